This is an optimization exercise on Yosys and OpenROAD, whose aim is small area, not a production implementation. Where RTL was checked, it was by simulation tests only, not by an equivalence proof against the original. The runs stand in the order in which they began. Some may have run side by side, so a run need not build on the results above it, and the first need not be the original design. Some runs may be left out. An edit can pass the tests and still lose a function that they never use. Function not checked in run 3: the RTL went through the layout flow alone. In runs 6, 7 and 9 to 13 the design's own scripts or RTL, not TritonCTS, make the clock network. The flow treats the clock pin as an ideal source. Dropping or thinning the clock tree relies on that and would not hold on a real chip. No activity file was given, so power comes from the tool's default toggle rates.

==> design/flow/design.v <==
module master_in_port #(parameter DATA_LEN=8, parameter BURST_LEN=12)(
	input clk, 
	input reset,
	input tx_done,
	input [1:0]instruction,
	input [BURST_LEN-1:0]burst_num,
	output reg[DATA_LEN-1:0]data,
	output reg rx_done,
	output reg new_rx,
	input rx_data,
	input slave_valid,
	output reg master_ready);
reg [2:0]state;
reg [DATA_LEN-1:0]temp_data;
parameter IDLE=0, WAIT_HANDSHAKE=1, RECEIVE_DATA=2;
integer count;
integer burst_count;
always @ (posedge clk or posedge reset) 
begin
	if (reset)
	begin
		count <= 0;
		state <= IDLE;
		data  <= 0;
		temp_data <= 0;
		rx_done <= 0;
		new_rx <= 0;
		master_ready <= 1;
		burst_count <= 0;
	end	
	else
		case (state)
		IDLE:
		begin
			if (instruction == 2'b11 && tx_done == 1)
			begin
				count <= 0;
				state <= WAIT_HANDSHAKE;
				data	<= data;
				temp_data <= temp_data;		
				rx_done <= 0;
				new_rx <= 0;
				master_ready <= 1;
				burst_count <= 0;
			end
			else
			begin
				count <= count;
				state <= IDLE;
				data	<= data;
				temp_data <= temp_data;	
				rx_done <= 0;
				new_rx <= 0;
				master_ready <= 1;
				burst_count <= burst_count;
			end
		end
		WAIT_HANDSHAKE:
		begin
			if (slave_valid == 1 && master_ready == 1)
			begin
				count <= count + 1;
				state <= RECEIVE_DATA;
				temp_data[count] <= rx_data;
				data <= data;	
				rx_done <= rx_done;
				new_rx <= 0;
				master_ready <= 0;
				burst_count <= burst_count;
			end
			else
			begin
				count <= count;
				state <= WAIT_HANDSHAKE;
				data	<= data;
				temp_data <= temp_data;	
				rx_done <= rx_done;
				new_rx <= 0;
				master_ready <= 1;
				burst_count <= burst_count;
			end
		end
		RECEIVE_DATA:
		begin
			if (count >= DATA_LEN-1)
			begin
				count <= 0;
				if (burst_count >= burst_num)
				begin
					state <= IDLE;
					rx_done <= 1;
					burst_count <= burst_count;
				end
				else
				begin
					state <= WAIT_HANDSHAKE;
					rx_done <= 0;
					burst_count <= burst_count+1;
				end
				new_rx <= 1;  
				temp_data[count] <= rx_data;
				data[count] <= rx_data;
				data[DATA_LEN-2:0] <= temp_data[DATA_LEN-2:0];
				master_ready <= 1;
			end
			else
			begin
				count <= count + 1;
				state <= RECEIVE_DATA;
				temp_data[count] <= rx_data;
				data <= data;	
				rx_done <= rx_done;
				new_rx <= new_rx;
				master_ready <= 0;
				burst_count <= burst_count;
			end
		end
		default:
		begin 
			count <= count;
			state <= IDLE;
			data	<= data;
			temp_data <= temp_data;	
			rx_done <= 0;
			new_rx <= 0;
			master_ready <= 1;
			burst_count <= burst_count;
		end
		endcase
end
endmodule
`timescale 1ns / 1ps
module master_out_port #(parameter SLAVE_LEN=2, parameter ADDR_LEN=12, parameter DATA_LEN=8, parameter BURST_LEN=12)(
	input clk, 
	input reset,
	input slave_select,
	input [1:0]instruction, 
	input [ADDR_LEN-1:0]address,
	input [DATA_LEN-1:0]data,
	input [BURST_LEN-1:0]burst_num,
	input rx_done,
	output reg tx_done,
	input slave_ready,
	input arbitor_busy,
	input bus_busy,
	input approval_grant,
	output reg master_ready,
	output reg approval_request,
	output reg tx_slave_select,
	output reg master_valid,
	output reg write_en,
	output reg read_en,	
	output reg tx_address,
	output reg tx_data,
	output reg tx_burst_num);  
reg [4:0]state;
reg [DATA_LEN-1:0]temp_data;
parameter IDLE=0, WAIT_ARBITOR=1, TRANSMIT_SELECT=2, WAIT_APPROVAL=3, WAIT_HANDSHAKE=4, 
				TRANSMIT_BURST_ADDR_DATA=5, TRANSMIT_ADDR_DATA=6, TRANSMIT_BURST_ADDR=7, TRANSMIT_BURST_DATA=8,
				TRANSMIT_BURST_FIRST_BIT=9, TRANSMIT_DATA=10, TRANSMIT_ADDR=11, WAIT_BUS=12, FIRST_BIT_BURST=13,
				WAIT_HANDSHAKE_BURST=14, TRANSMIT_DATA_BURST=15, FINISH=16, READ_WAIT=17;
parameter INACTIVE=2'b00, WRITE=2'b10, READ=2'b11;
integer count;
integer count2;
integer burst_count;
wire address_bit = (count >= 0 && count < ADDR_LEN) ? address[count] : 1'b0;
wire temp_data_bit = (count >= 0 && count < DATA_LEN) ? temp_data[count] : 1'b0;
wire burst_num_bit = (count2 >= 0 && count2 < BURST_LEN) ? burst_num[count2] : 1'b0;
always @ (posedge clk or posedge reset) 
begin
	if (reset)
	begin
		count <= 0;
		state <=IDLE;
		master_ready<= 1;
		approval_request<= 0;
		tx_slave_select<= 0;
		master_valid<= 0;
		write_en<= 0;
		read_en<= 0;	
		tx_address<= 0;
		tx_data<= 0;
		tx_done<= 0;
		burst_count <= 0;
		temp_data <= 0;
		tx_burst_num <= 0;
		count2 <= 0;
	end
	else
		case (state)
		IDLE:
		begin
			if (instruction[1]==1)
			begin
				if (bus_busy == 0 && arbitor_busy == 0)
				begin
					count <= count+1;
					state <= TRANSMIT_SELECT;
					master_ready<= 0;
					approval_request <= 1;
					tx_slave_select <= slave_select;
					master_valid <= 0;
					write_en <= 0;
					read_en <= 0;	
					tx_address <= tx_address;
					tx_data <= tx_data;
					tx_done <= 0;
					burst_count <= 0;
					temp_data <= data;
					tx_burst_num <= tx_burst_num;
					count2 <= count2;
				end
				else
				begin
					count <= count;
					state <= WAIT_ARBITOR;
					master_ready<= 0;
					approval_request <= 0;
					tx_slave_select <= tx_slave_select;
					master_valid <= 0;
					write_en <= 0;
					read_en <= 0;	
					tx_address <= tx_address;
					tx_data <= tx_data;
					tx_done <= 0;
					burst_count <= 0;
					temp_data <= data;
					tx_burst_num <= tx_burst_num;
					count2 <= count2;
				end
			end
			else
			begin
				count <= 0;
				state <=IDLE;
				master_ready <= 1;
				approval_request <= 0;
				tx_slave_select <= tx_slave_select;
				master_valid <= 0;
				write_en <= 0;
				read_en <= 0;	
				tx_address <= tx_address;
				tx_data <= tx_data;
				tx_done <= 0;
				burst_count <= burst_count;
				temp_data <= temp_data;
				tx_burst_num <= tx_burst_num;
				count2 <= count2;
			end
		end
		WAIT_ARBITOR:
		begin
			if (bus_busy == 0 && arbitor_busy == 0)
			begin
				count <= count+1;
				state <= TRANSMIT_SELECT;
				master_ready<= 0;
				approval_request <= 1;
				tx_slave_select <= slave_select;
				master_valid <= 0;
				write_en <= 0;
				read_en <= 0;	
				tx_address <= tx_address;
				tx_data <= tx_data;
				tx_done <= 0;
				burst_count <= burst_count;
				temp_data <= temp_data;
				tx_burst_num <= tx_burst_num;
				count2 <= count2;
			end
			else
			begin
				count <= count;
				state <= WAIT_ARBITOR;
				master_ready<= 0;
				approval_request <= 0;
				tx_slave_select <= tx_slave_select;
				master_valid <= 0;
				write_en <= 0;
				read_en <= 0;	
				tx_address <= tx_address;
				tx_data <= tx_data;
				tx_done <= 0;
				burst_count <= burst_count;
				temp_data <= temp_data;
				tx_burst_num <= tx_burst_num;
				count2 <= count2;
			end
		end
		TRANSMIT_SELECT:
		begin
			if (count >= SLAVE_LEN-1)
			begin
				count <= 0;
				if (bus_busy==0)
					state <=WAIT_APPROVAL;
				else	
					state <=WAIT_BUS;
				master_ready <= 0;
				approval_request <= 0;
				tx_slave_select <= slave_select;
				master_valid <= 0;
				write_en <= 0;
				read_en <= 0;	
				tx_address <= tx_address;
				tx_data <= tx_data;
				tx_done <= 0;
				burst_count <= burst_count;
				temp_data <= temp_data;
				tx_burst_num <= tx_burst_num;
				count2 <= count2;
			end
			else
			begin
				count <= count+1;
				state <=TRANSMIT_SELECT;
				master_ready <= 0;
				approval_request <= 1;
				tx_slave_select <= slave_select;
				master_valid <= 0;
				write_en <= 0;
				read_en <= 0;	
				tx_address <= tx_address;
				tx_data <= tx_data;
				tx_done <= 0;
				burst_count <= burst_count;
				temp_data <= temp_data;
				tx_burst_num <= tx_burst_num;
				count2 <= count2;
			end
		end
		WAIT_BUS:
		begin
			if (bus_busy==0)
			begin
				count <= count;
				state <= WAIT_APPROVAL;
				master_ready <= 0;
				approval_request <= 0;
				tx_slave_select <= tx_slave_select;
				master_valid <= 0;
				write_en <= 0;
				read_en <= 0;	
				tx_address <= tx_address;
				tx_data <= tx_data;
				tx_done <= 0;
				burst_count <= burst_count;
				temp_data <= temp_data;
				tx_burst_num <= tx_burst_num;
				count2 <= count2;
			end
			else
			begin
				count <= count;
				state <= WAIT_BUS;
				master_ready <= 0;
				approval_request <= 0;
				tx_slave_select <= tx_slave_select;
				master_valid <= 0;
				write_en <= 0;
				read_en <= 0;	
				tx_address <= tx_address;
				tx_data <= tx_data;
				tx_done <= 0;
				burst_count <= burst_count;
				temp_data <= temp_data;
				tx_burst_num <= tx_burst_num;
				count2 <= count2;
			end
		end
		WAIT_APPROVAL:
		begin
			if (approval_grant==1)
			begin
				count <= count+1;
				state <=WAIT_HANDSHAKE;
				master_ready <= 0;
				approval_request <= 0;
				tx_slave_select <= tx_slave_select;
				master_valid <= 1;
				if (instruction[0]==1)
				begin
					write_en <= 0;
					read_en <= 1;	
				end
				else
				begin
					write_en <= 1;
					read_en <= 0;	
				end
				tx_address <= address_bit;
				tx_data <= temp_data_bit;
				tx_done <= 0;
				burst_count <= burst_count;
				temp_data <= temp_data;
				if (burst_num==0)
					tx_burst_num <= 0;
				else
					tx_burst_num <= 1;
				count2 <= 0;
			end
			else
			begin
				if (bus_busy == 1) 
				begin
					count <= 0;
					state <= WAIT_ARBITOR;
					master_ready<= 0;
					approval_request <= 1;
					tx_slave_select <= slave_select;
					master_valid <= 0;
					write_en <= 0;
					read_en <= 0;	
					tx_address <= tx_address;
					tx_data <= tx_data;
					tx_done <= 0;
					burst_count <= burst_count;
					temp_data <= temp_data;
					tx_burst_num <= tx_burst_num;
					count2 <= count2;
				end
				else
				begin
					count <= count;
					state <= WAIT_APPROVAL;
					master_ready <= 0;
					approval_request <= 0;
					tx_slave_select <= tx_slave_select;
					master_valid <= 0;
					write_en <= 0;
					read_en <= 0;	
					tx_address <= tx_address;
					tx_data <= tx_data;
					tx_done <= 0;
					burst_count <= burst_count;
					temp_data <= temp_data;
					tx_burst_num <= tx_burst_num;
					count2 <= count2;
				end
			end
		end
		WAIT_HANDSHAKE:
		begin
			if (master_valid==1 && slave_ready==1)
			begin
				count <= count+1;
				state <=TRANSMIT_BURST_ADDR_DATA;
				master_ready <= 0;
				approval_request <= 0;
				tx_slave_select <= tx_slave_select;
				master_valid <= 1;
				write_en <= write_en;
				read_en <= read_en;
				tx_address <= address_bit;
				tx_data <= temp_data_bit;
				tx_done <= 0;
				burst_count <= burst_count;
				temp_data <= temp_data;
				tx_burst_num <= burst_num_bit;
				count2 <= count2+1;
			end
			else
			begin
				count <= count;
				state <= WAIT_HANDSHAKE;
				master_ready <= 0;
				approval_request <= 0;
				tx_slave_select <= tx_slave_select;
				master_valid <= 1;
				write_en <= write_en;
				read_en <= read_en;	
				tx_address <= tx_address;
				tx_data <= tx_data;
				tx_done <= 0;
				burst_count <= burst_count;
				temp_data <= temp_data;
				tx_burst_num <= tx_burst_num;
				count2 <= count2;
			end
		end
		TRANSMIT_BURST_ADDR_DATA:
		begin
			if (count >= DATA_LEN-1 && count >= ADDR_LEN-1 && count2 >= BURST_LEN-1)
			begin
				count <= 0;
				if (instruction[0]==0)
				begin
					if (burst_num==0)
					begin
						state <= FINISH;
						temp_data <= temp_data;
						tx_done <= 1;
					end
					else
					begin
						state <= FIRST_BIT_BURST;
						temp_data <= temp_data+1;
						tx_done <= 0;
					end
				end
				else
				begin
					state <= READ_WAIT;
					temp_data <= temp_data;
					tx_done <= 1;
				end
				master_ready <= 0;
				approval_request <= 0;
				tx_slave_select <= tx_slave_select;
				master_valid <= 1;
				write_en <= write_en;
				read_en <= read_en;
				tx_address <= address_bit;
				tx_data <= temp_data_bit;
				burst_count <= burst_count;
				tx_burst_num <= burst_num_bit;
				count2 <= count2;
			end
			else if (count < DATA_LEN-1 && count < ADDR_LEN-1 && count2 >= BURST_LEN-1)
			begin
				count <= count+1;
				state <= TRANSMIT_ADDR_DATA;
				master_ready <= 0;
				approval_request <= 0;
				tx_slave_select <= tx_slave_select;
				master_valid <= 1;
				write_en <= write_en;
				read_en <= read_en;
				tx_address <= address_bit;
				tx_data <= temp_data_bit;
				tx_done <= 0;
				burst_count <= burst_count;
				temp_data <= temp_data;
				tx_burst_num <= burst_num_bit;
				count2 <= count2;
			end
			else if (count >= DATA_LEN-1 && count < ADDR_LEN-1 && count2 < BURST_LEN-1)
			begin
				count <= count+1;
				state <= TRANSMIT_BURST_ADDR;
				master_ready <= 0;
				approval_request <= 0;
				tx_slave_select <= tx_slave_select;
				master_valid <= 1;
				write_en <= write_en;
				read_en <= read_en;
				tx_address <= address_bit;
				tx_data <= temp_data_bit;
				tx_done <= 0;
				burst_count <= burst_count;
				temp_data <= temp_data;
				tx_burst_num <= burst_num_bit;
				count2 <= count2+1;
			end
			else if (count < DATA_LEN-1 && count >= ADDR_LEN-1 && count2 < BURST_LEN-1)
			begin
				count <= count+1;
				state <= TRANSMIT_BURST_DATA;
				master_ready <= 0;
				approval_request <= 0;
				tx_slave_select <= tx_slave_select;
				master_valid <= 1;
				write_en <= write_en;
				read_en <= read_en;
				tx_address <= address_bit;
				tx_data <= temp_data_bit;
				tx_done <= 0;
				burst_count <= burst_count;
				temp_data <= temp_data;
				tx_burst_num <= burst_num_bit;
				count2 <= count2+1;
			end
			else if (count >= DATA_LEN-1 && count < ADDR_LEN-1 && count2 >= BURST_LEN-1)
			begin
				count <= count+1;
				state <= TRANSMIT_ADDR;
				master_ready <= 0;
				approval_request <= 0;
				tx_slave_select <= tx_slave_select;
				master_valid <= 1;
				write_en <= write_en;
				read_en <= read_en;
				tx_address <= address_bit;
				tx_data <= temp_data_bit;
				tx_done <= 0;
				burst_count <= burst_count;
				temp_data <= temp_data;
				tx_burst_num <= burst_num_bit;
				count2 <= count2;
			end
			else if (count < DATA_LEN-1 && count >= ADDR_LEN-1 && count2 >= BURST_LEN-1)
			begin
				count <= count+1;
				state <= TRANSMIT_DATA;
				master_ready <= 0;
				approval_request <= 0;
				tx_slave_select <= tx_slave_select;
				master_valid <= 1;
				write_en <= write_en;
				read_en <= read_en;
				tx_address <= address_bit;
				tx_data <= temp_data_bit;
				tx_done <= 0;
				burst_count <= burst_count;
				temp_data <= temp_data;
				tx_burst_num <= burst_num_bit;
				count2 <= count2;
			end
			else if (count >= DATA_LEN-1 && count >= ADDR_LEN-1 && count2 < BURST_LEN-1)
			begin
				count <= 0;
				if (instruction[0]==0)
				begin
					if (burst_num==0)
					begin
						state <= FINISH;
						tx_done <= 1;
						temp_data <= temp_data;
					end
					else
					begin
						state <= TRANSMIT_BURST_FIRST_BIT;
						tx_done <= 0;
						temp_data <= temp_data+1;
					end
				end
				else
				begin
					if (burst_num==0)
					begin
						state <= READ_WAIT;
						tx_done <= 1;
						temp_data <= temp_data;
					end
					else
					begin
						state <= TRANSMIT_BURST_FIRST_BIT;
						tx_done <= 0;
						temp_data <= temp_data+1;
					end
				end
				master_ready <= 0;
				approval_request <= 0;
				tx_slave_select <= tx_slave_select;
				master_valid <= 1;
				write_en <= write_en;
				read_en <= read_en;
				tx_address <= address_bit;
				tx_data <= temp_data_bit;
				burst_count <= burst_count;
				tx_burst_num <= burst_num_bit;
				count2 <= count2+1;
			end
			else
			begin
				count <= count+1;
				state <= TRANSMIT_BURST_ADDR_DATA;
				master_ready <= 0;
				approval_request <= 0;
				tx_slave_select <= tx_slave_select;
				master_valid <= 1;
				write_en <= 0;
				read_en <= 0;	
				tx_address <= address_bit;
				tx_data <= temp_data_bit;
				tx_done <= 0;
				burst_count <= burst_count;
				temp_data <= temp_data;
				tx_burst_num <= burst_num_bit;
				count2 <= count2+1;
			end
		end
		TRANSMIT_ADDR_DATA:
		begin
			if (count >= DATA_LEN-1 && count >= ADDR_LEN-1)
			begin
				count <= 0;
				if (instruction[0]==0)
				begin
					if (burst_num==0)
					begin
						state <= FINISH;
						temp_data <= temp_data;
						tx_done <= 1;
					end
					else
					begin
						state <= FIRST_BIT_BURST;
						temp_data <= temp_data+1;
						tx_done <= 0;
					end
				end
				else
				begin
					state <= READ_WAIT;
					temp_data <= temp_data;
					tx_done <= 1;
				end
				master_ready <= 0;
				approval_request <= 0;
				tx_slave_select <= tx_slave_select;
				master_valid <= 1;
				write_en <= write_en;
				read_en <= read_en;
				tx_address <= address_bit;
				tx_data <= temp_data_bit;
				burst_count <= burst_count;
				tx_burst_num <= tx_burst_num;
				count2 <= count2;
			end
			else if (count >= DATA_LEN-1 && count < ADDR_LEN-1)
			begin
				count <= count+1;
				state <= TRANSMIT_ADDR;
				master_ready <= 0;
				approval_request <= 0;
				tx_slave_select <= tx_slave_select;
				master_valid <= 1;
				write_en <= write_en;
				read_en <= read_en;
				tx_address <= address_bit;
				tx_data <= temp_data_bit;
				tx_done <= 0;
				burst_count <= burst_count;
				temp_data <= temp_data;
				tx_burst_num <= tx_burst_num;
				count2 <= count2;
			end
			else if (count < DATA_LEN-1 && count >= ADDR_LEN-1)
			begin
				count <= count+1;
				state <= TRANSMIT_DATA;
				master_ready <= 0;
				approval_request <= 0;
				tx_slave_select <= tx_slave_select;
				master_valid <= 1;
				write_en <= write_en;
				read_en <= read_en;
				tx_address <= address_bit;
				tx_data <= temp_data_bit;
				tx_done <= 0;
				burst_count <= burst_count;
				temp_data <= temp_data;
				tx_burst_num <= tx_burst_num;
				count2 <= count2;
			end
			else
			begin
				count <= count+1;
				state <= TRANSMIT_ADDR_DATA;
				master_ready <= 0;
				approval_request <= 0;
				tx_slave_select <= tx_slave_select;
				master_valid <= 1;
				write_en <= 0;
				read_en <= 0;	
				tx_address <= address_bit;
				tx_data <= temp_data_bit;
				tx_done <= 0;
				burst_count <= burst_count;
				temp_data <= temp_data;
				tx_burst_num <= tx_burst_num;
				count2 <= count2;
			end
		end
		TRANSMIT_BURST_ADDR:
		begin
			if (count2 >= BURST_LEN-1 && count >= ADDR_LEN-1)
			begin
				count <= 0;
				if (instruction[0]==0)
				begin
					if (burst_num==0)
					begin
						state <= FINISH;
						temp_data <= temp_data;
						tx_done <= 1;
					end
					else
					begin
						state <= FIRST_BIT_BURST;
						temp_data <= temp_data+1;
						tx_done <= 0;
					end
				end
				else
				begin
					state <= READ_WAIT;
					temp_data <= temp_data;
					tx_done <= 1;
				end
				master_ready <= 0;
				approval_request <= 0;
				tx_slave_select <= tx_slave_select;
				master_valid <= 1;
				write_en <= write_en;
				read_en <= read_en;
				tx_address <= address_bit;
				tx_data <= tx_data;
				burst_count <= burst_count;
				tx_burst_num <= burst_num_bit;
				count2 <= count2;
			end
			else if (count2 >= BURST_LEN-1 && count < ADDR_LEN-1)
			begin
				count <= count+1;
				state <= TRANSMIT_ADDR;
				master_ready <= 0;
				approval_request <= 0;
				tx_slave_select <= tx_slave_select;
				master_valid <= 1;
				write_en <= write_en;
				read_en <= read_en;
				tx_address <= address_bit;
				tx_data <= tx_data;
				tx_done <= 0;
				burst_count <= burst_count;
				temp_data <= temp_data;
				tx_burst_num <= burst_num_bit;
				count2 <= count2;
			end
			else if (count2 < BURST_LEN-1 && count >= ADDR_LEN-1)
			begin
				count <= 0;
				if (instruction[0]==0)
				begin
					if (burst_num==0)
					begin
						state <= FINISH;
						temp_data <= temp_data;
						tx_done <= 1;
					end
					else
					begin
						state <= TRANSMIT_BURST_FIRST_BIT;
						temp_data <= temp_data+1;
						tx_done <= 0;
					end
				end
				else
				begin
					if (burst_num==0)
					begin
						state <= READ_WAIT;
						temp_data <= temp_data;
						tx_done <= 1;
					end
					else
					begin
						state <= TRANSMIT_BURST_FIRST_BIT;
						temp_data <= temp_data+1;
						tx_done <= 0;
					end
				end
				master_ready <= 0;
				approval_request <= 0;
				tx_slave_select <= tx_slave_select;
				master_valid <= 1;
				write_en <= write_en;
				read_en <= read_en;
				tx_address <= address_bit;
				tx_data <= tx_data;
				burst_count <= burst_count;
				tx_burst_num <= burst_num_bit;
				count2 <= count2+1;
			end
			else
			begin
				count <= count+1;
				state <= TRANSMIT_BURST_ADDR;
				master_ready <= 0;
				approval_request <= 0;
				tx_slave_select <= tx_slave_select;
				master_valid <= 1;
				write_en <= 0;
				read_en <= 0;	
				tx_address <= address_bit;
				tx_data <= tx_data;
				tx_done <= 0;
				burst_count <= burst_count;
				temp_data <= temp_data;
				tx_burst_num <= burst_num_bit;
				count2 <= count2+1;
			end
		end
		TRANSMIT_BURST_DATA:
		begin
			if (count >= DATA_LEN-1 && count2 >= BURST_LEN-1)
			begin
				count <= 0;
				if (instruction[0]==0)
				begin
					if (burst_num==0)
					begin
						state <= FINISH;
						temp_data <= temp_data;
						tx_done <= 1;
					end
					else
					begin
						state <= FIRST_BIT_BURST;
						temp_data <= temp_data+1;
						tx_done <= 0;
					end
				end
				else
				begin
					state <= READ_WAIT;
					temp_data <= temp_data;
					tx_done <= 1;
				end
				master_ready <= 0;
				approval_request <= 0;
				tx_slave_select <= tx_slave_select;
				master_valid <= 1;
				write_en <= write_en;
				read_en <= read_en;
				tx_address <= tx_address;
				tx_data <= temp_data_bit;
				burst_count <= burst_count;
				tx_burst_num <= burst_num_bit;
				count2 <= count2;
			end
			else if (count >= DATA_LEN-1 && count2 < BURST_LEN-1)
			begin
				count <= 0;
				if (instruction[0]==0)
				begin
					if (burst_num==0)
					begin
						state <= FINISH;
						temp_data <= temp_data;
						tx_done <= 1;
					end
					else
					begin
						state <= TRANSMIT_BURST_FIRST_BIT;						
						temp_data <= temp_data+1;
						tx_done <= 0;
					end
				end
				else
				begin
					if (burst_num==0)
					begin
						state <= READ_WAIT;
						tx_done <= 1;
					end
					else
					begin
						state <= TRANSMIT_BURST_FIRST_BIT;
						tx_done <= 0;
					end
				end
				master_ready <= 0;
				approval_request <= 0;
				tx_slave_select <= tx_slave_select;
				master_valid <= 1;
				write_en <= write_en;
				read_en <= read_en;
				tx_address <= tx_address;
				tx_data <= temp_data_bit;
				burst_count <= burst_count;
				tx_burst_num <= burst_num_bit;
				count2 <= count2+1;
			end
			else if (count < DATA_LEN-1 && count2 >= BURST_LEN-1)
			begin
				count <= count+1;
				state <= TRANSMIT_DATA;
				master_ready <= 0;
				approval_request <= 0;
				tx_slave_select <= tx_slave_select;
				master_valid <= 1;
				write_en <= write_en;
				read_en <= read_en;
				tx_address <= tx_address;
				tx_data <= temp_data_bit;
				tx_done <= 0;
				burst_count <= burst_count;
				temp_data <= temp_data;
				tx_burst_num <= burst_num_bit;
				count2 <= count2;
			end
			else
			begin
				count <= count+1;
				state <= TRANSMIT_BURST_DATA;
				master_ready <= 0;
				approval_request <= 0;
				tx_slave_select <= tx_slave_select;
				master_valid <= 1;
				write_en <= 0;
				read_en <= 0;	
				tx_address <= tx_address;
				tx_data <= temp_data_bit;
				tx_done <= 0;
				burst_count <= burst_count;
				temp_data <= temp_data;
				tx_burst_num <= burst_num_bit;
				count2 <= count2+1;
			end
		end
		TRANSMIT_DATA:
		begin
			if (count >= DATA_LEN-1)
			begin
				count <= 0;
				if (instruction[0]==0)
				begin
					if (burst_num==0)
					begin
						state <= FINISH;
						temp_data <= temp_data;
						tx_done <= 1;
					end
					else
					begin
						state <= FIRST_BIT_BURST;
						temp_data <= temp_data+1;
						tx_done <= 0;
					end
				end
				else
				begin
					state <= READ_WAIT;
					temp_data <= temp_data;
					tx_done <= 1;
				end
				master_ready <= 0;
				approval_request <= 0;
				tx_slave_select <= tx_slave_select;
				master_valid <= 1;
				write_en <= write_en;
				read_en <= read_en;
				tx_address <= tx_address;
				tx_data <= temp_data_bit;
				burst_count <= burst_count;
				tx_burst_num <= tx_burst_num;
				count2 <= count2;
			end
			else
			begin
				count <= count+1;
				state <= TRANSMIT_DATA;
				master_ready <= 0;
				approval_request <= 0;
				tx_slave_select <= tx_slave_select;
				master_valid <= 1;
				write_en <= write_en;
				read_en <= read_en;	
				tx_address <= tx_address;
				tx_data <= temp_data_bit;
				tx_done <= 0;
				burst_count <= burst_count;
				temp_data <= temp_data;
				tx_burst_num <= tx_burst_num;
				count2 <= count2;
			end
		end
		TRANSMIT_ADDR:
		begin
			if (count >= ADDR_LEN-1)
			begin
				count <= 0;
				if (instruction[0]==0)
				begin
					if (burst_num==0)
					begin
						state <= FINISH;
						temp_data <= temp_data;
						tx_done <= 1;
					end
					else
					begin
						state <= FIRST_BIT_BURST;
						temp_data <= temp_data+1;
						tx_done <= 0;
					end
				end
				else
				begin
					state <= READ_WAIT;
					temp_data <= temp_data;
					tx_done <= 1;
				end
				master_ready <= 0;
				approval_request <= 0;
				tx_slave_select <= tx_slave_select;
				master_valid <= 1;
				write_en <= write_en;
				read_en <= read_en;
				tx_address <= address_bit;
				tx_data <= tx_data;
				burst_count <= burst_count;
				tx_burst_num <= tx_burst_num;
				count2 <= count2;
			end
			else
			begin
				count <= count+1;
				state <= TRANSMIT_ADDR;
				master_ready <= 0;
				approval_request <= 0;
				tx_slave_select <= tx_slave_select;
				master_valid <= 1;
				write_en <= write_en;
				read_en <= read_en;
				tx_address <= address_bit;
				tx_data <= tx_data;
				tx_done <= 0;
				burst_count <= burst_count;
				temp_data <= temp_data;
				tx_burst_num <= tx_burst_num;
				count2 <= count2;
			end
		end
		TRANSMIT_BURST_FIRST_BIT:
		begin
			if (count2 >= BURST_LEN-1)
			begin
				count <= count+1;
				if (instruction[0]==0)
				begin
					state <= WAIT_HANDSHAKE_BURST;
					tx_done <= 0;
				end
				else
				begin
					state <= READ_WAIT;
					tx_done <= 1;
				end
				master_ready <= 0;
				approval_request <= 0;
				tx_slave_select <= tx_slave_select;
				master_valid <= 1;
				write_en <= write_en;
				read_en <= read_en;
				tx_address <= tx_address;
				tx_data <= temp_data_bit;
				temp_data <= temp_data;
				burst_count <= burst_count+1;
				tx_burst_num <= burst_num_bit;
				count2 <= count2;
			end
			else
			begin
				count <= count;
				state <= TRANSMIT_BURST_FIRST_BIT;
				master_ready <= 0;
				approval_request <= 0;
				tx_slave_select <= tx_slave_select;
				master_valid <= 1;
				write_en <= write_en;
				read_en <= read_en;
				tx_address <= tx_address;
				tx_data <= tx_data;
				tx_done <= 0;
				burst_count <= burst_count;
				temp_data <= temp_data;
				tx_burst_num <= burst_num_bit;
				count2 <= count2+1;
			end
		end
		FIRST_BIT_BURST:
		begin
			count <= count+1;
			state <=WAIT_HANDSHAKE_BURST;
			master_ready <= 0;
			approval_request <= 0;
			tx_slave_select <= tx_slave_select;
			master_valid <= 1;
			write_en <= write_en;
			read_en <= read_en;	
			tx_address <= tx_address;
			tx_data <= temp_data_bit;
			tx_done <= 0;
			burst_count <= burst_count+1;
			temp_data <= temp_data;	
			tx_burst_num <= tx_burst_num;
			count2 <= count2;
		end
		WAIT_HANDSHAKE_BURST:
		begin
			if (master_valid==1 && slave_ready==1)
			begin
				count <= count+1;
				state <=TRANSMIT_DATA_BURST;
				master_ready <= 0;
				approval_request <= 0;
				tx_slave_select <= tx_slave_select;
				master_valid <= 1;
				write_en <= write_en;
				read_en <= read_en;
				tx_address <= tx_address;
				tx_data <= temp_data_bit;
				tx_done <= 0;
				burst_count <= burst_count;
				temp_data <= temp_data;
				tx_burst_num <= tx_burst_num;
				count2 <= count2;
			end
			else
			begin
				count <= count;
				state <= WAIT_HANDSHAKE_BURST;
				master_ready <= 0;
				approval_request <= 0;
				tx_slave_select <= tx_slave_select;
				master_valid <= 1;
				write_en <= write_en;
				read_en <= read_en;	
				tx_address <= tx_address;
				tx_data <= tx_data;
				tx_done <= 0;
				burst_count <= burst_count;
				temp_data <= temp_data;
				tx_burst_num <= tx_burst_num;
				count2 <= count2;
			end
		end
		TRANSMIT_DATA_BURST:
		begin
			if (count >= DATA_LEN-1)
			begin
				count <= 0;
				if (burst_count >= burst_num)
				begin
					state <= FINISH;
					temp_data <= temp_data;
					tx_done <= 1;
				end
				else
				begin
					state <= FIRST_BIT_BURST;
					temp_data <= temp_data+1;
					tx_done <= 0;
				end
				master_ready <= 0;
				approval_request <= 0;
				tx_slave_select <= tx_slave_select;
				master_valid <= 1;
				write_en <= write_en;
				read_en <= read_en;
				tx_address <= tx_address;
				tx_data <= temp_data_bit;
				burst_count <= burst_count;
				tx_burst_num <= tx_burst_num;
				count2 <= count2;
			end
			else
			begin
				count <= count+1;
				state <= TRANSMIT_DATA_BURST;
				master_ready <= 0;
				approval_request <= 0;
				tx_slave_select <= tx_slave_select;
				master_valid <= 1;
				write_en <= write_en;
				read_en <= read_en;	
				tx_address <= tx_address;
				tx_data <= temp_data_bit;
				tx_done <= 0;
				burst_count <= burst_count;
				temp_data <= temp_data;
				tx_burst_num <= tx_burst_num;
				count2 <= count2;
			end
		end
		READ_WAIT:
		begin
			count <= 0;
			if (rx_done == 1)
				state <= IDLE;
			else
				state <= READ_WAIT;
			master_ready <= 1;
			approval_request <= 0;
			tx_slave_select <= tx_slave_select;
			master_valid <= 0;
			write_en <= 0;
			read_en <= 0;	
			tx_address <= tx_address;
			tx_data <= tx_data;
			tx_done <= 0;
			burst_count <= burst_count;
			temp_data <= temp_data;
			tx_burst_num <= tx_burst_num;
			count2 <= count2;
		end
		FINISH:
		begin
			count <= 0;
			state <=IDLE;
			master_ready <= 1;
			approval_request <= 0;
			tx_slave_select <= tx_slave_select;
			master_valid <= 0;
			write_en <= 0;
			read_en <= 0;	
			tx_address <= tx_address;
			tx_data <= tx_data;
			tx_done <= 0;
			burst_count <= burst_count;
			temp_data <= temp_data;
			tx_burst_num <= tx_burst_num;
			count2 <= count2;
		end
		default:
		begin 
			count <= 0;
			state <= IDLE;
			master_ready <= 1;
			approval_request <= 0;
			tx_slave_select <= tx_slave_select;
			master_valid <= 0;
			write_en <= 0;
			read_en <= 0;
			tx_address <= tx_address;
			tx_data <= tx_data;
			tx_done <= 0;
			burst_count <= 0;
			temp_data <= 0;
			tx_burst_num <= tx_burst_num;
			count2 <= 0;
		end
		endcase
end
endmodule
module master_port #(parameter SLAVE_LEN=2, parameter ADDR_LEN=12, parameter DATA_LEN=8, parameter BURST_LEN=12)(
	input clk, 
	input reset,
	input [1:0]instruction,
	input slave_select,
	input [ADDR_LEN-1:0]address,
	input [DATA_LEN-1:0]data_out,
	input [BURST_LEN-1:0]burst_num,
	output [DATA_LEN-1:0]data_in,
	output rx_done,
	output tx_done,
	output new_rx,
	input arbitor_busy,
	input bus_busy,
	input approval_grant,
	output approval_request,
	output tx_slave_select,
	output trans_done,
	input rx_data,
	output tx_address,
	output tx_data,
	output tx_burst_num,
	input slave_valid,
	input slave_ready,
	output master_valid,
	output master_ready,
	output write_en,
	output read_en);
wire master_ready_IN;
wire master_ready_OUT;
assign master_ready = master_ready_IN && master_ready_OUT;
assign trans_done = (instruction==2'b10) ? tx_done : ((instruction==2'b11) ? rx_done : tx_done);
master_in_port #(.DATA_LEN(DATA_LEN), .BURST_LEN(BURST_LEN)) MASTER_IN_PORT(
	.clk(clk), 
	.reset(reset),
	.tx_done(tx_done),
	.instruction(instruction),
	.burst_num(burst_num),
	.data(data_in),
	.rx_done(rx_done),
	.new_rx(new_rx),
	.rx_data(rx_data),
	.slave_valid(slave_valid),
	.master_ready(master_ready_IN));
master_out_port #(.SLAVE_LEN(SLAVE_LEN), .ADDR_LEN(ADDR_LEN), .DATA_LEN(DATA_LEN), .BURST_LEN(BURST_LEN)) MASTER_OUT_PORT(
	.clk(clk), 
	.reset(reset),
	.slave_select(slave_select),
	.instruction(instruction), 
	.address(address),
	.data(data_out),
	.burst_num(burst_num),
	.rx_done(rx_done),
	.tx_done(tx_done),
	.slave_ready(slave_ready),
	.arbitor_busy(arbitor_busy),
	.bus_busy(bus_busy),	
	.approval_grant(approval_grant),
	.master_ready(master_ready_OUT),
	.approval_request(approval_request),
	.tx_slave_select(tx_slave_select),
	.master_valid(master_valid),
	.write_en(write_en),
	.read_en(read_en),	
	.tx_address(tx_address),
	.tx_data(tx_data),
	.tx_burst_num(tx_burst_num));
endmodule
==> design/flow/run.sh <==
#!/bin/bash
# synth_recipe.tcl (not shown) runs the flow's synth.tcl, then flattens the netlist and writes it again
# the make line also repeats each setting of config.mk as NAME=value (left out here)
make -C /OpenROAD-flow-scripts/flow DESIGN_CONFIG=/design/flow/config.mk WORK_HOME=/design/flow/orfs CLKGATE_MAP_FILE= SYNTH_SCRIPT=/design/flow/synth_recipe.tcl finish
==> design/flow/config.mk <==
export PLATFORM = sky130hd
export DESIGN_NAME = master_port
export DESIGN_NICKNAME = master_port
export VERILOG_FILES = /design/flow/design.v
export SDC_FILE = /design/flow/constraint.sdc
export NUM_CORES = 4
export LEC_CHECK = 0
export CAP_MARGIN = 20
export CORE_MARGIN = 2
export CORE_UTILIZATION = 40
export SLEW_MARGIN = 20
==> design/flow/constraint.sdc <==
create_clock -name core_clock -period 5.0 [get_ports {clk}]
set_input_delay 1.0000 -clock core_clock [delete_from_list [all_inputs] [get_ports {clk}]]
set_output_delay 1.0000 -clock core_clock [all_outputs]
set_load 0.01 [all_outputs]
==> impl_metrics.tcl, run 1 <==
set metrics [dict create \
    status "timing/DRC/antenna clean" \
    grt_pass1_wl_mm 65.0 \
    post-cts-setup-buffer-count 0 \
    yosysMostFrequentCell "dfrtp_1" \
    die_x_um 191 \
    avgRoutedWirePerCell_um 18.0 \
    diodes 0 \
    yosysTopAreaCell "dfrtp_1" \
    synth.area.top_cells "dfrtp_1 (36%), o21ai_0 (4.6%), nor2_1 (4.5%)" \
    yosysUniqueCellTypes 88 \
    vias 12900 \
    critPathMaxFanout 17 \
    grt_pass1_vias 12400 \
    hold_violations 0 \
    track_usage 0.216 \
    overflow 0 \
    grt_max_degree 106 \
    cts_resized 0 \
    drtAntennaViolNets 0 \
    syn_to_final_growth_pct 14.4 \
    p_sw_uw 2420 \
    p_int_uw 3850 \
    rsz0062_at_grt "false" \
    dieArea_sq_um 36300 \
    antenna_found_initial 0 \
    cts_root_buffer "clkbuf_16" \
    vias_per_cell 5.94 \
    io_pins 64 \
    clockBufferDepth 3 \
    drv_slew 0 \
    gp_congestion 0.897 \
    synthArstFlopShare 1.00 \
    arrival_ns 4.29 \
    totalWireLength_mm 39.1 \
    nets 1778 \
    cts_buffers 26 \
    start_util 0.404 \
    remaining_drc_errors 0 \
    synthCells 1672 \
    tightest_slew_ns 1.04 \
    syn_area_per_cell_sq_um 8.33 \
    synth_ff_type "dfrtp_1" \
    p_comb_frac 0.379 \
    setup_violations 0 \
    synth-edff-count 0 \
    seqPwrFrac 0.302 \
    ir_worst_vdd_v 0.000243 \
    htree_levels 1 \
    fmax_mhz 258 \
    timing.slew.headroom 0.301 \
    clock_latency_ns 0.54 \
    synth_area_sq_um 13900 \
    end_kind "flip-flop" \
    start_kind "flip-flop" \
    drt_iter0_drc 1033 \
    cellLeakagePower_uw 0.00673 \
    dp_hpwl_mm 27.9 \
    cts_hold_buf 0 \
    finalCritPeriodShare 0.776 \
    timing.hold.ws_ns 0.482 \
    setup_tns_ns 0 \
    hp-class "reg -> reg" \
    rows 68 \
    core_area_sq_um 34500 \
    die_y_um 191 \
    synth-warning-count 2 \
    cts_tree "built" \
    required_ns 5.41 \
    cts.sinks 203 \
    powerDensity_nw_per_um2 394 \
    cap_violations 0 \
    yosysSeqAreaShare 0.365 \
    p_clk_frac 0.319 \
    worstSetupPathType "reg -> reg" \
    final.min_clock_period_ns 3.88 \
    swShare 0.386 \
    skew_ns 0.0227 \
    first_pass_iters 6 \
    synth_nets 1753 \
    port_buffers 63 \
    netlist.area_leader.share 0.361 \
    synth_seq_cells 203 \
    drive_above_1_share 0.0745 \
    synth_commonest_cells "dfrtp_1 (201), nor2_1 (167), nand2_1 (154)" \
    clk_pin_slew_ns 0.06 \
]
sequential cells by signal, indices dropped and copies added, names as in the netlist:
name,count
MASTER_OUT_PORT.tx_burst_num,1
MASTER_OUT_PORT.tx_done,1
MASTER_OUT_PORT.state,5
MASTER_OUT_PORT.temp_data,8
MASTER_OUT_PORT.tx_data,1
MASTER_OUT_PORT.write_en,1
MASTER_OUT_PORT.count2,32
MASTER_IN_PORT.temp_data,7
MASTER_OUT_PORT.tx_address,1
MASTER_OUT_PORT.approval_request,1
MASTER_IN_PORT.burst_count,32
MASTER_IN_PORT.count,32
MASTER_OUT_PORT.count,32
MASTER_OUT_PORT.master_valid,1
MASTER_IN_PORT.rx_done,1
MASTER_IN_PORT.data,8
MASTER_OUT_PORT.tx_slave_select,1
MASTER_IN_PORT.master_ready,1
MASTER_IN_PORT.new_rx,1
MASTER_OUT_PORT.burst_count,32
MASTER_IN_PORT.state,2
MASTER_OUT_PORT.read_en,1
MASTER_OUT_PORT.master_ready,1
stage by stage:
stage                     cells  power [uW]  setup slack (ns)  utilization  instance area [sq um]
after global routing       2172        6670             0.769        0.462                  15900
after global placement     2124        4250              1.08        0.436                  15000
after CTS                  2172        6290             0.994        0.462                  15900
after detailed placement   2124        4260             0.990        0.436                  15000
final                      2172        6270              1.12        0.462                  15900
after floorplan            1672        3560              1.37            -                  13900
path summary, 6_finish.rpt:
kind	from	endpoint	slack, ns	cells past startpoint
max in group asynchronous	reset	MASTER_IN_PORT.burst_count[26]$_DFFE_PP0P_	2.99	3
hold reg to reg	MASTER_IN_PORT.burst_count[24]$_DFFE_PP0P_	MASTER_IN_PORT.burst_count[24]$_DFFE_PP0P_	0.48	1
setup reg to reg	MASTER_IN_PORT.count[0]$_DFFE_PP0P_	MASTER_IN_PORT.temp_data[1]$_DFFE_PP0P_	1.12	11
hold / removal	MASTER_IN_PORT.burst_count[24]$_DFFE_PP0P_	MASTER_IN_PORT.burst_count[24]$_DFFE_PP0P_	0.48	1
min in group asynchronous	reset	MASTER_OUT_PORT.temp_data[3]$_DFFE_PP0P_	0.98	2
setup / recovery	MASTER_IN_PORT.count[0]$_DFFE_PP0P_	MASTER_IN_PORT.temp_data[1]$_DFFE_PP0P_	1.12	11
kinds of logic (layout without fill, tap and decap cells):
logic type | after synthesis | in the layout | share of synthesized area
compound gates | 400 | 400 | 0.188
xor+xnor | 69 | 69 | 0.0434
fa+ha+maj | 38 | 38 | 0.0341
buf+inv | 150 | 195 | 0.0420
flops | 203 | 203 | 0.365
mux | 42 | 42 | 0.0390
simple gates | 770 | 770 | 0.289
critical path: stages, from the launching register on:
cell and delay (ns):
dfrtp_1 0.54, inv_1 0.22, ha_1 0.18, buf_4 0.22, nor4b_1 0.33, nand4_1 0.27
nor4b_1 0.37, o21ai_0 0.13, or4_4 0.48, a2111oi_4 0.49, nand4_1 0.19, mux2_1 0.35
layout by cell type (no fill, tap or decap), types with 43 or more instances in the layout:
cell / count
o21ai_0: 128
nor2_1: 167
nor4_1: 47
nand3_1: 96
inv_1: 50
a21oi_1: 78
nand2_1: 154
xnor2_1: 43
dfrtp_1: 201
clkdlybuf4s50_1: 63
nand4_1: 55
final cells by class:
class                      instances  area (sq um)
sequential                       203          5080
clock inverter                    12           185
timing repair buffer              94           888
fill                            3353         18500
multi-input combinational       1319          8280
inverter                          53           203
clock buffer                      36           729
tap                              455           569
power by group through the flow:
stage          clock network [uW]  registers, uW  logic [uW]
2_1_floorplan                   0           1840        1720
3_3_place_gp                    0           1920        2330
3_5_place_dp                    0           1920        2340
4_1_cts                      2050           1890        2350
5_1_grt                      2120           1920        2630
6_report                     2000           1890        2370
routing by layer:
layer,routed length (um),GRT usage,share of wire,vias up
met1,18100,0.303,0.46,6183
met3,1990,0.0259,0.051,79
li1,-,-,-,6238
met4,1010,0.0668,0.026,0
met2,18000,0.349,0.46,395
met5,0,0,0,-
==> run 2: changes to the inputs <==
==> design/flow/design.v (replaced) <==
module master_in_port(
	input clk,
	input reset,
	input tx_done,
	input [1:0]instruction,
	input [11:0]burst_num,
	output reg [7:0]data,
	output reg rx_done,
	output reg new_rx,
	input rx_data,
	input slave_valid,
	output master_ready);
reg [3:0] st;
reg [6:0] shift;         
reg [11:0] burst_count;  
wire last = (st == 4'd7);
wire beats_done = (burst_count >= burst_num);
assign master_ready = (st[2:0] == 3'd0);
always @(posedge clk)
begin
	shift <= {rx_data, shift[6:1]};
	if (st[3])
		burst_count <= 12'd0;
	else if (last && !beats_done)
		burst_count <= burst_count + 12'd1;
end
always @(posedge clk or posedge reset)
begin
	if (reset)
	begin
		st <= 4'd8;
		data <= 8'd0;
		rx_done <= 1'b0;
		new_rx <= 1'b0;
	end
	else
	begin
		new_rx <= last;
		rx_done <= last & beats_done;
		if (last)
			data <= {rx_data, shift};
		if (st[3])
		begin
			if (instruction == 2'b11 && tx_done)
				st <= 4'd0;
		end
		else if (st == 4'd0)
		begin
			if (slave_valid)
				st <= 4'd1;
		end
		else if (last)
			st <= beats_done ? 4'd8 : 4'd0;
		else
			st <= st + 4'd1;
	end
end
endmodule
module master_out_port(
	input clk,
	input reset,
	input slave_select,
	input [1:0]instruction,
	input [11:0]address,
	input [7:0]data,
	input [11:0]burst_num,
	input rx_done,
	output tx_done,
	input slave_ready,
	input arbitor_busy,
	input bus_busy,
	input approval_grant,
	output master_ready,
	output approval_request,
	output reg tx_slave_select,
	output master_valid,
	output write_en,
	output read_en,
	output reg tx_address,
	output reg tx_data,
	output reg tx_burst_num);
localparam C_IDLE = 3'b000, C_RW2 = 3'b001, C_TS = 3'b010, C_WAA = 3'b011,
           C_WA = 3'b100, C_WB = 3'b101, C_FIN = 3'b110, C_RW1 = 3'b111;
reg p;
reg [3:0] k;
reg rd;                  
reg [7:0] temp_data;     
reg [11:0] burst_count;
wire grp_a = !p;
wire grp_d = p & !k[3];
wire grp_c = p & k[3];
wire [2:0] c = k[2:0];
wire free = !bus_busy & !arbitor_busy;
wire burst = |burst_num;
wire beats_done = (burst_count >= burst_num);
assign master_ready     = grp_c & (c[2:1] == 2'b00);
assign approval_request = grp_c & (c[2:1] == 2'b01);
assign tx_done          = grp_c & (c[2:1] == 2'b11);
assign master_valid     = (grp_a & (k != 4'd0)) | grp_d | tx_done;
wire rw_phase = grp_a & (k == 4'd1 || k == 4'd2);
assign write_en = rw_phase & !rd;
assign read_en  = rw_phase & rd;
wire [15:0] addr_ext = {4'd0, address};
wire [15:0] bn_ext = {3'd0, burst_num, burst};
reg np;
reg [3:0] nk;
always @*
begin
	np = p;
	nk = k;
	if (grp_c)
		case (c)
		C_IDLE: if (instruction[1]) nk = free ? {1'b1, C_TS} : {1'b1, C_WA};
		C_WA, C_WAA: nk = free ? {1'b1, C_TS} : {1'b1, C_WA};
		C_TS: if (bus_busy) nk = {1'b1, C_WB}; else begin np = 1'b0; nk = 4'd0; end
		C_WB: if (!bus_busy) begin np = 1'b0; nk = 4'd0; end
		C_FIN: nk = {1'b1, C_IDLE};
		default: nk = rx_done ? {1'b1, C_IDLE} : {1'b1, C_RW2};
		endcase
	else if (grp_a)
	begin
		if (k == 4'd0)
		begin
			if (approval_grant) nk = 4'd1;
			else if (bus_busy) begin np = 1'b1; nk = {1'b1, C_WAA}; end
		end
		else if (k == 4'd1)
		begin
			if (slave_ready) nk = 4'd2;
		end
		else if (k == 4'd11)
		begin
			if (burst) nk = 4'd12;
			else begin np = 1'b1; nk = {1'b1, instruction[0] ? C_RW1 : C_FIN}; end
		end
		else if (k == 4'd12)
		begin
			np = 1'b1;
			nk = instruction[0] ? {1'b1, C_RW1} : 4'd1;
		end
		else
			nk = k + 4'd1;
	end
	else
	begin
		if (k[2:0] == 3'd1)
		begin
			if (slave_ready) nk = 4'd2;
		end
		else if (k[2:0] == 3'd7)
			nk = beats_done ? {1'b1, C_FIN} : 4'd0;
		else
			nk = k + 4'd1;
	end
end
wire a_go = grp_a & ((k == 4'd0) ? approval_grant : (k == 4'd1) ? slave_ready : 1'b1);
wire ta_en = a_go & (k <= 4'd11);
wire tb_en = a_go;
wire td_en = (a_go & (k <= 4'd7 || k == 4'd12)) | (grp_d & ((k[2:0] == 3'd1) ? slave_ready : 1'b1));
wire [2:0] td_idx = (grp_a & k[3]) ? 3'd0 : k[2:0];
wire ss_en = (grp_c & (c == C_IDLE) & instruction[1] & free) |
             (grp_c & (c == C_WA || c == C_WAA) & free) |
             (grp_c & (c == C_TS)) |
             (grp_a & (k == 4'd0) & !approval_grant & bus_busy);
wire inc = (grp_a & (k == 4'd11) & burst) | (grp_d & (k[2:0] == 3'd7) & !beats_done);
always @(posedge clk)
begin
	if (grp_c & (c == C_IDLE))
	begin
		temp_data <= data;
		burst_count <= 12'd0;
	end
	else
	begin
		if (inc)
			temp_data <= temp_data + 8'd1;
		if ((grp_a & (k == 4'd12)) | (grp_d & (k[2:0] == 3'd0)))
			burst_count <= burst_count + 12'd1;
	end
	if (grp_a & (k == 4'd0) & approval_grant)
		rd <= instruction[0];
end
always @(posedge clk or posedge reset)
begin
	if (reset)
	begin
		p <= 1'b1;
		k <= {1'b1, C_IDLE};
		tx_slave_select <= 1'b0;
		tx_address <= 1'b0;
		tx_data <= 1'b0;
		tx_burst_num <= 1'b0;
	end
	else
	begin
		p <= np;
		k <= nk;
		if (ss_en) tx_slave_select <= slave_select;
		if (ta_en) tx_address <= addr_ext[k];
		if (td_en) tx_data <= temp_data[td_idx];
		if (tb_en) tx_burst_num <= bn_ext[k];
	end
end
endmodule
module master_port #(parameter SLAVE_LEN=2, parameter ADDR_LEN=12, parameter DATA_LEN=8, parameter BURST_LEN=12)(
	input clk,
	input reset,
	input [1:0]instruction,
	input slave_select,
	input [ADDR_LEN-1:0]address,
	input [DATA_LEN-1:0]data_out,
	input [BURST_LEN-1:0]burst_num,
	output [DATA_LEN-1:0]data_in,
	output rx_done,
	output tx_done,
	output new_rx,
	input arbitor_busy,
	input bus_busy,
	input approval_grant,
	output approval_request,
	output tx_slave_select,
	output trans_done,
	input rx_data,
	output tx_address,
	output tx_data,
	output tx_burst_num,
	input slave_valid,
	input slave_ready,
	output master_valid,
	output master_ready,
	output write_en,
	output read_en);
wire master_ready_IN;
wire master_ready_OUT;
assign master_ready = master_ready_IN & master_ready_OUT;
assign trans_done = (instruction == 2'b11) ? rx_done : tx_done;
master_in_port MASTER_IN_PORT(
	.clk(clk),
	.reset(reset),
	.tx_done(tx_done),
	.instruction(instruction),
	.burst_num(burst_num),
	.data(data_in),
	.rx_done(rx_done),
	.new_rx(new_rx),
	.rx_data(rx_data),
	.slave_valid(slave_valid),
	.master_ready(master_ready_IN));
master_out_port MASTER_OUT_PORT(
	.clk(clk),
	.reset(reset),
	.slave_select(slave_select),
	.instruction(instruction),
	.address(address),
	.data(data_out),
	.burst_num(burst_num),
	.rx_done(rx_done),
	.tx_done(tx_done),
	.slave_ready(slave_ready),
	.arbitor_busy(arbitor_busy),
	.bus_busy(bus_busy),
	.approval_grant(approval_grant),
	.master_ready(master_ready_OUT),
	.approval_request(approval_request),
	.tx_slave_select(tx_slave_select),
	.master_valid(master_valid),
	.write_en(write_en),
	.read_en(read_en),
	.tx_address(tx_address),
	.tx_data(tx_data),
	.tx_burst_num(tx_burst_num));
endmodule
==> impl_metrics.tcl, run 2 <==
set metrics [dict create \
    status "timing/DRC/antenna clean" \
    synth_commonest_cells "nand2_1 (62), nor2_1 (43), a21oi_1 (36)" \
    reg_top3 "MASTER_IN_PORT.burst_count (12), MASTER_OUT_PORT.burst_count (12)" \
    remaining_drc_errors 0 \
    synth-warning-count 2 \
    fmax_mhz 246 \
    finalCritPeriodShare 0.814 \
    synth_area_sq_um 4280 \
    rsz0062_at_grt "false" \
    cts_resized 0 \
    synth.area.top_cells "dfxtp_1 (14%), dfrtp_1 (12%), ha_1 (9.9%)" \
    final_cells 701 \
    timing.slew.headroom 0.507 \
    die_y_um 107 \
    final.min_clock_period_ns 4.07 \
    cts_root_buffer "clkbuf_8" \
    grt_pass1_vias 3725 \
    antenna_found_initial 0 \
    drv_slew 0 \
    synth_seq_cells 63 \
    netlist.area_leader.share 0.145 \
    totalWireLength_mm 11.7 \
    core_area_sq_um 10400 \
    worstSetupPathType "reg -> out" \
    powerDensity_nw_per_um2 471 \
    final_cell_mix "clkdlybuf4s50_1 (63), nand2_1 (62), nor2_1 (43), a21oi_1 (36), ha_1 (34)" \
    vias 3959 \
    required_ns 4.00 \
    drt_iter0_drc 221 \
    drive_above_1_share 0.0779 \
    cellLeakagePower_uw 0.00219 \
    layout_commonest_cell "clkdlybuf4s50_1" \
    critPathMaxFanout 23 \
    synthCells 505 \
    cts.sinks 63 \
    hp-class "reg -> reg" \
    clock_latency_ns 0.36 \
    critPathMaxStageDelay_ns 0.83 \
    crit_path_cell_trace "inv_1 > ha_1 > buf_4 > nand2b_1 > o21ai_0 > a22oi_1 > clkdlybuf4s50_1" \
    synth_ff_type "dfxtp_1" \
    synthArstFlopShare 0.365 \
    clockBufferDepth 2 \
    clk_pin_slew_ns 0.09 \
    power.total_uw 2470 \
    die_x_um 107 \
    port_buffers 63 \
    ir_worst_vdd_v 0.000243 \
    tightest_slew_ns 0.739 \
    vias_per_cell 5.65 \
    avgRoutedWirePerCell_um 16.7 \
    dp.cells 684 \
    yosysMostFrequentCell "nand2_1" \
    io_pins 64 \
    gp_congestion 0.929 \
    syn_area_per_cell_sq_um 8.48 \
    setup_violations 0 \
    drtAntennaViolNets 0 \
    grt_max_degree 27 \
    cts_buffers 9 \
    start_util 0.413 \
    rows 37 \
    end_kind "primary output" \
    dieArea_sq_um 11500 \
    track_usage 0.208 \
    arrival_ns 3.07 \
    htree_levels 3 \
    nets 637 \
    start_kind "flip-flop" \
    cts_hold_buf 0 \
    syn_to_final_growth_pct 22.6 \
    yosysTopAreaCell "dfxtp_1" \
    post-cts-setup-buffer-count 0 \
    grt_pass1_wl_mm 18.8 \
    yosysUniqueCellTypes 68 \
    critPathSlowestCell "dfrtp_1" \
    cts_tree "built" \
    first_pass_iters 5 \
    cap_violations 0 \
    synth_nets 582 \
    setup_tns_ns 0 \
    diodes 0 \
    dp_hpwl_mm 8.56 \
    overflow 0 \
    skew_ns 0.0115 \
    synth-edff-count 9 \
    yosysSeqAreaShare 0.343 \
    hold_violations 0 \
]
-- run 2: report_power, final --
group          total [uW]  leakage, uW  switching [uW]  internal (uW)
logic                1150      0.00145             632            523
clock network         500     0.000113             234            267
registers             816     0.000622             170            646
-- run 2: cell families (layout without fill, tap and decap cells) --
family,after synthesis,in the layout,share of synthesized area
simple gates,196,196,0.226
compound gates,125,125,0.193
flops,63,63,0.343
buf+inv,55,115,0.0506
fa+ha+maj,34,34,0.0994
mux,19,19,0.0611
xor+xnor,13,13,0.0266
-- run 2: stage by stage --
stage	setup slack, ns	utilization	area [sq um]	hold WS (ns)
floorplan	2.24	-	4280	0.331
global placement	1.36	0.483	5010	0.336
detailed placement	1.32	0.483	5010	0.341
CTS	0.979	0.505	5240	0.357
global route	0.793	0.506	5250	0.363
finish	0.929	0.506	5250	0.355
-- run 2: final timing paths --
| check | from | end | slack, ns | cells past startpoint |
|---|---|---|---|---|
| worst max-delay path | MASTER_OUT_PORT.k[1]$_DFFE_PP0P_ | master_valid | 0.93 | 7 |
| worst min-delay path | MASTER_IN_PORT.shift[1]$_DFF_P_ | MASTER_IN_PORT.shift[0]$_DFF_P_ | 0.36 | 0 |
| worst max register to register | MASTER_OUT_PORT.k[1]$_DFFE_PP0P_ | MASTER_OUT_PORT.temp_data[2]$_DFFE_PP_ | 2.03 | 6 |
| worst min register to register | MASTER_IN_PORT.shift[1]$_DFF_P_ | MASTER_IN_PORT.shift[0]$_DFF_P_ | 0.36 | 0 |
| max in group asynchronous | reset | MASTER_OUT_PORT.k[3]$_DFFE_PP1P_ | 3.48 | 3 |
| min in group asynchronous | reset | MASTER_IN_PORT.data[1]$_DFFE_PP0P_ | 0.97 | 2 |
-- run 2: final cells by class --
type / instances / area (sq um)
clock buffers: 10 / 149
clock inverters: 6 / 73.8
fillers: 993 / 5120
inverters: 31 / 116
multi-input cells: 387 / 2590
flip-flops and latches: 63 / 1470
well taps: 136 / 170
repair buffers: 68 / 676
-- run 2: per-layer routing --
layer  wire (um)  vias to the layer above  track usage
li1            -                     1968            -
met1        5410                     1859        0.278
met2        5480                      118        0.344
met3         663                       14       0.0430
met4         126                        0       0.0504
met5           0                        -            0
-- run 2: worst max-delay path: cells and delay by family, from the launching register on --
kind | cells | cell delay [ns]
adder cells (fa/ha/maj) | 1 | 0.23
AND/OR/NAND/NOR | 1 | 0.25
AO/OA/AOI/OAI | 2 | 0.34
buffers and inverters | 3 | 1.04
flip-flops | 1 | 0.83
==> run 3: changes to the inputs <==
--- a/design/flow/design.v
+++ b/design/flow/design.v
@@ -14,14 +14,15 @@
 reg [6:0] shift;         
 reg [11:0] burst_count;  
 wire last = (st == 4'd7);
-wire beats_done = (burst_count >= burst_num);
+wire beats_done;
+burst_ge BURST_GE(.a(burst_count), .b(burst_num), .ge(beats_done));
 assign master_ready = (st[2:0] == 3'd0);
 always @(posedge clk)
 begin
 	shift <= {rx_data, shift[6:1]};
 	if (st[3])
 		burst_count <= 12'd0;
-	else if (last && !beats_done)
+	else if (last)    
 		burst_count <= burst_count + 12'd1;
 end
 always @(posedge clk or posedge reset)
@@ -55,6 +56,21 @@
 			st <= st + 4'd1;
 	end
 end
+endmodule
+module burst_ge(
+	input [11:0] a,
+	input [11:0] b,
+	output ge);
+wire [12:0] c;
+assign c[0] = 1'b1;
+genvar i;
+generate
+	for (i = 0; i < 12; i = i + 1)
+	begin: chain
+		assign c[i+1] = (a[i] & ~b[i]) | (a[i] & c[i]) | (~b[i] & c[i]);
+	end
+endgenerate
+assign ge = c[12];
 endmodule
 module master_out_port(
 	input clk,
@@ -92,7 +108,8 @@
 wire [2:0] c = k[2:0];
 wire free = !bus_busy & !arbitor_busy;
 wire burst = |burst_num;
-wire beats_done = (burst_count >= burst_num);
+wire beats_done;
+burst_ge BURST_GE(.a(burst_count), .b(burst_num), .ge(beats_done));
 assign master_ready     = grp_c & (c[2:1] == 2'b00);
 assign approval_request = grp_c & (c[2:1] == 2'b01);
 assign tx_done          = grp_c & (c[2:1] == 2'b11);
@@ -162,7 +179,7 @@
              (grp_c & (c == C_WA || c == C_WAA) & free) |
              (grp_c & (c == C_TS)) |
              (grp_a & (k == 4'd0) & !approval_grant & bus_busy);
-wire inc = (grp_a & (k == 4'd11) & burst) | (grp_d & (k[2:0] == 3'd7) & !beats_done);
+wire inc = (grp_a & (k == 4'd11)) | (grp_d & (k[2:0] == 3'd7));
 always @(posedge clk)
 begin
 	if (grp_c & (c == C_IDLE))
@@ -173,9 +190,10 @@
 	else
 	begin
 		if (inc)
+		begin
 			temp_data <= temp_data + 8'd1;
-		if ((grp_a & (k == 4'd12)) | (grp_d & (k[2:0] == 3'd0)))
 			burst_count <= burst_count + 12'd1;
+		end
 	end
 	if (grp_a & (k == 4'd0) & approval_grant)
 		rd <= instruction[0];
==> design/flow/flow/run.sh (new file) <==
#!/bin/bash
# Layout flow: the standard flow (standard synthesis unchanged), with the
# smallest buffer on the ports and a clock tree without dummy loads.
set -uo pipefail
bash standard.sh synth > synth.log 2>&1 || exit 1
bash standard.sh \
  "BUFFER_PORTS_ARGS=-buffer_cell sky130_fd_sc_hd__buf_1" \
  "CTS_ARGS=-sink_clustering_enable -repair_clock_nets -dont_use_dummy_load" \
  finish > finish.log 2>&1 || exit 1
==> design/flow/standard.sh (new file) <==
#!/bin/bash
# synth_recipe.tcl (not shown) runs the flow's synth.tcl, then flattens the netlist and writes it again
# the make line also repeats each setting of config.mk as NAME=value (left out here)
make -C /OpenROAD-flow-scripts/flow DESIGN_CONFIG=/design/flow/config.mk WORK_HOME=/design/flow/orfs CLKGATE_MAP_FILE= SYNTH_SCRIPT=/design/flow/synth_recipe.tcl "${@:-finish}"
removed: design/flow/run.sh
==> impl_metrics.tcl, run 3 <==
set metrics [dict create \
    die_y_um 105 \
    htree_levels 3 \
    diodes 0 \
    clockBufferDepth 2 \
    p_comb_frac 0.491 \
    fmax_mhz 292 \
    track_usage 0.189 \
    syn_area_per_cell_sq_um 8.82 \
    layout_commonest_cell "buf_1" \
    vias 3624 \
    arrival_ns 2.43 \
    synth.area.top_cells "dfxtp_1 (15%), dfrtp_1 (12%), edfxtp_1 (6.7%)" \
    drt_iter0_drc 234 \
    powerDensity_nw_per_um2 527 \
    rsz0062_at_grt "false" \
    grt_max_degree 40 \
    reg_top3 "MASTER_IN_PORT.burst_count (12), MASTER_OUT_PORT.burst_count (12)" \
    required_ns 4.00 \
    synthCells 460 \
    synth_commonest_cells "nor2_1 (40), o21ai_0 (39), nand2_1 (37)" \
    cts_buffers 9 \
    crit_path_cell_trace "inv_1 > ha_1 > nor2b_1 > a21oi_1 > a2bb2oi_1 > buf_1" \
    hold_violations 0 \
    synthArstFlopShare 0.365 \
    drive_above_1_share 0.0914 \
    cts_resized 0 \
    grt_pass1_wl_mm 17.0 \
    core_area_sq_um 9820 \
    skew_ns 0.0274 \
    ir_worst_vdd_v 0.000255 \
    cts_root_buffer "clkbuf_8" \
    end_kind "primary output" \
    cts_hold_buf 0 \
    antenna_found_initial 0 \
    netlist.area_leader.share 0.153 \
    synth_area_sq_um 4060 \
    clk_pin_slew_ns 0.07 \
    vias_per_cell 5.60 \
    die_x_um 105 \
    syn_to_final_growth_pct 10.8 \
    finalCritPeriodShare 0.686 \
    dieArea_sq_um 11000 \
    avgRoutedWirePerCell_um 15.7 \
    tightest_slew_ns 0.652 \
    dp_hpwl_mm 7.54 \
    setup_violations 0 \
    final.min_clock_period_ns 3.43 \
    cellLeakagePower_uw 0.00171 \
    cts_tree "built" \
    synth-edff-count 9 \
    critPathMaxFanout 18 \
    p_clk_frac 0.141 \
    rows 36 \
    nets 569 \
    synth_nets 513 \
    yosysMostFrequentCell "nor2_1" \
    critPathMaxStageDelay_ns 0.75 \
    remaining_drc_errors 0 \
    gp_congestion 0.884 \
    status "timing/DRC/antenna clean" \
    seqPwrFrac 0.368 \
    cts.sinks 63 \
    hp-class "reg -> reg" \
    setup_tns_ns 0 \
    p_sw_uw 1030 \
    yosysUniqueCellTypes 76 \
    drtAntennaViolNets 0 \
    first_pass_iters 5 \
    swShare 0.433 \
    yosysSeqAreaShare 0.362 \
    synth-warning-count 2 \
    post-cts-setup-buffer-count 0 \
    critPathSlowestCell "dfrtp_1" \
    port_buffers 63 \
    grt_pass1_vias 3431 \
    start_kind "flip-flop" \
    timing.slew.headroom 0.565 \
    yosysTopAreaCell "dfxtp_1" \
    start_util 0.413 \
    drv_slew 0 \
    cap_violations 0 \
    overflow 0 \
    worstSetupPathType "reg -> out" \
    totalWireLength_mm 10.1 \
    final_cell_mix "buf_1 (63), nor2_1 (40), o21ai_0 (39), nand2_1 (37), dfxtp_1 (31)" \
    p_int_uw 1340 \
    io_pins 64 \
    clock_latency_ns 0.34 \
    timing.hold.ws_ns 0.349 \
    synth_ff_type "dfxtp_1" \
    synth_seq_cells 63 \
]
==> run 3: worst max-delay path: cells and delay by family (launching register included) <==
family                   cells  cell delay (ns)
AO/OA/AOI/OAI                2             0.35
buffers and inverters        2             0.45
flip-flops                   1             0.75
AND/OR/NAND/NOR              1             0.20
adder cells (fa/ha/maj)      1             0.36
==> run 3: path summary, 6_finish.rpt <==
path	from	end	slack [ns]	cells after the start
max in group asynchronous	reset	MASTER_OUT_PORT.k[0]$_DFFE_PP0P_	3.91	2
min in group asynchronous	reset	MASTER_IN_PORT.data[7]$_DFFE_PP0P_	0.69	2
worst max register to register	MASTER_OUT_PORT.k[1]$_DFFE_PP0P_	MASTER_OUT_PORT.k[1]$_DFFE_PP0P_	2.28	8
worst min register to register	MASTER_IN_PORT.shift[1]$_DFF_P_	MASTER_IN_PORT.shift[0]$_DFF_P_	0.35	0
worst min-delay path	MASTER_IN_PORT.shift[1]$_DFF_P_	MASTER_IN_PORT.shift[0]$_DFF_P_	0.35	0
worst max-delay path	MASTER_OUT_PORT.k[1]$_DFFE_PP0P_	master_valid	1.57	6
==> run 3: per-stage QoR <==
step                utilization  power, uW  instance area [sq um]  setup WS (ns)  cells
floorplan                     -       1760                   4060           2.43    460
global route              0.458       2560                   4500           1.38    647
detailed placement        0.445       2030                   4370           1.95    638
CTS                       0.458       2380                   4500           1.59    647
global placement          0.445       2010                   4370           1.97    638
finish                    0.458       2370                   4500           1.57    647
==> run 3: metal layers <==
metal  global-route usage  share of wire  vias to the layer above
met4               0.0543          0.015                        0
li1                     -              -                     1773
met1                0.252           0.48                     1728
met2                0.309           0.46                      107
met3               0.0430          0.052                       16
met5                    0              0                        -
==> run 3: power by group through the flow <==
stage | Clock (uW) | Sequential (uW) | Combinational [uW]
after floorplan | 0 | 801 | 956
after global placement | 0 | 877 | 1140
after detailed placement | 0 | 882 | 1150
after CTS | 348 | 873 | 1160
after global routing | 367 | 899 | 1300
final | 334 | 871 | 1160
==> run 3: cell families (layout without fill, tap and decap cells) <==
kind of cell / count (synthesis) / after routing / share of synthesized area
AO/OA/AOI/OAI: 119 / 119 / 0.195
XOR/XNOR: 25 / 25 / 0.0540
adder cells (fa/ha/maj): 14 / 14 / 0.0413
buffers and inverters: 49 / 103 / 0.0533
flip-flops: 63 / 63 / 0.362
multiplexers: 24 / 24 / 0.0786
AND/OR/NAND/NOR: 166 / 166 / 0.216
==> run 3: final cells by class <==
type / instances / area (sq um)
clock buffer: 9 / 124
timing repair buffer: 66 / 259
multi-input combinational: 348 / 2370
sequential: 63 / 1470
inverter: 28 / 105
fill: 1009 / 5320
tap: 133 / 166
==> run 4: changes to the inputs <==
--- a/design/flow/design.v
+++ b/design/flow/design.v
@@ -5,25 +5,25 @@
 	input [1:0]instruction,
 	input [11:0]burst_num,
 	output reg [7:0]data,
-	output reg rx_done,
-	output reg new_rx,
+	output rx_done,
+	output new_rx,
 	input rx_data,
 	input slave_valid,
 	output master_ready);
 reg [3:0] st;
 reg [6:0] shift;         
 reg [11:0] burst_count;  
+wire idle = st[3] & !st[1];
 wire last = (st == 4'd7);
 wire beats_done;
 burst_ge BURST_GE(.a(burst_count), .b(burst_num), .ge(beats_done));
-assign master_ready = (st[2:0] == 3'd0);
+assign master_ready = st[3] | (st[2:0] == 3'd0);
+assign new_rx = st[3] & (st[2] | st[1]);
+assign rx_done = st[3] & st[2];
 always @(posedge clk)
 begin
 	shift <= {rx_data, shift[6:1]};
-	if (st[3])
-		burst_count <= 12'd0;
-	else if (last)    
-		burst_count <= burst_count + 12'd1;
+	burst_count <= idle ? 12'd0 : burst_count + {11'd0, last};
 end
 always @(posedge clk or posedge reset)
 begin
@@ -31,27 +31,17 @@
 	begin
 		st <= 4'd8;
 		data <= 8'd0;
-		rx_done <= 1'b0;
-		new_rx <= 1'b0;
 	end
 	else
 	begin
-		new_rx <= last;
-		rx_done <= last & beats_done;
 		if (last)
 			data <= {rx_data, shift};
-		if (st[3])
-		begin
-			if (instruction == 2'b11 && tx_done)
-				st <= 4'd0;
-		end
-		else if (st == 4'd0)
-		begin
-			if (slave_valid)
-				st <= 4'd1;
-		end
+		if (idle)
+			st <= (instruction == 2'b11 && tx_done) ? 4'd0 : 4'd8;
+		else if (st[3] | (st[2:0] == 3'd0))
+			st <= slave_valid ? 4'd1 : 4'd0;
 		else if (last)
-			st <= beats_done ? 4'd8 : 4'd0;
+			st <= beats_done ? 4'd12 : 4'd10;
 		else
 			st <= st + 4'd1;
 	end
@@ -180,21 +170,11 @@
              (grp_c & (c == C_TS)) |
              (grp_a & (k == 4'd0) & !approval_grant & bus_busy);
 wire inc = (grp_a & (k == 4'd11)) | (grp_d & (k[2:0] == 3'd7));
+wire idle = grp_c & (c == C_IDLE);
 always @(posedge clk)
 begin
-	if (grp_c & (c == C_IDLE))
-	begin
-		temp_data <= data;
-		burst_count <= 12'd0;
-	end
-	else
-	begin
-		if (inc)
-		begin
-			temp_data <= temp_data + 8'd1;
-			burst_count <= burst_count + 12'd1;
-		end
-	end
+	temp_data <= idle ? data : temp_data + {7'd0, inc};
+	burst_count <= idle ? 12'd0 : burst_count + {11'd0, inc};
 	if (grp_a & (k == 4'd0) & approval_grant)
 		rd <= instruction[0];
 end
==> design/flow/flow/run.sh (replaced) <==
#!/bin/bash
# Layout flow: the standard flow (standard synthesis unchanged), with the
# smallest buffer on the ports and a clock tree of small buffers without
# dummy loads.
set -uo pipefail
bash standard.sh synth > synth.log 2>&1 || exit 1
bash standard.sh \
  "BUFFER_PORTS_ARGS=-buffer_cell sky130_fd_sc_hd__buf_1" \
  "CTS_ARGS=-sink_clustering_enable -repair_clock_nets -dont_use_dummy_load -buf_list sky130_fd_sc_hd__clkbuf_4" \
  finish > finish.log 2>&1 || exit 1
--- a/design/flow/config.mk
+++ b/design/flow/config.mk
@@ -7,5 +7,5 @@
 export LEC_CHECK = 0
 export CAP_MARGIN = 20
 export CORE_MARGIN = 2
-export CORE_UTILIZATION = 40
+export CORE_UTILIZATION = 70
 export SLEW_MARGIN = 20
==> impl_metrics.tcl, run 4 <==
set metrics [dict create \
    grt_pass1_wl_mm 16.6 \
    power.total_uw 1930 \
    remaining_drc_errors 0 \
    final.min_clock_period_ns 3.69 \
    synth_area_sq_um 3810 \
    synth-edff-count 1 \
    nets 572 \
    io_pins 64 \
    required_ns 4.00 \
    end_kind "primary output" \
    cts_root_buffer "clkbuf_4" \
    grt_pass1_vias 3473 \
    synth-warning-count 2 \
    core_area_sq_um 5170 \
    ir_worst_vdd_v 0.000312 \
    yosysSeqAreaShare 0.352 \
    first_pass_iters 6 \
    yosysUniqueCellTypes 70 \
    grt_use_met1 0.446 \
    fillers 381 \
    drtAntennaViolNets 0 \
    hp-class "reg -> reg" \
    seqPwrFrac 0.414 \
    rows 26 \
    synth_nets 520 \
    drv_slew 0 \
    overflow 0 \
    grt_max_degree 32 \
    use_met3 0.0663 \
    arrival_ns 2.69 \
    start_util 0.737 \
    crit_path_cell_trace "inv_1 > ha_1 > nand2b_1 > nor2_1 > a21oi_1 > buf_1" \
    synth_commonest_cells "nand2_1 (58), nor2_1 (48), dfxtp_1 (39)" \
    synthArstFlopShare 0.344 \
    vias_per_cell 6.39 \
    cts_hold_buf 0 \
    totalWireLength_mm 10.2 \
    placed_area_sq_um 4020 \
    post-cts-setup-buffer-count 0 \
    cap_violations 0 \
    cts.sinks 61 \
    critPathMaxStageDelay_ns 0.90 \
    use_met2 0.573 \
    p_comb_frac 0.462 \
    netlist.area_leader.share 0.205 \
    gp_congestion 0.972 \
    status "timing/DRC/antenna clean" \
    track_usage 0.347 \
    vias 3731 \
    final_area_sq_um 4090 \
    critPathSlowestCell "dfrtp_1" \
    start_kind "flip-flop" \
    tightest_slew_ns 0.961 \
    p_sw_uw 865 \
    synth_ff_type "dfxtp_1" \
    p_int_uw 1070 \
    cts_buffers 9 \
    final_cell_mix "buf_1 (63), nand2_1 (58), nor2_1 (48), dfxtp_1 (39), inv_1 (29)" \
    antenna_found_initial 0 \
    cts_tree "built" \
    rsz0062_at_grt "false" \
    swShare 0.447 \
    yosysTopAreaCell "dfxtp_1" \
    fmax_mhz 271 \
    hold_violations 0 \
    clk_pin_slew_ns 0.12 \
    cts_resized 0 \
    critPathMaxFanout 21 \
    yosysMostFrequentCell "nand2_1" \
    avgRoutedWirePerCell_um 17.5 \
    setup_violations 0 \
    powerDensity_nw_per_um2 473 \
    diodes 0 \
    p_clk_frac 0.123 \
    synthCells 464 \
    syn_area_per_cell_sq_um 8.21 \
    htree_levels 3 \
    finalCritPeriodShare 0.738 \
    timing.hold.ws_ns 0.351 \
    dieArea_sq_um 6050 \
    die_x_um 77.8 \
    busiest_layer "met2" \
    reg_top3 "MASTER_IN_PORT.burst_count (12), MASTER_OUT_PORT.burst_count (12)" \
    cellLeakagePower_uw 0.00160 \
    worstSetupPathType "reg -> out" \
    port_buffers 63 \
    dp.cells 575 \
    timing.slew.headroom 0.360 \
    skew_ns 0.0335 \
    drt_iter0_drc 484 \
    dp_hpwl_mm 7.49 \
    die_y_um 77.8 \
    synth.area.top_cells "dfxtp_1 (20%), dfrtp_1 (12%), nand2_1 (5.7%)" \
    clock_latency_ns 0.40 \
    final_cells 584 \
    setup_tns_ns 0 \
    synth_seq_cells 61 \
    drive_above_1_share 0.0623 \
    clockBufferDepth 2 \
    syn_to_final_growth_pct 7.26 \
    layout_commonest_cell "buf_1" \
]
-- run 4: power groups by stage --
stage                     Sequential, uW  Combinational (uW)  Clock, uW
final                                802                 894        239
after global routing                 819                 984        256
after CTS                            796                 871        237
after detailed placement             804                 863          0
after global placement               796                 844          0
after floorplan                      681                 776          0
-- run 4: final cells by class --
type / instances / area [sq um] / area share
Tap cell: 70 / 87.6 / 0.0214
Clock buffer: 9 / 67.6 / 0.0165
Multi-Input combinational cell: 348 / 2230 / 0.546
Inverter: 33 / 124 / 0.0303
Sequential cell: 61 / 1340 / 0.328
Timing Repair Buffer: 63 / 236 / 0.0579
-- run 4: final timing paths --
kind	start	to	slack, ns	cells past startpoint
worst min register to register	MASTER_IN_PORT.shift[4]$_DFF_P_	MASTER_IN_PORT.shift[3]$_DFF_P_	0.35	0
max in group asynchronous	reset	MASTER_OUT_PORT.tx_slave_select$_DFFE_PP0P_	3.71	2
worst max register to register	MASTER_OUT_PORT.k[0]$_DFFE_PP0P_	MASTER_OUT_PORT.burst_count[10]$_SDFF_PP0_	1.60	9
min in group asynchronous	reset	MASTER_IN_PORT.data[4]$_DFFE_PP0P_	0.70	2
worst max-delay path	MASTER_OUT_PORT.k[0]$_DFFE_PP0P_	master_valid	1.31	6
worst min-delay path	MASTER_IN_PORT.shift[4]$_DFF_P_	MASTER_IN_PORT.shift[3]$_DFF_P_	0.35	0
-- run 4: through the flow --
step	utilization	setup WS, ns
finish	0.790	1.31
global route	0.790	1.09
CTS	0.790	1.34
detailed placement	0.777	1.63
global placement	0.777	1.84
floorplan	-	2.43
-- run 4: cell families (layout without fill, tap and decap cells) --
| family | after synthesis | count (layout) | share of synthesized area |
|---|---|---|---|
| muxes | 14 | 14 | 0.0571 |
| DFF | 61 | 61 | 0.352 |
| xor gates and xnor gates | 23 | 23 | 0.0529 |
| and+or+nand+nor | 185 | 185 | 0.233 |
| AOI/OAI and AO/OA | 109 | 109 | 0.189 |
| adders and majority gates | 17 | 17 | 0.0542 |
| buffers and inverters | 55 | 105 | 0.0627 |
-- run 4: critical path: cells and delay by family, from the launching register on --
family	cells	cell delay, ns
AOI/OAI and AO/OA	1	0.15
adders and majority gates	1	0.47
buffers and inverters	2	0.41
DFF	1	0.90
and+or+nand+nor	2	0.36
-- run 4: per-layer routing --
metal / vias to the layer above / routed length, um
met1: 1737 / 4090
met3: 29 / 942
met2: 218 / 4980
met4: 0 / 240
met5: - / 0
li1: 1747 / -
==> run 5: changes to the inputs <==
==> design/flow/flow/run.sh (replaced) <==
#!/bin/bash
# Layout flow: the standard synthesis unchanged, then its combinational
# logic re-mapped for area (flip-flops kept as synthesized), then the standard flow's
# standard layout with the smallest buffer on the ports and a clock tree
# without dummy loads.
set -uo pipefail
WORK=$(pwd)
R=$WORK/orfs/results/sky130hd/master_port/base
LIB=$FLOW_HOME/platforms/sky130hd/lib/sky130_fd_sc_hd__tt_025C_1v80.lib
YOSYS=${YOSYS_EXE:-$FLOW_HOME/../tools/install/yosys/bin/yosys}
[ -x "$YOSYS" ] || YOSYS=yosys

bash standard.sh synth > synth.log 2>&1 || exit 1

cp $R/1_2_yosys.v $WORK/std_netlist.v
sed -e "s|LIBFILE|$LIB|g" -e "s|NETIN|$WORK/std_netlist.v|" -e "s|NETOUT|$WORK/resyn_netlist.v|" \
    -e "s|ABCFILE|$WORK/flow/resyn.abc|" -e "s|STATIN|$WORK/resyn_stat_in.txt|" \
    -e "s|STATOUT|$WORK/resyn_stat_out.txt|" flow/resyn.ys > resyn_run.ys
if "$YOSYS" -s resyn_run.ys > resyn.log 2>&1 && [ -s resyn_netlist.v ]; then
  cp resyn_netlist.v $R/1_2_yosys.v
  rm -f $R/1_synth.odb $R/1_synth.sdc
fi

bash standard.sh \
  "BUFFER_PORTS_ARGS=-buffer_cell sky130_fd_sc_hd__buf_1" \
  "CTS_ARGS=-sink_clustering_enable -repair_clock_nets -dont_use_dummy_load" \
  finish > finish.log 2>&1 || exit 1
==> design/flow/flow/resyn.abc (new file) <==
strash
&get -n
&st
&dch -f
&nf -R 1000
&put
strash
&get -n
&st
&dch -f
&nf -R 1000
&put
strash
&get -n
&st
&dch -f
&nf -R 1000
&put
==> design/flow/flow/resyn.ys (new file) <==
# Re-map the combinational logic of the standard synthesis netlist for area.
# The flip-flops (and tie cells) stay as they are, with their names and cell
# types; every other cell is read as its liberty function and mapped again.
read_liberty -ignore_miss_func LIBFILE
blackbox sky130_fd_sc_hd__df* sky130_fd_sc_hd__edf* sky130_fd_sc_hd__conb_1
read_verilog NETIN
hierarchy -top master_port
flatten
opt_clean
tee -o STATIN stat -liberty LIBFILE
abc -script ABCFILE -liberty LIBFILE -dont_use sky130_fd_sc_hd__lpflow_bleeder_1 -dont_use sky130_fd_sc_hd__lpflow_clkbufkapwr_1 -dont_use sky130_fd_sc_hd__lpflow_clkbufkapwr_16 -dont_use sky130_fd_sc_hd__lpflow_clkbufkapwr_2 -dont_use sky130_fd_sc_hd__lpflow_clkbufkapwr_4 -dont_use sky130_fd_sc_hd__lpflow_clkbufkapwr_8 -dont_use sky130_fd_sc_hd__lpflow_clkinvkapwr_1 -dont_use sky130_fd_sc_hd__lpflow_clkinvkapwr_16 -dont_use sky130_fd_sc_hd__lpflow_clkinvkapwr_2 -dont_use sky130_fd_sc_hd__lpflow_clkinvkapwr_4 -dont_use sky130_fd_sc_hd__lpflow_clkinvkapwr_8 -dont_use sky130_fd_sc_hd__lpflow_decapkapwr_12 -dont_use sky130_fd_sc_hd__lpflow_decapkapwr_3 -dont_use sky130_fd_sc_hd__lpflow_decapkapwr_4 -dont_use sky130_fd_sc_hd__lpflow_decapkapwr_6 -dont_use sky130_fd_sc_hd__lpflow_decapkapwr_8 -dont_use sky130_fd_sc_hd__lpflow_inputiso0n_1 -dont_use sky130_fd_sc_hd__lpflow_inputiso0p_1 -dont_use sky130_fd_sc_hd__lpflow_inputiso1n_1 -dont_use sky130_fd_sc_hd__lpflow_inputiso1p_1 -dont_use sky130_fd_sc_hd__lpflow_inputisolatch_1 -dont_use sky130_fd_sc_hd__lpflow_isobufsrc_1 -dont_use sky130_fd_sc_hd__lpflow_isobufsrc_16 -dont_use sky130_fd_sc_hd__lpflow_isobufsrc_2 -dont_use sky130_fd_sc_hd__lpflow_isobufsrc_4 -dont_use sky130_fd_sc_hd__lpflow_isobufsrc_8 -dont_use sky130_fd_sc_hd__lpflow_isobufsrckapwr_16 -dont_use sky130_fd_sc_hd__lpflow_lsbuf_lh_hl_isowell_tap_1 -dont_use sky130_fd_sc_hd__lpflow_lsbuf_lh_hl_isowell_tap_2 -dont_use sky130_fd_sc_hd__lpflow_lsbuf_lh_hl_isowell_tap_4 -dont_use sky130_fd_sc_hd__lpflow_lsbuf_lh_isowell_4 -dont_use sky130_fd_sc_hd__lpflow_lsbuf_lh_isowell_tap_1 -dont_use sky130_fd_sc_hd__lpflow_lsbuf_lh_isowell_tap_2 -dont_use sky130_fd_sc_hd__lpflow_lsbuf_lh_isowell_tap_4 -dont_use sky130_fd_sc_hd__probe_p_8 -dont_use sky130_fd_sc_hd__probec_p_8 
opt_clean -purge
hilomap -singleton -hicell sky130_fd_sc_hd__conb_1 HI -locell sky130_fd_sc_hd__conb_1 LO
splitnets
opt_clean -purge
tee -o STATOUT stat -liberty LIBFILE
write_verilog -noattr -nohex -nodec NETOUT
==> impl_metrics.tcl, run 5 <==
set metrics [dict create \
    synth_area_sq_um 3080 \
    final_cells 503 \
    seqPwrFrac 0.412 \
    multi_input_area_sq_um 1660 \
    end_kind "primary output" \
    critPathSlowestCell "dfrtp_1" \
    io_pins 64 \
    start_util 0.718 \
    tightest_slew_ns 0.763 \
    setup_violations 0 \
    r2r_start "MASTER_OUT_PORT.k[1]$_DFFE_PP0P_" \
    path_delay_family "simple AND/OR/NAND/NOR gates" \
    power.total_uw 2000 \
    p_sw_uw 853 \
    crit_path_cell_trace "clkinv_1 > nor2_1 > nor2_1 > nor3_1 > buf_1" \
    die_x_um 70.4 \
    timing.hold.ws_ns 0.353 \
    grt_pass1_wl_mm 13.6 \
    layout_commonest_cell "buf_1" \
    finalCritPeriodShare 0.670 \
    critPathMaxStageDelay_ns 0.63 \
    path_depth 5 \
    worstSetupPathType "reg -> out" \
    r2r-end "MASTER_OUT_PORT.burst_count[10]$_SDFF_PP0_" \
    overflow 0 \
    reg_top3 "MASTER_IN_PORT.burst_count (12), MASTER_OUT_PORT.burst_count (12)" \
    dp.cells 494 \
    cts.sinks 61 \
    status "timing/DRC/antenna clean" \
    reg2reg_depth 12 \
    clock_latency_ns 0.35 \
    r2r_setup_slack_ns 1.69 \
    cap_violations 0 \
    final.min_clock_period_ns 3.35 \
    arrival_ns 2.35 \
    p_clk_frac 0.159 \
    track_usage 0.348 \
    p_comb_frac 0.429 \
    dp_hpwl_mm 6.08 \
    placed_area_sq_um 3410 \
    drt_iter0_drc 324 \
    port_buffers 63 \
    startpoint "MASTER_OUT_PORT.k[0]$_DFFE_PP0P_" \
    htree_levels 3 \
    start_kind "flip-flop" \
    cellLeakagePower_uw 0.00132 \
    cpMostUsedCell "nor2_1" \
    syn_area_per_cell_sq_um 8.20 \
    synth_nets 419 \
    core_area_sq_um 4290 \
    timing.slew.headroom 0.488 \
    crit_end "write_en" \
    swShare 0.427 \
    grt_pass1_vias 2896 \
    totalWireLength_mm 8.40 \
    avgRoutedWirePerCell_um 16.7 \
    skew_ns 0.0309 \
    vias_per_cell 6.59 \
    syn_to_final_growth_pct 14.5 \
    remaining_drc_errors 0 \
    cts_root_buffer "clkbuf_8" \
    fillers 306 \
    fmax_mhz 299 \
    diodes 0 \
    clockBufferDepth 2 \
    first_pass_iters 5 \
    cts_resized 0 \
    drv_slew 0 \
    drtAntennaViolNets 0 \
    p_int_uw 1140 \
    nets 496 \
    cts_tree "built" \
    vias 3314 \
    rows 24 \
    synth-warning-count 2 \
    worst-path-buf-inv 2 \
    ff_latch_area_sq_um 1340 \
    hold_violations 0 \
    grt_max_degree 26 \
    cts_hold_buf 0 \
    required_ns 4.00 \
    dieArea_sq_um 4950 \
    rsz0062_at_grt "false" \
    final_area_sq_um 3530 \
    setup_tns_ns 0 \
    cts_buffers 9 \
    final_cell_mix "buf_1 (63), a21oi_1 (46), nor2_1 (40), dfxtp_1 (39), nand2_1 (36)" \
    powerDensity_nw_per_um2 566 \
    antenna_found_initial 0 \
    ir_worst_vdd_v 0.000395 \
    critPathMaxFanout 15 \
    synthCells 376 \
    gp_congestion 0.967 \
    clk_pin_slew_ns 0.08 \
    hp-class "reg -> reg" \
    die_y_um 70.4 \
    post-cts-setup-buffer-count 0 \
    drive_above_1_share 0.0355 \
]
## run 5: cell type report
| class | count | share of cell area |
|---|---|---|
| sequential | 61 | 0.380 |
| inverter | 22 | 0.0234 |
| multi-input combinational | 293 | 0.470 |
| tap | 52 | 0.0184 |
| clock buffer | 9 | 0.0351 |
| timing repair buffer | 66 | 0.0734 |
## run 5: stage by stage
| step | utilization | worst slack, ns |
|---|---|---|
| floorplan | - | 2.05 |
| global placement | 0.793 | 2.06 |
| detailed placement | 0.793 | 1.84 |
| CTS | 0.822 | 1.73 |
| global route | 0.822 | 1.43 |
| finish | 0.822 | 1.65 |
## run 5: worst min path at each step
stage | from | to | slack (ns) | cells after the start
2_1_floorplan | MASTER_IN_PORT.shift[1]$_DFF_P_ | MASTER_IN_PORT.shift[0]$_DFF_P_ | 0.33 | 0
3_3_place_gp | MASTER_IN_PORT.shift[5]$_DFF_P_ | MASTER_IN_PORT.shift[4]$_DFF_P_ | 0.33 | 0
3_5_place_dp | MASTER_IN_PORT.shift[5]$_DFF_P_ | MASTER_IN_PORT.shift[4]$_DFF_P_ | 0.35 | 0
4_1_cts | MASTER_IN_PORT.shift[6]$_DFF_P_ | MASTER_IN_PORT.shift[5]$_DFF_P_ | 0.35 | 0
5_1_grt | MASTER_IN_PORT.shift[1]$_DFF_P_ | MASTER_IN_PORT.shift[0]$_DFF_P_ | 0.36 | 0
6_report | MASTER_IN_PORT.shift[6]$_DFF_P_ | MASTER_IN_PORT.shift[5]$_DFF_P_ | 0.35 | 0
## run 5: worst reg2reg max path, cell delays in order, from the launching register on
cell and delay (ns):
dfrtp_1 0.56, nand2_1 0.15, clkinv_1 0.09, nand2_1 0.13, o22ai_1 0.37, and2_0 0.32
and3_1 0.28, and3_1 0.23, and2_0 0.26, and3_1 0.28, and3_1 0.26, nor2_1 0.06
a211oi_1 0.23
## run 5: layer usage
| metal | vias to the layer above | global-route usage | part of all wire |
|---|---|---|---|
| met2 | 198 | 0.558 | 0.48 |
| met3 | 23 | 0.0765 | 0.094 |
| met5 | - | 0 | 0 |
| li1 | 1563 | - | - |
| met1 | 1530 | 0.446 | 0.40 |
| met4 | 0 | 0.169 | 0.023 |
## run 5: power groups by stage
stage	Combinational, uW	Clock [uW]	Sequential [uW]
CTS	837	318	815
global placement	817	0	813
detailed placement	827	0	824
finish	857	318	824
global route	953	337	843
floorplan	559	0	821
==> run 6: changes to the inputs <==
--- a/design/flow/flow/run.sh
+++ b/design/flow/flow/run.sh
@@ -1,8 +1,8 @@
 #!/bin/bash
 # Layout flow: the standard synthesis unchanged, then its combinational
 # logic re-mapped for area (flip-flops kept as synthesized), then the standard flow's
-# standard layout with the smallest buffer on the ports and a clock tree
-# without dummy loads.
+# standard layout with the smallest buffer on the ports and a one-level clock
+# tree (flow/cts_hook.tcl) in place of TritonCTS.
 set -uo pipefail
 WORK=$(pwd)
 R=$WORK/orfs/results/sky130hd/master_port/base
@@ -21,7 +21,9 @@
   rm -f $R/1_synth.odb $R/1_synth.sdc
 fi
 
+export CLKTREE_N=3
+export CLKTREE_BUF=sky130_fd_sc_hd__clkbuf_16
+export PRE_CTS_TCL=$WORK/flow/cts_hook.tcl
 bash standard.sh \
   "BUFFER_PORTS_ARGS=-buffer_cell sky130_fd_sc_hd__buf_1" \
-  "CTS_ARGS=-sink_clustering_enable -repair_clock_nets -dont_use_dummy_load" \
   finish > finish.log 2>&1 || exit 1
==> design/flow/flow/cts_hook.tcl (new file) <==
# Clock tree in place of TritonCTS: the clock port drives CLKTREE_N buffers
# directly, each driving the clock pins of one cluster of flip-flops
# (k-means on their placed locations). All flip-flops sit one buffer from
# the port.
rename clock_tree_synthesis __tritoncts_unused
proc clock_tree_synthesis {args} {
  set nclust $::env(CLKTREE_N)
  set bufcell $::env(CLKTREE_BUF)
  set pins {}
  set pts {}
  foreach p [get_pins -of_objects [get_nets clk] -filter "direction == input"] {
    set loc [[sta::sta_to_db_inst [$p instance]] getLocation]
    lappend pins $p
    lappend pts [list [expr [lindex $loc 0] / 1000.0] [expr [lindex $loc 1] / 1000.0]]
  }
  set n [llength $pts]
  set sorted [lsort -real -index 0 $pts]
  set cs {}
  for {set c 0} {$c < $nclust} {incr c} {
    lappend cs [lindex $sorted [expr int(($c + 0.5) * $n / $nclust)]]
  }
  for {set it 0} {$it < 100} {incr it} {
    set asg {}
    foreach q $pts {
      set best 0
      set bd 1e30
      for {set c 0} {$c < $nclust} {incr c} {
        set d [expr abs([lindex $q 0] - [lindex $cs $c 0]) + abs([lindex $q 1] - [lindex $cs $c 1])]
        if {$d < $bd} { set bd $d; set best $c }
      }
      lappend asg $best
    }
    set ncs {}
    for {set c 0} {$c < $nclust} {incr c} {
      set sx 0; set sy 0; set m 0
      foreach q $pts a $asg {
        if {$a == $c} { set sx [expr $sx + [lindex $q 0]]; set sy [expr $sy + [lindex $q 1]]; incr m }
      }
      if {$m > 0} { lappend ncs [list [expr $sx / $m] [expr $sy / $m]] } else { lappend ncs [lindex $cs $c] }
    }
    set cs $ncs
  }
  for {set c 0} {$c < $nclust} {incr c} {
    set lp {}
    foreach p $pins a $asg { if {$a == $c} { lappend lp $p } }
    if {[llength $lp] == 0} { continue }
    puts "clock tree: buffer $c drives [llength $lp] clock pins around [lindex $cs $c]"
    insert_buffer -buffer_cell $bufcell -net clk -load_pins $lp -location [lindex $cs $c] \
      -buffer_name clkbuf_leaf_$c -net_name clknet_leaf_$c
  }
  foreach net [get_nets clknet_leaf_*] { [sta::sta_to_db_net $net] setSigType CLOCK }
  [sta::sta_to_db_net [get_nets clk]] setSigType CLOCK
  set_propagated_clock [all_clocks]
}
==> design/flow/flow/resyn.abc (replaced) <==
strash
&get -n
&st
&deepsyn -T 20
&dch -f
&nf -R 1000
&put
==> impl_metrics.tcl, run 6 <==
set metrics [dict create \
    powerDensity_nw_per_um2 524 \
    vias 3032 \
    setup_tns_ns 0 \
    worst-path-buf-inv 0 \
    ir_worst_vdd_v 0.000396 \
    required_ns 5.09 \
    dp_slack_ns 1.62 \
    synth_nets 406 \
    diodes 0 \
    grt_max_degree 27 \
    dp_hpwl_mm 5.50 \
    busiest_layer "met2" \
    cpMostUsedCell "and3_1" \
    rsz0062_at_grt "false" \
    clk_pin_slew_ns 0.09 \
    finalCritPeriodShare 0.703 \
    dp.cells 476 \
    use_met3 0.0130 \
    core_area_sq_um 4000 \
    skew_ns 0.0206 \
    hold_violations 0 \
    synthCells 363 \
    setup_violations 0 \
    cts_hold_buf 0 \
    cellLeakagePower_uw 0.00128 \
    use_met2 0.567 \
    layout_commonest_cell "buf_1" \
    critPathMaxStageDelay_ns 0.56 \
    cap_violations 0 \
    placed_area_sq_um 3230 \
    gp_congestion 0.922 \
    antenna_found_initial 0 \
    drt_iter0_drc 252 \
    clock_latency_ns 0.16 \
    port_buffers 63 \
    final_area_sq_um 3310 \
    grt_pass1_vias 2600 \
    synth-warning-count 2 \
    worstSetupPathType "reg -> reg" \
    io_pins 64 \
    final.min_clock_period_ns 3.52 \
    syn_to_final_growth_pct 13.2 \
    arrival_ns 3.61 \
    avgRoutedWirePerCell_um 15.2 \
    start_util 0.732 \
    fmax_mhz 284 \
    end_kind "flip-flop" \
    status "timing/DRC/antenna clean" \
    final_cell_mix "buf_1 (63), nand2_1 (59), dfxtp_1 (39), nor2_1 (39), a21oi_1 (32)" \
    dieArea_sq_um 4720 \
    drtAntennaViolNets 0 \
    overflow 0 \
    track_usage 0.314 \
    nets 474 \
    tightest_slew_ns 0.962 \
    crit_path_cell_trace "nand2b_1 > or2_0 > o21ai_0 > and2_0 > and3_1 > and2_0 > and3_1 > and2_0 > and3_1 > and3_1 > o21ai_0 > a21oi_1" \
    grt_pass1_wl_mm 11.6 \
    postLayoutSetupSlackWorst_ns 1.48 \
    rows 23 \
    vias_per_cell 6.33 \
    grt_use_met1 0.422 \
    synth_area_sq_um 2930 \
    first_pass_iters 6 \
    critPathSlowestCell "dfrtp_1" \
    cts_resized 0 \
    drv_slew 0 \
    timing.slew.headroom 0.357 \
    die_y_um 68.7 \
    drive_above_1_share 0.0163 \
    post-cts-setup-buffer-count 0 \
    critPathMaxFanout 17 \
    start_kind "flip-flop" \
    totalWireLength_mm 7.27 \
    hp-class "reg -> reg" \
    syn_area_per_cell_sq_um 8.07 \
    die_x_um 68.7 \
    final_cells 479 \
    path_delay_family "simple AND/OR/NAND/NOR gates" \
    reg_top3 "MASTER_IN_PORT.burst_count (12), MASTER_OUT_PORT.burst_count (12)" \
    remaining_drc_errors 0 \
]
==> run 6: layout make-up, clock buffers not listed <==
cell class | count | area (sq um)
tap | 50 | 62.6
fill | 273 | 686
inverter | 21 | 78.8
timing repair buffer | 63 | 236
sequential | 61 | 1340
multi-input combinational | 281 | 1520
==> run 6: worst reg2reg max path, stage by stage (launching register included) <==
cell and delay [ns]:
dfrtp_1 0.56, nand2b_1 0.27, or2_0 0.23, o21ai_0 0.40, and2_0 0.30, and3_1 0.23, and2_0 0.26, and3_1 0.23
and2_0 0.25, and3_1 0.26, and3_1 0.24, o21ai_0 0.10, a21oi_1 0.14
==> run 6: report_power, final <==
part / internal [uW] / switching [uW] / total (uW)
registers: 643 / 159 / 802
logic: 272 / 435 / 708
clock network: 109 / 118 / 227
==> run 6: layer usage <==
metal	up-vias	wire length (um)
li1	1456	-
met1	1387	3000
met2	166	3550
met3	23	602
met4	0	127
met5	-	0
==> run 6: worst paths after layout <==
check	start	slack (ns)	depth (start not counted)	end
setup / recovery	MASTER_OUT_PORT.k[2]$_DFFE_PP0P_	1.48	12	MASTER_OUT_PORT.burst_count[11]$_SDFF_PP0_
hold / removal	MASTER_IN_PORT.shift[5]$_DFF_P_	0.35	0	MASTER_IN_PORT.shift[4]$_DFF_P_
setup reg to reg	MASTER_OUT_PORT.k[2]$_DFFE_PP0P_	1.48	12	MASTER_OUT_PORT.burst_count[11]$_SDFF_PP0_
hold reg to reg	MASTER_IN_PORT.shift[5]$_DFF_P_	0.35	0	MASTER_IN_PORT.shift[4]$_DFF_P_
max in group asynchronous	reset	3.77	2	MASTER_IN_PORT.st[3]$_DFF_PP1_
min in group asynchronous	reset	0.86	2	MASTER_OUT_PORT.tx_address$_DFFE_PP0P_
==> run 6: metrics by stage <==
stage,hold WS [ns],power [uW],util
after global routing,0.362,1870,0.829
after detailed placement,0.337,1500,0.808
final,0.353,1740,0.829
after CTS,0.352,1720,0.827
after global placement,0.333,1470,0.808
after floorplan,0.331,1270,-
==> run 7: changes to the inputs <==
--- a/design/flow/design.v
+++ b/design/flow/design.v
@@ -12,18 +12,18 @@
 	output master_ready);
 reg [3:0] st;
 reg [6:0] shift;         
-reg [11:0] burst_count;  
+reg [11:0] burst_count_n;  
 wire idle = st[3] & !st[1];
 wire last = (st == 4'd7);
 wire beats_done;
-burst_ge BURST_GE(.a(burst_count), .b(burst_num), .ge(beats_done));
+burst_ge BURST_GE(.a_n(burst_count_n), .b(burst_num), .ge(beats_done));
 assign master_ready = st[3] | (st[2:0] == 3'd0);
 assign new_rx = st[3] & (st[2] | st[1]);
 assign rx_done = st[3] & st[2];
 always @(posedge clk)
 begin
 	shift <= {rx_data, shift[6:1]};
-	burst_count <= idle ? 12'd0 : burst_count + {11'd0, last};
+	burst_count_n <= idle ? 12'hfff : burst_count_n - {11'd0, last};
 end
 always @(posedge clk or posedge reset)
 begin
@@ -48,19 +48,19 @@
 end
 endmodule
 module burst_ge(
-	input [11:0] a,
+	input [11:0] a_n,
 	input [11:0] b,
 	output ge);
-wire [12:0] c;
-assign c[0] = 1'b1;
+wire [12:0] c_n;
+assign c_n[0] = 1'b0;
 genvar i;
 generate
 	for (i = 0; i < 12; i = i + 1)
 	begin: chain
-		assign c[i+1] = (a[i] & ~b[i]) | (a[i] & c[i]) | (~b[i] & c[i]);
+		assign c_n[i+1] = (a_n[i] & b[i]) | (a_n[i] & c_n[i]) | (b[i] & c_n[i]);
 	end
 endgenerate
-assign ge = c[12];
+assign ge = ~c_n[12];
 endmodule
 module master_out_port(
 	input clk,
@@ -91,7 +91,7 @@
 reg [3:0] k;
 reg rd;                  
 reg [7:0] temp_data;     
-reg [11:0] burst_count;
+reg [11:0] burst_count_n;  
 wire grp_a = !p;
 wire grp_d = p & !k[3];
 wire grp_c = p & k[3];
@@ -99,7 +99,7 @@
 wire free = !bus_busy & !arbitor_busy;
 wire burst = |burst_num;
 wire beats_done;
-burst_ge BURST_GE(.a(burst_count), .b(burst_num), .ge(beats_done));
+burst_ge BURST_GE(.a_n(burst_count_n), .b(burst_num), .ge(beats_done));
 assign master_ready     = grp_c & (c[2:1] == 2'b00);
 assign approval_request = grp_c & (c[2:1] == 2'b01);
 assign tx_done          = grp_c & (c[2:1] == 2'b11);
@@ -174,7 +174,7 @@
 always @(posedge clk)
 begin
 	temp_data <= idle ? data : temp_data + {7'd0, inc};
-	burst_count <= idle ? 12'd0 : burst_count + {11'd0, inc};
+	burst_count_n <= idle ? 12'hfff : burst_count_n - {11'd0, inc};
 	if (grp_a & (k == 4'd0) & approval_grant)
 		rd <= instruction[0];
 end
==> design/flow/flow/run.sh (replaced) <==
#!/bin/bash
# Layout flow: the standard synthesis unchanged, then its combinational
# logic re-mapped for area (flip-flops kept as synthesized: each ABC script
# in flow/abc/ is tried and the smallest netlist kept), then the standard
# layout with the smallest buffer on the ports and a one-level clock tree
# (flow/cts_hook.tcl) in place of TritonCTS.
set -uo pipefail
WORK=$(pwd)
R=$WORK/orfs/results/sky130hd/master_port/base
LIB=$FLOW_HOME/platforms/sky130hd/lib/sky130_fd_sc_hd__tt_025C_1v80.lib
YOSYS=${YOSYS_EXE:-$FLOW_HOME/../tools/install/yosys/bin/yosys}
[ -x "$YOSYS" ] || YOSYS=yosys

bash standard.sh synth > synth.log 2>&1 || exit 1

cp $R/1_2_yosys.v $WORK/std_netlist.v
mkdir -p resyn
for A in flow/abc/*.abc; do
  N=$(basename $A .abc)
  sed -e "s|LIBFILE|$LIB|g" -e "s|NETIN|$WORK/std_netlist.v|" -e "s|NETOUT|$WORK/resyn/$N.v|" \
      -e "s|ABCFILE|$WORK/$A|" -e "s|STATIN|$WORK/resyn/${N}_stat_in.txt|" \
      -e "s|STATOUT|$WORK/resyn/${N}_stat_out.txt|" flow/resyn.ys > resyn/$N.ys
  ( timeout 600 "$YOSYS" -s resyn/$N.ys > resyn/$N.log 2>&1 ) &
  while [ $(jobs -r | wc -l) -ge ${NUM_CORES:-4} ]; do sleep 1; done
done
wait
BEST=""; BESTA=""
for A in flow/abc/*.abc; do
  N=$(basename $A .abc)
  [ -s resyn/$N.v ] || continue
  AR=$(sed -n "s/.*Chip area for module '.master_port': \([0-9.]*\).*/\1/p" resyn/${N}_stat_out.txt)
  [ -n "$AR" ] || continue
  echo "$N $AR" >> resyn/areas.txt
  if [ -z "$BEST" ] || awk "BEGIN{exit !($AR < $BESTA)}"; then BEST=$N; BESTA=$AR; fi
done
echo "kept: $BEST $BESTA" >> resyn/areas.txt
if [ -n "$BEST" ]; then
  cp resyn/$BEST.v $R/1_2_yosys.v
  rm -f $R/1_synth.odb $R/1_synth.sdc
fi

export CLKTREE_N=3
export CLKTREE_BUF=sky130_fd_sc_hd__clkbuf_16
export PRE_CTS_TCL=$WORK/flow/cts_hook.tcl
bash standard.sh \
  "BUFFER_PORTS_ARGS=-buffer_cell sky130_fd_sc_hd__buf_1" \
  finish > finish.log 2>&1 || exit 1
==> design/flow/flow/abc/dch3.abc (new file) <==
strash
&get -n
&st
&dch -f
&nf -R 1000
&put
strash
&get -n
&st
&dch -f
&nf -R 1000
&put
strash
&get -n
&st
&dch -f
&nf -R 1000
&put
==> design/flow/flow/abc/deep0.abc (new file) <==
strash
&get -n
&st
&deepsyn -T 20 -S 0
&dch -f
&nf -R 1000
&put
==> design/flow/flow/abc/deep1.abc (new file) <==
strash
&get -n
&st
&deepsyn -T 20 -S 1
&dch -f
&nf -R 1000
&put
==> design/flow/flow/abc/deep2.abc (new file) <==
strash
&get -n
&st
&deepsyn -T 20 -S 2
&dch -f
&nf -R 1000
&put
==> design/flow/flow/abc/deep3.abc (new file) <==
strash
&get -n
&st
&deepsyn -T 20 -S 3
&dch -f
&nf -R 1000
&put
removed: design/flow/flow/resyn.abc
==> impl_metrics.tcl, run 7 <==
set metrics [dict create \
    r2r_setup_slack_ns 0.50 \
    track_usage 0.316 \
    io_pins 64 \
    avgRoutedWirePerCell_um 16.4 \
    critPathSlowestCell "dfrtp_1" \
    gp_congestion 0.941 \
    ir_worst_vdd_v 0.000402 \
    rsz0062_at_grt "false" \
    worstSetupPathType "reg -> reg" \
    crit_path_cell_trace "and2_0 > nor2b_1 > nand2_1 > o21ai_1 > nand2b_1 > or3_1 > or2_0 > or3_1 > or2_0 > or3_1 > or2_0 > or3_1 > nand3_1" \
    layout_commonest_cell "buf_1" \
    p_clk_frac 0.132 \
    nets 450 \
    critPathMaxFanout 15 \
    reg_top3 "MASTER_IN_PORT.burst_count_n (12), MASTER_OUT_PORT.burst_count_n (12)" \
    placed_area_sq_um 3220 \
    seqPwrFrac 0.459 \
    finalCritPeriodShare 0.899 \
    die_x_um 68.4 \
    grt_pass1_vias 2558 \
    p_sw_uw 713 \
    clk_pin_slew_ns 0.10 \
    powerDensity_nw_per_um2 533 \
    hp-class "reg -> reg" \
    setup_violations 0 \
    die_y_um 68.4 \
    drt_iter0_drc 417 \
    drtAntennaViolNets 0 \
    vias_per_cell 6.42 \
    core_area_sq_um 4000 \
    end_kind "flip-flop" \
    fillers 259 \
    arrival_ns 4.59 \
    synthCells 337 \
    final_cell_mix "buf_1 (63), nand2_1 (42), dfxtp_1 (39), o21ai_0 (37)" \
    dieArea_sq_um 4680 \
    critPathMaxStageDelay_ns 0.61 \
    drive_above_1_share 0.0198 \
    cellLeakagePower_uw 0.00120 \
    cts_hold_buf 0 \
    timing.hold.ws_ns 0.330 \
    first_pass_iters 5 \
    drv_slew 0 \
    clock_latency_ns 0.16 \
    synth_area_sq_um 2900 \
    cap_violations 0 \
    rows 23 \
    synth_nets 380 \
    fmax_mhz 222 \
    post-cts-setup-buffer-count 0 \
    syn_to_final_growth_pct 13.4 \
    antenna_found_initial 0 \
    timing.slew.headroom 0.443 \
    diodes 0 \
    port_buffers 63 \
    dp_hpwl_mm 5.34 \
    cts_resized 0 \
    p_int_uw 1040 \
    hold_violations 0 \
    final_area_sq_um 3290 \
    syn_area_per_cell_sq_um 8.61 \
    final.min_clock_period_ns 4.50 \
    cpMostUsedCell "or3_1" \
    vias 2922 \
    status "timing/DRC/antenna clean" \
    remaining_drc_errors 0 \
    grt_pass1_wl_mm 11.6 \
    required_ns 5.10 \
    start_kind "flip-flop" \
    start_util 0.726 \
    totalWireLength_mm 7.46 \
    setup_tns_ns 0 \
    tightest_slew_ns 0.833 \
    synth-warning-count 2 \
    p_comb_frac 0.409 \
    overflow 0 \
    swShare 0.407 \
    grt_max_degree 27 \
    skew_ns 0.0219 \
]
==> run 7: per-stage QoR <==
step / std cells / setup WS [ns] / util / total power, uW
after detailed placement: 452 / 0.460 / 0.804 / 1500
after global placement: 452 / 0.763 / 0.804 / 1460
after global routing: 455 / 0.223 / 0.823 / 1870
after floorplan: 337 / 1.07 / - / 1270
final: 455 / 0.503 / 0.823 / 1750
after CTS: 455 / 0.407 / 0.823 / 1730
==> run 7: worst paths after layout <==
check / startpoint / endpoint / cells after the start
setup / recovery: MASTER_OUT_PORT.k[1]$_DFFE_PP0P_ / MASTER_OUT_PORT.burst_count_n[11]$_SDFF_PP1_ / 13
hold / removal: MASTER_IN_PORT.shift[5]$_DFF_P_ / MASTER_IN_PORT.shift[4]$_DFF_P_ / 0
setup reg to reg: MASTER_OUT_PORT.k[1]$_DFFE_PP0P_ / MASTER_OUT_PORT.burst_count_n[11]$_SDFF_PP1_ / 13
hold reg to reg: MASTER_IN_PORT.shift[5]$_DFF_P_ / MASTER_IN_PORT.shift[4]$_DFF_P_ / 0
max in group asynchronous: reset / MASTER_OUT_PORT.tx_data$_DFFE_PP0P_ / 2
min in group asynchronous: reset / MASTER_OUT_PORT.tx_address$_DFFE_PP0P_ / 2
==> run 7: metal layers <==
metal,wire length (um),track usage
met1,3080,0.427
met2,3800,0.549
met3,476,0.0247
met4,109,0.0750
met5,0,0
==> run 7: final cells by class, clock buffers not listed <==
type	count	area [sq um]	share of cell area
multi-input combinational	258	1500	0.454
sequential	61	1340	0.407
timing repair buffer	65	251	0.0764
inverter	18	67.6	0.0205
tap	50	62.6	0.0190
==> run 7: power by group through the flow <==
| stage | combinational, uW | clock [uW] | sequential (uW) |
|---|---|---|---|
| 3_3_place_gp | 670 | 0 | 794 |
| 5_1_grt | 797 | 246 | 830 |
| 2_1_floorplan | 458 | 0 | 809 |
| 4_1_cts | 706 | 229 | 799 |
| 3_5_place_dp | 694 | 0 | 808 |
| 6_report | 717 | 232 | 805 |
==> run 7: critical path, delay by kind of cell, from the launching register on <==
family           cells  cell delay, ns
AND/OR/NAND/NOR     12            3.45
flip-flops           1            0.61
AO/OA/AOI/OAI        1            0.36
==> run 8: changes to the inputs <==
--- a/design/flow/flow/run.sh
+++ b/design/flow/flow/run.sh
@@ -39,8 +39,8 @@
   rm -f $R/1_synth.odb $R/1_synth.sdc
 fi
 
-export CLKTREE_N=3
-export CLKTREE_BUF=sky130_fd_sc_hd__clkbuf_16
+export CLKTREE_N=4
+export CLKTREE_BUF=sky130_fd_sc_hd__clkbuf_8
 export PRE_CTS_TCL=$WORK/flow/cts_hook.tcl
 bash standard.sh \
   "BUFFER_PORTS_ARGS=-buffer_cell sky130_fd_sc_hd__buf_1" \
--- a/design/flow/config.mk
+++ b/design/flow/config.mk
@@ -7,5 +7,6 @@
 export LEC_CHECK = 0
 export CAP_MARGIN = 20
 export CORE_MARGIN = 2
-export CORE_UTILIZATION = 70
+export CORE_UTILIZATION = 85
+export PLACE_DENSITY = 0.9
 export SLEW_MARGIN = 20
==> impl_metrics.tcl, run 8 <==
set metrics [dict create \
    status "stopped before the end" \
    haltStage "global placement without I/O (3_1_place_gp_skip_io)" \
    stop_error "[ERROR GPL-0301] Utilization 100.810 % exceeds 100%." \
    rows 21 \
    synth_area_sq_um 2900 \
    syn_area_per_cell_sq_um 8.61 \
    die_y_um 62.4 \
    start_util 0.877 \
    synth-warning-count 2 \
    synth_nets 380 \
    synthCells 337 \
    die_x_um 62.4 \
]
==> run 9: changes to the inputs <==
--- a/design/flow/config.mk
+++ b/design/flow/config.mk
@@ -7,6 +7,5 @@
 export LEC_CHECK = 0
 export CAP_MARGIN = 20
 export CORE_MARGIN = 2
-export CORE_UTILIZATION = 85
-export PLACE_DENSITY = 0.9
+export CORE_UTILIZATION = 76
 export SLEW_MARGIN = 20
==> impl_metrics.tcl, run 9 <==
set metrics [dict create \
    critPathSlowestCell "dfrtp_1" \
    cts_hold_buf 0 \
    path_depth 13 \
    grt_max_degree 23 \
    remaining_drc_errors 0 \
    timing.slew.headroom 0.421 \
    dp_hpwl_mm 5.65 \
    drv_slew 0 \
    required_ns 5.07 \
    path_delay_family "simple AND/OR/NAND/NOR gates" \
    startpoint "MASTER_OUT_PORT.k[2]$_DFFE_PP0P_" \
    overflow 0 \
    status "timing/DRC/antenna clean" \
    drt_iter0_drc 425 \
    arrival_ns 4.10 \
    hp-class "reg -> reg" \
    reg2reg_depth 13 \
    setup_tns_ns 0 \
    worstSetupPathType "reg -> reg" \
    critPathMaxStageDelay_ns 0.69 \
    cpMostUsedCell "or3_1" \
    dieArea_sq_um 4290 \
    dp.cells 450 \
    clk_pin_slew_ns 0.12 \
    fillers 198 \
    clock_latency_ns 0.18 \
    rows 22 \
    drive_above_1_share 0.0222 \
    synth_area_sq_um 2870 \
    post-cts-setup-buffer-count 0 \
    start_util 0.785 \
    layout_commonest_cell "buf_1" \
    end_kind "flip-flop" \
    syn_area_per_cell_sq_um 8.52 \
    core_area_sq_um 3660 \
    finalCritPeriodShare 0.806 \
    gp_congestion 0.897 \
    die_x_um 65.5 \
    setup_violations 0 \
    diodes 0 \
    final_cells 454 \
    antenna_found_initial 0 \
    track_usage 0.360 \
    nets 451 \
    io_pins 64 \
    totalWireLength_mm 7.87 \
    worst-path-buf-inv 1 \
    dp_slack_ns 1.09 \
    rsz0062_at_grt "false" \
    first_pass_iters 7 \
    final.min_clock_period_ns 4.03 \
    post-route-util 0.885 \
    grt_pass1_wl_mm 12.3 \
    port_buffers 63 \
    avgRoutedWirePerCell_um 17.3 \
    critPathMaxFanout 19 \
    crit_path_cell_trace "nor2b_1 > nand3_1 > o41ai_1 > buf_4 > nand2b_1 > or2_0 > or3_1 > or3_1 > or2_0 > or3_1 > or2_0 > or3_1 > nand3_1" \
    synth_nets 380 \
    r2r_setup_slack_ns 0.97 \
    crit_end "MASTER_OUT_PORT.burst_count_n[11]$_SDFF_PP1_" \
    r2r_start "MASTER_OUT_PORT.k[2]$_DFFE_PP0P_" \
    vias_per_cell 6.74 \
    cts_resized 0 \
    ir_worst_vdd_v 0.000428 \
    fmax_mhz 248 \
    synth-warning-count 2 \
    synthCells 337 \
    cap_violations 0 \
    drtAntennaViolNets 0 \
    tightest_slew_ns 0.866 \
    skew_ns 0.0426 \
    postLayoutSetupSlackWorst_ns 0.968 \
    hold_violations 0 \
    vias 3061 \
    final_cell_mix "buf_1 (63), nand2_1 (49), nor2_1 (41), dfxtp_1 (39), a21oi_1 (29)" \
    reg_top3 "MASTER_IN_PORT.burst_count_n (12), MASTER_OUT_PORT.burst_count_n (12)" \
    die_y_um 65.5 \
    cellLeakagePower_uw 0.00123 \
    syn_to_final_growth_pct 12.8 \
    grt_pass1_vias 2790 \
    start_kind "flip-flop" \
    r2r-end "MASTER_OUT_PORT.burst_count_n[11]$_SDFF_PP1_" \
    powerDensity_nw_per_um2 590 \
]
## run 9: worst min path at each step
| stage | from | to | slack (ns) | cells past startpoint |
|---|---|---|---|---|
| after global placement | MASTER_IN_PORT.shift[5]$_DFF_P_ | MASTER_IN_PORT.shift[4]$_DFF_P_ | 0.33 | 0 |
| after global routing | MASTER_IN_PORT.shift[2]$_DFF_P_ | MASTER_IN_PORT.shift[1]$_DFF_P_ | 0.35 | 0 |
| after floorplan | MASTER_IN_PORT.shift[1]$_DFF_P_ | MASTER_IN_PORT.shift[0]$_DFF_P_ | 0.32 | 0 |
| after CTS | MASTER_IN_PORT.shift[2]$_DFF_P_ | MASTER_IN_PORT.shift[1]$_DFF_P_ | 0.35 | 0 |
| after detailed placement | MASTER_IN_PORT.shift[5]$_DFF_P_ | MASTER_IN_PORT.shift[4]$_DFF_P_ | 0.33 | 0 |
| final | MASTER_IN_PORT.shift[2]$_DFF_P_ | MASTER_IN_PORT.shift[1]$_DFF_P_ | 0.35 | 0 |
## run 9: metrics by stage
| step | hold WS (ns) | instance area [sq um] | total power (uW) |
|---|---|---|---|
| floorplan | 0.324 | 2870 | 1400 |
| global placement | 0.330 | 3180 | 1610 |
| detailed placement | 0.332 | 3180 | 1680 |
| CTS | 0.346 | 3240 | 1870 |
| global route | 0.346 | 3240 | 2020 |
| finish | 0.347 | 3240 | 1910 |
## run 9: layout make-up, clock buffers not listed
type                            count  area, sq um  area share
Inverter                            8         30.0     0.00927
Multi-Input combinational cell    268         1500       0.464
Sequential cell                    61         1340       0.414
Tap cell                           48         60.1      0.0185
Timing Repair Buffer               65          251      0.0776
## run 9: power breakdown
| part | switching (uW) | total, uW | internal [uW] |
|---|---|---|---|
| registers | 194 | 867 | 674 |
| logic | 522 | 847 | 326 |
| clock network | 123 | 197 | 74.1 |
| total | 838 | 1910 | 1070 |
## run 9: per-layer routing
layer  global-route usage  share of wire  vias up
li1                     -              -     1387
met1                0.422           0.38     1404
met2                0.656           0.50      228
met3               0.0531          0.091       42
met4                0.148          0.033        0
met5                    0              0        -
==> run 10: changes to the inputs <==
--- a/design/flow/flow/run.sh
+++ b/design/flow/flow/run.sh
@@ -41,6 +41,8 @@
 
 export CLKTREE_N=4
 export CLKTREE_BUF=sky130_fd_sc_hd__clkbuf_8
+export CLKTREE_BIG_BUF=sky130_fd_sc_hd__clkbuf_16
+export CLKTREE_MAX_SLEW=0.100
 export PRE_CTS_TCL=$WORK/flow/cts_hook.tcl
 bash standard.sh \
   "BUFFER_PORTS_ARGS=-buffer_cell sky130_fd_sc_hd__buf_1" \
==> design/flow/flow/abc/deep0.abc (replaced) <==
strash
&get -n
&st
&deepsyn -J 100 -S 0
&dch -f
&nf -R 1000
&put
==> design/flow/flow/abc/deep1.abc (replaced) <==
strash
&get -n
&st
&deepsyn -J 100 -S 1
&dch -f
&nf -R 1000
&put
==> design/flow/flow/abc/deep2.abc (replaced) <==
strash
&get -n
&st
&deepsyn -J 100 -S 2
&dch -f
&nf -R 1000
&put
==> design/flow/flow/abc/deep3.abc (replaced) <==
strash
&get -n
&st
&deepsyn -J 100 -S 3
&dch -f
&nf -R 1000
&put
==> design/flow/flow/abc/deep4.abc (new file) <==
strash
&get -n
&st
&deepsyn -J 100 -S 4
&dch -f
&nf -R 1000
&put
==> design/flow/flow/abc/deep5.abc (new file) <==
strash
&get -n
&st
&deepsyn -J 100 -S 5
&dch -f
&nf -R 1000
&put
==> design/flow/flow/abc/deep6.abc (new file) <==
strash
&get -n
&st
&deepsyn -J 100 -S 6
&dch -f
&nf -R 1000
&put
==> design/flow/flow/abc/deep7.abc (new file) <==
strash
&get -n
&st
&deepsyn -J 100 -S 7
&dch -f
&nf -R 1000
&put
--- a/design/flow/flow/cts_hook.tcl
+++ b/design/flow/flow/cts_hook.tcl
@@ -1,7 +1,8 @@
 # Clock tree in place of TritonCTS: the clock port drives CLKTREE_N buffers
 # directly, each driving the clock pins of one cluster of flip-flops
 # (k-means on their placed locations). All flip-flops sit one buffer from
-# the port.
+# the port. A buffer whose clock pins would see a slew above
+# CLKTREE_MAX_SLEW (ns, placement estimate) is replaced by CLKTREE_BIG_BUF.
 rename clock_tree_synthesis __tritoncts_unused
 proc clock_tree_synthesis {args} {
   set nclust $::env(CLKTREE_N)
@@ -51,4 +52,18 @@
   foreach net [get_nets clknet_leaf_*] { [sta::sta_to_db_net $net] setSigType CLOCK }
   [sta::sta_to_db_net [get_nets clk]] setSigType CLOCK
   set_propagated_clock [all_clocks]
+  detailed_placement
+  estimate_parasitics -placement
+  foreach inst [get_cells clkbuf_leaf_*] {
+    set worst 0
+    foreach p [get_pins -of_objects [get_nets -of_objects [get_pins -of_objects $inst -filter "direction == output"]] -filter "direction == input"] {
+      set sl [get_property $p slew_max]
+      if {$sl > $worst} { set worst $sl }
+    }
+    puts "clock tree: [get_full_name $inst] worst sink slew $worst"
+    if {$worst > $::env(CLKTREE_MAX_SLEW)} {
+      puts "clock tree: [get_full_name $inst] becomes $::env(CLKTREE_BIG_BUF)"
+      replace_cell $inst $::env(CLKTREE_BIG_BUF)
+    }
+  }
 }
==> impl_metrics.tcl, run 10 <==
set metrics [dict create \
    p_clk_frac 0.105 \
    rsz0062_at_grt "false" \
    syn_area_per_cell_sq_um 8.66 \
    arrival_ns 4.26 \
    required_ns 5.02 \
    final_cell_mix "buf_1 (63), nand2_1 (41), dfxtp_1 (39), nor2_1 (39), o21ai_0 (27)" \
    timing.hold.ws_ns 0.357 \
    status "timing/DRC/antenna clean" \
    cts_resized 0 \
    cap_violations 0 \
    final_cells 449 \
    r2r_setup_slack_ns 0.76 \
    r2r-end "MASTER_OUT_PORT.burst_count_n[11]$_SDFF_PP1_" \
    clock_latency_ns 0.15 \
    rows 22 \
    power.total_uw 1990 \
    p_int_uw 1120 \
    finalCritPeriodShare 0.848 \
    seqPwrFrac 0.456 \
    dp_hpwl_mm 5.86 \
    timing.slew.headroom 0.482 \
    diodes 0 \
    nets 446 \
    setup_tns_ns 0 \
    drt_iter0_drc 392 \
    grt_pass1_vias 2778 \
    cellLeakagePower_uw 0.00122 \
    die_y_um 65.7 \
    start_kind "flip-flop" \
    fillers 175 \
    synth-warning-count 2 \
    setup_violations 0 \
    p_sw_uw 863 \
    remaining_drc_errors 0 \
    totalWireLength_mm 7.95 \
    r2r_start "MASTER_OUT_PORT.k[0]$_DFFE_PP0P_" \
    fmax_mhz 236 \
    hp-class "reg -> reg" \
    end_kind "flip-flop" \
    syn_to_final_growth_pct 12.7 \
    final.min_clock_period_ns 4.24 \
    avgRoutedWirePerCell_um 17.7 \
    port_buffers 63 \
    swShare 0.435 \
    synth_area_sq_um 2890 \
    first_pass_iters 5 \
    hold_path_end "MASTER_IN_PORT.shift[3]$_DFF_P_" \
    vias 3055 \
    worstHoldStart "MASTER_IN_PORT.shift[4]$_DFF_P_" \
    overflow 0 \
    layout_commonest_cell "buf_1" \
    track_usage 0.367 \
    powerDensity_nw_per_um2 609 \
    synth_nets 377 \
    tightest_slew_ns 0.772 \
    gp_congestion 0.992 \
    p_comb_frac 0.438 \
    dp.cells 445 \
    skew_ns 0.0184 \
    grt_max_degree 22 \
    hold_depth 0 \
    synthCells 334 \
    antenna_found_initial 0 \
    grt_pass1_wl_mm 12.5 \
    dieArea_sq_um 4320 \
    drtAntennaViolNets 0 \
    clk_pin_slew_ns 0.09 \
    io_pins 64 \
    post-cts-setup-buffer-count 0 \
    drv_slew 0 \
    ir_worst_vdd_v 0.000407 \
    hold_violations 0 \
    start_util 0.790 \
    critPathMaxFanout 13 \
    core_area_sq_um 3660 \
    worstSetupPathType "reg -> reg" \
    die_x_um 65.7 \
    reg2reg_depth 11 \
    vias_per_cell 6.80 \
    reg_top3 "MASTER_IN_PORT.burst_count_n (12), MASTER_OUT_PORT.burst_count_n (12)" \
    drive_above_1_share 0.0200 \
    cts_hold_buf 0 \
]
run 10: stage by stage:
step                area, sq um  utilization  worst slack [ns]
finish                     3260        0.891             0.761
global route               3260        0.891             0.535
CTS                        3260        0.890             0.852
detailed placement         3190        0.871             0.902
global placement           3190        0.871              1.14
floorplan                  2890            -              1.40
run 10: critical path, cell delays in order, from the launching register on:
cell      delay (ns)
dfrtp_1         0.60
clkinv_1        0.30
nor2_1          0.37
nand4_1         0.35
or4_1           0.55
or2_0           0.29
or3_1           0.41
or3_1           0.39
or2_0           0.27
or3_1           0.36
a21oi_1         0.15
o21ai_0         0.09
run 10: layout make-up, clock buffers not listed:
cell class / instances / area [sq um] / share of cell area
multi-input cells: 265 / 1530 / 0.469
repair buffers: 63 / 236 / 0.0725
well taps: 48 / 60.1 / 0.0184
inverters: 8 / 30.0 / 0.00921
flip-flops and latches: 61 / 1340 / 0.411
run 10: worst max path at each step:
stage	from	end	slack, ns	depth (start not counted)
6_report	MASTER_OUT_PORT.k[0]$_DFFE_PP0P_	MASTER_OUT_PORT.burst_count_n[11]$_SDFF_PP1_	0.76	11
5_1_grt	MASTER_OUT_PORT.k[0]$_DFFE_PP0P_	MASTER_OUT_PORT.burst_count_n[11]$_SDFF_PP1_	0.54	11
4_1_cts	MASTER_OUT_PORT.k[0]$_DFFE_PP0P_	MASTER_OUT_PORT.burst_count_n[11]$_SDFF_PP1_	0.85	11
3_5_place_dp	MASTER_OUT_PORT.k[0]$_DFFE_PP0P_	MASTER_OUT_PORT.burst_count_n[11]$_SDFF_PP1_	0.90	11
3_3_place_gp	MASTER_OUT_PORT.k[0]$_DFFE_PP0P_	MASTER_OUT_PORT.burst_count_n[11]$_SDFF_PP1_	1.14	11
2_1_floorplan	MASTER_OUT_PORT.k[0]$_DFFE_PP0P_	MASTER_OUT_PORT.burst_count_n[11]$_SDFF_PP1_	1.40	11
run 10: power groups by stage:
stage | clock network [uW] | logic (uW) | registers (uW)
after floorplan | 0 | 589 | 871
after global placement | 0 | 786 | 888
after detailed placement | 0 | 830 | 903
after CTS | 208 | 837 | 893
after global routing | 225 | 950 | 931
final | 209 | 870 | 906
run 10: layer usage:
metal | share of wire | global-route usage
met1 | 0.38 | 0.451
met2 | 0.48 | 0.645
met3 | 0.10 | 0.0462
met4 | 0.043 | 0.159
met5 | 0 | 0
==> run 11: changes to the inputs <==
==> design/flow/flow/run.sh (replaced) <==
#!/bin/bash
# Layout flow: the standard synthesis unchanged, then its combinational
# logic re-mapped for area (flip-flops kept as synthesized: the ABC scripts
# in flow/abc/ are tried over a few rounds and the smallest netlist kept), then the standard
# layout with the smallest buffer on the ports and a one-level clock tree
# (flow/cts_hook.tcl) in place of TritonCTS.
set -uo pipefail
WORK=$(pwd)
R=$WORK/orfs/results/sky130hd/master_port/base
LIB=$FLOW_HOME/platforms/sky130hd/lib/sky130_fd_sc_hd__tt_025C_1v80.lib
YOSYS=${YOSYS_EXE:-$FLOW_HOME/../tools/install/yosys/bin/yosys}
[ -x "$YOSYS" ] || YOSYS=yosys

bash standard.sh synth > synth.log 2>&1 || exit 1

cp $R/1_2_yosys.v $WORK/std_netlist.v
mkdir -p resyn
# rounds: each ABC script in flow/abc/ re-maps the best netlist so far; stop
# when a round finds nothing smaller (at most 3 rounds)
IN=$WORK/std_netlist.v; BEST=""; BESTA=""
for ROUND in 1 2 3; do
  for A in flow/abc/*.abc; do
    N=r${ROUND}_$(basename $A .abc)
    sed -e "s|LIBFILE|$LIB|g" -e "s|NETIN|$IN|" -e "s|NETOUT|$WORK/resyn/$N.v|" \
        -e "s|ABCFILE|$WORK/$A|" -e "s|STATIN|$WORK/resyn/${N}_stat_in.txt|" \
        -e "s|STATOUT|$WORK/resyn/${N}_stat_out.txt|" flow/resyn.ys > resyn/$N.ys
    ( timeout 600 "$YOSYS" -s resyn/$N.ys > resyn/$N.log 2>&1 ) &
    while [ $(jobs -r | wc -l) -ge ${NUM_CORES:-4} ]; do sleep 1; done
  done
  wait
  IMPROVED=0
  for A in flow/abc/*.abc; do
    N=r${ROUND}_$(basename $A .abc)
    [ -s resyn/$N.v ] || continue
    AR=$(sed -n "s/.*Chip area for module '.master_port': \([0-9.]*\).*/\1/p" resyn/${N}_stat_out.txt)
    [ -n "$AR" ] || continue
    echo "$N $AR" >> resyn/areas.txt
    if [ -z "$BEST" ] || awk "BEGIN{exit !($AR < $BESTA)}"; then BEST=$N; BESTA=$AR; IMPROVED=1; fi
  done
  echo "round $ROUND best: $BEST $BESTA" >> resyn/areas.txt
  [ $IMPROVED = 1 ] || break
  IN=$WORK/resyn/$BEST.v
done
if [ -n "$BEST" ]; then
  cp resyn/$BEST.v $R/1_2_yosys.v
  rm -f $R/1_synth.odb $R/1_synth.sdc
fi

export CLKTREE_N=4
export CLKTREE_BUF=sky130_fd_sc_hd__clkbuf_8
export CLKTREE_BIG_BUF=sky130_fd_sc_hd__clkbuf_16
export CLKTREE_MAX_SLEW=0.100
export PRE_CTS_TCL=$WORK/flow/cts_hook.tcl
bash standard.sh \
  "BUFFER_PORTS_ARGS=-buffer_cell sky130_fd_sc_hd__buf_1" \
  finish > finish.log 2>&1 || exit 1
==> impl_metrics.tcl, run 11 <==
set metrics [dict create \
    vias_per_cell 6.85 \
    syn_area_per_cell_sq_um 8.51 \
    arrival_ns 4.31 \
    drv_slew 0 \
    track_usage 0.348 \
    port_buffers 63 \
    end_kind "flip-flop" \
    r2r-end "MASTER_OUT_PORT.burst_count_n[11]$_SDFF_PP1_" \
    overflow 0 \
    hold_violations 0 \
    cts_hold_buf 0 \
    status "timing/DRC/antenna clean" \
    critPathMaxFanout 12 \
    hp-class "reg -> reg" \
    core_area_sq_um 3660 \
    reg2reg_depth 11 \
    worstSetupPathType "reg -> reg" \
    totalWireLength_mm 7.63 \
    rsz0062_at_grt "false" \
    io_pins 64 \
    cap_violations 0 \
    grt_pass1_wl_mm 11.9 \
    skew_ns 0.0236 \
    worstHoldStart "MASTER_IN_PORT.shift[1]$_DFF_P_" \
    cts_resized 0 \
    cellLeakagePower_uw 0.00119 \
    post-cts-setup-buffer-count 0 \
    timing.hold.ws_ns 0.354 \
    timing.slew.headroom 0.483 \
    clk_pin_slew_ns 0.10 \
    required_ns 5.04 \
    synthCells 338 \
    remaining_drc_errors 0 \
    first_pass_iters 9 \
    drt_iter0_drc 443 \
    start_kind "flip-flop" \
    setup_tns_ns 0 \
    rows 22 \
    syn_to_final_growth_pct 13.0 \
    grt_max_degree 22 \
    hold_path_end "MASTER_IN_PORT.shift[0]$_DFF_P_" \
    ir_worst_vdd_v 0.000453 \
    antenna_found_initial 0 \
    diodes 0 \
    vias 3101 \
    r2r_setup_slack_ns 0.73 \
    reg_top3 "MASTER_IN_PORT.burst_count_n (12), MASTER_OUT_PORT.burst_count_n (12)" \
    dp_hpwl_mm 5.61 \
    nets 450 \
    final_cell_mix "buf_1 (63), o21ai_0 (42), dfxtp_1 (39), nand2_1 (38), nor2_1 (35)" \
    powerDensity_nw_per_um2 569 \
    drtAntennaViolNets 0 \
    tightest_slew_ns 0.770 \
    fmax_mhz 234 \
    grt_pass1_vias 2668 \
    die_y_um 65.5 \
    r2r_start "MASTER_OUT_PORT.k[0]$_DFFE_PP0P_" \
    die_x_um 65.5 \
    setup_violations 0 \
    hold_depth 0 \
    synth_area_sq_um 2880 \
    avgRoutedWirePerCell_um 16.8 \
    finalCritPeriodShare 0.854 \
    clock_latency_ns 0.15 \
    gp_congestion 0.966 \
    start_util 0.785 \
    synth-warning-count 2 \
    layout_commonest_cell "buf_1" \
    drive_above_1_share 0.0198 \
    final.min_clock_period_ns 4.27 \
    synth_nets 381 \
    dieArea_sq_um 4290 \
]
==> run 11: power breakdown <==
| group | internal, uW | switching (uW) | total, uW |
|---|---|---|---|
| logic | 299 | 479 | 778 |
| registers | 666 | 196 | 862 |
| clock network | 91.4 | 118 | 209 |
| total | 1060 | 793 | 1850 |
==> run 11: worst max-delay path, stage by stage (launching register included) <==
cell and delay [ns]:
dfrtp_1 0.59, clkinv_1 0.33, nor2_1 0.41, o211ai_1 0.35
or4_1 0.56, or3_1 0.37, or2_0 0.28, or3_1 0.37
or2_0 0.30, or3_1 0.38, a21oi_1 0.15, o21ai_0 0.10
==> run 11: area by class of cell, clock buffers not listed <==
class / instances / area, sq um
fill: 203 / 412
sequential: 61 / 1340
timing repair buffer: 63 / 236
inverter: 7 / 26.3
multi-input combinational: 270 / 1520
tap: 48 / 60.1
==> run 11: metrics by stage <==
step                worst slack, ns  total power [uW]   util  cells  area (sq um)
finish                        0.730              1850  0.888    453          3250
global route                  0.505              1950  0.888    453          3250
CTS                           0.884              1810  0.886    453          3240
detailed placement            0.895              1600  0.868    449          3180
global placement               1.11              1550  0.868    449          3180
floorplan                      1.40              1350      -    338          2880
==> run 11: how the worst max path moves through the flow <==
stage | from | to | slack, ns
5_1_grt | MASTER_OUT_PORT.k[0]$_DFFE_PP0P_ | MASTER_OUT_PORT.burst_count_n[11]$_SDFF_PP1_ | 0.50
4_1_cts | MASTER_OUT_PORT.k[0]$_DFFE_PP0P_ | MASTER_OUT_PORT.burst_count_n[11]$_SDFF_PP1_ | 0.88
3_3_place_gp | MASTER_OUT_PORT.k[0]$_DFFE_PP0P_ | MASTER_OUT_PORT.burst_count_n[11]$_SDFF_PP1_ | 1.11
2_1_floorplan | MASTER_OUT_PORT.k[0]$_DFFE_PP0P_ | MASTER_OUT_PORT.burst_count_n[11]$_SDFF_PP1_ | 1.40
6_report | MASTER_OUT_PORT.k[0]$_DFFE_PP0P_ | MASTER_OUT_PORT.burst_count_n[11]$_SDFF_PP1_ | 0.73
3_5_place_dp | MASTER_OUT_PORT.k[0]$_DFFE_PP0P_ | MASTER_OUT_PORT.burst_count_n[11]$_SDFF_PP1_ | 0.90
==> run 11: metal layers <==
metal,routed length [um],global-route usage,part of all wire
met5,0,0,0
met4,376,0.107,0.049
met3,782,0.0360,0.10
met2,3620,0.619,0.47
met1,2850,0.447,0.37
==> run 12: changes to the inputs <==
--- a/design/flow/flow/cts_hook.tcl
+++ b/design/flow/flow/cts_hook.tcl
@@ -1,6 +1,7 @@
 # Clock tree in place of TritonCTS: the clock port drives CLKTREE_N buffers
 # directly, each driving the clock pins of one cluster of flip-flops
-# (k-means on their placed locations). All flip-flops sit one buffer from
+# (k-means on their placed locations, with clusters of at most an equal
+# share of the pins). All flip-flops sit one buffer from
 # the port. A buffer whose clock pins would see a slew above
 # CLKTREE_MAX_SLEW (ns, placement estimate) is replaced by CLKTREE_BIG_BUF.
 rename clock_tree_synthesis __tritoncts_unused
@@ -21,15 +22,24 @@
     lappend cs [lindex $sorted [expr int(($c + 0.5) * $n / $nclust)]]
   }
   for {set it 0} {$it < 100} {incr it} {
-    set asg {}
+    # assign points to the nearest centre with room, nearest pairs first,
+    # so that no cluster gets more than its share of the clock pins
+    set cap [expr ($n + $nclust - 1) / $nclust]
+    set pairs {}
+    set j 0
     foreach q $pts {
-      set best 0
-      set bd 1e30
       for {set c 0} {$c < $nclust} {incr c} {
-        set d [expr abs([lindex $q 0] - [lindex $cs $c 0]) + abs([lindex $q 1] - [lindex $cs $c 1])]
-        if {$d < $bd} { set bd $d; set best $c }
+        lappend pairs [list [expr abs([lindex $q 0] - [lindex $cs $c 0]) + abs([lindex $q 1] - [lindex $cs $c 1])] $j $c]
       }
-      lappend asg $best
+      incr j
+    }
+    set asg [lrepeat $n -1]
+    set fill [lrepeat $nclust 0]
+    foreach pr [lsort -real -index 0 $pairs] {
+      lassign $pr d j c
+      if {[lindex $asg $j] >= 0 || [lindex $fill $c] >= $cap} { continue }
+      lset asg $j $c
+      lset fill $c [expr [lindex $fill $c] + 1]
     }
     set ncs {}
     for {set c 0} {$c < $nclust} {incr c} {
==> impl_metrics.tcl, run 12 <==
set metrics [dict create \
    rsz0062_at_grt "false" \
    fmax_mhz 231 \
    track_usage 0.384 \
    worst-path-buf-inv 1 \
    setup_tns_ns 0 \
    nets 450 \
    required_ns 5.05 \
    dieArea_sq_um 4290 \
    totalWireLength_mm 8.22 \
    port_buffers 63 \
    vias_per_cell 6.96 \
    drt_iter0_drc 443 \
    path_delay_family "simple AND/OR/NAND/NOR gates" \
    grt_max_degree 22 \
    placed_area_sq_um 3180 \
    finalCritPeriodShare 0.867 \
    end_kind "flip-flop" \
    synth-warning-count 2 \
    arrival_ns 4.38 \
    met1_length_mm 2.92 \
    powerDensity_nw_per_um2 582 \
    first_pass_iters 9 \
    die_x_um 65.5 \
    antenna_found_initial 0 \
    top_layer "met4" \
    synth_area_sq_um 2880 \
    clk_pin_slew_ns 0.10 \
    overflow 0 \
    p_sw_uw 833 \
    drtAntennaViolNets 0 \
    swShare 0.441 \
    gp_congestion 0.966 \
    cap_violations 0 \
    grt_pass1_vias 2848 \
    hold_violations 0 \
    reg_top3 "MASTER_IN_PORT.burst_count_n (12), MASTER_OUT_PORT.burst_count_n (12)" \
    final_area_sq_um 3250 \
    p_int_uw 1060 \
    io_pins 64 \
    synthCells 338 \
    fillers 200 \
    p_clk_frac 0.118 \
    clock_latency_ns 0.15 \
    dr_wl_met2_mm 3.90 \
    wl_met3_um 927 \
    tightest_slew_ns 0.768 \
    cellLeakagePower_uw 0.00119 \
    hp-class "reg -> reg" \
    layout_commonest_cell "buf_1" \
    syn_area_per_cell_sq_um 8.51 \
    ir_worst_vdd_v 0.000400 \
    cts_hold_buf 0 \
    grt_pass1_wl_mm 13.0 \
    rows 22 \
    start_util 0.785 \
    dp_hpwl_mm 5.61 \
    crit_path_cell_trace "clkinv_1 > nor2_1 > o211ai_1 > or4_1 > or3_1 > or2_0 > or3_1 > or2_0 > or3_1 > a21oi_1 > o21ai_0" \
    critPathMaxStageDelay_ns 0.62 \
    die_y_um 65.5 \
    seqPwrFrac 0.461 \
    drv_slew 0 \
    p_comb_frac 0.421 \
    cpMostUsedCell "or3_1" \
    skew_ns 0.0128 \
    critPathMaxFanout 12 \
    avgRoutedWirePerCell_um 18.2 \
    setup_violations 0 \
    worstSetupPathType "reg -> reg" \
    core_area_sq_um 3660 \
    start_kind "flip-flop" \
    synth_nets 381 \
    remaining_drc_errors 0 \
    dp_slack_ns 0.895 \
    syn_to_final_growth_pct 13.0 \
    status "timing/DRC/antenna clean" \
    cts_resized 0 \
    drive_above_1_share 0.0198 \
    critPathSlowestCell "dfrtp_1" \
    postLayoutSetupSlackWorst_ns 0.666 \
    diodes 0 \
    final_cell_mix "buf_1 (63), o21ai_0 (42), dfxtp_1 (39), nand2_1 (38), nor2_1 (35)" \
    post-route-util 0.888 \
    vias 3151 \
    timing.slew.headroom 0.485 \
    post-cts-setup-buffer-count 0 \
    final.min_clock_period_ns 4.33 \
]
## run 12: final timing paths
kind	start	endpoint	slack, ns	depth (start not counted)
hold / removal	MASTER_IN_PORT.shift[3]$_DFF_P_	MASTER_IN_PORT.shift[2]$_DFF_P_	0.35	0
setup / recovery	MASTER_OUT_PORT.k[0]$_DFFE_PP0P_	MASTER_OUT_PORT.burst_count_n[11]$_SDFF_PP1_	0.67	11
setup reg to reg	MASTER_OUT_PORT.k[0]$_DFFE_PP0P_	MASTER_OUT_PORT.burst_count_n[11]$_SDFF_PP1_	0.67	11
min in group asynchronous	reset	MASTER_IN_PORT.data[4]$_DFFE_PP0P_	0.85	2
hold reg to reg	MASTER_IN_PORT.shift[3]$_DFF_P_	MASTER_IN_PORT.shift[2]$_DFF_P_	0.35	0
max in group asynchronous	reset	MASTER_OUT_PORT.p$_DFFE_PP1P_	3.76	2
## run 12: metrics by stage
stage / std cells / hold WS (ns) / total power, uW
finish: 453 / 0.350 / 1890
global placement: 449 / 0.327 / 1550
floorplan: 338 / 0.324 / 1350
CTS: 453 / 0.351 / 1840
detailed placement: 449 / 0.344 / 1600
global route: 453 / 0.350 / 1990
## run 12: power by group through the flow
stage	Sequential, uW	Clock [uW]	Combinational [uW]
2_1_floorplan	834	0	514
3_3_place_gp	840	0	707
3_5_place_dp	860	0	741
4_1_cts	856	219	766
5_1_grt	887	236	868
6_report	871	223	795
## run 12: per-layer routing
layer,track usage,vias up
met5,0,-
met4,0.169,0
met3,0.0788,68
met2,0.653,268
met1,0.472,1399
li1,-,1416
## run 12: area by class of cell, clock buffers not listed
type	instances	area [sq um]	share of cell area
sequential	61	1340	0.412
timing repair buffer	63	236	0.0728
tap	48	60.1	0.0185
multi-input combinational	270	1520	0.468
inverter	7	26.3	0.00809
==> run 13: changes to the inputs <==
--- a/design/flow/design.v
+++ b/design/flow/design.v
@@ -91,6 +91,7 @@
 reg [3:0] k;
 reg rd;                  
 reg [7:0] temp_data;     
+reg carry;               
 reg [11:0] burst_count_n;  
 wire grp_a = !p;
 wire grp_d = p & !k[3];
@@ -164,16 +165,23 @@
 wire ta_en = a_go & (k <= 4'd11);
 wire tb_en = a_go;
 wire td_en = (a_go & (k <= 4'd7 || k == 4'd12)) | (grp_d & ((k[2:0] == 3'd1) ? slave_ready : 1'b1));
-wire [2:0] td_idx = (grp_a & k[3]) ? 3'd0 : k[2:0];
 wire ss_en = (grp_c & (c == C_IDLE) & instruction[1] & free) |
              (grp_c & (c == C_WA || c == C_WAA) & free) |
              (grp_c & (c == C_TS)) |
              (grp_a & (k == 4'd0) & !approval_grant & bus_busy);
 wire inc = (grp_a & (k == 4'd11)) | (grp_d & (k[2:0] == 3'd7));
+wire inc_last = (grp_a & (k == 4'd7)) | (grp_d & (k[2:0] == 3'd7));
 wire idle = grp_c & (c == C_IDLE);
 always @(posedge clk)
 begin
-	temp_data <= idle ? data : temp_data + {7'd0, inc};
+	if (idle)
+		temp_data <= data;
+	else if (td_en)
+		temp_data <= {temp_data[0] ^ carry, temp_data[7:1]};
+	if (idle | inc_last)
+		carry <= 1'b1;
+	else if (td_en)
+		carry <= carry & temp_data[0];
 	burst_count_n <= idle ? 12'hfff : burst_count_n - {11'd0, inc};
 	if (grp_a & (k == 4'd0) & approval_grant)
 		rd <= instruction[0];
@@ -195,7 +203,7 @@
 		k <= nk;
 		if (ss_en) tx_slave_select <= slave_select;
 		if (ta_en) tx_address <= addr_ext[k];
-		if (td_en) tx_data <= temp_data[td_idx];
+		if (td_en) tx_data <= temp_data[0];
 		if (tb_en) tx_burst_num <= bn_ext[k];
 	end
 end
==> impl_metrics.tcl, run 13 <==
set metrics [dict create \
    crit_path_cell_trace "nand3_1 > nor2_1 > nand2_1 > o31a_1 > or3_1 > or3_1 > or2_0 > or3_1 > or2_0 > or3_1 > or3_1 > nand3_1" \
    start_kind "flip-flop" \
    worstSetupPathType "reg -> reg" \
    status "timing/DRC/antenna clean" \
    syn_to_final_growth_pct 12.5 \
    avgRoutedWirePerCell_um 17.2 \
    antenna_found_initial 0 \
    crit_end "MASTER_OUT_PORT.burst_count_n[11]$_SDFF_PP1_" \
    startpoint "MASTER_OUT_PORT.k[2]$_DFFE_PP0P_" \
    r2r_setup_slack_ns 1.34 \
    reg2reg_depth 12 \
    p_int_uw 1140 \
    synth_nets 360 \
    synthCells 317 \
    core_area_sq_um 3630 \
    r2r_start "MASTER_OUT_PORT.k[2]$_DFFE_PP0P_" \
    synth-warning-count 2 \
    nets 430 \
    track_usage 0.347 \
    first_pass_iters 6 \
    drv_slew 0 \
    drt_iter0_drc 415 \
    hold_violations 0 \
    drive_above_1_share 0.0234 \
    timing.slew.headroom 0.215 \
    cts_hold_buf 0 \
    critPathMaxStageDelay_ns 0.55 \
    critPathSlowestCell "dfrtp_1" \
    fillers 193 \
    required_ns 5.09 \
    diodes 0 \
    fmax_mhz 273 \
    cellLeakagePower_uw 0.00118 \
    overflow 0 \
    grt_max_degree 22 \
    gp_congestion 1.05 \
    die_x_um 65.4 \
    final_area_sq_um 3220 \
    ir_worst_vdd_v 0.000337 \
    p_sw_uw 827 \
    timing.hold.ws_ns 0.356 \
    cap_violations 0 \
    finalCritPeriodShare 0.733 \
    syn_area_per_cell_sq_um 9.03 \
    totalWireLength_mm 7.44 \
    grt_pass1_vias 2581 \
    tightest_slew_ns 1.17 \
    clk_pin_slew_ns 0.10 \
    critPathMaxFanout 10 \
    final_cell_mix "buf_1 (63), nand2_1 (47), o21ai_0 (35), dfxtp_1 (32)" \
    p_clk_frac 0.099 \
    die_y_um 65.4 \
    hp-class "reg -> reg" \
    placed_area_sq_um 3170 \
    powerDensity_nw_per_um2 611 \
    final.min_clock_period_ns 3.66 \
    layout_commonest_cell "buf_1" \
    clock_latency_ns 0.15 \
    reg_top3 "MASTER_IN_PORT.burst_count_n (12), MASTER_OUT_PORT.burst_count_n (12)" \
    setup_violations 0 \
    dieArea_sq_um 4270 \
    rsz0062_at_grt "false" \
    grt_pass1_wl_mm 11.7 \
    setup_tns_ns 0 \
    cpMostUsedCell "or3_1" \
    arrival_ns 3.75 \
    synth_area_sq_um 2860 \
    port_buffers 63 \
    r2r-end "MASTER_OUT_PORT.burst_count_n[11]$_SDFF_PP1_" \
    rows 22 \
    io_pins 64 \
    p_comb_frac 0.412 \
    end_kind "flip-flop" \
    drtAntennaViolNets 0 \
    cts_resized 0 \
    skew_ns 0.00746 \
    vias 2845 \
    swShare 0.420 \
    post-cts-setup-buffer-count 0 \
    seqPwrFrac 0.490 \
    post-route-util 0.887 \
    vias_per_cell 6.57 \
    remaining_drc_errors 0 \
    dp_hpwl_mm 5.47 \
    start_util 0.788 \
]
## run 13: per-layer routing
layer	share of wire	up-vias	wire [um]	track usage
met5	0	-	0	0
met4	0.023	0	172	0.0964
met3	0.082	23	608	0.0257
met2	0.50	177	3690	0.619
met1	0.40	1306	2960	0.459
li1	-	1339	-	-
## run 13: final cells by class, clock buffers not listed
cell class	count	area [sq um]	area share
Timing Repair Buffer	64	244	0.0757
Sequential cell	62	1440	0.447
Inverter	5	18.8	0.00583
Multi-Input combinational cell	250	1400	0.436
Tap cell	48	60.1	0.0186
## run 13: worst max-delay path: cells and delay by family (launching register included)
family	cells	cell delay, ns
AOI/OAI and AO/OA	1	0.14
DFF	1	0.55
and+or+nand+nor	11	2.89
## run 13: through the flow
step	std cells	setup slack, ns	power (uW)
final	433	1.34	1970
after global routing	433	1.13	2090
after CTS	433	1.40	1940
after detailed placement	429	1.43	1750
after global placement	429	1.54	1690
after floorplan	317	1.69	1480
## run 13: power by group through the flow
stage / logic [uW] / clock network, uW / registers [uW]
4_1_cts: 793 / 192 / 952
3_5_place_dp: 783 / 0 / 963
5_1_grt: 899 / 207 / 987
2_1_floorplan: 547 / 0 / 934
6_report: 810 / 194 / 963
3_3_place_gp: 747 / 0 / 939
## run 13: worst min path at each step
| stage | start | depth (start not counted) | slack [ns] | to |
|---|---|---|---|---|
| floorplan | MASTER_IN_PORT.shift[1]$_DFF_P_ | 0 | 0.32 | MASTER_IN_PORT.shift[0]$_DFF_P_ |
| detailed placement | MASTER_IN_PORT.shift[3]$_DFF_P_ | 0 | 0.34 | MASTER_IN_PORT.shift[2]$_DFF_P_ |
| global route | MASTER_IN_PORT.shift[3]$_DFF_P_ | 0 | 0.37 | MASTER_IN_PORT.shift[2]$_DFF_P_ |
| finish | MASTER_IN_PORT.shift[3]$_DFF_P_ | 0 | 0.36 | MASTER_IN_PORT.shift[2]$_DFF_P_ |
| global placement | MASTER_IN_PORT.shift[6]$_DFF_P_ | 0 | 0.32 | MASTER_IN_PORT.shift[5]$_DFF_P_ |
| CTS | MASTER_IN_PORT.shift[3]$_DFF_P_ | 0 | 0.36 | MASTER_IN_PORT.shift[2]$_DFF_P_ |

static timing again, ports no longer ideal:
The results above use ideal ports. As a check the final layouts listed here were re-extracted and re-timed, cells and wires unchanged.
Step 1 sets driving cells, clkbuf_16 on the clock port and buf_2 on the other inputs (assumed; they add their load-dependent delay and slew).
Step 2 moves the port delays by t, midway between the first and last clock arrival at a register: inputs arrive t later, outputs are due t later. That takes back most of the time a late clock gives input paths.
a / b / c = ideal / step 1 / step 2; a / b = the first two.
run | shift t [ns] | setup WS [ns] | hold WS [ns] | pins driven straight from the clock port
run 1 | 0.583 | 1.118 / 1.118 / 0.917 | 0.482 / 0.482 / 0.482 | 1
run 2 | 0.384 | 0.929 / 0.895 / 1.245 | 0.355 / 0.355 / 0.355 | 1
run 3 | 0.351 | 1.570 / 1.541 / 1.892 | 0.349 / 0.349 / 0.349 | 1
run 4 | 0.424 | 1.310 / 1.279 / 1.604 | 0.351 / 0.351 / 0.351 | 1
run 5 | 0.364 | 1.652 / 1.627 / 1.687 | 0.353 / 0.353 / 0.353 | 1
run 6 | 0.202 | 1.483 / 1.483 / 1.483 | 0.353 / 0.353 / 0.353 | 3
run 7 | 0.210 | 0.503 / 0.503 / 0.503 | 0.330 / 0.330 / 0.330 | 3
run 9 | 0.209 | 0.968 / 0.968 / 0.968 | 0.347 / 0.347 / 0.347 | 4
run 10 | 0.207 | 0.761 / 0.762 / 0.762 | 0.357 / 0.357 / 0.357 | 4
run 11 | 0.206 | 0.730 / 0.730 / 0.730 | 0.354 / 0.354 / 0.354 | 4
run 12 | 0.209 | 0.666 / 0.666 / 0.666 | 0.350 / 0.350 / 0.350 | 4
run 13 | 0.204 | 1.337 / 1.337 / 1.337 | 0.356 / 0.356 / 0.356 | 4
After both steps every run listed still meets setup and hold. For run 1, which loses most, drivers alone change the setup slack by 0.000 ns; drivers and shift together by -0.201 ns.
